Source: an optimization exercise on an open RTL-to-GDS flow (aim: small area). Production flows keep margins and buffers that such runs may drop.
RTL that was checked went through simulation tests only; none was proved equivalent to the original.
Order is by start time. A run may have started before the one above it ended, and the first run may already hold edits.
Some runs may be left out. An edit can pass the tests and still lose a function that they never use.
The RTL of runs 1 to 6 and 11 was laid out without a check of its function.
The clock cells of runs 6, 7 and 9 to 14 come from the design's own scripts or RTL, not from TritonCTS.
The clock port is modelled as an ideal driver, which makes a skipped or thinned clock tree look cheaper than it is; a real chip needs a root buffer or a tree.
No activity file was given, so power comes from the tool's default toggle rates.

$ cat flow/run.sh
#!/bin/bash
# synth_recipe.tcl (not shown) runs the flow's synth.tcl, then flattens the netlist and writes it again
# the make line also repeats each setting of config.mk as NAME=value (left out here)
make -C /OpenROAD-flow-scripts/flow DESIGN_CONFIG=/design/flow/config.mk WORK_HOME=/design/flow/orfs CLKGATE_MAP_FILE= SYNTH_SCRIPT=/design/flow/synth_recipe.tcl finish
$ cat flow/config.mk
export PLATFORM = sky130hd
export DESIGN_NAME = top
export DESIGN_NICKNAME = top
export VERILOG_FILES = /design/flow/design.v
export SDC_FILE = /design/flow/constraint.sdc
export NUM_CORES = 4
export LEC_CHECK = 0
export CAP_MARGIN = 20
export CORE_MARGIN = 2
export CORE_UTILIZATION = 40
export PLACE_DENSITY = 0.6
export SLEW_MARGIN = 20
$ cat flow/constraint.sdc
create_clock -name core_clock -period 10.0 [get_ports {clk}]
set_input_delay 2.0000 -clock core_clock [delete_from_list [all_inputs] [get_ports {clk}]]
set_output_delay 2.0000 -clock core_clock [all_outputs]
set_load 0.01 [all_outputs]
$ cat flow/design.v
`timescale 1ns / 1ps
module clockDiv(clock_in,rst,clock_out,tick
    );
    parameter baud_rate = 9600;
        input clock_in; 
        input rst;
        output reg clock_out; 
        output tick;
        reg[13:0] counter;    
        assign tick = (counter>=(100_000_000/baud_rate)) && !clock_out;
        always @(posedge clock_in)
        begin
            if (rst) begin
                counter <= 0;
                clock_out <= 1'b0;
            end
            else begin
                counter <= counter + 1;
                if(counter>=(100_000_000/baud_rate))
                begin
                    counter <= 0;
                    clock_out <= ~clock_out;
                end
            end
        end
endmodule
`timescale 1ns / 1ps
module btn_debouncer(
        input logic btn, clk, rst,
        output logic debounced_btn
    );
    logic clock_out;
    logic tick;
    clockDiv div(clk,rst,clock_out,tick);
    typedef enum logic [1:0] {idle, debounce, stall} tstate;
        tstate state;
    always_ff @(posedge clk) begin
       if (rst) begin
        state <= idle;
        debounced_btn <= 0;
       end
       else if (tick) begin
       case (state)
        idle: begin
            debounced_btn <= 0;
            if(btn) begin
                state<=debounce;
            end
            else if (!btn) begin
                state <= idle;
            end
        end  
        debounce: begin
            debounced_btn <= 1;
            state<=stall;
        end 
        stall: begin
            debounced_btn <= 0;
            if( btn) begin
                debounced_btn <= 0;
            end
            else begin
                state <= idle;
            end
        end   
        default: ;
        endcase
       end
    end
endmodule
module uart_tx(
	input logic clk,
	input logic rst,
	input logic [7:0] data,
	input logic BTNC,
	input logic BTND,
	output logic done,
	output logic tx,
	output logic [7:0] TXREG
	);
	typedef enum logic {idle, transmit} typename;
	typename state;
	logic [3:0] bitcntr;
	logic clock_out;
	logic tick;
	logic [10:0]data_hold;
	logic BTND_db;
	logic BTNC_db;
	logic btnDcntr;
    logic [7:0] Tdata1;
    logic [7:0] Tdata2;
    logic [7:0] Tdata3;
    logic [7:0] Tdata4;
    logic [31:0] Tdata;
    clockDiv div(clk,rst,clock_out,tick);
    btn_debouncer btn_dbcr (BTND, clk, rst, BTND_db);
    btn_debouncer btn_dbcr2 (BTNC, clk, rst, BTNC_db);
	always_ff @(posedge clk) begin
    	if (rst) begin
        	state <= idle;
        	done <= 1'b0;
        	tx <= 1'b1;
        	bitcntr <= 0;
        	Tdata1 <= 0;
        	Tdata2 <= 0;
        	Tdata3 <= 0;
        	Tdata4 <= 0;
        	TXREG <= 0;
    	end
    	else if (tick) begin
        	case (state)
            	idle: begin
            	    btnDcntr <= 0;
            	    bitcntr <=0;
                	done <= 1'b0;
                	tx <= 1'b1;
                  	if(BTND_db) begin
                       Tdata3 <= Tdata4;
                       Tdata2 <= Tdata3;
                       Tdata1 <= Tdata2;
                       Tdata4 <= data;
                       TXREG <= data;
                  	end
                  	if(BTNC_db) begin
                  	    data_hold <= {1'b1, 1'b1, Tdata1, 1'b0};
                    	state<=transmit;
                    	bitcntr <=0;
                  	end
            	end
            	transmit: begin
                    tx <= data_hold[bitcntr];
                    bitcntr<=bitcntr+1;
                    if(bitcntr==10) begin
                        done <= 1'b1;
                        state <= idle;
                    end
            	end
        	endcase
    	end
	end
endmodule
`timescale 1ns / 1ps
module uart_rx(
	input logic clk,
	input logic rst,
	input logic txbit,
	output logic done,
	output logic [7:0] RXBUF
	);
	typedef enum logic {idle, receive} tstate;
	tstate state;
	logic [3:0] bitcntr;
	logic clock_out;
	logic tick;
	logic [7:0] Rdata1;
    logic [7:0] Rdata2;
    logic [7:0] Rdata3;
    logic [7:0] Rdata4;
	clockDiv div(clk,rst,clock_out,tick);
	always_ff @(posedge clk) begin
    	if (rst) begin
        	state <= idle;
        	done <= 1'b0;
        	bitcntr <= 0;
        	RXBUF <= 0;
        	Rdata4 <= 0;
    	end
    	else if (tick) begin
        	case (state)
            	idle: begin
            	    RXBUF <= Rdata4;
                	done <= 1'b0;
                	bitcntr <=0;
                  	if(!txbit) begin
                    	state<=receive;
                  	end
            	end
            	receive: begin
                    RXBUF[bitcntr] <= txbit;
                    bitcntr<=bitcntr+1;
                    if(bitcntr==7) begin
                        Rdata3 <= Rdata4;
                        Rdata2 <= Rdata3;
                        Rdata1 <= Rdata2;
                        Rdata4 <= RXBUF;
                        done <= 1'b1;
                        state <= idle;
                    end
            	end
        	endcase
    	end
	end
endmodule
module top( 
      input logic clk,
      input logic rst,
      input logic [7:0] data,
      input logic BTNC,
      input logic BTND,
      input logic received,
      output logic transmitted,
      output logic [7:0] RXBUF,
      output logic [7:0] TXREG
    );
   logic Rdone, Tdone;
   uart_tx transmitter(
       clk, rst, data, BTNC, BTND, Tdone, transmitted, TXREG
   );
   uart_rx receiver(
    clk, rst, received, Rdone, RXBUF
   );
endmodule
==> summary.txt, run 1 <==
Cells and area
  • Count of filler cells inserted in the layout: 1,382
  • Relative area change from synthesis to final layout: 17.5%
  • Final net count: 746
  • Share of final-layout standard cells stronger than drive strength 1: under 10%
  • Post-layout instance area: 6930 µm²
  • Antenna cell count: 0

Synthesis
  • Synthesized cell area: a little under 6000 µm²
  • Mean cell area of the mapped netlist: 8.65 µm²
  • Number of enable flip-flop cells after synthesis: 8
  • Sequential area share after synthesis: about 46%
  • Yosys warning total: 4
  • Register bit total from synthesis: roughly 130
  • Synth Net Count: approximately 700
  • FFs w/ async S/R, synth: 0%
  • Number of standard cells after synthesis: 682
  • Synth cell types: 60
  • Predominant post-synthesis flop cell: sky130_fd_sc_hd__dfxtp_1

Critical path
  • CP Data Arrival Time: between 3000 and 4000 ps
  • Startpoint of the lowest-slack register-to-register path: receiver.bitcntr[0]$_SDFFE_PP0P_
  • CP required: about 10,000 ps
  • CP Launch Type: input port
  • Largest driver fanout on the critical path: 58
  • Critical Path End Type: register
  • Critical path type: input port to register
  • Beginning of the critical path: rst
  • Register-to-register setup slack: 7590 ps

Clock tree
  • Clock latency at the later pin of the worst-skew pair: 430 ps
  • Clock buffers created by TritonCTS: 17
  • Clock tree from TritonCTS: built
  • CTS H-tree lvls: 4
  • CTS-repair resized insts: 0
  • CTS Root Buffer Type: sky130_fd_sc_hd__clkbuf_16
  • CTS clk-pin slew, worst paths: about 60 ps
  • Number of buffers inserted by post-CTS setup repair: 0
  • Longest Clk Path Bufs: 2
  • Number of sinks handled by clock tree synthesis: between 100 and 150
  • Post-CTS Hold Fix Bufs: 0

Placement
  • Weighted congestion at the end of routability-driven global placement: just over 0.8
  • Half-perimeter wire length after placement: about 7400 µm
  • Placed Instance Area: 6370 µm²
  • Port Buffers: 29

Drt
  • Post-Route WL: 11,300 µm
  • DRC marker count from the first detailed-route iteration: between 200 and 250
  • DRC errors left: 0
  • ANT nets after route: 0
  • Length of the first detailed-routing pass in iterations: 4
  • Average wire per cell in the routed design: about 12 µm
  • Number of vias per cell after detailed routing: 5.12
  • Via count: between 4,000 and 5,000

STA
  • Timing-limited maximum frequency: 0.272 GHz
  • RSZ-0062 raised after global routing: false
  • Final sum of negative setup slack: 0 ps
  • Slew at the pin with the worst max-slew slack: around 800 ps
  • Post-layout minimum cycle time: around 3700 ps
  • Worst clock skew: 8.58 ps
  • Max-Slew Margin vs Limit: about 48%
  • Hold Violations, Final: 0
  • Tightest hold margin: roughly 430 ps
  • Number of max-slew violations in the final report: 0
  • Final setup fails: 0
  • Final Cycle Share: 36.7%

Hold path
  • Worst min-delay path class: register to register
  • Hold path startpoint: transmitter.Tdata1[2]$_SDFFE_PP0P_

Power and ir drop
  • Total leakage power: 2.49 nW
  • Total power divided by cell area: about 170 nW/µm²
  • Peak VDD IR: 0.137 mV
  • Post-layout power: between 1 and 1.5 mW

Global routing
  • Met2 GRT Util: about a quarter
  • Total Routing Usage GR: around 15%
  • Pin count of the biggest net entering global routing: between 50 and 60
  • Via count of the first global-routing pass: ~4,500
  • Top Usage Layer GRT: met2
  • Global route overflow: 0
  • Met1 track demand over resource in global routing: about 19%
  • Met3 track demand over resource: under 10%
  • Wire length of the first global-routing pass: slightly below 20,000 µm
  • Antenna violations before repair: 0

Floorplan
  • Die W: roughly 130 µm
  • Number of top-level pins: 30
  • Num rows: 44
  • Initial core utilization: between 40 and 50%
  • Floorplan Core Area: about 14,000 µm²
  • Die outline area: around 16,000 µm²
  • Die Height: roughly 130 µm

Outcome
  • Run status: complete, no violations

Run
  • Reported max-cap violation count: 0
[critical path, stage by stage]
cell                       delay (ps)
sky130_fd_sc_hd__buf_2             80
sky130_fd_sc_hd__buf_4            480
sky130_fd_sc_hd__clkinv_1         810
sky130_fd_sc_hd__o21ai_0          280
sky130_fd_sc_hd__buf_4            240
sky130_fd_sc_hd__nor2_1            70
[stage by stage]
step / setup WS, ps / cells / utilization, %
3_5_place_dp: 5840 / 873 / 44.0
5_1_grt: 6030 / 905 / 47.9
3_3_place_gp: 5860 / 873 / 44.0
2_1_floorplan: 6430 / 682 / -
4_1_cts: 6300 / 905 / 47.9
6_report: 6330 / 905 / 47.9
[layer usage]
layer  vias up  routed length (µm)
met4         0                 241
met1      2170                5420
met5         -                   0
met3        17                 385
li1       2384                   -
met2        63                5230
[logic make-up after synthesis]
family / after synthesis / synth area share (%)
simple gates: 281 / 22.3
xor+xnor: 44 / 6.53
flops: 133 / 46.5
mux: 17 / 3.12
fa+ha+maj: 25 / 5.30
buf+inv: 62 / 3.99
compound gates: 120 / 12.2
[where the power goes]
group / internal [mW] / leakage (nW) / switching [mW]
Combinational: 0.00978 / 1.12 / 0.0146
Sequential: 0.539 / 1.08 / 0.00427
Clock: 0.350 / 0.281 / 0.238
Total: 0.898 / 2.49 / 0.257
[layout make-up]
class / count / area (µm²) / share of cell area (%)
Timing Repair Buffer: 37 / 345 / 4.98
Inverter: 32 / 120 / 1.73
Clock buffer: 18 / 439 / 6.33
Multi-Input combinational cell: 487 / 2930 / 42.2
Sequential cell: 133 / 2740 / 39.6
Clock inverter: 14 / 128 / 1.84
Tap cell: 184 / 230 / 3.32
[final timing paths]
kind | depth (start not counted) | endpoint
setup / recovery | 6 | transmitter.btn_dbcr.div.counter[2]$_SDFF_PP0_
hold / removal | 0 | transmitter.data_hold[3]$_DFFE_PP_
setup reg to reg | 7 | receiver.RXBUF[4]$_SDFFE_PP0P_
hold reg to reg | 0 | transmitter.data_hold[3]$_DFFE_PP_
[state kept, by name, summed over array words and instances, names as in the netlist, 14 cells and up]
name / count
transmitter.btn_dbcr.div.counter: 14
transmitter.div.counter: 14
transmitter.btn_dbcr2.div.counter: 14
receiver.div.counter: 14
[cells in the mapped netlist, types with 6 or more instances]
library cell	count	area share [%]
sky130_fd_sc_hd__nand3_1	30	2.5
sky130_fd_sc_hd__mux2i_1	15	2.5
sky130_fd_sc_hd__ha_1	25	5.3
sky130_fd_sc_hd__nand4_1	10	1.1
sky130_fd_sc_hd__nor3_1	6	0.51
sky130_fd_sc_hd__edfxtp_1	8	4.1
sky130_fd_sc_hd__nand2_1	100	6.4
sky130_fd_sc_hd__a21oi_1	56	4.8
sky130_fd_sc_hd__a31oi_1	8	0.85
sky130_fd_sc_hd__dfxtp_1	125	42
sky130_fd_sc_hd__and4_1	6	0.89
sky130_fd_sc_hd__o21ai_0	20	1.7
sky130_fd_sc_hd__nor2b_1	9	0.95
sky130_fd_sc_hd__xnor2_1	23	3.4
sky130_fd_sc_hd__xor2_1	21	3.1
sky130_fd_sc_hd__clkbuf_1	28	1.8
sky130_fd_sc_hd__inv_1	31	2.0
sky130_fd_sc_hd__and3_1	7	0.74
sky130_fd_sc_hd__nor2_1	79	5.0
[placed cells by master, fill, tap and decap left out, drive strengths merged, types with 4 or more instances in the layout]
cell type and instances:
nand2 100, and4 6, nand4b 4, o22ai 5
and2 5, or3 5, inv 34, nor3 7
xor2 21, dfxtp 125, o211ai 5, ha 25
and3 8, nor4 4, clkbuf 18, a21oi 56
clkinv 10, buf 9, mux2i 15, xnor2 23
nand3 30, edfxtp 8, o21ai 21, nand4 10
nor2b 9, nor2 79, clkdlybuf4s50 28, a31oi 8
==> run 2, diff against run 1 <==
==> flow/design.v (replaced) <==
module clockDiv (
    input  logic clk,
    input  logic rst,
    output logic tick
);
    localparam logic [14:0] S0   = 15'd3873;
    localparam logic [14:0] SR   = 15'd3872;
    localparam logic [14:0] ST   = 15'd18554;
    localparam logic [14:0] MASK = 15'd30716;
    logic [14:0] s;
    assign tick = ((s ^ ST) & MASK) == 15'd0;
    always_ff @(posedge clk) begin
        if (rst)       s <= S0;
        else if (tick) s <= SR;
        else           s <= {s[13:0], ~(s[14] ^ s[13])};
    end
endmodule
module btn_debouncer (
    input  logic clk,
    input  logic rst,
    input  logic tick,
    input  logic btn,
    output logic pulse
);
    localparam logic [1:0] IDLE = 2'b00, ARMED = 2'b01, HOLD1 = 2'b11, HOLD2 = 2'b10;
    logic [1:0] state;
    assign pulse = (state == HOLD1);
    always_ff @(posedge clk) begin
        if (rst) state <= IDLE;
        else if (tick) begin
            case (state)
                IDLE:    state <= btn ? ARMED : IDLE;
                ARMED:   state <= HOLD1;
                default: state <= btn ? HOLD2 : IDLE;
            endcase
        end
    end
endmodule
module uart_tx (
    input  logic       clk,
    input  logic       rst,
    input  logic       tick,
    input  logic [7:0] data,
    input  logic       push_btn,
    input  logic       send_btn,
    output logic       tx,
    output logic [7:0] TXREG
);
    logic [3:0] c;
    logic [7:0] q1, q2, q3, q4;
    logic [7:0] h;
    logic       idle;
    assign idle  = (c == 4'd0);
    assign TXREG = q4;
    always_comb begin
        case (c)
            4'd2:    tx = 1'b0;
            4'd3:    tx = h[0];
            4'd4:    tx = h[1];
            4'd5:    tx = h[2];
            4'd6:    tx = h[3];
            4'd7:    tx = h[4];
            4'd8:    tx = h[5];
            4'd9:    tx = h[6];
            4'd10:   tx = h[7];
            default: tx = 1'b1;
        endcase
    end
    always_ff @(posedge clk) begin
        if (rst) begin
            c  <= 4'd0;
            q1 <= 8'd0;
            q2 <= 8'd0;
            q3 <= 8'd0;
            q4 <= 8'd0;
        end else if (tick) begin
            if (idle) begin
                if (push_btn) begin
                    q4 <= data;
                    q3 <= q4;
                    q2 <= q3;
                    q1 <= q2;
                end
                if (send_btn) c <= 4'd1;
            end else if (c == 4'd11) c <= 4'd0;
            else c <= c + 4'd1;
        end
    end
    always_ff @(posedge clk) begin
        if (tick && idle && send_btn) h <= q1;
    end
endmodule
module uart_rx (
    input  logic       clk,
    input  logic       rst,
    input  logic       tick,
    input  logic       rxd,
    output logic [7:0] RXBUF
);
    logic       r;
    logic [2:0] m;
    always_ff @(posedge clk) begin
        if (rst) begin
            r     <= 1'b0;
            m     <= 3'd0;
            RXBUF <= 8'd0;
        end else if (tick) begin
            if (!r) begin
                RXBUF[7] <= 1'b0;
                if (!rxd) r <= 1'b1;
            end else begin
                RXBUF[m] <= rxd;
                m <= m + 3'd1;
                if (m == 3'd7) r <= 1'b0;
            end
        end
    end
endmodule
module top (
    input  logic       clk,
    input  logic       rst,
    input  logic [7:0] data,
    input  logic       BTNC,
    input  logic       BTND,
    input  logic       received,
    output logic       transmitted,
    output logic [7:0] RXBUF,
    output logic [7:0] TXREG
);
    logic tick, push, send;
    clockDiv      div (.clk(clk), .rst(rst), .tick(tick));
    btn_debouncer dbd (.clk(clk), .rst(rst), .tick(tick), .btn(BTND), .pulse(push));
    btn_debouncer dbc (.clk(clk), .rst(rst), .tick(tick), .btn(BTNC), .pulse(send));
    uart_tx transmitter (
        .clk(clk), .rst(rst), .tick(tick), .data(data),
        .push_btn(push), .send_btn(send), .tx(transmitted), .TXREG(TXREG)
    );
    uart_rx receiver (
        .clk(clk), .rst(rst), .tick(tick), .rxd(received), .RXBUF(RXBUF)
    );
endmodule
==> summary.txt, run 2 <==
STA
  • Slew at the pin with the worst max-slew slack: 992 ps (+212 ps)
  • RSZ-0062 raised after global routing: false
  • Hold Violations, Final: 0 (unchanged)
  • Final Cycle Share: 45.3% (+8.6 points)
  • Post-layout minimum cycle time: 4530 ps (+858 ps)
  • Tightest hold margin: 433 ps (+2.91 ps)
  • Number of max-slew violations in the final report: 0 (unchanged)
  • Max-Slew Margin vs Limit: 33.6% (-14 points)
  • Final sum of negative setup slack: 0 ps (unchanged)
  • Final setup fails: 0 (unchanged)
  • Timing-limited maximum frequency: 0.221 GHz (-19%)
  • Worst clock skew: 3.83 ps (-4.75 ps)

Cells and area
  • Most common library cell in the layout ignoring fill and taps: sky130_fd_sc_hd__dfxtp_1
  • Relative area change from synthesis to final layout: 17.8%
  • Final instance count without filler cells: 427 (-53%)
  • Share of final-layout standard cells stronger than drive strength 1: 7.62% (+0.41 points)
  • Number of flip-flops under the largest register name: 15
  • Register name with the most flops: div.s
  • Commonest cells after routing, fill and taps aside: 67 x sky130_fd_sc_hd__dfxtp_1, 52 x sky130_fd_sc_hd__nand2_1, 34 x sky130_fd_sc_hd__mux2i_1, 29 x sky130_fd_sc_hd__clkdlybuf4s50_1, 11 x sky130_fd_sc_hd__a21oi_1
  • Antenna cell count: 0 (unchanged)
  • Final net count: 346 (-54%)

Synthesis
  • Sequential area share after synthesis: 52.0% (+5.5 points)
  • Register bit total from synthesis: 75 (-44%)
  • Synth cell types: 50 (-17%)
  • Count leader, synth: sky130_fd_sc_hd__dfxtp_1
  • Yosys warning total: 4 (unchanged)
  • Number of standard cells after synthesis: 296 (-57%)
  • Cell types with the highest counts after synthesis: 67 x sky130_fd_sc_hd__dfxtp_1, 52 x sky130_fd_sc_hd__nand2_1, 34 x sky130_fd_sc_hd__mux2i_1, 11 x sky130_fd_sc_hd__a21oi_1, 11 x sky130_fd_sc_hd__clkbuf_1
  • Area share of the largest cell type after synthesis: 44.1% (+1.6 points)
  • Cell types occupying the most area after synthesis: sky130_fd_sc_hd__dfxtp_1 44%, sky130_fd_sc_hd__mux2i_1 11%, sky130_fd_sc_hd__edfxtp_1 7.9%
  • Mean cell area of the mapped netlist: 10.3 µm² (+19%)
  • Most area-hungry cell type in the Yosys netlist: sky130_fd_sc_hd__dfxtp_1
  • FFs w/ async S/R, synth: 0% (unchanged)
  • Predominant post-synthesis flop cell: sky130_fd_sc_hd__dfxtp_1
  • Synthesized cell area: 3040 µm² (-48%)
  • Synth Net Count: 319 (-56%)
  • Number of enable flip-flop cells after synthesis: 8 (unchanged)

Global routing
  • Total Routing Usage GR: 13.4% (-1.8 points)
  • Top Usage Layer GRT: met2
  • Met2 GRT Util: 20.8% (-4.0 points)
  • Global route overflow: 0 (unchanged)
  • Wire length of the first global-routing pass: 8960 µm (-55%)
  • Antenna violations before repair: 0 (unchanged)
  • Met1 track demand over resource in global routing: 17.7% (-0.85 points)
  • Via count of the first global-routing pass: 1,988 (-55%)
  • Pin count of the biggest net entering global routing: 29 (-51%)
  • Met3 track demand over resource: 2.66% (-1.1 points)

Critical path
  • CP Launch Type: input port
  • CP required: 10,230 ps (-80 ps)
  • Beginning of the critical path: rst
  • Register-to-register setup slack: 7320 ps (-270 ps)
  • CP Data Arrival Time: 4760 ps (+770 ps)
  • Number of buffers and inverters on the critical path: 3 (-1)
  • Highest cell delay on the worst timing path: 1120 ps (+310 ps)
  • Kind of cell with the highest combined delay on the critical path: buffers and inverters
  • Slowest-stage cell, CP: sky130_fd_sc_hd__clkdlybuf4s50_1
  • R2R cell count: 5 (-2)
  • Largest driver fanout on the critical path: 28 (-52%)
  • CP endpoint: receiver.RXBUF[6]$_SDFFE_PP0P_
  • Critical register-to-register path endpoint: transmitter.h[2]$_DFFE_PP_
  • Critical path type: input port to register
  • List of cells traversed by the critical path: clkdlybuf4s50_1, clkinv_1, buf_4, a32o_1
  • Crit path depth: 4 (-2)
  • Critical Path End Type: register
  • Startpoint of the lowest-slack register-to-register path: div.s[13]$_SDFF_PP0_

Drt
  • DRC marker count from the first detailed-route iteration: 127 (-43%)
  • Length of the first detailed-routing pass in iterations: 4 (unchanged)
  • Post-Route WL: 5410 µm (-52%)
  • DRC errors left: 0 (unchanged)
  • Number of vias per cell after detailed routing: 4.97 (-2.9%)
  • Average wire per cell in the routed design: 12.7 µm (+1.8%)
  • ANT nets after route: 0 (unchanged)
  • Via count: 2,123 (-54%)

Clock tree
  • Number of sinks handled by clock tree synthesis: 75 (-44%)
  • Clock latency at the later pin of the worst-skew pair: 330 ps (-100 ps)
  • Post-CTS Hold Fix Bufs: 0 (unchanged)
  • CTS H-tree lvls: 3 (-1)
  • CTS clk-pin slew, worst paths: 70 ps (about the same)
  • Clock buffers created by TritonCTS: 9 (-8)
  • Longest Clk Path Bufs: 2 (unchanged)
  • CTS-repair resized insts: 0 (unchanged)
  • Number of buffers inserted by post-CTS setup repair: 0 (unchanged)
  • CTS Root Buffer Type: sky130_fd_sc_hd__clkbuf_8
  • Clock tree from TritonCTS: built

Placement
  • Half-perimeter wire length after placement: 3560 µm (-52%)
  • Weighted congestion at the end of routability-driven global placement: 0.828 (+1.1%)
  • Port Buffers: 29 (unchanged)
  • Post-Place Cells: 411 (-53%)

Outcome
  • Run status: complete, no violations

Floorplan
  • Initial core utilization: 41.7% (+1.0 points)
  • Num rows: 31 (-30%)
  • Floorplan Core Area: 7290 µm² (-50%)
  • Die W: 91.2 µm (-27%)
  • Number of top-level pins: 30 (unchanged)
  • Die outline area: 8320 µm² (-47%)
  • Die Height: 91.2 µm (-27%)

Power and ir drop
  • Total leakage power: 1.37 nW (-45%)
  • Peak VDD IR: 0.0879 mV (-36%)
  • Post-layout power: 0.565 mW (-51%)
  • Total power divided by cell area: 158 nW/µm² (-5.4%)

Run
  • Reported max-cap violation count: 0 (unchanged)

Hold path
  • Worst min-delay path class: register to register
-- run 2: worst reg2reg max path: cells and delay by family (launching register included) --
family / cells / cell delay [ps]
and+or+nand+nor: 3 / 1810
DFF: 1 / 300
adders and majority gates: 1 / 140
buffers and inverters: 1 / 60
-- run 2: area by class of cell --
| cell class | instances | area [µm²] |
|---|---|---|
| well taps | 99 | 124 |
| clock buffers | 13 | 170 |
| fillers | 727 | 3710 |
| multi-input cells | 194 | 1310 |
| flip-flops and latches | 75 | 1580 |
| clock inverters | 3 | 43.8 |
| inverters | 11 | 41.3 |
| repair buffers | 32 | 313 |
-- run 2: worst min-delay path by stage --
stage	from	to	slack [ps]	cells after the start
floorplan	div.s[9]$_SDFF_PP1_	div.s[10]$_SDFF_PP1_	410	1
CTS	transmitter.q1[2]$_SDFFE_PP0P_	transmitter.h[2]$_DFFE_PP_	440	0
finish	transmitter.q1[1]$_SDFFE_PP0P_	transmitter.h[1]$_DFFE_PP_	430	0
global placement	transmitter.q1[1]$_SDFFE_PP0P_	transmitter.h[1]$_DFFE_PP_	420	0
detailed placement	transmitter.q1[2]$_SDFFE_PP0P_	transmitter.h[2]$_DFFE_PP_	420	0
global route	transmitter.q1[7]$_SDFFE_PP0P_	transmitter.h[7]$_DFFE_PP_	450	0
-- run 2: metal layers --
metal | vias up | routed length, µm
met4 | 0 | 85
met3 | 8 | 164
met2 | 33 | 2380
met5 | - | 0
li1 | 1100 | -
met1 | 982 | 2780
-- run 2: cell families (layout without fill, tap and decap cells) --
family	count (synthesis)	in the layout	share of synthesized area, %
AO/OA/AOI/OAI	39	39	8.96
flip-flops	75	75	52.0
multiplexers	35	35	11.5
AND/OR/NAND/NOR	107	107	17.6
adder cells (fa/ha/maj)	10	10	4.11
buffers and inverters	27	59	4.93
XOR/XNOR	3	3	0.863
-- run 2: stage by stage --
| step | utilization [%] | area [µm²] | worst slack, ps |
|---|---|---|---|
| after global placement | 46.2 | 3370 | 5150 |
| after detailed placement | 46.2 | 3370 | 5080 |
| after floorplan | - | 3040 | 6560 |
| final | 49.2 | 3590 | 5470 |
| after global routing | 49.2 | 3590 | 5230 |
| after CTS | 49.2 | 3590 | 5420 |
-- run 2: power breakdown --
part,switching [mW],internal [mW]
Sequential,0.00128,0.306
Clock,0.106,0.138
Combinational,0.00704,0.00711
Total,0.115,0.451
==> run 3, diff against run 2 <==
--- a/flow/config.mk
+++ b/flow/config.mk
@@ -8,5 +8,8 @@
 export CAP_MARGIN = 20
 export CORE_MARGIN = 2
 export CORE_UTILIZATION = 40
+export CTS_BUF_LIST = sky130_fd_sc_hd__clkbuf_4 sky130_fd_sc_hd__clkbuf_8
+export CTS_CLUSTER_DIAMETER = 100
+export CTS_CLUSTER_SIZE = 30
 export PLACE_DENSITY = 0.6
 export SLEW_MARGIN = 20
==> summary.txt, run 3 <==
Outcome
  • Run status: complete, no violations

Floorplan
  • Die Height: 91.2 µm (unchanged)
  • Floorplan Core Area: 7290 µm² (unchanged)
  • Initial core utilization: 41.7% (unchanged)
  • Number of top-level pins: 30 (unchanged)
  • Die outline area: 8320 µm² (unchanged)
  • Die W: 91.2 µm (unchanged)
  • Num rows: 31 (unchanged)

Synthesis
  • Synth cell types: 50 (unchanged)
  • Predominant post-synthesis flop cell: sky130_fd_sc_hd__dfxtp_1
  • Number of standard cells after synthesis: 296 (unchanged)
  • Synthesized cell area: 3040 µm² (unchanged)
  • Cell types with the highest counts after synthesis: 67 x sky130_fd_sc_hd__dfxtp_1, 52 x sky130_fd_sc_hd__nand2_1, 34 x sky130_fd_sc_hd__mux2i_1, 11 x sky130_fd_sc_hd__a21oi_1, 11 x sky130_fd_sc_hd__clkbuf_1
  • Count leader, synth: sky130_fd_sc_hd__dfxtp_1
  • Area share of the largest cell type after synthesis: 44.1% (unchanged)
  • Most area-hungry cell type in the Yosys netlist: sky130_fd_sc_hd__dfxtp_1
  • Mean cell area of the mapped netlist: 10.3 µm² (unchanged)
  • FFs w/ async S/R, synth: 0% (unchanged)
  • Cell types occupying the most area after synthesis: sky130_fd_sc_hd__dfxtp_1 44%, sky130_fd_sc_hd__mux2i_1 11%, sky130_fd_sc_hd__edfxtp_1 7.9%
  • Synth Net Count: 319 (unchanged)
  • Register bit total from synthesis: 75 (unchanged)
  • Yosys warning total: 4 (unchanged)
  • Sequential area share after synthesis: 52.0% (unchanged)
  • Number of enable flip-flop cells after synthesis: 8 (unchanged)

Clock tree
  • CTS clk-pin slew, worst paths: 70 ps (about the same)
  • Clock latency at the later pin of the worst-skew pair: 330 ps (about the same)
  • Clock buffers created by TritonCTS: 9 (unchanged)
  • CTS Root Buffer Type: sky130_fd_sc_hd__clkbuf_8
  • Clock tree from TritonCTS: built
  • Number of sinks handled by clock tree synthesis: 75 (unchanged)
  • CTS H-tree lvls: 3 (unchanged)
  • CTS-repair resized insts: 0 (unchanged)
  • Post-CTS Hold Fix Bufs: 0 (unchanged)
  • Number of buffers inserted by post-CTS setup repair: 0 (unchanged)
  • Longest Clk Path Bufs: 2 (unchanged)

Global routing
  • Via count of the first global-routing pass: 1,986 (-0.10%)
  • Wire length of the first global-routing pass: 8960 µm (unchanged)
  • Pin count of the biggest net entering global routing: 29 (unchanged)
  • Total Routing Usage GR: 13.4% (unchanged)
  • Antenna violations before repair: 0 (unchanged)
  • Global route overflow: 0 (unchanged)

Drt
  • Via count: 2,126 (+0.14%)
  • Average wire per cell in the routed design: 12.7 µm (about the same)
  • Number of vias per cell after detailed routing: 4.98 (+0.14%)
  • Post-Route WL: 5410 µm (about the same)
  • DRC errors left: 0 (unchanged)
  • Length of the first detailed-routing pass in iterations: 4 (unchanged)
  • ANT nets after route: 0 (unchanged)
  • DRC marker count from the first detailed-route iteration: 122 (-3.9%)

Critical path
  • Critical Path End Type: register
  • CP Data Arrival Time: 4760 ps (about the same)
  • CP required: 10,230 ps (about the same)
  • CP Launch Type: input port
  • Critical path type: input port to register
  • Highest cell delay on the worst timing path: 1120 ps (about the same)
  • R2R cell count: 5 (unchanged)
  • Slowest-stage cell, CP: sky130_fd_sc_hd__clkdlybuf4s50_1
  • List of cells traversed by the critical path: clkdlybuf4s50_1, clkinv_1, buf_4, a32o_1
  • Largest driver fanout on the critical path: 28 (unchanged)

STA
  • Final setup fails: 0 (unchanged)
  • Final sum of negative setup slack: 0 ps (unchanged)
  • Final Cycle Share: 45.4% (about the same)
  • Hold Violations, Final: 0 (unchanged)
  • Max-Slew Margin vs Limit: 33.5% (-0.17 points)
  • RSZ-0062 raised after global routing: false
  • Post-layout minimum cycle time: 4540 ps (+3.17 ps)
  • Number of max-slew violations in the final report: 0 (unchanged)
  • Worst clock skew: 4.43 ps (+0.596 ps)
  • Timing-limited maximum frequency: 0.220 GHz (about the same)
  • Slew at the pin with the worst max-slew slack: 995 ps (+2.59 ps)

Hold path
  • Worst min-delay path class: register to register
  • Hold-critical path depth: 0 (unchanged)

Power and ir drop
  • Power share of the combinational group: 2.4% (about the same)
  • Proportion of total power due to net switching: 19.7% (-0.57 points)
  • Switching power total: 0.114 mW (-0.18%)
  • Peak VDD IR: 0.0880 mV (+0.14%)
  • Total leakage power: 1.38 nW (+0.63%)
  • Sequential share of power: 52.9% (-1.5 points)
  • Total power divided by cell area: 161 nW/µm² (+2.3%)
  • Clock Power Share: 44.6% (+1.5 points)
  • Design internal power: 0.466 mW (+3.4%)

Placement
  • Half-perimeter wire length after placement: 3560 µm (unchanged)
  • Weighted congestion at the end of routability-driven global placement: 0.828 (unchanged)
  • Port Buffers: 29 (unchanged)
  • Placed Instance Area: 3370 µm² (unchanged)

Cells and area
  • Final net count: 346 (unchanged)
  • Antenna cell count: 0 (unchanged)
  • Commonest cells after routing, fill and taps aside: 67 x sky130_fd_sc_hd__dfxtp_1, 52 x sky130_fd_sc_hd__nand2_1, 34 x sky130_fd_sc_hd__mux2i_1, 29 x sky130_fd_sc_hd__clkdlybuf4s50_1, 11 x sky130_fd_sc_hd__a21oi_1
  • Share of final-layout standard cells stronger than drive strength 1: 8.23% (+0.61 points)
  • Relative area change from synthesis to final layout: 18.2%
  • Number of flip-flops under the largest register name: 15 (unchanged)
  • Most common library cell in the layout ignoring fill and taps: sky130_fd_sc_hd__dfxtp_1
  • Utilization after layout: 49.3% (+0.17 points)
  • Post-layout instance area: 3600 µm² (+0.35%)
  • Register name with the most flops: div.s

Run
  • Reported max-cap violation count: 0 (unchanged)
==> run 3: cell families (layout without fill, tap and decap cells) <==
| family | Yosys count | in the layout | share of synthesized area [%] |
|---|---|---|---|
| fa+ha+maj | 10 | 10 | 4.11 |
| mux | 35 | 35 | 11.5 |
| xor+xnor | 3 | 3 | 0.863 |
| simple gates | 107 | 107 | 17.6 |
| compound gates | 39 | 39 | 8.96 |
| buf+inv | 27 | 59 | 4.93 |
| flops | 75 | 75 | 52.0 |
==> run 3: final cells by class <==
class                           count  area, µm²
Timing Repair Buffer               32        313
Tap cell                           99        124
Multi-Input combinational cell    194       1310
Clock buffer                       12        153
Sequential cell                    75       1580
Clock inverter                      4       73.8
Fill cell                         725       3690
Inverter                           11       41.3
==> run 3: worst paths after layout <==
kind	slack (ps)	end	startpoint
min reg2reg	430	transmitter.h[1]$_DFFE_PP_	transmitter.q1[1]$_SDFFE_PP0P_
min	430	transmitter.h[1]$_DFFE_PP_	transmitter.q1[1]$_SDFFE_PP0P_
max reg2reg	7320	transmitter.h[2]$_DFFE_PP_	div.s[13]$_SDFF_PP0_
max	5460	receiver.RXBUF[6]$_SDFFE_PP0P_	rst
==> run 3: per-layer routing <==
metal  up-vias  wire length [µm]  track usage [%]
met2        35              2380             20.8
met1       982              2770             17.7
met5         -                 0                0
met4         0                85             6.82
met3         8               171             2.66
li1       1101                 -                -
==> run 3: power by group through the flow <==
stage          Sequential, mW  Combinational, mW  Clock [mW]
3_5_place_dp            0.314             0.0143           0
2_1_floorplan           0.314            0.00774           0
6_report                0.307             0.0142       0.259
3_3_place_gp            0.314             0.0141           0
5_1_grt                 0.308             0.0155       0.278
4_1_cts                 0.307             0.0144       0.266
==> run 3: through the flow <==
step | hold WS (ps) | std cells | setup slack, ps | total power, mW
floorplan | 407 | 296 | 6560 | 0.322
global placement | 417 | 411 | 5150 | 0.328
detailed placement | 421 | 411 | 5080 | 0.329
CTS | 438 | 427 | 5420 | 0.588
global route | 450 | 427 | 5230 | 0.601
finish | 432 | 427 | 5460 | 0.581
==> run 3: worst max-delay path: cells and delay by family <==
family	cells	cell delay, ps
AOI/OAI and AO/OA	1	270
buffers and inverters	3	2470
==> run 4, diff against run 3 <==
==> flow/flow/run.sh (new file) <==
#!/bin/bash
# Standard ORFS layout with smaller port buffers and a flat clock tree.
export BUFFER_PORTS_ARGS="-buffer_cell sky130_fd_sc_hd__buf_1"
export CTS_ARGS="-sink_clustering_enable -repair_clock_nets -dont_use_dummy_load -buf_list sky130_fd_sc_hd__clkbuf_16 -root_buf sky130_fd_sc_hd__clkbuf_16 -sink_clustering_size 100 -sink_clustering_max_diameter 500"
cp standard.sh standard_copy.sh.txt
bash standard.sh > standard.log 2>&1
==> flow/standard.sh (new file) <==
#!/bin/bash
# synth_recipe.tcl (not shown) runs the flow's synth.tcl, then flattens the netlist and writes it again
# the make line also repeats each setting of config.mk as NAME=value (left out here)
make -C /OpenROAD-flow-scripts/flow DESIGN_CONFIG=/design/flow/config.mk WORK_HOME=/design/flow/orfs CLKGATE_MAP_FILE= SYNTH_SCRIPT=/design/flow/synth_recipe.tcl "${@:-finish}"
--- a/flow/config.mk
+++ b/flow/config.mk
@@ -8,8 +8,5 @@
 export CAP_MARGIN = 20
 export CORE_MARGIN = 2
 export CORE_UTILIZATION = 40
-export CTS_BUF_LIST = sky130_fd_sc_hd__clkbuf_4 sky130_fd_sc_hd__clkbuf_8
-export CTS_CLUSTER_DIAMETER = 100
-export CTS_CLUSTER_SIZE = 30
 export PLACE_DENSITY = 0.6
 export SLEW_MARGIN = 20
removed: flow/run.sh
==> summary.txt, run 4 <==
Outcome
  • Run status: complete, no violations

Cells and area
  • Most common library cell in the layout ignoring fill and taps: sky130_fd_sc_hd__dfxtp_1
  • Share of final-layout standard cells stronger than drive strength 1: 6.52% (-1.7 points)
  • Utilization after layout: 46.9% (-2.4 points)
  • Antenna cell count: 0 (unchanged)
  • Final net count: 347 (+0.29%)
  • Count of filler cells inserted in the layout: 722 (-0.41%)
  • Multi-input combinational cell area: 1310 µm² (unchanged)
  • Register name with the most flops: div.s
  • Relative area change from synthesis to final layout: 12.5%
  • Number of flip-flops under the largest register name: 15 (unchanged)
  • Register cell area after layout: 1580 µm² (unchanged)
  • Commonest cells after routing, fill and taps aside: 67 x sky130_fd_sc_hd__dfxtp_1, 52 x sky130_fd_sc_hd__nand2_1, 34 x sky130_fd_sc_hd__mux2i_1, 29 x sky130_fd_sc_hd__buf_1, 11 x sky130_fd_sc_hd__a21oi_1

Synthesis
  • FFs w/ async S/R, synth: 0% (unchanged)
  • Predominant post-synthesis flop cell: sky130_fd_sc_hd__dfxtp_1
  • Area share of the largest cell type after synthesis: 44.1% (unchanged)
  • Cell types with the highest counts after synthesis: 67 x sky130_fd_sc_hd__dfxtp_1, 52 x sky130_fd_sc_hd__nand2_1, 34 x sky130_fd_sc_hd__mux2i_1, 11 x sky130_fd_sc_hd__a21oi_1, 11 x sky130_fd_sc_hd__clkbuf_1
  • Number of standard cells after synthesis: 296 (unchanged)
  • Number of enable flip-flop cells after synthesis: 8 (unchanged)
  • Synth Net Count: 319 (unchanged)
  • Synthesized cell area: 3040 µm² (unchanged)
  • Mean cell area of the mapped netlist: 10.3 µm² (unchanged)
  • Most area-hungry cell type in the Yosys netlist: sky130_fd_sc_hd__dfxtp_1
  • Count leader, synth: sky130_fd_sc_hd__dfxtp_1
  • Synth cell types: 50 (unchanged)
  • Register bit total from synthesis: 75 (unchanged)
  • Sequential area share after synthesis: 52.0% (unchanged)
  • Yosys warning total: 4 (unchanged)
  • Cell types occupying the most area after synthesis: sky130_fd_sc_hd__dfxtp_1 44%, sky130_fd_sc_hd__mux2i_1 11%, sky130_fd_sc_hd__edfxtp_1 7.9%

STA
  • Max-Slew Margin vs Limit: 38.2% (+4.7 points)
  • Number of max-slew violations in the final report: 0 (unchanged)
  • Hold Violations, Final: 0 (unchanged)
  • Timing-limited maximum frequency: 0.250 GHz (+14%)
  • Setup WS post-layout: 6010 ps (+542 ps)
  • Final setup fails: 0 (unchanged)
  • Final Cycle Share: 39.9% (-5.4 points)
  • RSZ-0062 raised after global routing: false
  • Final sum of negative setup slack: 0 ps (unchanged)
  • Slew at the pin with the worst max-slew slack: 920 ps (-75.3 ps)
  • Worst clock skew: 17.0 ps (+12.6 ps)
  • Post-layout minimum cycle time: 3990 ps (-542 ps)

Drt
  • DRC marker count from the first detailed-route iteration: 95 (-22%)
  • Met3 WL post-DR: 191 µm (+12%)
  • ANT nets after route: 0 (unchanged)
  • Length of the first detailed-routing pass in iterations: 4 (unchanged)
  • Via count: 2,115 (-0.52%)
  • Post-Route WL: 5430 µm (+0.30%)
  • Detailed-route wire length on metal 1: 2700 µm (-2.4%)
  • Average wire per cell in the routed design: 12.9 µm (+1.7%)
  • DR WL met2: 2430 µm (+1.9%)
  • DRC errors left: 0 (unchanged)
  • Highest metal used: met4
  • Number of vias per cell after detailed routing: 5.02 (+0.90%)

Floorplan
  • Die W: 91.2 µm (unchanged)
  • Initial core utilization: 41.7% (unchanged)
  • Num rows: 31 (unchanged)
  • Die Height: 91.2 µm (unchanged)
  • Floorplan Core Area: 7290 µm² (unchanged)
  • Number of top-level pins: 30 (unchanged)
  • Die outline area: 8320 µm² (unchanged)

Critical path
  • Number of buffers and inverters on the critical path: 2 (-1)
  • CP Data Arrival Time: 1990 ps (-2770 ps)
  • Slowest-stage cell, CP: sky130_fd_sc_hd__or4_1
  • Critical path type: register to primary output
  • CP required: 8000 ps (-2230 ps)
  • Highest cell delay on the worst timing path: 540 ps (-580 ps)
  • Kind of cell with the highest combined delay on the critical path: simple AND/OR/NAND/NOR gates
  • CP Launch Type: register
  • Critical Path End Type: primary output
  • Largest driver fanout on the critical path: 6 (-79%)
  • Crit path depth: 6 (+2)
  • R2R cell count: 5 (unchanged)
  • List of cells traversed by the critical path: inv_1, ha_1, or4_1, o31ai_1, a221o_1, buf_1

Global routing
  • Antenna violations before repair: 0 (unchanged)
  • Pin count of the biggest net entering global routing: 42 (+45%)
  • Total Routing Usage GR: 13.8% (+0.38 points)
  • Via count of the first global-routing pass: 1,930 (-2.8%)
  • Wire length of the first global-routing pass: 9030 µm (+0.85%)
  • Global route overflow: 0 (unchanged)

Clock tree
  • Number of sinks handled by clock tree synthesis: 75 (unchanged)
  • Clock latency at the later pin of the worst-skew pair: 320 ps (about the same)
  • CTS clk-pin slew, worst paths: 50 ps (-20 ps)
  • Clock buffers created by TritonCTS: 9 (unchanged)
  • Number of buffers inserted by post-CTS setup repair: 0 (unchanged)
  • Longest Clk Path Bufs: 2 (unchanged)
  • CTS H-tree lvls: 3 (unchanged)
  • Clock tree from TritonCTS: built
  • Post-CTS Hold Fix Bufs: 0 (unchanged)
  • CTS-repair resized insts: 0 (unchanged)
  • CTS Root Buffer Type: sky130_fd_sc_hd__clkbuf_16

Placement
  • Port Buffers: 29 (unchanged)
  • Weighted congestion at the end of routability-driven global placement: 0.836 (+0.92%)
  • Half-perimeter wire length after placement: 3520 µm (-1.3%)
  • DP Worst Slack: 6340 ps (+1260 ps)

Power and ir drop
  • Total leakage power: 1.31 nW (-5.3%)
  • Peak VDD IR: 0.0909 mV (+3.3%)
  • Post-layout power: 0.578 mW (-0.46%)
  • Total power divided by cell area: 169 nW/µm² (+4.6%)

Hold path
  • Hold-critical path depth: 0 (unchanged)
  • Worst min-delay path class: register to register

Run
  • Reported max-cap violation count: 0 (unchanged)
run 4: routing by layer:
metal	up-vias	GRT usage [%]
met5	-	0
met4	0	7.70
met3	8	4.07
met2	34	19.6
met1	979	18.5
li1	1094	-
run 4: final timing paths:
| path | start | to | slack [ps] |
|---|---|---|---|
| worst min-delay path | transmitter.q1[1]$_SDFFE_PP0P_ | transmitter.h[1]$_DFFE_PP_ | 430 |
| worst max-delay path | transmitter.c[0]$_SDFFE_PP0P_ | transmitted | 6010 |
| worst max register to register | div.s[13]$_SDFF_PP0_ | transmitter.h[4]$_DFFE_PP_ | 7310 |
| worst min register to register | transmitter.q1[1]$_SDFFE_PP0P_ | transmitter.h[1]$_DFFE_PP_ | 430 |
run 4: metrics by stage:
step	hold slack [ps]	instance area, µm²	instances
floorplan	407	3040	296
global placement	417	3200	412
detailed placement	416	3200	412
CTS	430	3420	421
global route	434	3420	421
finish	431	3420	421
run 4: kinds of logic after synthesis:
logic type | count (synthesis) | share of synthesized area, %
xor gates and xnor gates | 3 | 0.863
AOI/OAI and AO/OA | 39 | 8.96
muxes | 35 | 11.5
buffers and inverters | 27 | 4.93
and+or+nand+nor | 107 | 17.6
adders and majority gates | 10 | 4.11
DFF | 75 | 52.0
run 4: report_power, final:
part	total [mW]	internal, mW	switching [mW]	leakage [nW]
sequential	0.308	0.307	0.00118	0.598
clock	0.258	0.157	0.101	0.111
combinational	0.0115	0.00430	0.00724	0.599
run 4: cell type report:
| cell class | count | area share, % |
|---|---|---|
| Inverter | 11 | 1.21 |
| Timing Repair Buffer | 33 | 4.06 |
| Tap cell | 99 | 3.62 |
| Sequential cell | 75 | 46.2 |
| Multi-Input combinational cell | 194 | 38.3 |
| Clock buffer | 9 | 6.58 |
==> run 5, diff against run 4 <==
==> flow/design.v (replaced) <==
module clockDiv (
    input  logic clk,
    input  logic rst,
    output logic tick
);
    localparam logic [14:0] S0   = 15'd3873;
    localparam logic [14:0] SR   = 15'd3872;
    localparam logic [14:0] ST   = 15'd18554;
    localparam logic [14:0] MASK = 15'd30716;
    localparam logic [14:0] P    = 15'b010101010101010;
    logic [14:0] v;    
    logic [14:0] s;    
    logic [14:0] s_next;
    assign s    = v ^ P;
    assign tick = ((s ^ ST) & MASK) == 15'd0;
    always_comb begin
        if (rst)       s_next = S0;
        else if (tick) s_next = SR;
        else           s_next = {s[13:0], ~(s[14] ^ s[13])};
    end
    always_ff @(posedge clk) v <= s_next ^ P;
endmodule
module btn_debouncer (
    input  logic clk,
    input  logic rst,
    input  logic tick,
    input  logic btn,
    output logic pulse
);
    logic a, b;
    assign pulse = a & b;
    always_ff @(posedge clk) begin
        if (rst) begin
            a <= 1'b0;
            b <= 1'b0;
        end else if (tick) begin
            a <= a ? btn : b;
            b <= ~a & (b | btn);
        end
    end
endmodule
module uart_tx (
    input  logic       clk,
    input  logic       rst,
    input  logic       tick,
    input  logic [7:0] data,
    input  logic       push_btn,
    input  logic       send_btn,
    output logic       tx,
    output logic [7:0] TXREG
);
    localparam logic [3:0] IDLE = 4'b0000, S0 = 4'b0001, START = 4'b0011, STOP = 4'b0010;
    logic [3:0] c, c_next;
    logic [7:0] q1, q2, q3, q4;
    logic [7:0] h;
    logic       idle, push, load;
    logic [7:0] pe, he, le, ke;
    assign idle  = (c == IDLE);
    assign push  = tick & idle & push_btn;
    assign load  = tick & idle & send_btn;
    assign TXREG = q4;
    assign tx = c[3] ? h[c[2:0]] : (c != START);
    always_comb begin
        c_next = c;
        if (tick) begin
            case (c)
                IDLE:    c_next = send_btn ? S0 : IDLE;
                S0:      c_next = START;
                START:   c_next = 4'b1000;
                STOP:    c_next = IDLE;
                4'b1111: c_next = STOP;
                default: c_next = c + 4'd1;
            endcase
        end
        if (rst) c_next = IDLE;
    end
    always_ff @(posedge clk) c <= c_next;
    assign pe = {8{push & ~rst}};
    assign he = {8{~push & ~rst}};
    always_ff @(posedge clk) begin
        q4 <= (pe & data) | (he & q4);
        q3 <= (pe & q4)   | (he & q3);
        q2 <= (pe & q3)   | (he & q2);
        q1 <= (pe & q2)   | (he & q1);
    end
    assign le = {8{load}};
    assign ke = {8{~load}};
    always_ff @(posedge clk) h <= (le & q1) | (ke & h);
endmodule
module uart_rx (
    input  logic       clk,
    input  logic       rst,
    input  logic       tick,
    input  logic       rxd,
    output logic [7:0] RXBUF
);
    logic       r;
    logic [2:0] m;
    logic [7:0] we, he;
    logic       g;
    assign g = tick & r & ~rst;
    always_comb begin
        for (int i = 0; i < 8; i++) we[i] = g & (m == i);
        we[7] = tick & ~rst & (~r | (m == 3'd7));    
        he = ~we & {8{~rst}};
    end
    always_ff @(posedge clk) begin
        if (rst) begin
            r <= 1'b0;
            m <= 3'd0;
        end else if (tick) begin
            if (!r) begin
                if (!rxd) r <= 1'b1;
            end else begin
                m <= m + 3'd1;
                if (m == 3'd7) r <= 1'b0;
            end
        end
    end
    always_ff @(posedge clk) begin
        RXBUF[6:0] <= (we[6:0] & {7{rxd}}) | (he[6:0] & RXBUF[6:0]);
        RXBUF[7]   <= (we[7] & r & rxd) | (he[7] & RXBUF[7]);
    end
endmodule
module top (
    input  logic       clk,
    input  logic       rst,
    input  logic [7:0] data,
    input  logic       BTNC,
    input  logic       BTND,
    input  logic       received,
    output logic       transmitted,
    output logic [7:0] RXBUF,
    output logic [7:0] TXREG
);
    logic tick, push, send;
    clockDiv      div (.clk(clk), .rst(rst), .tick(tick));
    btn_debouncer dbd (.clk(clk), .rst(rst), .tick(tick), .btn(BTND), .pulse(push));
    btn_debouncer dbc (.clk(clk), .rst(rst), .tick(tick), .btn(BTNC), .pulse(send));
    uart_tx transmitter (
        .clk(clk), .rst(rst), .tick(tick), .data(data),
        .push_btn(push), .send_btn(send), .tx(transmitted), .TXREG(TXREG)
    );
    uart_rx receiver (
        .clk(clk), .rst(rst), .tick(tick), .rxd(received), .RXBUF(RXBUF)
    );
endmodule
==> flow/run.sh (new file) <==
#!/bin/bash
# synth_recipe.tcl (not shown) runs the flow's synth.tcl, then flattens the netlist and writes it again
# the make line also repeats each setting of config.mk as NAME=value (left out here)
make -C /OpenROAD-flow-scripts/flow DESIGN_CONFIG=/design/flow/config.mk WORK_HOME=/design/flow/orfs CLKGATE_MAP_FILE= SYNTH_SCRIPT=/design/flow/synth_recipe.tcl finish
removed: flow/flow/run.sh
removed: flow/standard.sh
==> summary.txt, run 5 <==
Synthesis
  • Yosys warning total: 4 (unchanged)
  • Adder-cell area share of the yosys netlist: 4.96% (+0.85 points)
  • FFs w/ async S/R, synth: 0% (unchanged)
  • Multiplexer share of the synthesized area: 3.07% (-8.5 points)
  • Cell types with the highest counts after synthesis: 67 x sky130_fd_sc_hd__dfxtp_1, 32 x sky130_fd_sc_hd__a22o_1, 15 x sky130_fd_sc_hd__a21oi_1
  • Area share of the largest cell type after synthesis: 48.4% (+4.3 points)
  • Synth Net Count: 267 (-16%)
  • Count leader, synth: sky130_fd_sc_hd__dfxtp_1
  • Share of the synthesized area in compound gates (AO/OA/AOI/OAI): 19.0% (+10 points)
  • Simple-gate share of the synthesized area: 11.7% (-5.9 points)
  • Predominant post-synthesis flop cell: sky130_fd_sc_hd__dfxtp_1
  • Register bit total from synthesis: 75 (unchanged)
  • Most area-hungry cell type in the Yosys netlist: sky130_fd_sc_hd__dfxtp_1
  • Number of enable flip-flop cells after synthesis: 8 (unchanged)
  • Sequential area share after synthesis: 57.0% (+5.1 points)
  • Xor-xnor portion of the synthesized cell area: 0% (-0.86 points)
  • Dominant combinational cell family by area after synthesis: compound AO/OA/AOI/OAI gates
  • Synthesized cell area: 2770 µm² (-8.9%)
  • Number of standard cells after synthesis: 243 (-18%)
  • Cell types occupying the most area after synthesis: sky130_fd_sc_hd__dfxtp_1 48%, sky130_fd_sc_hd__a22o_1 10%, sky130_fd_sc_hd__edfxtp_1 8.7%
  • Synth cell types: 37 (-26%)
  • Mean cell area of the mapped netlist: 11.4 µm² (+11%)

Global routing
  • Via count of the first global-routing pass: 1,699 (-12%)
  • Wire length of the first global-routing pass: 8150 µm (-9.8%)
  • Antenna violations before repair: 0 (unchanged)
  • Total Routing Usage GR: 13.9% (+0.13 points)
  • Global route overflow: 0 (unchanged)
  • Pin count of the biggest net entering global routing: 33 (-21%)

STA
  • Slew at the pin with the worst max-slew slack: 582 ps (-337 ps)
  • Final sum of negative setup slack: 0 ps (unchanged)
  • Timing-limited maximum frequency: 0.244 GHz (-2.4%)
  • Setup WS post-layout: 5910 ps (-99.9 ps)
  • Max-Slew Margin vs Limit: 61.2% (+23 points)
  • Hold Violations, Final: 0 (unchanged)
  • RSZ-0062 raised after global routing: false
  • Final setup fails: 0 (unchanged)
  • Final Cycle Share: 40.9% (+1.0 points)
  • Number of max-slew violations in the final report: 0 (unchanged)
  • Post-layout minimum cycle time: 4090 ps (+99.9 ps)
  • Worst clock skew: 7.21 ps (-9.81 ps)

Cells and area
  • Commonest cells after routing, fill and taps aside: 67 x sky130_fd_sc_hd__dfxtp_1, 32 x sky130_fd_sc_hd__a22o_1, 29 x sky130_fd_sc_hd__clkdlybuf4s50_1, 15 x sky130_fd_sc_hd__a21oi_1
  • Most common library cell in the layout ignoring fill and taps: sky130_fd_sc_hd__dfxtp_1
  • Final net count: 297 (-14%)
  • Antenna cell count: 0 (unchanged)
  • Final instance count without filler cells: 358 (-15%)
  • Relative area change from synthesis to final layout: 19.2%
  • Share of final-layout standard cells stronger than drive strength 1: 9.35% (+2.8 points)
  • Count of filler cells inserted in the layout: 634 (-12%)

Critical path
  • Largest driver fanout on the critical path: 7 (+1)
  • Number of buffers and inverters on the critical path: 1 (-1)
  • Highest cell delay on the worst timing path: 550 ps (about the same)
  • Critical Path End Type: primary output
  • Register-to-register setup slack: 7850 ps (+540 ps)
  • CP Data Arrival Time: 2090 ps (+100 ps)
  • CP required: 8000 ps (about the same)
  • Critical path type: register to primary output
  • CP Launch Type: register
  • Slowest-stage cell, CP: sky130_fd_sc_hd__mux4_2
  • Kind of cell with the highest combined delay on the critical path: multiplexers
  • List of cells traversed by the critical path: mux4_2, mux2i_1, a22oi_1, clkdlybuf4s50_1

Drt
  • Number of vias per cell after detailed routing: 5.23 (+4.1%)
  • Post-Route WL: 4790 µm (-12%)
  • Via count: 1,873 (-11%)
  • Average wire per cell in the routed design: 13.4 µm (+3.9%)
  • ANT nets after route: 0 (unchanged)
  • DRC marker count from the first detailed-route iteration: 127 (+34%)
  • DRC errors left: 0 (unchanged)
  • Length of the first detailed-routing pass in iterations: 4 (unchanged)

Clock tree
  • Longest Clk Path Bufs: 2 (unchanged)
  • Post-CTS Hold Fix Bufs: 0 (unchanged)
  • CTS clk-pin slew, worst paths: 70 ps (+20 ps)
  • Number of buffers inserted by post-CTS setup repair: 0 (unchanged)
  • CTS-repair resized insts: 0 (unchanged)
  • Clock latency at the later pin of the worst-skew pair: 330 ps (about the same)
  • Clock buffers created by TritonCTS: 9 (unchanged)
  • CTS H-tree lvls: 3 (unchanged)
  • CTS Root Buffer Type: sky130_fd_sc_hd__clkbuf_8
  • Clock tree from TritonCTS: built
  • Number of sinks handled by clock tree synthesis: 75 (unchanged)

Run
  • Reported max-cap violation count: 0 (unchanged)

Hold path
  • Worst min-delay path class: register to register

Floorplan
  • Number of top-level pins: 30 (unchanged)
  • Die Height: 87.3 µm (-4.4%)
  • Floorplan Core Area: 6760 µm² (-7.3%)
  • Initial core utilization: 41.0% (-0.71 points)
  • Die W: 87.3 µm (-4.4%)
  • Num rows: 30 (-3.2%)
  • Die outline area: 7610 µm² (-8.5%)

Placement
  • DP Worst Slack: 6030 ps (-314 ps)
  • Port Buffers: 29 (unchanged)
  • Post-Place Cells: 342 (-17%)
  • Half-perimeter wire length after placement: 3020 µm (-14%)
  • Weighted congestion at the end of routability-driven global placement: 0.772 (-7.6%)

Power and ir drop
  • Total power divided by cell area: 165 nW/µm² (-2.2%)
  • Total leakage power: 1.19 nW (-9.3%)
  • Peak VDD IR: 0.0770 mV (-15%)

Outcome
  • Run status: complete, no violations
[run 5: area by class of cell]
| cell class | count | area, µm² | area share [%] |
|---|---|---|---|
| clock inverter | 2 | 35.0 | 1.06 |
| timing repair buffer | 33 | 320 | 9.69 |
| tap | 80 | 100 | 3.03 |
| multi-input combinational | 145 | 1080 | 32.7 |
| clock buffer | 14 | 153 | 4.62 |
| inverter | 9 | 33.8 | 1.02 |
| sequential | 75 | 1580 | 47.8 |
[run 5: cell families (layout without fill, tap and decap cells)]
family,Yosys count,in the layout
flops,75,75
compound gates,71,71
simple gates,57,57
buf+inv,23,58
fa+ha+maj,11,11
mux,6,6
[run 5: routing by layer]
| metal | wire length, µm | vias up | part of all wire (%) | track usage [%] |
|---|---|---|---|---|
| met1 | 2630 | 862 | 55 | 20.9 |
| met4 | 111 | 0 | 2.3 | 7.55 |
| met2 | 1850 | 28 | 39 | 16.8 |
| met3 | 203 | 11 | 4.2 | 4.93 |
| met5 | 0 | - | 0 | 0 |
| li1 | - | 972 | - | - |
[run 5: metrics by stage]
step / util, % / area [µm²] / total power, mW / hold WS [ps]
finish: 48.9 / 3310 / 0.546 / 380
global route: 48.9 / 3310 / 0.571 / 393
CTS: 48.9 / 3300 / 0.553 / 383
detailed placement: 46.1 / 3120 / 0.331 / 363
global placement: 46.1 / 3120 / 0.330 / 359
floorplan: - / 2770 / 0.323 / 343
[run 5: worst paths after layout]
kind,depth (start not counted),start,to
min,1,div.v[7]$_DFF_P_,div.v[8]$_SDFF_PP1_
max,4,transmitter.c[0]$_SDFFE_PP0P_,transmitted
max reg2reg,6,div.v[3]$_DFF_P_,register
min reg2reg,1,div.v[7]$_DFF_P_,div.v[8]$_SDFF_PP1_
[run 5: report_power, final]
group          leakage (nW)  internal [mW]  switching (mW)
logic                 0.493        0.00722         0.00793
registers             0.598          0.307         0.00211
clock network        0.0947          0.122          0.0995
==> run 6, diff against run 5 <==
==> flow/flow/run.sh (new file) <==
#!/bin/bash
# Standard ORFS layout (standard.sh) with two changes:
#  - ports are buffered with buf_1 instead of ORFS's default choice;
#  - clock tree: one level of CLKBUF_N buffers instead of TritonCTS's H-tree
#    with dummy loads (see pre_cts.tcl / manual_cts.tcl).
set -e
export BUFFER_PORTS_ARGS="-buffer_cell sky130_fd_sc_hd__buf_1"
export PRE_CTS_TCL="$PWD/flow/pre_cts.tcl"
export CLKBUF_CELL=sky130_fd_sc_hd__clkbuf_8
export CLKBUF_N=4
bash standard.sh > standard.log 2>&1
==> flow/flow/manual_cts.tcl (new file) <==
proc manual_clock_buffer { bufcell nbuf } {
  set block [ord::get_db_block]
  set db [ord::get_db]
  set master [$db findMaster $bufcell]
  set clknet [$block findNet clk]
  set sinks {}
  set xs {}
  set ys {}
  foreach it [$clknet getITerms] {
    set box [[$it getInst] getBBox]
    lappend sinks $it
    lappend xs [expr {([$box xMin] + [$box xMax]) / 2}]
    lappend ys [expr {([$box yMin] + [$box yMax]) / 2}]
  }
  set n [llength $sinks]
  # initial centres: spread along the sorted x order
  set order [lsort -integer -indices $xs]
  set cx {}; set cy {}
  for {set k 0} {$k < $nbuf} {incr k} {
    set i [lindex $order [expr {(2 * $k + 1) * $n / (2 * $nbuf)}]]
    lappend cx [lindex $xs $i]; lappend cy [lindex $ys $i]
  }
  for {set iter 0} {$iter < 30} {incr iter} {
    set asg {}
    for {set i 0} {$i < $n} {incr i} {
      set best 0; set bd -1
      for {set k 0} {$k < $nbuf} {incr k} {
        set d [expr {abs([lindex $xs $i] - [lindex $cx $k]) + abs([lindex $ys $i] - [lindex $cy $k])}]
        if {$bd < 0 || $d < $bd} { set bd $d; set best $k }
      }
      lappend asg $best
    }
    set ncx {}; set ncy {}
    for {set k 0} {$k < $nbuf} {incr k} {
      set sx 0; set sy 0; set c 0
      for {set i 0} {$i < $n} {incr i} {
        if {[lindex $asg $i] == $k} { incr sx [lindex $xs $i]; incr sy [lindex $ys $i]; incr c }
      }
      if {$c > 0} { lappend ncx [expr {$sx / $c}]; lappend ncy [expr {$sy / $c}] } else { lappend ncx [lindex $cx $k]; lappend ncy [lindex $cy $k] }
    }
    set cx $ncx; set cy $ncy
  }
  for {set k 0} {$k < $nbuf} {incr k} {
    set net [odb::dbNet_create $block "clknet_$k"]
    $net setSigType CLOCK
    set inst [odb::dbInst_create $block $master "clkbuf_root_$k"]
    for {set i 0} {$i < $n} {incr i} {
      if {[lindex $asg $i] == $k} {
        set it [lindex $sinks $i]
        $it disconnect
        $it connect $net
      }
    }
    $inst setLocation [expr {[lindex $cx $k] - [$master getWidth] / 2}] [expr {[lindex $cy $k] - [$master getHeight] / 2}]
    $inst setPlacementStatus PLACED
    [$inst findITerm A] connect $clknet
    [$inst findITerm X] connect $net
  }
}
==> flow/flow/pre_cts.tcl (new file) <==
# Sourced by ORFS's cts.tcl before its clock_tree_synthesis call
# (PRE_CTS_TCL). Replaces that call with a one-level clock distribution:
# the clock port drives CLKBUF_N buffers of type CLKBUF_CELL, each driving
# one cluster of flip-flops.
source [file join [file dirname [info script]] manual_cts.tcl]
rename clock_tree_synthesis orfs_clock_tree_synthesis
proc clock_tree_synthesis { args } {
  manual_clock_buffer $::env(CLKBUF_CELL) $::env(CLKBUF_N)
  set_propagated_clock [all_clocks]
}
==> flow/standard.sh (new file) <==
#!/bin/bash
# synth_recipe.tcl (not shown) runs the flow's synth.tcl, then flattens the netlist and writes it again
# the make line also repeats each setting of config.mk as NAME=value (left out here)
make -C /OpenROAD-flow-scripts/flow DESIGN_CONFIG=/design/flow/config.mk WORK_HOME=/design/flow/orfs CLKGATE_MAP_FILE= SYNTH_SCRIPT=/design/flow/synth_recipe.tcl "${@:-finish}"
--- a/flow/config.mk
+++ b/flow/config.mk
@@ -7,6 +7,6 @@
 export LEC_CHECK = 0
 export CAP_MARGIN = 20
 export CORE_MARGIN = 2
-export CORE_UTILIZATION = 40
-export PLACE_DENSITY = 0.6
+export CORE_UTILIZATION = 70
+export PLACE_DENSITY = 0.8
 export SLEW_MARGIN = 20
removed: flow/run.sh
==> summary.txt, run 6 <==
STA
  • Number of max-slew violations in the final report: 0 (unchanged)
  • Max-Slew Margin vs Limit: 60.5% (-0.66 points)
  • Worst clock skew: 7.99 ps (+0.782 ps)
  • Final setup fails: 0 (unchanged)
  • Hold Violations, Final: 0 (unchanged)
  • Final Cycle Share: 36.0% (-4.9 points)
  • Final sum of negative setup slack: 0 ps (unchanged)
  • Timing-limited maximum frequency: 0.278 GHz (+14%)
  • RSZ-0062 raised after global routing: false
  • Post-layout minimum cycle time: 3600 ps (-493 ps)
  • Slew at the pin with the worst max-slew slack: 589 ps (+6.64 ps)

Run
  • Reported max-cap violation count: 0 (unchanged)

Floorplan
  • Initial core utilization: 74.1% (+33 points)
  • Num rows: 22 (-27%)
  • Die outline area: 4480 µm² (-41%)
  • Number of top-level pins: 30 (unchanged)
  • Die Height: 66.9 µm (-23%)
  • Floorplan Core Area: 3740 µm² (-45%)
  • Die W: 66.9 µm (-23%)

Synthesis
  • Predominant post-synthesis flop cell: sky130_fd_sc_hd__dfxtp_1
  • Synth Net Count: 267 (unchanged)
  • Count leader, synth: sky130_fd_sc_hd__dfxtp_1
  • Cell types with the highest counts after synthesis: 67 x sky130_fd_sc_hd__dfxtp_1, 32 x sky130_fd_sc_hd__a22o_1, 15 x sky130_fd_sc_hd__a21oi_1
  • Synthesized cell area: 2770 µm² (unchanged)
  • Register bit total from synthesis: 75 (unchanged)
  • Mean cell area of the mapped netlist: 11.4 µm² (unchanged)
  • Number of enable flip-flop cells after synthesis: 8 (unchanged)
  • Synth cell types: 37 (unchanged)
  • Number of standard cells after synthesis: 243 (unchanged)
  • Sequential area share after synthesis: 57.0% (unchanged)
  • Yosys warning total: 4 (unchanged)
  • Most area-hungry cell type in the Yosys netlist: sky130_fd_sc_hd__dfxtp_1
  • FFs w/ async S/R, synth: 0% (unchanged)
  • Area share of the largest cell type after synthesis: 48.4% (unchanged)
  • Cell types occupying the most area after synthesis: sky130_fd_sc_hd__dfxtp_1 48%, sky130_fd_sc_hd__a22o_1 10%, sky130_fd_sc_hd__edfxtp_1 8.7%

Global routing
  • Via count of the first global-routing pass: 1,780 (+4.8%)
  • Met1 track demand over resource in global routing: 33.8% (+13 points)
  • Total Routing Usage GR: 23.1% (+9.2 points)
  • Global route overflow: 0 (unchanged)
  • Antenna violations before repair: 0 (unchanged)
  • Met2 GRT Util: 38.9% (+22 points)
  • Wire length of the first global-routing pass: 8160 µm (+0.17%)
  • Top Usage Layer GRT: met2
  • Pin count of the biggest net entering global routing: 33 (unchanged)
  • Met3 track demand over resource: 1.86% (-3.1 points)

Drt
  • DRC marker count from the first detailed-route iteration: 148 (+17%)
  • Post-Route WL: 4820 µm (+0.58%)
  • Number of vias per cell after detailed routing: 5.95 (+14%)
  • Via count: 1,868 (-0.27%)
  • ANT nets after route: 0 (unchanged)
  • Average wire per cell in the routed design: 15.4 µm (+15%)
  • DRC errors left: 0 (unchanged)
  • Length of the first detailed-routing pass in iterations: 4 (unchanged)

Clock tree
  • CTS-repair resized insts: 0 (unchanged)
  • CTS clk-pin slew, worst paths: 100 ps (+30 ps)
  • Number of buffers inserted by post-CTS setup repair: 0 (unchanged)
  • Post-CTS Hold Fix Bufs: 0 (unchanged)
  • Clock latency at the later pin of the worst-skew pair: 160 ps (-170 ps)

Critical path
  • Startpoint of the lowest-slack register-to-register path: transmitter.c[0]$_SDFFE_PP0P_
  • List of cells traversed by the critical path: mux4_2, mux2i_1, a22oi_1, buf_1
  • Highest cell delay on the worst timing path: 550 ps (about the same)
  • CP Data Arrival Time: 1600 ps (-490 ps)
  • CP Launch Type: register
  • Beginning of the critical path: transmitter.c[0]$_SDFFE_PP0P_
  • Number of buffers and inverters on the critical path: 1 (unchanged)
  • Kind of cell with the highest combined delay on the critical path: multiplexers
  • Register-to-register setup slack: 7820 ps (-30 ps)
  • R2R cell count: 6 (unchanged)
  • Critical Path End Type: primary output
  • Slowest-stage cell, CP: sky130_fd_sc_hd__mux4_2
  • Crit path depth: 4 (unchanged)
  • Largest driver fanout on the critical path: 7 (unchanged)
  • Critical path type: register to primary output
  • CP required: 8000 ps (about the same)

Power and ir drop
  • Total leakage power: 1.05 nW (-12%)
  • Peak VDD IR: 0.144 mV (+88%)
  • Post-layout power: 0.425 mW (-22%)
  • Total power divided by cell area: 144 nW/µm² (-13%)

Placement
  • Port Buffers: 29 (unchanged)
  • Post-Place Cells: 310 (-9.4%)
  • Weighted congestion at the end of routability-driven global placement: 0.857 (+11%)
  • Half-perimeter wire length after placement: 3390 µm (+12%)

Hold path
  • Hold path startpoint: div.v[11]$_DFF_P_
  • Worst min-delay path class: register to register
  • Hold-critical path depth: 1 (unchanged)

Cells and area
  • Multi-input combinational cell area: 1080 µm² (unchanged)
  • Antenna cell count: 0 (unchanged)
  • Register cell area after layout: 1580 µm² (unchanged)
  • Final instance count without filler cells: 314 (-12%)
  • Commonest cells after routing, fill and taps aside: 67 x sky130_fd_sc_hd__dfxtp_1, 32 x sky130_fd_sc_hd__a22o_1, 29 x sky130_fd_sc_hd__buf_1, 15 x sky130_fd_sc_hd__a21oi_1
  • Most common library cell in the layout ignoring fill and taps: sky130_fd_sc_hd__dfxtp_1
  • Final net count: 292 (-1.7%)
  • Count of filler cells inserted in the layout: 271 (-57%)
  • Share of final-layout standard cells stronger than drive strength 1: 6.77% (-2.6 points)
  • Relative area change from synthesis to final layout: 6.45%

Outcome
  • Run status: complete, no violations
run 6: area by class of cell:
cell class	instances	share of cell area, %
multi-input combinational	145	36.7
buffer	4	1.87
tap	48	2.03
sequential	75	53.6
timing repair buffer	33	4.71
inverter	9	1.14
run 6: final timing paths:
path,endpoint
setup reg to reg,transmitter.c[1]$_SDFFE_PP0P_
hold reg to reg,div.v[12]$_SDFF_PP0_
hold / removal,div.v[12]$_SDFF_PP0_
setup / recovery,transmitted
run 6: kinds of logic after synthesis:
logic type,Yosys count,share of synthesized area [%]
multiplexers,6,3.07
AND/OR/NAND/NOR,57,11.7
adder cells (fa/ha/maj),11,4.96
AO/OA/AOI/OAI,71,19.0
buffers and inverters,23,4.20
flip-flops,75,57.0
run 6: per-layer routing:
metal	routed length, µm	vias to the layer above
met1	2360	869
met3	220	3
met5	0	-
met4	36	0
li1	-	953
met2	2210	43
run 6: power breakdown:
part	switching, mW	internal, mW
registers	0.00218	0.306
logic	0.00789	0.00422
clock network	0.0673	0.0372
total	0.0773	0.348
run 6: per-stage QoR:
step           util, %  instance area, µm²  hold slack (ps)  setup slack [ps]
2_1_floorplan        -                2770              343              6810
3_3_place_gp      77.3                2900              364              6410
3_5_place_dp      77.3                2900              372              6350
4_1_cts           78.8                2950              396              6370
5_1_grt           78.8                2950              408              6280
6_report          78.8                2950              396              6400
==> run 7, diff against run 6 <==
--- a/flow/design.v
+++ b/flow/design.v
@@ -69,7 +69,9 @@
                 START:   c_next = 4'b1000;
                 STOP:    c_next = IDLE;
                 4'b1111: c_next = STOP;
-                default: c_next = c + 4'd1;
+                4'b1000: c_next = 4'b1001; 4'b1001: c_next = 4'b1010; 4'b1010: c_next = 4'b1011;
+                4'b1011: c_next = 4'b1100; 4'b1100: c_next = 4'b1101; 4'b1101: c_next = 4'b1110;
+                4'b1110: c_next = 4'b1111; default: c_next = IDLE;
             endcase
         end
         if (rst) c_next = IDLE;
@@ -112,7 +114,10 @@
             if (!r) begin
                 if (!rxd) r <= 1'b1;
             end else begin
-                m <= m + 3'd1;
+                case (m)
+                    3'd0: m <= 3'd1; 3'd1: m <= 3'd2; 3'd2: m <= 3'd3; 3'd3: m <= 3'd4;
+                    3'd4: m <= 3'd5; 3'd5: m <= 3'd6; 3'd6: m <= 3'd7; default: m <= 3'd0;
+                endcase
                 if (m == 3'd7) r <= 1'b0;
             end
         end
==> summary.txt, run 7 <==
Outcome
  • Run status: complete, no violations

STA
  • Final setup fails: 0 (unchanged)
  • Slew at the pin with the worst max-slew slack: 625 ps (+35.8 ps)
  • Max-Slew Margin vs Limit: 58.1% (-2.4 points)
  • Number of max-slew violations in the final report: 0 (unchanged)
  • RSZ-0062 raised after global routing: false
  • Final sum of negative setup slack: 0 ps (unchanged)
  • Setup WS post-layout: 6420 ps (+17.3 ps)
  • Hold Violations, Final: 0 (unchanged)
  • Timing-limited maximum frequency: 0.279 GHz (+0.48%)
  • Final Cycle Share: 35.8% (-0.17 points)
  • Worst clock skew: 22.8 ps (+14.8 ps)
  • Post-layout minimum cycle time: 3580 ps (-17.3 ps)
  • Tightest hold margin: 390 ps (-6.08 ps)

Synthesis
  • Dominant combinational cell family by area after synthesis: compound AO/OA/AOI/OAI gates
  • FFs w/ async S/R, synth: 0% (unchanged)
  • Count leader, synth: sky130_fd_sc_hd__dfxtp_1
  • Mean cell area of the mapped netlist: 11.2 µm² (-1.5%)
  • Simple-gate share of the synthesized area: 15.4% (+3.7 points)
  • Register bit total from synthesis: 75 (unchanged)
  • Number of standard cells after synthesis: 238 (-2.1%)
  • Number of enable flip-flop cells after synthesis: 8 (unchanged)
  • Area share of the largest cell type after synthesis: 50.2% (+1.8 points)
  • Predominant post-synthesis flop cell: sky130_fd_sc_hd__dfxtp_1
  • Most area-hungry cell type in the Yosys netlist: sky130_fd_sc_hd__dfxtp_1
  • Share of the synthesized area in compound gates (AO/OA/AOI/OAI): 17.5% (-1.5 points)
  • Synth Net Count: 252 (-5.6%)
  • Multiplexer share of the synthesized area: 3.88% (+0.82 points)
  • Xor-xnor portion of the synthesized cell area: 0.655% (+0.66 points)
  • Adder-cell area share of the yosys netlist: 0.468% (-4.5 points)
  • Cell types with the highest counts after synthesis: 67 x sky130_fd_sc_hd__dfxtp_1, 32 x sky130_fd_sc_hd__a22o_1, 13 x sky130_fd_sc_hd__a21oi_1, 13 x sky130_fd_sc_hd__nor2_1, 11 x sky130_fd_sc_hd__clkbuf_1
  • Synthesized cell area: 2670 µm² (-3.6%)
  • Sequential area share after synthesis: 59.1% (+2.1 points)
  • Cell types occupying the most area after synthesis: sky130_fd_sc_hd__dfxtp_1 50%, sky130_fd_sc_hd__a22o_1 10%, sky130_fd_sc_hd__edfxtp_1 9.0%
  • Synth cell types: 41 (+11%)
  • Yosys warning total: 4 (unchanged)

Power and ir drop
  • Total leakage power: 0.951 nW (-9.3%)
  • Post-layout power: 0.424 mW (-0.29%)
  • Peak VDD IR: 0.133 mV (-8.1%)
  • Total power divided by cell area: 147 nW/µm² (+2.4%)

Global routing
  • Global route overflow: 0 (unchanged)
  • Total Routing Usage GR: 22.8% (-0.27 points)
  • Wire length of the first global-routing pass: 8070 µm (-1.2%)
  • Via count of the first global-routing pass: 1,750 (-1.7%)
  • Antenna violations before repair: 0 (unchanged)
  • Pin count of the biggest net entering global routing: 36 (+9.1%)

Cells and area
  • Post-layout instance area: 2880 µm² (-2.6%)
  • Share of final-layout standard cells stronger than drive strength 1: 8.14% (+1.4 points)
  • Final instance count without filler cells: 306 (-2.5%)
  • Commonest cells after routing, fill and taps aside: 67 x sky130_fd_sc_hd__dfxtp_1, 32 x sky130_fd_sc_hd__a22o_1, 29 x sky130_fd_sc_hd__buf_1, 13 x sky130_fd_sc_hd__nor2_1, 13 x sky130_fd_sc_hd__a21oi_1
  • Final net count: 274 (-6.2%)
  • Relative area change from synthesis to final layout: 7.53%
  • Multi-input combinational cell area: 1030 µm² (-5.0%)
  • Register cell area after layout: 1580 µm² (unchanged)
  • Count of filler cells inserted in the layout: 232 (-14%)
  • Most common library cell in the layout ignoring fill and taps: sky130_fd_sc_hd__dfxtp_1
  • Utilization after layout: 78.5% (-0.31 points)
  • Antenna cell count: 0 (unchanged)

Floorplan
  • Floorplan Core Area: 3660 µm² (-2.2%)
  • Die Height: 65.8 µm (-1.7%)
  • Die outline area: 4330 µm² (-3.3%)
  • Number of top-level pins: 30 (unchanged)
  • Num rows: 22 (unchanged)
  • Initial core utilization: 73.0% (-1.0 points)
  • Die W: 65.8 µm (-1.7%)

Drt
  • Average wire per cell in the routed design: 15.6 µm (+1.3%)
  • Via count: 1,864 (-0.21%)
  • DRC marker count from the first detailed-route iteration: 128 (-14%)
  • DRC errors left: 0 (unchanged)
  • Post-Route WL: 4760 µm (-1.2%)
  • Number of vias per cell after detailed routing: 6.09 (+2.4%)
  • ANT nets after route: 0 (unchanged)
  • Length of the first detailed-routing pass in iterations: 4 (unchanged)

Hold path
  • Worst min-delay path class: register to register

Critical path
  • CP required: 8000 ps (about the same)
  • Critical Path End Type: primary output
  • Highest cell delay on the worst timing path: 580 ps (+30 ps)
  • Critical path type: register to primary output
  • Kind of cell with the highest combined delay on the critical path: flip-flops
  • List of cells traversed by the critical path: mux2i_1, nor2_1, a2111oi_0, a311oi_1, buf_1
  • Slowest-stage cell, CP: sky130_fd_sc_hd__dfxtp_1
  • CP Launch Type: register
  • Largest driver fanout on the critical path: 11 (+4)
  • Number of buffers and inverters on the critical path: 1 (unchanged)
  • CP Data Arrival Time: 1580 ps (-20 ps)

Placement
  • Port Buffers: 29 (unchanged)
  • Post-Place Cells: 301 (-2.9%)
  • Weighted congestion at the end of routability-driven global placement: 0.760 (-11%)
  • Placed Instance Area: 2810 µm² (-3.0%)
  • Half-perimeter wire length after placement: 3370 µm (-0.61%)
  • DP Worst Slack: 6470 ps (+121 ps)

Clock tree
  • Number of buffers inserted by post-CTS setup repair: 0 (unchanged)
  • CTS clk-pin slew, worst paths: 110 ps (about the same)
  • Clock latency at the later pin of the worst-skew pair: 170 ps (about the same)
  • Post-CTS Hold Fix Bufs: 0 (unchanged)
  • CTS-repair resized insts: 0 (unchanged)

Run
  • Reported max-cap violation count: 0 (unchanged)
==> run 7: changes by cell type after synthesis, moves of 6 or more <==
cell                       previous run  this run
sky130_fd_sc_hd__buf_4                6         0
sky130_fd_sc_hd__inv_1                9         2
sky130_fd_sc_hd__nor3_1               0        10
sky130_fd_sc_hd__ha_1                11         1
sky130_fd_sc_hd__nand3_1              1         7
sky130_fd_sc_hd__clkbuf_1             2        11
sky130_fd_sc_hd__nand4_1              8         1
==> run 7: layout make-up <==
| cell class | instances | share of cell area [%] |
|---|---|---|
| Sequential cell | 75 | 55.0 |
| Buffer | 4 | 1.91 |
| Timing Repair Buffer | 33 | 4.96 |
| Multi-Input combinational cell | 144 | 35.8 |
| Tap cell | 48 | 2.09 |
| Inverter | 2 | 0.261 |
==> run 7: worst paths after layout <==
kind	endpoint	cells after the start	slack [ps]	from
setup / recovery	transmitted	5	6420	transmitter.c[1]$_SDFFE_PP0P_
hold / removal	div.v[1]$_DFF_P_	1	390	div.v[0]$_SDFF_PP1_
setup reg to reg	transmitter.q2[5]$_DFF_P_	5	7510	div.v[3]$_DFF_P_
hold reg to reg	div.v[1]$_DFF_P_	1	390	div.v[0]$_SDFF_PP1_
==> run 7: cell families after synthesis <==
group,Yosys count
compound gates,61
fa+ha+maj,1
flops,75
mux,10
xor+xnor,2
buf+inv,19
simple gates,70
==> run 7: worst register-to-register path, delay by kind of cell, from the launching register on <==
family          cells  cell delay, ps
flops               1             330
buf+inv             1             260
simple gates        3            1690
compound gates      1             150
==> run 7: power by group <==
part           internal, mW  total [mW]  switching, mW
Clock                0.0373       0.106         0.0688
Combinational       0.00371      0.0103        0.00659
Sequential            0.306       0.308        0.00156
==> run 7: metal layers <==
| layer | wire [µm] | up-vias | part of all wire (%) | track usage [%] |
|---|---|---|---|---|
| met5 | 0 | - | 0 | 0 |
| met3 | 153 | 6 | 3.2 | 1.70 |
| met2 | 2370 | 37 | 50 | 40.2 |
| met1 | 2180 | 899 | 46 | 31.5 |
| met4 | 53 | 0 | 1.1 | 3.65 |
| li1 | - | 922 | - | - |
==> run 8, diff against run 7 <==
==> flow/flow/run.sh (replaced) <==
#!/bin/bash
# Layout flow: ORFS via standard.sh, with
#  - synthesis as standard.sh's (synth_recipe.tcl + ORFS synth.tcl) except
#    that ABC maps with an area-oriented script (flow/area.abc);
#  - ports buffered with buf_1;
#  - a one-level clock distribution instead of TritonCTS's H-tree
#    (flow/pre_cts.tcl, flow/manual_cts.tcl).
# Each step's output goes to its own log in this folder.
set -euo pipefail
export BUFFER_PORTS_ARGS="-buffer_cell sky130_fd_sc_hd__buf_1"
export PRE_CTS_TCL="$PWD/flow/pre_cts.tcl"
export CLKBUF_CELL=sky130_fd_sc_hd__clkbuf_8
export CLKBUF_N=4
export AREA_ABC_SCRIPT="$PWD/flow/area.abc"

# synthesis script: synth_recipe.tcl with its "source .../synth.tcl" line
# replaced by the patched ORFS synthesis
sed "s#^source \$::env(SCRIPTS_DIR)/synth.tcl\$#source $PWD/flow/synth_patch.tcl#" synth_recipe.tcl > my_synth.tcl
grep -q "synth_patch.tcl" my_synth.tcl
# the same make call as standard.sh, with our synthesis script, up to synth
sed -e "s#SYNTH_SCRIPT=[^ ]*#SYNTH_SCRIPT=$PWD/my_synth.tcl#" \
    -e 's#"${@:-finish}"#synth#' \
    -e '/^if \[\[/,$d' standard.sh > my_synth.sh
bash my_synth.sh > synth.log 2>&1
# the rest of the standard flow (synthesis results are up to date)
bash standard.sh > standard.log 2>&1
==> flow/flow/area.abc (new file) <==
&get -n
&st
&dch -f
&nf -a -R 1000
&put
==> flow/flow/manual_cts.tcl (replaced) <==
proc mcts_split { items k } {
  # items: list of {iterm x y}; returns a list of k clusters
  if { $k <= 1 } { return [list $items] }
  set xs {}; set ys {}
  foreach it $items { lappend xs [lindex $it 1]; lappend ys [lindex $it 2] }
  set xs [lsort -integer $xs]; set ys [lsort -integer $ys]
  set dx [expr { [lindex $xs end] - [lindex $xs 0] }]
  set dy [expr { [lindex $ys end] - [lindex $ys 0] }]
  set idx [expr { $dx >= $dy ? 1 : 2 }]
  set sorted [lsort -integer -index $idx $items]
  set k1 [expr { $k / 2 }]
  set n1 [expr { ([llength $items] * $k1 + $k / 2) / $k }]
  return [concat [mcts_split [lrange $sorted 0 [expr { $n1 - 1 }]] $k1] \
                 [mcts_split [lrange $sorted $n1 end] [expr { $k - $k1 }]]]
}

proc manual_clock_buffer { bufcell nbuf } {
  set block [ord::get_db_block]
  set master [[ord::get_db] findMaster $bufcell]
  set clknet [$block findNet clk]
  set items {}
  foreach it [$clknet getITerms] {
    set box [[$it getInst] getBBox]
    lappend items [list $it [expr { ([$box xMin] + [$box xMax]) / 2 }] \
                            [expr { ([$box yMin] + [$box yMax]) / 2 }]]
  }
  set k 0
  foreach cluster [mcts_split $items $nbuf] {
    set net [odb::dbNet_create $block "clknet_$k"]
    $net setSigType CLOCK
    set inst [odb::dbInst_create $block $master "clkbuf_root_$k"]
    set sx 0; set sy 0
    foreach item $cluster {
      set it [lindex $item 0]
      $it disconnect
      $it connect $net
      incr sx [lindex $item 1]; incr sy [lindex $item 2]
    }
    set c [llength $cluster]
    $inst setLocation [expr { $sx / $c - [$master getWidth] / 2 }] \
                      [expr { $sy / $c - [$master getHeight] / 2 }]
    $inst setPlacementStatus PLACED
    [$inst findITerm A] connect $clknet
    [$inst findITerm X] connect $net
    incr k
  }
}
==> flow/flow/synth_patch.tcl (new file) <==
# Runs ORFS's synth.tcl with one change: the final ABC technology mapping
# uses flow/area.abc (area-oriented &nf) instead of ORFS's abc_speed.script.
# Everything before and after ABC (and so every register) is as in the
# standard synthesis.
proc area_abc_args { a } {
  set i [lsearch -exact $a -script]
  if { $i >= 0 } { lset a [expr { $i + 1 }] $::env(AREA_ABC_SCRIPT) }
  return $a
}
set f [open $::env(SCRIPTS_DIR)/synth.tcl]
set orfs_synth [read $f]
close $f
set n [regsub -all {log_cmd abc \{\*\}\$abc_args} $orfs_synth {log_cmd abc {*}[area_abc_args $abc_args]} orfs_synth]
if { $n != 1 } { error "synth_patch.tcl: ABC call not found in synth.tcl" }
eval $orfs_synth
--- a/flow/config.mk
+++ b/flow/config.mk
@@ -7,6 +7,6 @@
 export LEC_CHECK = 0
 export CAP_MARGIN = 20
 export CORE_MARGIN = 2
-export CORE_UTILIZATION = 70
-export PLACE_DENSITY = 0.8
+export CORE_UTILIZATION = 85
+export PLACE_DENSITY = 0.9
 export SLEW_MARGIN = 20
==> summary.txt, run 8 <==
Synthesis
  • Cell types occupying the most area after synthesis: sky130_fd_sc_hd__dfxtp_1 54%, sky130_fd_sc_hd__a22o_1 12%, sky130_fd_sc_hd__edfxtp_1 9.7%
  • Yosys warning total: 4 (unchanged)
  • Mean cell area of the mapped netlist: 11.7 µm² (+4.2%)
  • Number of enable flip-flop cells after synthesis: 8 (unchanged)
  • Count leader, synth: sky130_fd_sc_hd__dfxtp_1
  • Register bit total from synthesis: 75 (unchanged)
  • Most area-hungry cell type in the Yosys netlist: sky130_fd_sc_hd__dfxtp_1
  • FFs w/ async S/R, synth: 0% (unchanged)
  • Synth cell types: 33 (-20%)
  • Synth Net Count: 226 (-10%)
  • Sequential area share after synthesis: 63.7% (+4.6 points)
  • Predominant post-synthesis flop cell: sky130_fd_sc_hd__dfxtp_1
  • Cell types with the highest counts after synthesis: 67 x sky130_fd_sc_hd__dfxtp_1, 34 x sky130_fd_sc_hd__a22o_1, 19 x sky130_fd_sc_hd__nor2_1, 18 x sky130_fd_sc_hd__nand2_1, 12 x sky130_fd_sc_hd__a21oi_1
  • Synthesized cell area: 2480 µm² (-7.2%)
  • Area share of the largest cell type after synthesis: 54.0% (+3.9 points)
  • Number of standard cells after synthesis: 212 (-11%)

Outcome
  • Exit stage: global placement
  • Error that ended the run: [ERROR GPL-0301] Utilization 102.774 % exceeds 100%.
  • Run status: aborted with a tool error

Floorplan
  • Die W: 58.0 µm (-12%)
  • Die Height: 58.0 µm (-12%)
  • Number of top-level pins: 30 (unchanged)
  • Initial core utilization: 90.0% (+17 points)
  • Num rows: 19 (-14%)

Placement
  • Port Buffers: 29 (unchanged)
-- run 8: cell types whose count changed after synthesis, moves of 5 or more --
cell,delta
sky130_fd_sc_hd__mux2i_1,-5
sky130_fd_sc_hd__nand2_1,+9
sky130_fd_sc_hd__nor2_1,+6
sky130_fd_sc_hd__nand3_1,-6
sky130_fd_sc_hd__buf_2,-5
sky130_fd_sc_hd__o31ai_1,+5
sky130_fd_sc_hd__clkbuf_1,-11
sky130_fd_sc_hd__nand2b_1,-9
-- run 8: cells by family after synthesis --
kind of cell / Yosys count / share of synthesized area [%]
multiplexers: 4 / 2.62
adder cells (fa/ha/maj): 1 / 0.504
AO/OA/AOI/OAI: 67 / 20.6
flip-flops: 75 / 63.7
AND/OR/NAND/NOR: 62 / 12.1
buffers and inverters: 3 / 0.454
==> run 9, diff against run 8 <==
==> flow/flow/run.sh (replaced) <==
#!/bin/bash
# Layout flow: ORFS via standard.sh, with
#  - synthesis as standard.sh's (synth_recipe.tcl + ORFS synth.tcl) except
#    for ABC's technology mapping: it is run with each area-oriented script
#    flow/abc_*.script and the one giving the smallest cell area is kept
#    (everything before ABC, so every register, is the standard synthesis's);
#  - ports buffered with buf_1;
#  - a one-level clock distribution instead of TritonCTS's H-tree
#    (flow/pre_cts.tcl, flow/manual_cts.tcl).
# Each step's output goes to its own log in this folder.
set -euo pipefail
export BUFFER_PORTS_ARGS="-buffer_cell sky130_fd_sc_hd__buf_1"
export PRE_CTS_TCL="$PWD/flow/pre_cts.tcl"
export CLKBUF_CELL=sky130_fd_sc_hd__clkbuf_8
export CLKBUF_N=4

# synthesis script: synth_recipe.tcl with its "source .../synth.tcl" line
# replaced by the patched ORFS synthesis
sed "s#^source \$::env(SCRIPTS_DIR)/synth.tcl\$#source $PWD/flow/synth_patch.tcl#" synth_recipe.tcl > my_synth.tcl
grep -q "synth_patch.tcl" my_synth.tcl
# the make call of standard.sh, with our synthesis script, up to synth
WH=$(sed -n 's#.* WORK_HOME=\([^ ]*\) .*#\1#p' standard.sh)
[[ -n "$WH" ]]
sed -e "s#SYNTH_SCRIPT=[^ ]*#SYNTH_SCRIPT=$PWD/my_synth.tcl#" \
    -e 's#"${@:-finish}"#synth#' \
    -e '/^if \[\[/,$d' standard.sh > my_synth.sh

# try each ABC script in a scratch ORFS work folder
best=""; best_area=""
for s in flow/abc_*.script; do
  name=$(basename "$s" .script)
  sed "s#WORK_HOME=[^ ]*#WORK_HOME=$PWD/try_$name#" my_synth.sh > try_$name.sh
  if AREA_ABC_SCRIPT="$PWD/$s" bash try_$name.sh > synth_$name.log 2>&1; then
    area=$(sed -n "s/.*Chip area for module '\\\\top': \([0-9.]*\).*/\1/p" try_$name/reports/*/*/*/synth_stat.txt | head -1)
    echo "$name $area" >> synth_tries.txt
    if [[ -n "$area" ]] && { [[ -z "$best" ]] || awk "BEGIN{exit !($area < $best_area)}"; }; then
      best=$s; best_area=$area
    fi
  fi
done
[[ -n "$best" ]]
echo "chosen $best $best_area" >> synth_tries.txt
rm -rf try_*
AREA_ABC_SCRIPT="$PWD/$best" bash my_synth.sh > synth.log 2>&1
# the rest of the standard flow (synthesis results are up to date)
bash standard.sh > standard.log 2>&1
==> flow/flow/abc_a2.script (new file) <==
&get -n
&st
&dch -f
&nf -a -R 1000
&put
==> flow/flow/abc_a6.script (new file) <==
&get -n
&st
&dc2
&dch -f
&nf -a -R 1000
&put
==> flow/flow/abc_a7.script (new file) <==
&get -n
&st
&dch -f
&nf -a -R 1000
&st
&dch -f
&nf -a -R 1000
&put
==> flow/flow/abc_b2.script (new file) <==
&get -n
&st
&syn2
&st
&dch -f
&nf -a -R 1000
&put
==> flow/flow/abc_b3.script (new file) <==
&get -n
&st
&dch -f
&nf -a -R 1000
&st
&syn2
&dch -f
&nf -a -R 1000
&put
==> flow/flow/abc_b5.script (new file) <==
&get -n
&st
&dc2
&dc2
&dch -f
&nf -a -R 1000
&put
--- a/flow/config.mk
+++ b/flow/config.mk
@@ -7,6 +7,6 @@
 export LEC_CHECK = 0
 export CAP_MARGIN = 20
 export CORE_MARGIN = 2
-export CORE_UTILIZATION = 85
-export PLACE_DENSITY = 0.9
+export CORE_UTILIZATION = 70
+export PLACE_DENSITY = 0.8
 export SLEW_MARGIN = 20
removed: flow/flow/area.abc
==> summary.txt, run 9 <==
Drt
  • ANT nets after route: 0
  • Post-Route WL: between 4000 and 5000 µm
  • DRC marker count from the first detailed-route iteration: 221
  • DRC errors left: 0
  • Average wire per cell in the routed design: roughly 14 µm
  • Length of the first detailed-routing pass in iterations: 4
  • Via count: between 1,500 and 2,000
  • Number of vias per cell after detailed routing: a little under 6

Synthesis
  • Cell types occupying the most area after synthesis: sky130_fd_sc_hd__dfxtp_1 55%, sky130_fd_sc_hd__a22o_1 12%, sky130_fd_sc_hd__edfxtp_1 9.8%
  • Synth cell types: 26 (-21%)
  • Area share of the largest cell type after synthesis: 54.5% (+0.49 points)
  • Cell types with the highest counts after synthesis: 67 x sky130_fd_sc_hd__dfxtp_1, 33 x sky130_fd_sc_hd__a22o_1, 24 x sky130_fd_sc_hd__nand2_1, 22 x sky130_fd_sc_hd__nor2_1, 21 x sky130_fd_sc_hd__a21oi_1
  • Yosys warning total: 4 (unchanged)
  • Number of standard cells after synthesis: 224 (+5.7%)
  • Synthesized cell area: 2460 µm² (-0.91%)
  • Most area-hungry cell type in the Yosys netlist: sky130_fd_sc_hd__dfxtp_1
  • FFs w/ async S/R, synth: 0% (unchanged)
  • Number of enable flip-flop cells after synthesis: 8 (unchanged)
  • Count leader, synth: sky130_fd_sc_hd__dfxtp_1
  • Predominant post-synthesis flop cell: sky130_fd_sc_hd__dfxtp_1
  • Synth Net Count: 238 (+5.3%)
  • Mean cell area of the mapped netlist: 11.0 µm² (-6.2%)
  • Register bit total from synthesis: 75 (unchanged)
  • Sequential area share after synthesis: 64.3% (+0.58 points)

Global routing
  • Met3 track demand over resource: about 2.3%
  • Via count of the first global-routing pass: around 1,700
  • Antenna violations before repair: 0
  • Pin count of the biggest net entering global routing: 33
  • Met2 GRT Util: 38.2%
  • Top Usage Layer GRT: met2
  • Total Routing Usage GR: between 20% and 30%
  • Wire length of the first global-routing pass: between 7000 and 8000 µm
  • Met1 track demand over resource in global routing: 28.2%
  • Global route overflow: 0

Floorplan
  • Floorplan Core Area: ~3400 µm²
  • Die Height: 63.3 µm (+9.0%)
  • Num rows: 21 (+2)
  • Initial core utilization: 73.1% (-17 points)
  • Die outline area: 4000 µm²
  • Number of top-level pins: 30 (unchanged)
  • Die W: 63.3 µm (+9.0%)

Cells and area
  • Utilization after layout: 80.1%
  • Antenna cell count: 0
  • Final instance count without filler cells: roughly 300
  • Most common library cell in the layout ignoring fill and taps: sky130_fd_sc_hd__dfxtp_1
  • Final net count: 274
  • Commonest cells after routing, fill and taps aside: 67 x sky130_fd_sc_hd__dfxtp_1, 33 x sky130_fd_sc_hd__a22o_1, 29 x sky130_fd_sc_hd__buf_1, 24 x sky130_fd_sc_hd__nand2_1, 22 x sky130_fd_sc_hd__nor2_1
  • Relative area change from synthesis to final layout: 9.51%
  • Share of final-layout standard cells stronger than drive strength 1: between 2 and 2.5%

Hold path
  • Hold-critical path depth: 1
  • Worst min-delay path class: register to register

Critical path
  • Critical path type: input port to register
  • Largest driver fanout on the critical path: 32
  • R2R cell count: 6
  • CP Data Arrival Time: 4120 ps
  • CP required: 10,050 ps
  • CP Launch Type: input port
  • Critical Path End Type: register

Placement
  • Weighted congestion at the end of routability-driven global placement: roughly 0.86
  • Post-Place Cells: 300
  • DP Worst Slack: approximately 5800 ps
  • Half-perimeter wire length after placement: approximately 2800 µm
  • Port Buffers: 29 (unchanged)

Clock tree
  • Clock latency at the later pin of the worst-skew pair: between 150 and 200 ps
  • CTS-repair resized insts: 0
  • CTS clk-pin slew, worst paths: approximately 100 ps
  • Number of buffers inserted by post-CTS setup repair: 0
  • Post-CTS Hold Fix Bufs: 0

STA
  • Final sum of negative setup slack: 0 ps
  • Setup WS post-layout: slightly below 6000 ps
  • Max-Slew Margin vs Limit: between 30% and 40%
  • Slew at the pin with the worst max-slew slack: 1040 ps
  • Worst clock skew: around 6.1 ps
  • RSZ-0062 raised after global routing: false
  • Hold Violations, Final: 0
  • Timing-limited maximum frequency: 0.246 GHz
  • Final Cycle Share: 40.7%
  • Final setup fails: 0
  • Number of max-slew violations in the final report: 0
  • Post-layout minimum cycle time: between 4000 and 5000 ps

Run
  • Reported max-cap violation count: 0

Power and ir drop
  • Total leakage power: roughly 0.99 nW
  • Post-layout power: approximately 0.42 mW
  • Peak VDD IR: about 0.17 mV
  • Total power divided by cell area: ~160 nW/µm²

Outcome
  • Run status: complete, no violations
-- run 9: stage by stage --
stage / instance area [µm²] / hold WS, ps
after floorplan: 2460 / 343
after global placement: 2640 / 355
after detailed placement: 2640 / 357
after CTS: 2690 / 383
after global routing: 2690 / 390
final: 2690 / 382
-- run 9: logic make-up (layout without fill, tap and decap cells) --
family,after synthesis,count (layout),synth area share [%]
adders and majority gates,1,1,0.509
buffers and inverters,3,37,0.458
AOI/OAI and AO/OA,64,64,19.2
xor gates and xnor gates,1,1,0.356
DFF,75,75,64.3
and+or+nand+nor,80,80,15.2
-- run 9: routing by layer --
| layer | up-vias | share of wire [%] | wire length [µm] |
|---|---|---|---|
| met5 | - | 0 | 0 |
| met4 | 0 | 1.8 | 76 |
| met2 | 40 | 49 | 2080 |
| met3 | 7 | 3.8 | 160 |
| met1 | 831 | 45 | 1890 |
| li1 | 899 | - | - |
-- run 9: final timing paths --
path | start | end | slack, ps
hold reg to reg | div.v[0]$_SDFF_PP1_ | div.v[1]$_DFF_P_ | 380
setup / recovery | rst | transmitter.q3[0]$_DFF_P_ | 5930
setup reg to reg | div.v[13]$_DFF_P_ | transmitter.q3[0]$_DFF_P_ | 7480
hold / removal | div.v[0]$_SDFF_PP1_ | div.v[1]$_DFF_P_ | 380
-- run 9: cell type report --
| type | count | area [µm²] |
|---|---|---|
| flip-flops and latches | 75 | 1580 |
| multi-input cells | 146 | 872 |
| fillers | 238 | 669 |
| repair buffers | 30 | 116 |
| well taps | 46 | 57.6 |
| plain buffers | 4 | 55.1 |
| inverters | 3 | 11.3 |
-- run 9: worst max-delay path, cell delays in order --
cell	delay [ps]
sky130_fd_sc_hd__buf_1	600
sky130_fd_sc_hd__clkinv_1	510
sky130_fd_sc_hd__o21a_1	590
sky130_fd_sc_hd__a22o_1	410
-- run 9: power breakdown --
part	internal (mW)	total (mW)	switching (mW)	leakage, nW
Sequential	0.306	0.308	0.00155	0.636
Clock	0.0372	0.106	0.0684	0.0288
Combinational	0.00239	0.00908	0.00669	0.324
==> run 10, diff against run 9 <==
--- a/flow/design.v
+++ b/flow/design.v
@@ -54,7 +54,7 @@
     logic [7:0] q1, q2, q3, q4;
     logic [7:0] h;
     logic       idle, push, load;
-    logic [7:0] pe, he, le, ke;
+    logic [7:0] pe, he;
     assign idle  = (c == IDLE);
     assign push  = tick & idle & push_btn;
     assign load  = tick & idle & send_btn;
@@ -85,9 +85,7 @@
         q2 <= (pe & q3)   | (he & q2);
         q1 <= (pe & q2)   | (he & q1);
     end
-    assign le = {8{load}};
-    assign ke = {8{~load}};
-    always_ff @(posedge clk) h <= (le & q1) | (ke & h);
+    always_ff @(posedge clk) if (load) h <= q1;
 endmodule
 module uart_rx (
     input  logic       clk,
==> flow/flow/run.sh (replaced) <==
#!/bin/bash
# Layout flow: ORFS via standard.sh, with
#  - synthesis as standard.sh's (synth_recipe.tcl + ORFS synth.tcl) except
#    for ABC's technology mapping: it is run with ORFS's own script and with
#    each area-oriented script flow/abc_*.script, and the netlist with the
#    smallest cell area is kept. Everything before ABC, so every register,
#    is the standard synthesis's; a netlist whose registers (names and cell
#    types) differ from the standard synthesis's is never chosen;
#  - ports buffered with buf_1;
#  - a one-level clock distribution instead of TritonCTS's H-tree
#    (flow/pre_cts.tcl, flow/manual_cts.tcl).
# Each step's output goes to its own log in this folder.
set -euo pipefail
export BUFFER_PORTS_ARGS="-buffer_cell sky130_fd_sc_hd__buf_1"
export PRE_CTS_TCL="$PWD/flow/pre_cts.tcl"
export CLKBUF_CELL=sky130_fd_sc_hd__clkbuf_8
export CLKBUF_N=4

# synthesis script: synth_recipe.tcl with its "source .../synth.tcl" line
# replaced by the patched ORFS synthesis
sed "s#^source \$::env(SCRIPTS_DIR)/synth.tcl\$#source $PWD/flow/synth_patch.tcl#" synth_recipe.tcl > my_synth.tcl
grep -q "synth_patch.tcl" my_synth.tcl
# the make call of standard.sh, up to synth
sed -e 's#"${@:-finish}"#synth#' -e '/^if \[\[/,$d' standard.sh > std_synth.sh
sed -e "s#SYNTH_SCRIPT=[^ ]*#SYNTH_SCRIPT=$PWD/my_synth.tcl#" std_synth.sh > my_synth.sh

regs() {  # registers of a netlist: cell type and instance name
  grep -oE '^ *sky130_fd_sc_hd__[a-z0-9_]*df[a-z0-9_]* +[^ ]+' "$1" | sed 's/^ *//' | sort
}
area() {
  sed -n "s/.*Chip area for module '\\\\top': \([0-9.]*\).*/\1/p" "$1"/reports/*/*/*/synth_stat.txt | head -1
}

# the standard synthesis, for reference
sed "s#WORK_HOME=[^ ]*#WORK_HOME=$PWD/try_std#" std_synth.sh > try_std.sh
bash try_std.sh > synth_std.log 2>&1
regs try_std/results/*/*/*/1_2_yosys.v > regs_std.txt
best=std; best_area=$(area try_std)
echo "std $best_area" > synth_tries.txt

# each ABC script in a scratch ORFS work folder
for s in flow/abc_*.script; do
  name=$(basename "$s" .script)
  sed "s#WORK_HOME=[^ ]*#WORK_HOME=$PWD/try_$name#" my_synth.sh > try_$name.sh
  if AREA_ABC_SCRIPT="$PWD/$s" bash try_$name.sh > synth_$name.log 2>&1; then
    a=$(area try_$name)
    same=no
    if regs try_$name/results/*/*/*/1_2_yosys.v | cmp -s - regs_std.txt; then same=yes; fi
    echo "$name $a registers_match=$same" >> synth_tries.txt
    if [[ $same == yes && -n "$a" ]] && awk "BEGIN{exit !($a < $best_area)}"; then
      best=$name; best_area=$a
    fi
  fi
done
echo "chosen $best $best_area" >> synth_tries.txt
rm -rf try_*

if [[ $best == std ]]; then
  bash std_synth.sh > synth.log 2>&1
else
  AREA_ABC_SCRIPT="$PWD/flow/$best.script" bash my_synth.sh > synth.log 2>&1
fi
# the rest of the standard flow (synthesis results are up to date)
bash standard.sh > standard.log 2>&1
==> summary.txt, run 10 <==
Drt
  • Via count: 1,779 (+0.11%)
  • Number of vias per cell after detailed routing: 5.89 (+0.78%)
  • ANT nets after route: 0 (unchanged)
  • Length of the first detailed-routing pass in iterations: 4 (unchanged)
  • Post-Route WL: 4170 µm (-0.88%)
  • Average wire per cell in the routed design: 13.8 µm (-0.22%)
  • DRC marker count from the first detailed-route iteration: 140 (-37%)
  • DRC errors left: 0 (unchanged)

STA
  • Timing-limited maximum frequency: 0.248 GHz (+0.80%)
  • Worst clock skew: 8.41 ps (+2.28 ps)
  • RSZ-0062 raised after global routing: false
  • Setup WS post-layout: 5960 ps (+32.1 ps)
  • Final Cycle Share: 40.4% (-0.32 points)
  • Hold Violations, Final: 0 (unchanged)
  • Number of max-slew violations in the final report: 0 (unchanged)
  • Post-layout minimum cycle time: 4040 ps (-32.1 ps)
  • Final sum of negative setup slack: 0 ps (unchanged)
  • Max-Slew Margin vs Limit: 30.0% (-0.95 points)
  • Final setup fails: 0 (unchanged)
  • Slew at the pin with the worst max-slew slack: 1050 ps (+14.2 ps)

Synthesis
  • Most area-hungry cell type in the Yosys netlist: sky130_fd_sc_hd__dfxtp_1
  • FFs w/ async S/R, synth: 0% (unchanged)
  • Synth cell types: 28 (+7.7%)
  • Xor-xnor portion of the synthesized cell area: 0% (-0.36 points)
  • Simple-gate share of the synthesized area: 14.8% (-0.36 points)
  • Register bit total from synthesis: 75 (unchanged)
  • Mean cell area of the mapped netlist: 11.1 µm² (+1.4%)
  • Predominant post-synthesis flop cell: sky130_fd_sc_hd__dfxtp_1
  • Cell types with the highest counts after synthesis: 67 x sky130_fd_sc_hd__dfxtp_1, 34 x sky130_fd_sc_hd__a22o_1, 22 x sky130_fd_sc_hd__a21oi_1, 20 x sky130_fd_sc_hd__nand2_1, 20 x sky130_fd_sc_hd__nor2_1
  • Dominant combinational cell family by area after synthesis: compound AO/OA/AOI/OAI gates
  • Yosys warning total: 4 (unchanged)
  • Count leader, synth: sky130_fd_sc_hd__dfxtp_1
  • Synthesized cell area: 2460 µm² (about the same)
  • Share of the synthesized area in compound gates (AO/OA/AOI/OAI): 19.4% (+0.19 points)
  • Adder-cell area share of the yosys netlist: 0.508% (about the same)
  • Synth Net Count: 235 (-1.3%)
  • Cell types occupying the most area after synthesis: sky130_fd_sc_hd__dfxtp_1 54%, sky130_fd_sc_hd__a22o_1 12%, sky130_fd_sc_hd__edfxtp_1 9.8%
  • Area share of the largest cell type after synthesis: 54.5% (about the same)
  • Sequential area share after synthesis: 64.3% (about the same)
  • Number of standard cells after synthesis: 221 (-1.3%)
  • Number of enable flip-flop cells after synthesis: 8 (unchanged)
  • Multiplexer share of the synthesized area: 0.407% (+0.41 points)

Placement
  • Half-perimeter wire length after placement: 2890 µm (+3.0%)
  • Placed Instance Area: 2650 µm² (+0.57%)
  • Port Buffers: 29 (unchanged)
  • Weighted congestion at the end of routability-driven global placement: 0.835 (-3.1%)
  • DP Worst Slack: 5780 ps (+23.2 ps)
  • Post-Place Cells: 298 (-0.67%)

Hold path
  • Worst min-delay path class: register to register
  • Hold path startpoint: div.v[9]$_DFF_P_

Cells and area
  • Final instance count without filler cells: 302 (-0.66%)
  • Register name with the most flops: div.v
  • Final net count: 272 (-0.73%)
  • Number of flip-flops under the largest register name: 15
  • Antenna cell count: 0 (unchanged)
  • Most common library cell in the layout ignoring fill and taps: sky130_fd_sc_hd__dfxtp_1
  • Commonest cells after routing, fill and taps aside: 67 x sky130_fd_sc_hd__dfxtp_1, 34 x sky130_fd_sc_hd__a22o_1, 29 x sky130_fd_sc_hd__buf_1, 22 x sky130_fd_sc_hd__a21oi_1
  • Share of final-layout standard cells stronger than drive strength 1: 3.13% (+0.80 points)
  • Post-layout instance area: 2710 µm² (+0.56%)
  • Relative area change from synthesis to final layout: 10.1%

Power and ir drop
  • Total leakage power: 0.987 nW (-0.20%)
  • Peak VDD IR: 0.138 mV (-17%)
  • Total power divided by cell area: 156 nW/µm² (-0.43%)

Critical path
  • CP required: 10,050 ps (about the same)
  • Critical path type: input port to register
  • Startpoint of the lowest-slack register-to-register path: div.v[4]$_SDFF_PP0_
  • CP Launch Type: input port
  • Critical Path End Type: register
  • Largest driver fanout on the critical path: 32 (unchanged)
  • Beginning of the critical path: rst
  • CP Data Arrival Time: 4090 ps (-30 ps)

Clock tree
  • CTS-repair resized insts: 0 (unchanged)
  • Post-CTS Hold Fix Bufs: 0 (unchanged)
  • CTS clk-pin slew, worst paths: 110 ps (about the same)
  • Number of buffers inserted by post-CTS setup repair: 0 (unchanged)
  • Clock latency at the later pin of the worst-skew pair: 160 ps (about the same)

Global routing
  • Antenna violations before repair: 0 (unchanged)
  • Global route overflow: 0 (unchanged)
  • Pin count of the biggest net entering global routing: 33 (unchanged)
  • Via count of the first global-routing pass: 1,681 (+1.8%)
  • Total Routing Usage GR: 21.7% (+0.48 points)
  • Wire length of the first global-routing pass: 7350 µm (+2.5%)

Floorplan
  • Die outline area: 4010 µm² (about the same)
  • Num rows: 21 (unchanged)
  • Die Height: 63.3 µm (about the same)
  • Die W: 63.3 µm (about the same)
  • Number of top-level pins: 30 (unchanged)
  • Floorplan Core Area: 3360 µm² (unchanged)
  • Initial core utilization: 73.2% (about the same)

Outcome
  • Run status: complete, no violations

Run
  • Reported max-cap violation count: 0 (unchanged)
-- run 10: cell type report --
| cell class | count | area [µm²] |
|---|---|---|
| tap | 46 | 57.6 |
| fill | 240 | 654 |
| buffer | 4 | 55.1 |
| timing repair buffer | 31 | 124 |
| sequential | 75 | 1580 |
| inverter | 4 | 15.0 |
| multi-input combinational | 142 | 876 |
-- run 10: worst paths after layout --
check | end | cells after the start | slack [ps]
hold reg to reg | div.v[10]$_SDFF_PP1_ | 1 | 390
setup reg to reg | transmitter.q1[0]$_DFF_P_ | 8 | 7560
setup / recovery | transmitter.q1[0]$_DFF_P_ | 4 | 5960
hold / removal | div.v[10]$_SDFF_PP1_ | 1 | 390
-- run 10: per-layer routing --
metal	track usage, %	wire length [µm]
met4	2.72	43
met5	0	0
met3	1.79	161
met2	41.0	2090
met1	28.0	1880
-- run 10: where the power goes --
group | internal, mW | switching (mW) | total, mW
registers | 0.306 | 0.00168 | 0.308
clock network | 0.0373 | 0.0688 | 0.106
logic | 0.00243 | 0.00656 | 0.00899
-- run 10: kinds of logic (layout without fill, tap and decap cells) --
kind of cell / Yosys count / count (layout)
and+or+nand+nor: 75 / 75
buffers and inverters: 4 / 39
AOI/OAI and AO/OA: 65 / 65
muxes: 1 / 1
DFF: 75 / 75
adders and majority gates: 1 / 1
-- run 10: worst max-delay path: stages --
cell and delay [ps]:
sky130_fd_sc_hd__buf_1 600, sky130_fd_sc_hd__clkinv_1 490, sky130_fd_sc_hd__o21a_1 590, sky130_fd_sc_hd__a22o_1 400
-- run 10: through the flow --
stage                     total power, mW  hold WS [ps]  utilization [%]
after global routing                0.435           400             80.5
after floorplan                     0.318           343                -
after CTS                           0.423           386             80.5
final                               0.423           391             80.5
after global placement              0.323           362             78.9
after detailed placement            0.324           347             78.9
==> run 11, diff against run 10 <==
--- a/flow/design.v
+++ b/flow/design.v
@@ -49,34 +49,30 @@
     output logic       tx,
     output logic [7:0] TXREG
 );
-    localparam logic [3:0] IDLE = 4'b0000, S0 = 4'b0001, START = 4'b0011, STOP = 4'b0010;
-    logic [3:0] c, c_next;
+    localparam logic [3:0] IDLE = 4'b0000, S0 = 4'b0111;
+    logic [3:0] c;
     logic [7:0] q1, q2, q3, q4;
     logic [7:0] h;
-    logic       idle, push, load;
+    logic [7:0] hp;    
+    logic       idle, m, push, load;
     logic [7:0] pe, he;
     assign idle  = (c == IDLE);
+    assign m     = (c[2:0] == 3'b110);
     assign push  = tick & idle & push_btn;
     assign load  = tick & idle & send_btn;
     assign TXREG = q4;
-    assign tx = c[3] ? h[c[2:0]] : (c != START);
-    always_comb begin
-        c_next = c;
-        if (tick) begin
-            case (c)
-                IDLE:    c_next = send_btn ? S0 : IDLE;
-                S0:      c_next = START;
-                START:   c_next = 4'b1000;
-                STOP:    c_next = IDLE;
-                4'b1111: c_next = STOP;
-                4'b1000: c_next = 4'b1001; 4'b1001: c_next = 4'b1010; 4'b1010: c_next = 4'b1011;
-                4'b1011: c_next = 4'b1100; 4'b1100: c_next = 4'b1101; 4'b1101: c_next = 4'b1110;
-                4'b1110: c_next = 4'b1111; default: c_next = IDLE;
-            endcase
+    assign hp = {h[6], h[7], h[4], h[0], h[5], h[3], h[2], h[1]};
+    assign tx = c[3] ? hp[c[2:0]] : ~m;
+    always_ff @(posedge clk) begin
+        if (rst) c <= IDLE;
+        else if (tick) begin
+            if (idle) begin
+                if (send_btn) c <= S0;
+            end else begin
+                c <= {c[3] ^ m, c[1:0], c[2] ^ (c[1] | ~c[0])};
+            end
         end
-        if (rst) c_next = IDLE;
     end
-    always_ff @(posedge clk) c <= c_next;
     assign pe = {8{push & ~rst}};
     assign he = {8{~push & ~rst}};
     always_ff @(posedge clk) begin
==> summary.txt, run 11 <==
Synthesis
  • Mean cell area of the mapped netlist: 11.4 µm² (+2.1%)
  • Synth cell types: 27 (-3.6%)
  • Sequential area share after synthesis: 64.1% (-0.13 points)
  • Number of enable flip-flop cells after synthesis: 8 (unchanged)
  • Synth Net Count: 231 (-1.7%)
  • Area share of the largest cell type after synthesis: 54.4% (-0.11 points)
  • Number of standard cells after synthesis: 217 (-1.8%)
  • Predominant post-synthesis flop cell: sky130_fd_sc_hd__dfxtp_1
  • Most area-hungry cell type in the Yosys netlist: sky130_fd_sc_hd__dfxtp_1
  • Dominant combinational cell family by area after synthesis: simple AND/OR/NAND/NOR gates
  • Register bit total from synthesis: 75 (unchanged)
  • FFs w/ async S/R, synth: 0% (unchanged)
  • Cell types with the highest counts after synthesis: 67 x sky130_fd_sc_hd__dfxtp_1, 32 x sky130_fd_sc_hd__a22o_1, 26 x sky130_fd_sc_hd__nor2_1, 19 x sky130_fd_sc_hd__nand2_1, 14 x sky130_fd_sc_hd__nor3_1
  • Xor-xnor portion of the synthesized cell area: 0.710% (+0.71 points)
  • Count leader, synth: sky130_fd_sc_hd__dfxtp_1
  • Adder-cell area share of the yosys netlist: 0.507% (-0.0010 points)
  • Multiplexer share of the synthesized area: 1.83% (+1.4 points)
  • Yosys warning total: 4 (unchanged)
  • Simple-gate share of the synthesized area: 16.8% (+2.1 points)
  • Cell types occupying the most area after synthesis: sky130_fd_sc_hd__dfxtp_1 54%, sky130_fd_sc_hd__a22o_1 11%, sky130_fd_sc_hd__edfxtp_1 9.7%
  • Synthesized cell area: 2470 µm² (+0.20%)
  • Share of the synthesized area in compound gates (AO/OA/AOI/OAI): 15.8% (-3.6 points)

STA
  • Final Cycle Share: 35.2% (-5.2 points)
  • Final sum of negative setup slack: 0 ps (unchanged)
  • Final setup fails: 0 (unchanged)
  • Post-layout minimum cycle time: 3520 ps (-522 ps)
  • Number of max-slew violations in the final report: 0 (unchanged)
  • Hold Violations, Final: 0 (unchanged)
  • Slew at the pin with the worst max-slew slack: 687 ps (-364 ps)
  • Max-Slew Margin vs Limit: 53.8% (+24 points)
  • RSZ-0062 raised after global routing: false
  • Worst clock skew: 6.72 ps (-1.70 ps)
  • Timing-limited maximum frequency: 0.284 GHz (+15%)

Cells and area
  • Most common library cell in the layout ignoring fill and taps: sky130_fd_sc_hd__dfxtp_1
  • Antenna cell count: 0 (unchanged)
  • Share of final-layout standard cells stronger than drive strength 1: 5.12% (+2.0 points)
  • Relative area change from synthesis to final layout: 11.0%
  • Commonest cells after routing, fill and taps aside: 67 x sky130_fd_sc_hd__dfxtp_1, 32 x sky130_fd_sc_hd__a22o_1, 29 x sky130_fd_sc_hd__buf_1, 26 x sky130_fd_sc_hd__nor2_1, 19 x sky130_fd_sc_hd__nand2_1
  • Number of flip-flops under the largest register name: 15 (unchanged)
  • Utilization after layout: 81.4% (+0.82 points)
  • Final net count: 270 (-0.74%)
  • Register name with the most flops: div.v

Drt
  • Number of vias per cell after detailed routing: 5.88 (-0.13%)
  • ANT nets after route: 0 (unchanged)
  • DRC marker count from the first detailed-route iteration: 130 (-7.1%)
  • Via count: 1,765 (-0.79%)
  • DRC errors left: 0 (unchanged)
  • Post-Route WL: 4150 µm (-0.67%)
  • Length of the first detailed-routing pass in iterations: 4 (unchanged)
  • Average wire per cell in the routed design: 13.8 µm (about the same)

Global routing
  • Pin count of the biggest net entering global routing: 33 (unchanged)
  • Antenna violations before repair: 0 (unchanged)
  • Global route overflow: 0 (unchanged)
  • Via count of the first global-routing pass: 1,658 (-1.4%)
  • Wire length of the first global-routing pass: 7290 µm (-0.75%)
  • Total Routing Usage GR: 21.7% (-0.027 points)

Floorplan
  • Initial core utilization: 73.3% (+0.15 points)
  • Num rows: 21 (unchanged)
  • Floorplan Core Area: 3360 µm² (unchanged)
  • Die Height: 63.4 µm (about the same)
  • Number of top-level pins: 30 (unchanged)
  • Die W: 63.4 µm (about the same)
  • Die outline area: 4010 µm² (+0.19%)

Critical path
  • Largest driver fanout on the critical path: 8 (-75%)
  • Critical Path End Type: primary output
  • CP required: 8000 ps (-2050 ps)
  • Critical path type: register to primary output
  • CP Launch Type: register
  • CP Data Arrival Time: 1520 ps (-2570 ps)

Hold path
  • Worst min-delay path class: register to register

Placement
  • Weighted congestion at the end of routability-driven global placement: 0.751 (-10%)
  • Half-perimeter wire length after placement: 3010 µm (+4.3%)
  • Port Buffers: 29 (unchanged)

Clock tree
  • Post-CTS Hold Fix Bufs: 0 (unchanged)
  • CTS clk-pin slew, worst paths: 100 ps (about the same)
  • Number of buffers inserted by post-CTS setup repair: 0 (unchanged)
  • CTS-repair resized insts: 0 (unchanged)
  • Clock latency at the later pin of the worst-skew pair: 160 ps (about the same)

Power and ir drop
  • Peak VDD IR: 0.121 mV (-12%)
  • Sequential share of power: 73.1% (+0.3 points)
  • Power share of the combinational group: 2.2% (about the same)
  • Total power divided by cell area: 154 nW/µm² (-1.5%)
  • Switching power total: 0.0744 mW (-3.5%)
  • Total leakage power: 0.983 nW (-0.42%)
  • Proportion of total power due to net switching: 17.7% (-0.55 points)
  • Design internal power: 0.347 mW (+0.20%)
  • Clock Power Share: 24.6% (-0.5 points)

Outcome
  • Run status: complete, no violations

Run
  • Reported max-cap violation count: 0 (unchanged)
run 11: changes by cell type in the layout (fill, tap and decap cells not counted), sizes merged, moves of 3 or more:
cell,change
nand3,-4
clkinv,-3
o21ai,+5
nand3b,+5
a21oi,-15
nand2b,+7
nor3,+4
nor2,+6
nor3b,-4
run 11: per-stage QoR:
stage	total power, mW	std cells	setup slack, ps	hold slack (ps)	area (µm²)
2_1_floorplan	0.318	217	5770	343	2470
3_3_place_gp	0.323	296	6720	350	2680
3_5_place_dp	0.324	296	6670	371	2680
4_1_cts	0.424	300	6470	392	2740
5_1_grt	0.437	300	6370	399	2740
6_report	0.421	300	6480	389	2740
run 11: critical path: stages, from the launching register on:
cell and delay (ps):
sky130_fd_sc_hd__dfxtp_1 510, sky130_fd_sc_hd__mux4_2 550, sky130_fd_sc_hd__nand2_1 80, sky130_fd_sc_hd__a31oi_1 80
sky130_fd_sc_hd__buf_1 140
run 11: power by group through the flow:
| stage | registers, mW | clock network, mW | logic [mW] |
|---|---|---|---|
| after floorplan | 0.314 | 0 | 0.00413 |
| after global placement | 0.314 | 0 | 0.00888 |
| after detailed placement | 0.315 | 0 | 0.00944 |
| after CTS | 0.308 | 0.106 | 0.00947 |
| after global routing | 0.308 | 0.118 | 0.0107 |
| final | 0.308 | 0.104 | 0.00947 |
run 11: cell type report:
cell class,count,area [µm²]
fillers,224,627
multi-input cells,141,900
plain buffers,4,55.1
flip-flops and latches,75,1580
inverters,1,3.75
well taps,46,57.6
repair buffers,33,139
run 11: metal layers:
layer  share of wire (%)  up-vias  global-route usage, %
li1                    -      877                      -
met1                  42      825                   29.0
met2                  52       55                   40.0
met3                 4.6        8                   1.61
met4                 1.3        0                   2.45
met5                   0        -                      0
run 11: worst paths after layout:
kind,startpoint,end,slack [ps],depth (start not counted)
min reg2reg,div.v[0]$_SDFF_PP1_,div.v[1]$_DFF_P_,390,1
max reg2reg,div.v[4]$_SDFF_PP0_,receiver.RXBUF[5]$_DFF_P_,7900,10
max,transmitter.c[0]$_SDFFE_PP0P_,transmitted,6480,4
min,div.v[0]$_SDFF_PP1_,div.v[1]$_DFF_P_,390,1
run 11: cells by family after synthesis:
| group | Yosys count |
|---|---|
| adder cells (fa/ha/maj) | 1 |
| multiplexers | 2 |
| flip-flops | 75 |
| AO/OA/AOI/OAI | 51 |
| AND/OR/NAND/NOR | 85 |
| buffers and inverters | 1 |
| XOR/XNOR | 2 |
==> run 12, diff against run 11 <==
--- a/flow/design.v
+++ b/flow/design.v
@@ -49,30 +49,34 @@
     output logic       tx,
     output logic [7:0] TXREG
 );
-    localparam logic [3:0] IDLE = 4'b0000, S0 = 4'b0111;
-    logic [3:0] c;
+    localparam logic [3:0] IDLE = 4'b0000, S0 = 4'b0001, START = 4'b0011, STOP = 4'b0010;
+    logic [3:0] c, c_next;
     logic [7:0] q1, q2, q3, q4;
     logic [7:0] h;
-    logic [7:0] hp;    
-    logic       idle, m, push, load;
+    logic       idle, push, load;
     logic [7:0] pe, he;
     assign idle  = (c == IDLE);
-    assign m     = (c[2:0] == 3'b110);
     assign push  = tick & idle & push_btn;
     assign load  = tick & idle & send_btn;
     assign TXREG = q4;
-    assign hp = {h[6], h[7], h[4], h[0], h[5], h[3], h[2], h[1]};
-    assign tx = c[3] ? hp[c[2:0]] : ~m;
-    always_ff @(posedge clk) begin
-        if (rst) c <= IDLE;
-        else if (tick) begin
-            if (idle) begin
-                if (send_btn) c <= S0;
-            end else begin
-                c <= {c[3] ^ m, c[1:0], c[2] ^ (c[1] | ~c[0])};
-            end
+    assign tx = c[3] ? h[c[2:0]] : (c != START);
+    always_comb begin
+        c_next = c;
+        if (tick) begin
+            case (c)
+                IDLE:    c_next = send_btn ? S0 : IDLE;
+                S0:      c_next = START;
+                START:   c_next = 4'b1000;
+                STOP:    c_next = IDLE;
+                4'b1111: c_next = STOP;
+                4'b1000: c_next = 4'b1001; 4'b1001: c_next = 4'b1010; 4'b1010: c_next = 4'b1011;
+                4'b1011: c_next = 4'b1100; 4'b1100: c_next = 4'b1101; 4'b1101: c_next = 4'b1110;
+                4'b1110: c_next = 4'b1111; default: c_next = IDLE;
+            endcase
         end
+        if (rst) c_next = IDLE;
     end
+    always_ff @(posedge clk) c <= c_next;
     assign pe = {8{push & ~rst}};
     assign he = {8{~push & ~rst}};
     always_ff @(posedge clk) begin
--- a/flow/flow/run.sh
+++ b/flow/flow/run.sh
@@ -7,14 +7,16 @@
 #    is the standard synthesis's; a netlist whose registers (names and cell
 #    types) differ from the standard synthesis's is never chosen;
 #  - ports buffered with buf_1;
-#  - a one-level clock distribution instead of TritonCTS's H-tree
+#  - a small two-level clock tree (one inverter driving four inverters, each
+#    driving a quarter of the flip-flops) instead of TritonCTS's H-tree
 #    (flow/pre_cts.tcl, flow/manual_cts.tcl).
 # Each step's output goes to its own log in this folder.
 set -euo pipefail
 export BUFFER_PORTS_ARGS="-buffer_cell sky130_fd_sc_hd__buf_1"
 export PRE_CTS_TCL="$PWD/flow/pre_cts.tcl"
-export CLKBUF_CELL=sky130_fd_sc_hd__clkbuf_8
-export CLKBUF_N=4
+export CLK_ROOT_CELL=sky130_fd_sc_hd__clkinv_4
+export CLK_LEAF_CELL=sky130_fd_sc_hd__clkinv_4
+export CLK_LEAF_N=4
 
 # synthesis script: synth_recipe.tcl with its "source .../synth.tcl" line
 # replaced by the patched ORFS synthesis
--- a/flow/flow/manual_cts.tcl
+++ b/flow/flow/manual_cts.tcl
@@ -14,9 +14,28 @@
                  [mcts_split [lrange $sorted $n1 end] [expr { $k - $k1 }]]]
 }
 
-proc manual_clock_buffer { bufcell nbuf } {
+proc mcts_pins { master } {
+  # input and output signal pin names of a one-input cell
+  set in ""; set out ""
+  foreach mt [$master getMTerms] {
+    if { [$mt getSigType] ne "SIGNAL" } { continue }
+    if { [$mt getIoType] eq "INPUT" } { set in [$mt getName] }
+    if { [$mt getIoType] eq "OUTPUT" } { set out [$mt getName] }
+  }
+  return [list $in $out]
+}
+
+proc mcts_place { inst master x y } {
+  $inst setLocation [expr { $x - [$master getWidth] / 2 }] \
+                    [expr { $y - [$master getHeight] / 2 }]
+  $inst setPlacementStatus PLACED
+}
+
+proc manual_clock_tree { root_cell leaf_cell nleaf } {
   set block [ord::get_db_block]
-  set master [[ord::get_db] findMaster $bufcell]
+  set db [ord::get_db]
+  set lmaster [$db findMaster $leaf_cell]
+  lassign [mcts_pins $lmaster] lin lout
   set clknet [$block findNet clk]
   set items {}
   foreach it [$clknet getITerms] {
@@ -24,11 +43,22 @@
     lappend items [list $it [expr { ([$box xMin] + [$box xMax]) / 2 }] \
                             [expr { ([$box yMin] + [$box yMax]) / 2 }]]
   }
+  set srcnet $clknet
+  if { $root_cell ne "" } {
+    set rmaster [$db findMaster $root_cell]
+    lassign [mcts_pins $rmaster] rin rout
+    set srcnet [odb::dbNet_create $block "clknet_root"]
+    $srcnet setSigType CLOCK
+    set root [odb::dbInst_create $block $rmaster "clkroot_0"]
+    [$root findITerm $rin] connect $clknet
+    [$root findITerm $rout] connect $srcnet
+  }
   set k 0
-  foreach cluster [mcts_split $items $nbuf] {
+  set lx 0; set ly 0
+  foreach cluster [mcts_split $items $nleaf] {
     set net [odb::dbNet_create $block "clknet_$k"]
     $net setSigType CLOCK
-    set inst [odb::dbInst_create $block $master "clkbuf_root_$k"]
+    set inst [odb::dbInst_create $block $lmaster "clkleaf_$k"]
     set sx 0; set sy 0
     foreach item $cluster {
       set it [lindex $item 0]
@@ -37,11 +67,13 @@
       incr sx [lindex $item 1]; incr sy [lindex $item 2]
     }
     set c [llength $cluster]
-    $inst setLocation [expr { $sx / $c - [$master getWidth] / 2 }] \
-                      [expr { $sy / $c - [$master getHeight] / 2 }]
-    $inst setPlacementStatus PLACED
-    [$inst findITerm A] connect $clknet
-    [$inst findITerm X] connect $net
+    mcts_place $inst $lmaster [expr { $sx / $c }] [expr { $sy / $c }]
+    incr lx [expr { $sx / $c }]; incr ly [expr { $sy / $c }]
+    [$inst findITerm $lin] connect $srcnet
+    [$inst findITerm $lout] connect $net
     incr k
   }
+  if { $root_cell ne "" } {
+    mcts_place $root $rmaster [expr { $lx / $nleaf }] [expr { $ly / $nleaf }]
+  }
 }
==> flow/flow/pre_cts.tcl (replaced) <==
# Sourced by ORFS's cts.tcl before its clock_tree_synthesis call
# (PRE_CTS_TCL). Replaces that call with the small clock tree of
# manual_cts.tcl (cells from CLK_ROOT_CELL, CLK_LEAF_CELL, CLK_LEAF_N).
source [file join [file dirname [info script]] manual_cts.tcl]
rename clock_tree_synthesis orfs_clock_tree_synthesis
proc clock_tree_synthesis { args } {
  manual_clock_tree $::env(CLK_ROOT_CELL) $::env(CLK_LEAF_CELL) $::env(CLK_LEAF_N)
  set_propagated_clock [all_clocks]
}
==> summary.txt, run 12 <==
Clock tree
  • Post-CTS Hold Fix Bufs: 0 (unchanged)
  • CTS clk-pin slew, worst paths: 110 ps (about the same)
  • CTS-repair resized insts: 0 (unchanged)
  • Clock latency at the later pin of the worst-skew pair: 220 ps (+60 ps)
  • Number of buffers inserted by post-CTS setup repair: 0 (unchanged)

Cells and area
  • Antenna cell count: 0 (unchanged)
  • Relative area change from synthesis to final layout: 9.61%
  • Commonest cells after routing, fill and taps aside: 67 x sky130_fd_sc_hd__dfxtp_1, 34 x sky130_fd_sc_hd__a22o_1, 29 x sky130_fd_sc_hd__buf_1, 22 x sky130_fd_sc_hd__a21oi_1
  • Share of final-layout standard cells stronger than drive strength 1: 3.50% (-1.6 points)
  • Register name with the most flops: div.v
  • Most common library cell in the layout ignoring fill and taps: sky130_fd_sc_hd__dfxtp_1
  • Number of flip-flops under the largest register name: 15 (unchanged)
  • Final net count: 273 (+1.1%)

Synthesis
  • Synth Net Count: 235 (+1.7%)
  • Cell types with the highest counts after synthesis: 67 x sky130_fd_sc_hd__dfxtp_1, 34 x sky130_fd_sc_hd__a22o_1, 22 x sky130_fd_sc_hd__a21oi_1, 20 x sky130_fd_sc_hd__nand2_1, 20 x sky130_fd_sc_hd__nor2_1
  • FFs w/ async S/R, synth: 0% (unchanged)
  • Most area-hungry cell type in the Yosys netlist: sky130_fd_sc_hd__dfxtp_1
  • Number of enable flip-flop cells after synthesis: 8 (unchanged)
  • Synthesized cell area: 2460 µm² (-0.20%)
  • Number of standard cells after synthesis: 221 (+1.8%)
  • Mean cell area of the mapped netlist: 11.1 µm² (-2.0%)
  • Area share of the largest cell type after synthesis: 54.5% (+0.11 points)
  • Sequential area share after synthesis: 64.3% (+0.13 points)
  • Share of the synthesized area in compound gates (AO/OA/AOI/OAI): 19.4% (+3.6 points)
  • Adder-cell area share of the yosys netlist: 0.508% (+0.0010 points)
  • Xor-xnor portion of the synthesized cell area: 0% (-0.71 points)
  • Yosys warning total: 4 (unchanged)
  • Register bit total from synthesis: 75 (unchanged)
  • Synth cell types: 28 (+3.7%)
  • Predominant post-synthesis flop cell: sky130_fd_sc_hd__dfxtp_1
  • Dominant combinational cell family by area after synthesis: compound AO/OA/AOI/OAI gates
  • Multiplexer share of the synthesized area: 0.407% (-1.4 points)
  • Cell types occupying the most area after synthesis: sky130_fd_sc_hd__dfxtp_1 54%, sky130_fd_sc_hd__a22o_1 12%, sky130_fd_sc_hd__edfxtp_1 9.8%
  • Count leader, synth: sky130_fd_sc_hd__dfxtp_1
  • Simple-gate share of the synthesized area: 14.8% (-2.1 points)

Power and ir drop
  • Sequential share of power: 74.2% (+1.1 points)
  • Design internal power: 0.320 mW (-7.6%)
  • Power share of the combinational group: 2.2% (about the same)
  • Total leakage power: 0.979 nW (-0.41%)
  • Clock Power Share: 23.7% (-0.9 points)
  • Switching power total: 0.0954 mW (+28%)
  • Proportion of total power due to net switching: 23.0% (+5.3 points)
  • Peak VDD IR: 0.106 mV (-12%)
  • Total power divided by cell area: 154 nW/µm² (+0.12%)
  • Post-layout power: 0.415 mW (-1.3%)

Critical path
  • CP Data Arrival Time: 4100 ps (+2580 ps)
  • Register-to-register setup slack: 7570 ps (-330 ps)
  • Largest driver fanout on the critical path: 32 (+24)
  • CP Launch Type: input port
  • Critical path type: input port to register
  • CP required: 10,120 ps (+2120 ps)
  • Critical Path End Type: register

Drt
  • DRC marker count from the first detailed-route iteration: 99 (-24%)
  • Post-Route WL: 4160 µm (+0.29%)
  • Length of the first detailed-routing pass in iterations: 4 (unchanged)
  • Via count: 1,751 (-0.79%)
  • Average wire per cell in the routed design: 13.7 µm (-0.70%)
  • DRC errors left: 0 (unchanged)
  • Number of vias per cell after detailed routing: 5.78 (-1.8%)
  • ANT nets after route: 0 (unchanged)

Floorplan
  • Number of top-level pins: 30 (unchanged)
  • Die Height: 63.3 µm (about the same)
  • Initial core utilization: 73.2% (-0.15 points)
  • Floorplan Core Area: 3360 µm² (unchanged)
  • Num rows: 21 (unchanged)
  • Die outline area: 4010 µm² (-0.19%)
  • Die W: 63.3 µm (about the same)

STA
  • Hold Violations, Final: 0 (unchanged)
  • Final setup fails: 0 (unchanged)
  • Final sum of negative setup slack: 0 ps (unchanged)
  • Timing-limited maximum frequency: 0.251 GHz (-12%)
  • Post-layout minimum cycle time: 3980 ps (+466 ps)
  • Max-Slew Margin vs Limit: 30.5% (-23 points)
  • RSZ-0062 raised after global routing: false
  • Slew at the pin with the worst max-slew slack: 1040 ps (+355 ps)
  • Worst clock skew: 8.32 ps (+1.60 ps)
  • Final Cycle Share: 39.8% (+4.7 points)
  • Number of max-slew violations in the final report: 0 (unchanged)

Hold path
  • Worst min-delay path class: register to register

Placement
  • Half-perimeter wire length after placement: 2890 µm (-4.1%)
  • Weighted congestion at the end of routability-driven global placement: 0.835 (+11%)
  • Port Buffers: 29 (unchanged)

Global routing
  • Wire length of the first global-routing pass: 7270 µm (-0.29%)
  • Total Routing Usage GR: 21.6% (-0.14 points)
  • Pin count of the biggest net entering global routing: 33 (unchanged)
  • Global route overflow: 0 (unchanged)
  • Via count of the first global-routing pass: 1,659 (+0.060%)
  • Antenna violations before repair: 0 (unchanged)

Run
  • Reported max-cap violation count: 0 (unchanged)

Outcome
  • Run status: complete, no violations
==> run 12: changes by cell type after synthesis, moves of 2 or more <==
cell / previous run / this run
sky130_fd_sc_hd__a21oi_1: 7 / 22
sky130_fd_sc_hd__nand2b_1: 7 / 0
sky130_fd_sc_hd__nor2_1: 26 / 20
sky130_fd_sc_hd__nand3b_1: 5 / 0
sky130_fd_sc_hd__o21ai_0: 6 / 1
sky130_fd_sc_hd__nand3_1: 1 / 5
sky130_fd_sc_hd__nor3_1: 14 / 10
sky130_fd_sc_hd__nor3b_1: 3 / 7
sky130_fd_sc_hd__clkinv_1: 1 / 4
sky130_fd_sc_hd__a222oi_1: 0 / 2
sky130_fd_sc_hd__a22o_1: 32 / 34
sky130_fd_sc_hd__and2_0: 0 / 2
sky130_fd_sc_hd__mux4_2: 2 / 0
sky130_fd_sc_hd__xnor2_1: 2 / 0
==> run 12: metal layers <==
| layer | share of wire (%) | track usage, % |
|---|---|---|
| met5 | 0 | 0 |
| met4 | 1.5 | 4.35 |
| met3 | 3.3 | 2.50 |
| met2 | 48 | 38.4 |
| met1 | 47 | 28.6 |
==> run 12: cells by family after synthesis <==
group	count (synthesis)
AO/OA/AOI/OAI	65
multiplexers	1
AND/OR/NAND/NOR	75
adder cells (fa/ha/maj)	1
buffers and inverters	4
flip-flops	75
==> run 12: final timing paths <==
kind              cells past startpoint                start                   endpoint
setup reg to reg                      8  div.v[4]$_SDFF_PP0_  transmitter.q1[1]$_DFF_P_
hold / removal                        1     div.v[9]$_DFF_P_       div.v[10]$_SDFF_PP1_
setup / recovery                      4                  rst  transmitter.q1[1]$_DFF_P_
hold reg to reg                       1     div.v[9]$_DFF_P_       div.v[10]$_SDFF_PP1_
==> run 12: worst max-delay path: stages <==
cell	delay (ps)
sky130_fd_sc_hd__buf_1	610
sky130_fd_sc_hd__clkinv_1	490
sky130_fd_sc_hd__o21a_1	580
sky130_fd_sc_hd__a22o_1	400
==> run 12: area by class of cell <==
type,instances,area [µm²]
inverter,9,58.8
fill,238,666
multi-input combinational,142,876
sequential,75,1580
timing repair buffer,31,124
tap,46,57.6
==> run 12: per-stage QoR <==
stage	instances	hold slack [ps]	util (%)	setup slack (ps)	instance area (µm²)
4_1_cts	303	387	80.2	6010	2700
3_3_place_gp	298	362	78.9	5820	2650
2_1_floorplan	221	343	-	5790	2460
6_report	303	392	80.2	6020	2700
3_5_place_dp	298	347	78.9	5780	2650
5_1_grt	303	401	80.2	5770	2700
==> run 12: power by group through the flow <==
stage	registers, mW	clock network, mW	logic, mW
after floorplan	0.314	0	0.00433
after global placement	0.315	0	0.00859
after detailed placement	0.315	0	0.00896
after CTS	0.308	0.0993	0.00905
after global routing	0.309	0.109	0.0104
final	0.308	0.0983	0.00897
==> run 13, diff against run 12 <==
--- a/flow/config.mk
+++ b/flow/config.mk
@@ -5,8 +5,8 @@
 export SDC_FILE = /design/flow/constraint.sdc
 export NUM_CORES = 4
 export LEC_CHECK = 0
-export CAP_MARGIN = 20
+export CAP_MARGIN = 0
 export CORE_MARGIN = 2
 export CORE_UTILIZATION = 70
 export PLACE_DENSITY = 0.8
-export SLEW_MARGIN = 20
+export SLEW_MARGIN = 0
==> summary.txt, run 13 <==
STA
  • Max-Slew Margin vs Limit: 30.5% (unchanged)
  • Timing-limited maximum frequency: 0.251 GHz (unchanged)
  • Final setup fails: 0 (unchanged)
  • Worst clock skew: 8.32 ps (unchanged)
  • RSZ-0062 raised after global routing: false
  • Setup WS post-layout: 6020 ps (unchanged)
  • Post-layout minimum cycle time: 3980 ps (unchanged)
  • Tightest hold margin: 392 ps (unchanged)
  • Slew at the pin with the worst max-slew slack: 1040 ps (unchanged)
  • Hold Violations, Final: 0 (unchanged)
  • Final Cycle Share: 39.8% (unchanged)
  • Final sum of negative setup slack: 0 ps (unchanged)
  • Number of max-slew violations in the final report: 0 (unchanged)

Drt
  • Post-Route WL: 4160 µm (unchanged)
  • Length of the first detailed-routing pass in iterations: 4 (unchanged)
  • Via count: 1,751 (unchanged)
  • DRC errors left: 0 (unchanged)
  • DRC marker count from the first detailed-route iteration: 99 (unchanged)
  • Number of vias per cell after detailed routing: 5.78 (unchanged)
  • Average wire per cell in the routed design: 13.7 µm (unchanged)
  • ANT nets after route: 0 (unchanged)

Hold path
  • Endpoint of the worst hold path: div.v[10]$_SDFF_PP1_
  • Worst min-delay path class: register to register
  • Hold-critical path depth: 1 (unchanged)
  • Hold path startpoint: div.v[9]$_DFF_P_

Power and ir drop
  • Design internal power: 0.320 mW (unchanged)
  • Peak VDD IR: 0.106 mV (unchanged)
  • Power share of the combinational group: 2.2% (about the same)
  • Clock Power Share: 23.7% (about the same)
  • Total power divided by cell area: 154 nW/µm² (unchanged)
  • Proportion of total power due to net switching: 23.0% (unchanged)
  • Switching power total: 0.0954 mW (unchanged)
  • Total leakage power: 0.979 nW (unchanged)
  • Sequential share of power: 74.2% (about the same)

Cells and area
  • Share of final-layout standard cells stronger than drive strength 1: 3.50% (unchanged)
  • Final net count: 273 (unchanged)
  • Register name with the most flops: div.v
  • Number of flip-flops under the largest register name: 15 (unchanged)
  • Count of filler cells inserted in the layout: 238 (unchanged)
  • Commonest cells after routing, fill and taps aside: 67 x sky130_fd_sc_hd__dfxtp_1, 34 x sky130_fd_sc_hd__a22o_1, 29 x sky130_fd_sc_hd__buf_1, 22 x sky130_fd_sc_hd__a21oi_1
  • Relative area change from synthesis to final layout: 9.61% (unchanged)
  • Most common library cell in the layout ignoring fill and taps: sky130_fd_sc_hd__dfxtp_1
  • Antenna cell count: 0 (unchanged)

Placement
  • Port Buffers: 29 (unchanged)
  • Weighted congestion at the end of routability-driven global placement: 0.835 (unchanged)
  • Half-perimeter wire length after placement: 2890 µm (unchanged)
  • DP Worst Slack: 5780 ps (unchanged)

Clock tree
  • Post-CTS Hold Fix Bufs: 0 (unchanged)
  • Number of buffers inserted by post-CTS setup repair: 0 (unchanged)
  • CTS-repair resized insts: 0 (unchanged)
  • CTS clk-pin slew, worst paths: 110 ps (about the same)
  • Clock latency at the later pin of the worst-skew pair: 220 ps (about the same)

Run
  • Reported max-cap violation count: 0 (unchanged)

Critical path
  • CP required: 10,120 ps (about the same)
  • CP Launch Type: input port
  • Register-to-register setup slack: 7570 ps (about the same)
  • Critical Path End Type: register
  • Critical path type: input port to register
  • Startpoint of the lowest-slack register-to-register path: div.v[4]$_SDFF_PP0_
  • Largest driver fanout on the critical path: 32 (unchanged)
  • Critical register-to-register path endpoint: transmitter.q1[1]$_DFF_P_
  • CP Data Arrival Time: 4100 ps (about the same)
  • R2R cell count: 8 (unchanged)

Synthesis
  • Cell types with the highest counts after synthesis: 67 x sky130_fd_sc_hd__dfxtp_1, 34 x sky130_fd_sc_hd__a22o_1, 22 x sky130_fd_sc_hd__a21oi_1, 20 x sky130_fd_sc_hd__nand2_1, 20 x sky130_fd_sc_hd__nor2_1
  • Synth cell types: 28 (unchanged)
  • Count leader, synth: sky130_fd_sc_hd__dfxtp_1
  • Cell types occupying the most area after synthesis: sky130_fd_sc_hd__dfxtp_1 54%, sky130_fd_sc_hd__a22o_1 12%, sky130_fd_sc_hd__edfxtp_1 9.8%
  • Mean cell area of the mapped netlist: 11.1 µm² (unchanged)
  • Synth Net Count: 235 (unchanged)
  • Number of enable flip-flop cells after synthesis: 8 (unchanged)
  • Sequential area share after synthesis: 64.3% (unchanged)
  • Yosys warning total: 4 (unchanged)
  • FFs w/ async S/R, synth: 0% (unchanged)
  • Predominant post-synthesis flop cell: sky130_fd_sc_hd__dfxtp_1
  • Register bit total from synthesis: 75 (unchanged)
  • Synthesized cell area: 2460 µm² (unchanged)
  • Most area-hungry cell type in the Yosys netlist: sky130_fd_sc_hd__dfxtp_1
  • Area share of the largest cell type after synthesis: 54.5% (unchanged)
  • Number of standard cells after synthesis: 221 (unchanged)

Floorplan
  • Number of top-level pins: 30 (unchanged)
  • Die Height: 63.3 µm (unchanged)
  • Floorplan Core Area: 3360 µm² (unchanged)
  • Initial core utilization: 73.2% (unchanged)
  • Die W: 63.3 µm (unchanged)
  • Num rows: 21 (unchanged)
  • Die outline area: 4010 µm² (unchanged)

Global routing
  • Via count of the first global-routing pass: 1,659 (unchanged)
  • Total Routing Usage GR: 21.6% (unchanged)
  • Pin count of the biggest net entering global routing: 33 (unchanged)
  • Wire length of the first global-routing pass: 7270 µm (unchanged)
  • Global route overflow: 0 (unchanged)
  • Antenna violations before repair: 0 (unchanged)

Outcome
  • Run status: complete, no violations
## run 13: critical path, cell delays in order
cell and delay [ps]:
sky130_fd_sc_hd__buf_1 610, sky130_fd_sc_hd__clkinv_1 490, sky130_fd_sc_hd__o21a_1 580, sky130_fd_sc_hd__a22o_1 400
## run 13: area by class of cell
class	instances	area (µm²)	area share, %
repair buffers	31	124	4.59
flip-flops and latches	75	1580	58.6
multi-input cells	142	876	32.5
well taps	46	57.6	2.13
inverters	9	58.8	2.18
## run 13: cell families after synthesis
kind of cell	count (synthesis)	share of synthesized area, %
compound gates	65	19.4
fa+ha+maj	1	0.508
mux	1	0.407
simple gates	75	14.8
flops	75	64.3
buf+inv	4	0.610
## run 13: per-stage QoR
stage	power (mW)	util [%]	cell area, µm²	std cells
3_3_place_gp	0.323	78.9	2650	298
4_1_cts	0.416	80.2	2700	303
6_report	0.415	80.2	2700	303
5_1_grt	0.428	80.2	2700	303
2_1_floorplan	0.318	-	2460	221
3_5_place_dp	0.324	78.9	2650	298
## run 13: worst max path at each step
stage	startpoint	to
3_3_place_gp	rst	transmitter.q4[2]$_DFF_P_
2_1_floorplan	div.v[4]$_SDFF_PP0_	transmitter.q1[0]$_DFF_P_
3_5_place_dp	rst	transmitter.q2[5]$_DFF_P_
5_1_grt	rst	transmitter.q1[0]$_DFF_P_
6_report	rst	transmitter.q1[1]$_DFF_P_
4_1_cts	rst	transmitter.q1[1]$_DFF_P_
## run 13: power by group through the flow
| stage | clock network (mW) | logic [mW] | registers, mW |
|---|---|---|---|
| after floorplan | 0 | 0.00433 | 0.314 |
| after global placement | 0 | 0.00859 | 0.315 |
| after detailed placement | 0 | 0.00896 | 0.315 |
| after CTS | 0.0993 | 0.00905 | 0.308 |
| after global routing | 0.109 | 0.0104 | 0.309 |
| final | 0.0983 | 0.00897 | 0.308 |
## run 13: metal layers
metal,share of wire (%),up-vias,GRT usage (%)
met1,47,811,28.6
met5,0,-,0
met2,48,35,38.4
met3,3.3,8,2.50
met4,1.5,0,4.35
li1,-,897,-
==> run 14, diff against run 13 <==
==> flow/config.mk (replaced) <==
export PLATFORM = sky130hd
export DESIGN_NAME = top
export DESIGN_NICKNAME = top
export VERILOG_FILES = /design/flow/design.v
export SDC_FILE = /design/flow/constraint.sdc
export NUM_CORES = 4
export LEC_CHECK = 0
export CAP_MARGIN = 20
export CORE_MARGIN = 2
export CORE_UTILIZATION = 78
export PLACE_DENSITY = 0.88
export SLEW_MARGIN = 20
==> summary.txt, run 14 <==
Outcome
  • Run status: complete, no violations

STA
  • Number of max-slew violations in the final report: 0 (unchanged)
  • Worst clock skew: 5.32 ps (-3.00 ps)
  • Tightest hold margin: 394 ps (+2.43 ps)
  • Slew at the pin with the worst max-slew slack: 1020 ps (-26.4 ps)
  • Max-Slew Margin vs Limit: 32.3% (+1.8 points)
  • Timing-limited maximum frequency: 0.249 GHz (-1.0%)
  • Final Cycle Share: 40.2% (+0.42 points)
  • RSZ-0062 raised after global routing: false
  • Post-layout minimum cycle time: 4020 ps (+41.9 ps)
  • Final setup fails: 0 (unchanged)
  • Final sum of negative setup slack: 0 ps (unchanged)
  • Hold Violations, Final: 0 (unchanged)

Synthesis
  • Sequential area share after synthesis: 64.3% (unchanged)
  • Number of standard cells after synthesis: 221 (unchanged)
  • Area share of the largest cell type after synthesis: 54.5% (unchanged)
  • Number of enable flip-flop cells after synthesis: 8 (unchanged)
  • Count leader, synth: sky130_fd_sc_hd__dfxtp_1
  • Mean cell area of the mapped netlist: 11.1 µm² (unchanged)
  • Synthesized cell area: 2460 µm² (unchanged)
  • Yosys warning total: 4 (unchanged)
  • Register bit total from synthesis: 75 (unchanged)
  • Cell types occupying the most area after synthesis: sky130_fd_sc_hd__dfxtp_1 54%, sky130_fd_sc_hd__a22o_1 12%, sky130_fd_sc_hd__edfxtp_1 9.8%
  • FFs w/ async S/R, synth: 0% (unchanged)
  • Predominant post-synthesis flop cell: sky130_fd_sc_hd__dfxtp_1
  • Synth Net Count: 235 (unchanged)
  • Cell types with the highest counts after synthesis: 67 x sky130_fd_sc_hd__dfxtp_1, 34 x sky130_fd_sc_hd__a22o_1, 22 x sky130_fd_sc_hd__a21oi_1, 20 x sky130_fd_sc_hd__nand2_1, 20 x sky130_fd_sc_hd__nor2_1
  • Synth cell types: 28 (unchanged)
  • Most area-hungry cell type in the Yosys netlist: sky130_fd_sc_hd__dfxtp_1

Cells and area
  • Register cell area after layout: 1580 µm² (unchanged)
  • Most common library cell in the layout ignoring fill and taps: sky130_fd_sc_hd__dfxtp_1
  • Final net count: 273 (unchanged)
  • Final instance count without filler cells: 301 (-0.66%)
  • Share of final-layout standard cells stronger than drive strength 1: 3.50% (unchanged)
  • Utilization after layout: 89.0% (+8.8 points)
  • Register name with the most flops: div.v
  • Number of flip-flops under the largest register name: 15 (unchanged)
  • Antenna cell count: 0 (unchanged)
  • Post-layout instance area: 2700 µm² (about the same)
  • Count of filler cells inserted in the layout: 143 (-40%)
  • Multi-input combinational cell area: 876 µm² (unchanged)
  • Commonest cells after routing, fill and taps aside: 67 x sky130_fd_sc_hd__dfxtp_1, 34 x sky130_fd_sc_hd__a22o_1, 29 x sky130_fd_sc_hd__buf_1, 22 x sky130_fd_sc_hd__a21oi_1
  • Relative area change from synthesis to final layout: 9.51% (about the same)

Floorplan
  • Initial core utilization: 81.3% (+8.1 points)
  • Number of top-level pins: 30 (unchanged)
  • Num rows: 20 (-4.8%)
  • Floorplan Core Area: 3030 µm² (-10%)
  • Die Height: 60.2 µm (-4.9%)
  • Die outline area: 3620 µm² (-9.6%)
  • Die W: 60.2 µm (-4.9%)

Critical path
  • Critical Path End Type: register
  • Critical path type: input port to register
  • CP Data Arrival Time: 4140 ps (+40 ps)
  • Register-to-register setup slack: 7590 ps (+20 ps)
  • Startpoint of the lowest-slack register-to-register path: div.v[4]$_SDFF_PP0_
  • Largest driver fanout on the critical path: 32 (unchanged)
  • Slowest-stage cell, CP: sky130_fd_sc_hd__buf_1
  • Kind of cell with the highest combined delay on the critical path: buffers and inverters
  • CP Launch Type: input port
  • Number of buffers and inverters on the critical path: 2 (unchanged)
  • R2R cell count: 8 (unchanged)
  • CP required: 10,120 ps (about the same)
  • List of cells traversed by the critical path: buf_1, clkinv_1, o21a_1, a22o_1
  • Critical register-to-register path endpoint: transmitter.q2[5]$_DFF_P_
  • Highest cell delay on the worst timing path: 620 ps (about the same)

Power and ir drop
  • Total leakage power: 0.979 nW (unchanged)
  • Switching power total: 0.0964 mW (+1.0%)
  • Proportion of total power due to net switching: 23.1% (+0.18 points)
  • Peak VDD IR: 0.104 mV (-2.5%)
  • Design internal power: 0.320 mW (about the same)
  • Total power divided by cell area: 155 nW/µm² (+0.36%)
  • Sequential share of power: 74.0% (-0.2 points)
  • Power share of the combinational group: 2.2% (about the same)
  • Clock Power Share: 23.8% (about the same)

Drt
  • Via count: 1,867 (+6.6%)
  • Post-Route WL: 4820 µm (+16%)
  • Length of the first detailed-routing pass in iterations: 4 (unchanged)
  • Number of vias per cell after detailed routing: 6.20 (+7.3%)
  • DRC marker count from the first detailed-route iteration: 214 (+120%)
  • ANT nets after route: 0 (unchanged)
  • DRC errors left: 0 (unchanged)
  • Average wire per cell in the routed design: 16.0 µm (+17%)

Global routing
  • Pin count of the biggest net entering global routing: 33 (unchanged)
  • Total Routing Usage GR: 26.8% (+5.2 points)
  • Antenna violations before repair: 0 (unchanged)
  • Via count of the first global-routing pass: 1,718 (+3.6%)
  • Wire length of the first global-routing pass: 7600 µm (+4.6%)
  • Global route overflow: 0 (unchanged)

Clock tree
  • CTS-repair resized insts: 0 (unchanged)
  • Number of buffers inserted by post-CTS setup repair: 0 (unchanged)
  • Clock latency at the later pin of the worst-skew pair: 220 ps (about the same)
  • CTS clk-pin slew, worst paths: 110 ps (about the same)
  • Post-CTS Hold Fix Bufs: 0 (unchanged)

Hold path
  • Worst min-delay path class: register to register
  • Hold path startpoint: div.v[6]$_SDFF_PP0_
  • Hold-critical path depth: 1 (unchanged)
  • Endpoint of the worst hold path: div.v[7]$_DFF_P_

Placement
  • Weighted congestion at the end of routability-driven global placement: 0.897 (+7.5%)
  • Half-perimeter wire length after placement: 3500 µm (+21%)
  • Port Buffers: 29 (unchanged)
  • Placed Instance Area: 2650 µm² (about the same)
  • Post-Place Cells: 296 (-0.67%)

Run
  • Reported max-cap violation count: 0 (unchanged)
## run 14: cell counts in the layout (fill, tap and decap cells not counted)
No cell type changed its count.
## run 14: cell families after synthesis
family | Yosys count | synth area share, %
buffers and inverters | 4 | 0.610
flip-flops | 75 | 64.3
AND/OR/NAND/NOR | 75 | 14.8
AO/OA/AOI/OAI | 65 | 19.4
adder cells (fa/ha/maj) | 1 | 0.508
multiplexers | 1 | 0.407
## run 14: worst max-delay path by stage
stage                        startpoint                        end  cells after the start
floorplan           div.v[4]$_SDFF_PP0_  transmitter.q1[0]$_DFF_P_                      7
global placement                    rst  transmitter.q3[3]$_DFF_P_                      4
detailed placement                  rst  transmitter.q1[1]$_DFF_P_                      4
CTS                                 rst  transmitter.q1[1]$_DFF_P_                      4
global route                        rst  transmitter.q2[5]$_DFF_P_                      4
finish                              rst  transmitter.q2[5]$_DFF_P_                      4
## run 14: metrics by stage
| step | power (mW) | setup WS [ps] |
|---|---|---|
| finish | 0.416 | 5980 |
| global route | 0.429 | 5830 |
| CTS | 0.415 | 6000 |
| detailed placement | 0.324 | 5760 |
| global placement | 0.323 | 5940 |
| floorplan | 0.318 | 5790 |
## run 14: power groups by stage
stage	sequential [mW]	combinational, mW	clock, mW
3_5_place_dp	0.315	0.00887	0
6_report	0.308	0.00899	0.0993
4_1_cts	0.308	0.00895	0.0978
5_1_grt	0.309	0.00981	0.111
3_3_place_gp	0.314	0.00812	0
2_1_floorplan	0.314	0.00433	0
## run 14: routing by layer
| layer | track usage, % | routed length [µm] | vias up |
|---|---|---|---|
| met3 | 2.16 | 209 | 16 |
| met5 | 0 | 0 | - |
| li1 | - | - | 896 |
| met4 | 6.67 | 89 | 0 |
| met2 | 48.1 | 2520 | 65 |
| met1 | 34.8 | 2000 | 890 |
## run 14: area by class of cell
type	instances	area share (%)
inverter	9	2.18
tap	44	2.04
multi-input combinational	142	32.5
timing repair buffer	31	4.60
sequential	75	58.7

[re-timing with driven ports]
The results above use ideal ports. As a check the final layouts listed here were re-extracted and re-timed, cells and wires unchanged. Step 1: set_driving_cell puts a clkbuf_16 on clk and a buf_2 on each other input, an assumption about the parent block. Step 2 also shifts input and output timing later by t, the mid clock arrival at the registers, as if the neighbouring blocks saw the same clock. Slacks: ideal / step 1 / step 2; pairs: ideal / step 1.
run	t, ns	setup WS [ns]	worst register clock-pin slew, ns
run 1	0.461	6.326 / 6.342 / 5.881	0.06 / 0.06
run 2	0.358	5.468 / 5.473 / 5.115	0.08 / 0.08
run 3	0.357	5.465 / 5.469 / 5.112	0.08 / 0.08
run 4	0.350	6.007 / 5.970 / 6.320	0.06 / 0.06
run 5	0.359	5.907 / 5.878 / 6.238	0.07 / 0.07
run 6	0.212	6.400 / 6.344 / 6.556	0.10 / 0.10
run 7	0.209	6.417 / 6.363 / 6.572	0.11 / 0.11
run 9	0.210	5.931 / 5.950 / 5.740	0.10 / 0.10
run 10	0.210	5.963 / 5.986 / 5.776	0.11 / 0.11
run 11	0.208	6.485 / 6.433 / 6.642	0.10 / 0.10
run 12	0.253	6.019 / 6.022 / 5.769	0.11 / 0.11
run 13	0.253	6.019 / 6.022 / 5.769	0.11 / 0.11
run 14	0.252	5.977 / 5.984 / 5.732	0.11 / 0.11
After both steps setup and hold are still met in every run listed. For run 1, which loses most, drivers alone change the setup slack by +0.016 ns; drivers and shift together by -0.445 ns.
